This design comes from an exercise in tuning for small area, a short achievable clock period and few clock cycles on the open sky130 flow, not from production work. At most, simulation tests tie the RTL to the original design; equivalence was not proved. Runs are listed by start time; runs that overlapped did not see each other's results, and the first one shown may already differ from the original design. Not every run is shown, and edits may drop behaviour that the tests do not exercise. For run 4, only the layout was checked, not whether the RTL still works. Power is estimated from default activity; no workload was simulated.

File: run.sh
#!/bin/bash
# synth_recipe.tcl (not shown) runs the flow's synth.tcl, then flattens the netlist and writes it again
# the make line also repeats each setting of config.mk as NAME=value (left out here)
make -C /OpenROAD-flow-scripts/flow DESIGN_CONFIG=/design/flow/config.mk WORK_HOME=/design/flow/orfs CLKGATE_MAP_FILE= SYNTH_SCRIPT=/design/flow/synth_recipe.tcl finish
File: config.mk
export PLATFORM = sky130hd
export DESIGN_NAME = processor
export DESIGN_NICKNAME = processor
export VERILOG_FILES = /design/flow/design.v
export SDC_FILE = /design/flow/constraint.sdc
export NUM_CORES = 4
export LEC_CHECK = 0
export CAP_MARGIN = 20
export CORE_MARGIN = 2
export CORE_UTILIZATION = 40
export SLEW_MARGIN = 20
File: constraint.sdc
create_clock -name core_clock -period 12.0 [get_ports {Clk}]
set_input_delay 2.4000 -clock core_clock [delete_from_list [all_inputs] [get_ports {Clk}]]
set_output_delay 2.4000 -clock core_clock [all_outputs]
set_load 0.01 [all_outputs]
File: design.v
`timescale 1ns / 1ps
`timescale 1ns / 1ps
`timescale 1ns / 1ps
module  pipereg (
        input clk,
        input rst,
        input flush,
        input stall,
        input [WIDTH-1:0] in,
        output reg [WIDTH-1:0] out
    );
    parameter WIDTH = 32;
    always @(posedge clk)
    begin
    if(rst)
       out <= {WIDTH{1'b0}};
    else 
       out <= (stall == 1'b1) ?    out :
              (flush == 1'b1) ?    {WIDTH{1'b0}}  :
                                   in  ;
    end
endmodule
`timescale 1ns / 1ps
module ROM(
    input Clk,
    input Rst,
    input En,
    input [31:0] Addr,
    output [31:0] Data,
    output Imiss,
    output [31:0] MemAddr,
    input [31:0] MemData
);
wire [31:0] o_rom;
assign MemAddr = Addr;
assign o_rom = MemData;
assign Data =   (Rst)     ?     32'b0:  
                                o_rom;
assign Imiss = 0;                          
endmodule
`timescale 1ns / 1ps
module InstrFetch(
    input Clk,
    input Rst,
    input [31:0] InstrAddr,
    input IF_ID_Flush,
    input IF_ID_Stall,
    output [31:0] IR,
    output Imiss,
    output [31:0] IMemAddr,
    input [31:0] IMemData
    );
     ROM inst_mem(
      .Clk(Clk),                                                   
      .Rst(Rst),                                                    
      .En(~(IF_ID_Flush | IF_ID_Stall)),                                                  
      .Addr(InstrAddr),                                                    
      .Data(IR),
      .Imiss(Imiss),
      .MemAddr(IMemAddr),
      .MemData(IMemData)                                                         
    );
endmodule
`timescale 1ns / 1ps
module PCUpdate(
    input Clk,
    input Rst,
    output reg [31:0] PC,
    output reg [31:0] InstrAddr,  
    input FlushPipeandPC,
    input PCStall,
    input [31:0] Predict,
    input PCSource,
    input [31:0] JmpAddr
    );
    wire [31:0]    new_InstrAddr;
    assign new_InstrAddr = (Rst)            ?  32'b0:
                           (FlushPipeandPC) ?  JmpAddr:
                           (PCStall)        ?  InstrAddr:                           
                           (PCSource)       ?  Predict:
                                               PC;
    always@ (posedge Clk)
    begin
    if(Rst)
    begin
            PC <= 32'b0;
            InstrAddr <= 32'b0;
    end
    else
    begin
            InstrAddr <= new_InstrAddr; 
            PC <=  new_InstrAddr + 32'd4;
    end
    end  
endmodule
`timescale 1ns / 1ps
module PredictCache(
    input Rst,
    input Clk,
    input [31:0] RAddr,          
    input [31:0] WAddr,          
    input WE,                    
    input [1:0] Instr_new_CB,    
    input [31:0] Data,           
    output wire [33:0] PPC_CB,   
    output PC_Source             
    );
reg [(32 + 32 + 2 + 1)-1:0] cache [32-1:0];    
wire [(32 + 32 + 2 + 1)-1:0] RcacheLine;                
assign RcacheLine = cache[RAddr[6:2]];      
assign PC_Source = ((RAddr == RcacheLine[66:35]) && ((RcacheLine[2:1] == 2'b10) || (RcacheLine[2:1] == 2'b11)) && (RcacheLine[0]));
assign PPC_CB = {RcacheLine[34:3],RcacheLine[2:1]};
integer i;
always@(posedge Clk) begin
    if(Rst)
        begin
            for (i=0; i<32;i=i+1)
                cache[i] <= {(32 + 32 + 2 + 1){1'd0}};
        end
    else if (WE)
        cache[WAddr[6:2]] <= {WAddr,Data,Instr_new_CB,1'b1}; 
end
endmodule
`timescale 1ns / 1ps
module fetchLogic(
    input Clk,
    input Rst,
    input FlushPipeandPC,
    input PCStall,
    input IF_ID_Flush,
    input IF_ID_Stall,
    input WriteEnable,
    input [1:0] CB_o,
    output Imiss,
    input [31:0] JmpAddr,
    input [31:0] JmpInstrAddr,
    input [31:0] JmpTarget,
    output [31:0] IMemAddr,
    input [31:0] IMemData,
    output [31:0] IR,
    output [31:0] PC,
    output [31:0] InstrAddr,
    output PCSource,
    output [31:0] Predict,
    output [1:0] CB
    );
   PCUpdate pcupdate(
       .Clk(Clk),
       .Rst(Rst),
       .PC(PC),
       .InstrAddr(InstrAddr),
       .FlushPipeandPC(FlushPipeandPC),
       .PCStall(PCStall),
       .Predict(Predict),
       .PCSource(PCSource),
       .JmpAddr(JmpAddr)
    );
    InstrFetch instfetch(
       .Clk(Clk),
       .Rst(Rst),
       .InstrAddr(InstrAddr),
       .IF_ID_Flush(IF_ID_Flush),
       .IF_ID_Stall(IF_ID_Stall),
       .IR(IR),
       .Imiss(Imiss),
       .IMemAddr(IMemAddr),
       .IMemData(IMemData)
    );
    wire [33:0] PPC_CB;
    PredictCache predictcache(
        .Rst(Rst),
        .Clk(Clk),
        .RAddr(InstrAddr),  
        .WAddr(JmpInstrAddr), 
        .WE(WriteEnable),
        .Instr_new_CB(CB_o),
        .PPC_CB(PPC_CB),
        .Data(JmpTarget),
        .PC_Source(PCSource)
    );
   assign CB=PPC_CB[1:0];
   assign Predict=PPC_CB[33:2];
endmodule
`timescale 1ns / 1ps
 `timescale 1ns / 1ps
module IF(
    input Clk,
    input Rst,
    input FlushPipeandPC,
    input WriteEnable,
    input [1:0] CB_o,
    input PCStall,    
    input IF_ID_Stall,
    input IF_ID_Flush,
    output Imiss,
    input [31:0] JmpAddr,
    input [31:0] JmpInstrAddr,
    input [31:0] JmpTarget,
    output [31:0] IMemAddr,
    input [31:0] IMemData,
    output [31:0] IR,
    output [31:0] PC,
    output [31:0] InstrAddr,
    output PCSource,
    output [33:0] PPCCB
);
    wire [31:0] IR_w, PC_w, InstrAddr_w, Predict_w;
    wire PCSource_w;
    wire [1:0] CB_w;
    fetchLogic fetchlogic(
        .Clk(Clk),               
        .Rst(Rst),               
        .FlushPipeandPC(FlushPipeandPC),
        .PCStall(PCStall),   
        .IF_ID_Flush(IF_ID_Flush),              
        .IF_ID_Stall(IF_ID_Stall),      
        .WriteEnable(WriteEnable),   
        .CB_o(CB_o),          
        .Imiss(Imiss),         
        .JmpAddr(JmpAddr),       
        .JmpInstrAddr(JmpInstrAddr),
        .JmpTarget(JmpTarget),
        .IMemAddr(IMemAddr),
        .IMemData(IMemData),        
        .IR(IR_w),            
        .PC(PC_w),            
        .InstrAddr(InstrAddr_w),         
        .PCSource(PCSource_w),      
        .Predict(Predict_w),       
        .CB(CB_w)            
    );
    wire [(32 + 1 + 32 + 34 + 32)-1:0]in;
    assign in = (Rst)          ?      {(32 + 1 + 32 + 34 + 32){1'b0}}:
                                      {InstrAddr_w,CB_w,Predict_w,PC_w,PCSource_w,IR_w};
    wire [(32 + 1 + 32 + 34 + 32)-1:0]out;
    assign IR = (Rst)          ?      32'b0:
                                      out[(32 - 1 + (0)) : (0)];
    assign PC = (Rst)          ?      32'b0:
                                      out[(32 - 1 + ((1 - 1 + ((32 - 1 + (0)) + 1)) + 1)) : ((1 - 1 + ((32 - 1 + (0)) + 1)) + 1)];
    assign InstrAddr = (Rst)   ?      32'b0:
                                      out[(32 - 1 + ((34 - 1 + ((32 - 1 + ((1 - 1 + ((32 - 1 + (0)) + 1)) + 1)) + 1)) + 1)) : ((34 - 1 + ((32 - 1 + ((1 - 1 + ((32 - 1 + (0)) + 1)) + 1)) + 1)) + 1)];
    assign PPCCB = (Rst)       ?      34'b0:                 
                                      out[(34 - 1 + ((32 - 1 + ((1 - 1 + ((32 - 1 + (0)) + 1)) + 1)) + 1)) : ((32 - 1 + ((1 - 1 + ((32 - 1 + (0)) + 1)) + 1)) + 1)];
    assign PCSource = (Rst)    ?      1'b0:   
                                      out[(1 - 1 + ((32 - 1 + (0)) + 1)) : ((32 - 1 + (0)) + 1)];
    pipereg #((32 + 1 + 32 + 34 + 32)) IFIDreg(
        .clk(Clk),                
        .rst(Rst),                
        .flush(IF_ID_Flush),              
        .stall(IF_ID_Stall),              
        .in(in),     
        .out(out)  
    );
endmodule
`timescale 1ns / 1ps
 `timescale 1ns / 1ps
module signExtend(
    input [1:0] msb,
    input [22:0] imm_i,
    output [31:0] imm_o
    );
    assign imm_o =  (msb == 2'b00)     ?       {{(31-15){imm_i[15]}},imm_i[15:0]} : 
                    (msb == 2'b01)     ?       {{(31-16){imm_i[16]}},imm_i[16:0]} :
                    (msb == 2'b10)     ?       {{(31-21){imm_i[21]}},imm_i[21:0]} : 
                    (msb == 2'b11)     ?       {{(31-22){imm_i[22]}},imm_i[22:0]} : 
                                                                0;
endmodule
`timescale 1ns / 1ps
module registerFile(
    input [4:0] oRAddr1,
    input [4:0] oRAddr2,
    output [31:0] oData1,
    output [31:0] oData2,
    input [4:0] iWAddr,
    input [31:0] iWData,
    input we,
    input clk,
    input reset
    );
	reg [31:0] buff[31:0];
	assign oData1 = (we && (iWAddr == oRAddr1)) ? iWData : buff[oRAddr1];
	assign oData2 = (we && (iWAddr == oRAddr2)) ? iWData : buff[oRAddr2];
always@ (posedge clk) 
begin
    if(reset) begin
        buff[ 0] <= 0;                                                                                                                                                                                                                  
        buff[ 1] <= 0;                                                                                                                                                                                                                  
        buff[ 2] <= 0;                                                                                                                                                                                                                  
        buff[ 3] <= 0;                                                                                                                                                                                                                  
        buff[ 4] <= 0;                                                                                                                                                                                                                  
        buff[ 5] <= 0;                                                                                                                                                                                                                  
        buff[ 6] <= 0;                                                                                                                                                                                                                  
        buff[ 7] <= 0;                                                                                                                                                                                                                  
        buff[ 8] <= 0;                                                                                                                                                                                                                  
        buff[ 9] <= 0;                                                                                                                                                                                                                  
        buff[10] <= 0;                                                                                                                                                                                                                  
        buff[11] <= 0;                                                                                                                                                                                                                  
        buff[12] <= 0;                                                                                                                                                                                                                  
        buff[13] <= 0;                                                                                                                                                                                                                  
        buff[14] <= 0;                                                                                                                                                                                                                  
        buff[15] <= 0;                                                                                                                                                                                                                  
        buff[16] <= 0;                                                                                                                                                                                                                  
        buff[17] <= 0;                                                                                                                                                                                                                  
        buff[18] <= 0;                                                                                                                                                                                                                  
        buff[19] <= 0;                                                                                                                                                                                                                  
        buff[20] <= 0;                                                                                                                                                                                                                  
        buff[21] <= 0;                                                                                                                                                                                                                  
        buff[22] <= 0;                                                                                                                                                                                                                  
        buff[23] <= 0;                                                                                                                                                                                                                  
        buff[24] <= 0;                                                                                                                                                                                                                  
        buff[25] <= 0;                                                                                                                                                                                                                  
        buff[26] <= 0;                                                                                                                                                                                                                  
        buff[27] <= 0;                                                                                                                                                                                                                  
        buff[28] <= 0;                                                                                                                                                                                                                  
        buff[29] <= 0;                                                                                                                                                                                                                  
        buff[30] <= 0;                                                                                                                                                                                                                  
        buff[31] <= 0;
    end
    else if(we) begin
        buff[iWAddr] <= iWData;
    end
end
endmodule
`timescale 1ns / 1ps
 `timescale 1ns / 1ps
 `timescale 1ns / 1ps
module ControlUnit(
        input Clk,
        input reset,
        input [4:0] opcode,
        input bit16,
        input [3:0] CondBits,
        output reg [1:0] SignExt,
        output reg RS2_Sel,
        output reg [14:0] EXStage,
        output reg [1:0] MAStage,
        output reg [2:0] WBStage
    );
always @(*)
begin
    SignExt =  2'b0;
    RS2_Sel =  1'b0;
    EXStage =  15'b0;
    MAStage =  2'b0;
    WBStage =  3'b0;
    if(!reset)
        case(opcode) 
            5'd0 :
            begin
                SignExt = 2'b0;
                RS2_Sel = 1'b0;
                EXStage[14:11] = 4'b0;
                EXStage[10:8] = 3'b0;
                EXStage[7:6] = 2'b0;
                EXStage[5] = 1'b0;
                EXStage[4] = 1'b0;
                EXStage[3] = 1'b0;
                EXStage[2 ] = 1'b0;
                EXStage[1] = 1'b0;
                EXStage[0] =  1'b0;
                MAStage[1] = 1'b0;
                MAStage[0] = 1'b0;                  
                WBStage[2] = 1'b0;
                WBStage[1:0] = 2'b0;           
            end
            5'd1 : 
            begin
                SignExt = bit16 ? 0 : 2'b0;
                RS2_Sel = 1'b0;
                EXStage[14:11] = 4'b0;
                EXStage[10:8] = 3'b001;
                EXStage[7:6] = 2'b00;
                EXStage[5] = bit16;
                EXStage[4] = 1;
                EXStage[3] = 0;
                EXStage[2 ] = 0;
                EXStage[1] = 1;
                EXStage[0] = !bit16;
                MAStage[1] = 0;
                MAStage[0] = 0;               
                WBStage[2] = 1;
                WBStage[1:0] = 2'b01;           
            end
            5'd2 :
            begin
                SignExt = bit16 ? 0 : 2'b0;
                RS2_Sel = 1'b0;
                EXStage[14:11] = 4'b0;
                EXStage[10:8] = 3'b010;
                EXStage[7:6] = 2'b00;
                EXStage[5] = bit16;
                EXStage[4] = 1;
                EXStage[3] = 0;
                EXStage[2 ] = 0;
                EXStage[1] = 1;
                EXStage[0] = !bit16;
                MAStage[1] = 0; 
                MAStage[0] = 0;               
                WBStage[2] = 1;
                WBStage[1:0] = 2'b01;           
            end
            5'd3  :
            begin
                SignExt = bit16 ? 0 : 2'b0;
                RS2_Sel = 1'b0;
                EXStage[14:11] = 4'b0;
                EXStage[10:8] = 3'b011;
                EXStage[7:6] = 2'b00;
                EXStage[5] = bit16;
                EXStage[4] = 0;
                EXStage[3] = 0;
                EXStage[2] = 0;
                EXStage[1] = 1;
                EXStage[0] = !bit16;
                MAStage[1] = 0;
                MAStage[0] = 0;               
                WBStage[2] = 1;
                WBStage[1:0] = 2'b01;           
            end  
            5'd4 : 
            begin
                SignExt = bit16 ? 0 : 2'b0;
                RS2_Sel = 1'b0;
                EXStage[14:11] = 4'b0;
                EXStage[10:8] = 3'b100;
                EXStage[7:6] = 2'b00;
                EXStage[5] = bit16;
                EXStage[4] = 0;
                EXStage[3] = 0;
                EXStage[2 ] = 0;
                EXStage[1] = 1;
                EXStage[0] = !bit16;
                MAStage[1] = 0;
                MAStage[0] = 0;               
                WBStage[2] = 1;
                WBStage[1:0] = 2'b01; 
            end
            5'd5 :
            begin
                SignExt = 2'b0;
                RS2_Sel = 1'b0;
                EXStage[14:11] = 4'b0;
                EXStage[10:8] = 3'b101;
                EXStage[7:6] = 2'b00;
                EXStage[5] = 1'b0;
                EXStage[4] = 0;
                EXStage[3] = 0;
                EXStage[2 ] = 0;
                EXStage[1] = 1;
                EXStage[0] = 0;
                MAStage[1] = 0; 
                MAStage[0] = 0;               
                WBStage[2] = 1;
                WBStage[1:0] = 2'b01;           
            end
            5'd6 :
            begin
                SignExt = bit16 ? 0 : 2'b0;
                RS2_Sel = 1'b0;
                EXStage[14:11] = 4'b0;
                EXStage[10:8] = 3'b110;
                EXStage[7:6] = 2'b00;
                EXStage[5] = bit16;
                EXStage[4] = 0;
                EXStage[3] = 0;
                EXStage[2] = 0;
                EXStage[1] = 1;
                EXStage[0] = !bit16;
                MAStage[1] = 0;
                MAStage[0] = 0;               
                WBStage[2] = 1;
                WBStage[1:0] = 2'b01; 
            end
            5'd7 :
            begin
                SignExt = bit16 ? 0 : 2'b0;
                RS2_Sel = 1'b0;
                EXStage[14:11] = 4'b0;
                EXStage[10:8] = 3'b010;
                EXStage[7:6] = 2'b00;
                EXStage[5] = bit16;
                EXStage[4] = 1;
                EXStage[3] = 0;
                EXStage[2] = 0;
                EXStage[1] = 1;
                EXStage[0] = !bit16;
                MAStage[1] = 0;
                MAStage[0] = 0;               
                WBStage[2] = 0;
                WBStage[1:0] = 2'b00; 
            end
            5'd8 :
            begin
                SignExt = 2'b11;
                RS2_Sel = 1'b0;
                EXStage[14:11] = CondBits;
                EXStage[10:8] = 3'b001;
                EXStage[7:6] = 2'b01;
                EXStage[5] = 1'b1;
                EXStage[4] = 0;
                EXStage[3] = 0;
                EXStage[2 ] = 1;
                EXStage[1] = 0;
                EXStage[0] = 0;
                MAStage[1] = 0; 
                MAStage[0] = 0;               
                WBStage[2] = 0;
                WBStage[1:0] = 2'b0;           
            end
            5'd9 :
            begin
                SignExt = 2'b00;
                RS2_Sel = 1'b0;
                EXStage[14:11] = 4'b0;
                EXStage[10:8] = 3'b001;
                EXStage[7:6] = 2'b00;
                EXStage[5] = 1'b1;
                EXStage[4] = 0;
                EXStage[3] = 1;
                EXStage[2] = 0;
                EXStage[1] = 1;
                EXStage[0] = 0;
                MAStage[1] = 0;
                MAStage[0] = 0;                     
                WBStage[2] = bit16;
                WBStage[1:0] = (bit16)? 2'b10:2'b0; 
            end
            5'd10 :
            begin
                SignExt = 2'b10;
                RS2_Sel = 1'b0;
                EXStage[14:11] = 4'b0;
                EXStage[10:8] = 3'b001;
                EXStage[7:6] = 2'b10;
                EXStage[5] = 1;
                EXStage[4] = 0;
                EXStage[3] = 0;
                EXStage[2 ] = 0;
                EXStage[1] = 0;
                EXStage[0] = 0;
                MAStage[1] = 0;
                MAStage[0] = 1;               
                WBStage[2] = 1;
                WBStage[1:0] = 2'b00; 
            end
            5'd11 :
            begin
                SignExt = 2'b10;
                RS2_Sel = 1'b0;
                EXStage[14:11] = 4'b0;
                EXStage[10:8] = 3'b001;
                EXStage[7:6] = 2'b10;
                EXStage[5] = 1'b1;
                EXStage[4] = 0;
                EXStage[3] = 0;
                EXStage[2 ] = 0;
                EXStage[1] = 0;
                EXStage[0] = 0;
                MAStage[1] = 0;
                MAStage[0] = 1;               
                WBStage[2] = 1;
                WBStage[1:0] = 2'b01;           
            end
            5'd12 :
            begin
                SignExt = 2'b01;
                RS2_Sel = 1'b0;
                EXStage[14:11] = 4'b0;
                EXStage[10:8] = 3'b001;
                EXStage[7:6] = 2'b00;
                EXStage[5] = 1'b1;
                EXStage[4] = 0;
                EXStage[3] = 0;
                EXStage[2 ] = 0;
                EXStage[1] = 1;
                EXStage[0] = 0;
                MAStage[1] = 0; 
                MAStage[0] = 1;               
                WBStage[2] = 1;
                WBStage[1:0] = 2'b00;
            end
            5'd13 : 
            begin
                SignExt = 2'b10;
                RS2_Sel = 1'b1;
                EXStage[14:11] = 4'b0;
                EXStage[10:8] = 3'b001;
                EXStage[7:6] = 2'b10;
                EXStage[5] = 1'b1;
                EXStage[4] = 0;
                EXStage[3] = 0;
                EXStage[2 ] = 0;
                EXStage[1] = 0;
                EXStage[0] = 1;
                MAStage[1] = 1;
                MAStage[0] = 1;                
                WBStage[2] = 0;
                WBStage[1:0] = 2'b0; 
            end
            5'd14 :
            begin
                SignExt = 2'b01;
                RS2_Sel = 1'b1;
                EXStage[14:11] = 4'b0;
                EXStage[10:8] = 3'b001;
                EXStage[7:6] = 2'b00;
                EXStage[5] = 1'b1;
                EXStage[4] = 0;
                EXStage[3] = 0;
                EXStage[2 ] = 0;
                EXStage[1] = 1;
                EXStage[0] = 1;
                MAStage[1] = 1;
                MAStage[0] = 1;               
                WBStage[2] = 0;
                WBStage[1:0] = 2'b0;           
            end
            5'd31 :
            begin
                SignExt = 2'b0;
                RS2_Sel = 1'b0;
                EXStage[14:11] = 4'b0;
                EXStage[10:8] = 3'b000;
                EXStage[7:6] = 2'b00;
                EXStage[5] = 1'b0;
                EXStage[4] = 0;
                EXStage[3] = 0;
                EXStage[2] = 0;
                EXStage[1] = 0;
                EXStage[0] = 0;
                MAStage[1] = 0;
                MAStage[0] = 0;               
                WBStage[2] = 0;
                WBStage[1:0] = 2'b0; 
            end
            default : ;
        endcase
    end
endmodule
`timescale 1ns / 1ps
 `timescale 1ns / 1ps
 `timescale 1ns / 1ps
module idStage(
    input [32-1:0] iIR,
    input rf_we,
    input [4:0] WAddr,
    input [31:0] WData,
    output [5-1:0] woRdsAddr,
    output [5-1:0] woRs1Addr,
    output [5-1:0] woRs2Addr,
    output [32-1:0] woOP1,
    output [32-1:0] woOP2,
    output [32-1:0] woIMM,
    input clk,
    input reset,
    input iR2Select,
    input [1:0] iSignExtCtrl
    );
    registerFile regF(
        .oRAddr1(woRs1Addr),
        .oRAddr2(woRs2Addr),
        .oData1(woOP1),
        .oData2(woOP2),
        .iWAddr(WAddr),
        .iWData(WData),
        .we(rf_we),
        .clk(clk),
        .reset(reset)
    );
    wire [4:0] Rs2 = iIR[15:11];
    wire [4:0] Rst = iIR[26:22];
    assign woRs1Addr = iIR[21:17];
    assign woRs2Addr = (iR2Select) ? Rst : Rs2;  
    assign woRdsAddr = iIR[26:22];
    signExtend sext(
        .msb(iSignExtCtrl),
        .imm_i(iIR[22:0]),
        .imm_o(woIMM)
    );
endmodule
`timescale 1ns / 1ps
 `timescale 1ns / 1ps
 `timescale 1ns / 1ps
module IDControlUnit(
    input Clk,
    input reset,
    input rf_we,
    input [4:0] WAddr,
    input [31:0] WData,
    input [32-1:0] iIC,
    input [34-1:0] iPPCCB,
    input [32-1:0] iPC, 
    input [1-1:0] iValid,
    input [32-1:0] iIR,
    input stall,
    input flush,
    output [32-1:0] oIC,
    output [34-1:0] oPPCCB,
    output [32-1:0] oPC, 
    output [1-1:0] oValid,
    output [5-1:0] oRDS,
    output [5-1:0] oRS1,
    output [5-1:0] oRS2,
    output [32-1:0] oOP1,
    output [32-1:0] oOP2,
    output [32-1:0] oIM,
    output [15-1:0] oEX,   
    output [2-1:0] oMA,
    output [3-1:0] oWB,
    output [5-1:0] oIDRS1,
    output [5-1:0] oIDRS2,
    output oIDNeedRS1,
    output oIDNeedRS2
    );
    wire [(3 + 2 + 15 + 1 + 32 + 32 + 32 + 5 + 5 + 5 + 32 + 34 + 32)-1:0] idStageOutBus;
    wire [(3 + 2 + 15 + 1 + 32 + 32 + 32 + 5 + 5 + 5 + 32 + 34 + 32)-1:0] oEXStage;
    wire [1:0] iSignExtCtrl;
    wire iR2Select;
    ControlUnit cUnit(
    .Clk(Clk),
    .reset(reset),
    .opcode(iIR[31:27]),
    .bit16(iIR[16]),
    .CondBits(iIR[26:23]),
    .SignExt(iSignExtCtrl),
    .RS2_Sel(iR2Select),
    .EXStage(idStageOutBus[(15 - 1 + ((2 - 1 + ((3 - 1 + (0)) + 1)) + 1)) : ((2 - 1 + ((3 - 1 + (0)) + 1)) + 1)]),
    .MAStage(idStageOutBus[(2 - 1 + ((3 - 1 + (0)) + 1)) : ((3 - 1 + (0)) + 1)]),
    .WBStage(idStageOutBus[(3 - 1 + (0)) : (0)])
    );
    idStage idStage(
    .iIR(iIR),
    .rf_we(rf_we),
    .WAddr(WAddr),
    .WData(WData),
    .woRdsAddr(idStageOutBus[(5 - 1 + ((32 - 1 + ((32 - 1 + ((32 - 1 + ((1 - 1 + ((15 - 1 + ((2 - 1 + ((3 - 1 + (0)) + 1)) + 1)) + 1)) + 1)) + 1)) + 1)) + 1)) : ((32 - 1 + ((32 - 1 + ((32 - 1 + ((1 - 1 + ((15 - 1 + ((2 - 1 + ((3 - 1 + (0)) + 1)) + 1)) + 1)) + 1)) + 1)) + 1)) + 1)]),
    .woRs1Addr(idStageOutBus[(5 - 1 + ((5 - 1 + ((32 - 1 + ((32 - 1 + ((32 - 1 + ((1 - 1 + ((15 - 1 + ((2 - 1 + ((3 - 1 + (0)) + 1)) + 1)) + 1)) + 1)) + 1)) + 1)) + 1)) + 1)) : ((5 - 1 + ((32 - 1 + ((32 - 1 + ((32 - 1 + ((1 - 1 + ((15 - 1 + ((2 - 1 + ((3 - 1 + (0)) + 1)) + 1)) + 1)) + 1)) + 1)) + 1)) + 1)) + 1)]),
    .woRs2Addr(idStageOutBus[(5 - 1 + ((5 - 1 + ((5 - 1 + ((32 - 1 + ((32 - 1 + ((32 - 1 + ((1 - 1 + ((15 - 1 + ((2 - 1 + ((3 - 1 + (0)) + 1)) + 1)) + 1)) + 1)) + 1)) + 1)) + 1)) + 1)) + 1)) : ((5 - 1 + ((5 - 1 + ((32 - 1 + ((32 - 1 + ((32 - 1 + ((1 - 1 + ((15 - 1 + ((2 - 1 + ((3 - 1 + (0)) + 1)) + 1)) + 1)) + 1)) + 1)) + 1)) + 1)) + 1)) + 1)]),
    .woOP1(idStageOutBus[(32 - 1 + ((1 - 1 + ((15 - 1 + ((2 - 1 + ((3 - 1 + (0)) + 1)) + 1)) + 1)) + 1)) : ((1 - 1 + ((15 - 1 + ((2 - 1 + ((3 - 1 + (0)) + 1)) + 1)) + 1)) + 1)]),
    .woOP2(idStageOutBus[(32 - 1 + ((32 - 1 + ((1 - 1 + ((15 - 1 + ((2 - 1 + ((3 - 1 + (0)) + 1)) + 1)) + 1)) + 1)) + 1)) : ((32 - 1 + ((1 - 1 + ((15 - 1 + ((2 - 1 + ((3 - 1 + (0)) + 1)) + 1)) + 1)) + 1)) + 1)]),
    .woIMM(idStageOutBus[(32 - 1 + ((32 - 1 + ((32 - 1 + ((1 - 1 + ((15 - 1 + ((2 - 1 + ((3 - 1 + (0)) + 1)) + 1)) + 1)) + 1)) + 1)) + 1)) : ((32 - 1 + ((32 - 1 + ((1 - 1 + ((15 - 1 + ((2 - 1 + ((3 - 1 + (0)) + 1)) + 1)) + 1)) + 1)) + 1)) + 1)]),
    .clk(Clk),
    .reset(reset),
    .iR2Select(iR2Select),
    .iSignExtCtrl(iSignExtCtrl)
    );
    assign idStageOutBus[(1 - 1 + ((15 - 1 + ((2 - 1 + ((3 - 1 + (0)) + 1)) + 1)) + 1)) : ((15 - 1 + ((2 - 1 + ((3 - 1 + (0)) + 1)) + 1)) + 1)] = iValid;
    assign idStageOutBus[(32 - 1 + ((5 - 1 + ((5 - 1 + ((5 - 1 + ((32 - 1 + ((32 - 1 + ((32 - 1 + ((1 - 1 + ((15 - 1 + ((2 - 1 + ((3 - 1 + (0)) + 1)) + 1)) + 1)) + 1)) + 1)) + 1)) + 1)) + 1)) + 1)) + 1)) : ((5 - 1 + ((5 - 1 + ((5 - 1 + ((32 - 1 + ((32 - 1 + ((32 - 1 + ((1 - 1 + ((15 - 1 + ((2 - 1 + ((3 - 1 + (0)) + 1)) + 1)) + 1)) + 1)) + 1)) + 1)) + 1)) + 1)) + 1)) + 1)]    = iPC;
    assign idStageOutBus[(34 - 1 + ((32 - 1 + ((5 - 1 + ((5 - 1 + ((5 - 1 + ((32 - 1 + ((32 - 1 + ((32 - 1 + ((1 - 1 + ((15 - 1 + ((2 - 1 + ((3 - 1 + (0)) + 1)) + 1)) + 1)) + 1)) + 1)) + 1)) + 1)) + 1)) + 1)) + 1)) + 1)) : ((32 - 1 + ((5 - 1 + ((5 - 1 + ((5 - 1 + ((32 - 1 + ((32 - 1 + ((32 - 1 + ((1 - 1 + ((15 - 1 + ((2 - 1 + ((3 - 1 + (0)) + 1)) + 1)) + 1)) + 1)) + 1)) + 1)) + 1)) + 1)) + 1)) + 1)) + 1)] = iPPCCB;
    assign idStageOutBus[(32 - 1 + ((34 - 1 + ((32 - 1 + ((5 - 1 + ((5 - 1 + ((5 - 1 + ((32 - 1 + ((32 - 1 + ((32 - 1 + ((1 - 1 + ((15 - 1 + ((2 - 1 + ((3 - 1 + (0)) + 1)) + 1)) + 1)) + 1)) + 1)) + 1)) + 1)) + 1)) + 1)) + 1)) + 1)) + 1)) : ((34 - 1 + ((32 - 1 + ((5 - 1 + ((5 - 1 + ((5 - 1 + ((32 - 1 + ((32 - 1 + ((32 - 1 + ((1 - 1 + ((15 - 1 + ((2 - 1 + ((3 - 1 + (0)) + 1)) + 1)) + 1)) + 1)) + 1)) + 1)) + 1)) + 1)) + 1)) + 1)) + 1)) + 1)]    = iIC;
    pipereg #(.WIDTH((3 + 2 + 15 + 1 + 32 + 32 + 32 + 5 + 5 + 5 + 32 + 34 + 32))) IDEXRegs(
     .clk(Clk),
     .rst(reset),
     .flush(flush),
     .stall(stall),
     .in(idStageOutBus),
     .out(oEXStage)
    );
    wire [15-1:0] idEX = idStageOutBus[(15 - 1 + ((2 - 1 + ((3 - 1 + (0)) + 1)) + 1)) : ((2 - 1 + ((3 - 1 + (0)) + 1)) + 1)];
    assign oIDRS1     = idStageOutBus[(5 - 1 + ((5 - 1 + ((32 - 1 + ((32 - 1 + ((32 - 1 + ((1 - 1 + ((15 - 1 + ((2 - 1 + ((3 - 1 + (0)) + 1)) + 1)) + 1)) + 1)) + 1)) + 1)) + 1)) + 1)) : ((5 - 1 + ((32 - 1 + ((32 - 1 + ((32 - 1 + ((1 - 1 + ((15 - 1 + ((2 - 1 + ((3 - 1 + (0)) + 1)) + 1)) + 1)) + 1)) + 1)) + 1)) + 1)) + 1)];
    assign oIDRS2     = idStageOutBus[(5 - 1 + ((5 - 1 + ((5 - 1 + ((32 - 1 + ((32 - 1 + ((32 - 1 + ((1 - 1 + ((15 - 1 + ((2 - 1 + ((3 - 1 + (0)) + 1)) + 1)) + 1)) + 1)) + 1)) + 1)) + 1)) + 1)) + 1)) : ((5 - 1 + ((5 - 1 + ((32 - 1 + ((32 - 1 + ((32 - 1 + ((1 - 1 + ((15 - 1 + ((2 - 1 + ((3 - 1 + (0)) + 1)) + 1)) + 1)) + 1)) + 1)) + 1)) + 1)) + 1)) + 1)];
    assign oIDNeedRS1 = idEX[1];
    assign oIDNeedRS2 = idEX[0];
    assign oEX    = oEXStage[(15 - 1 + ((2 - 1 + ((3 - 1 + (0)) + 1)) + 1)) : ((2 - 1 + ((3 - 1 + (0)) + 1)) + 1)];
    assign oMA    = oEXStage[(2 - 1 + ((3 - 1 + (0)) + 1)) : ((3 - 1 + (0)) + 1)];
    assign oWB    = oEXStage[(3 - 1 + (0)) : (0)];
    assign oIC    = oEXStage[(32 - 1 + ((34 - 1 + ((32 - 1 + ((5 - 1 + ((5 - 1 + ((5 - 1 + ((32 - 1 + ((32 - 1 + ((32 - 1 + ((1 - 1 + ((15 - 1 + ((2 - 1 + ((3 - 1 + (0)) + 1)) + 1)) + 1)) + 1)) + 1)) + 1)) + 1)) + 1)) + 1)) + 1)) + 1)) + 1)) : ((34 - 1 + ((32 - 1 + ((5 - 1 + ((5 - 1 + ((5 - 1 + ((32 - 1 + ((32 - 1 + ((32 - 1 + ((1 - 1 + ((15 - 1 + ((2 - 1 + ((3 - 1 + (0)) + 1)) + 1)) + 1)) + 1)) + 1)) + 1)) + 1)) + 1)) + 1)) + 1)) + 1)) + 1)];
    assign oPPCCB = oEXStage[(34 - 1 + ((32 - 1 + ((5 - 1 + ((5 - 1 + ((5 - 1 + ((32 - 1 + ((32 - 1 + ((32 - 1 + ((1 - 1 + ((15 - 1 + ((2 - 1 + ((3 - 1 + (0)) + 1)) + 1)) + 1)) + 1)) + 1)) + 1)) + 1)) + 1)) + 1)) + 1)) + 1)) : ((32 - 1 + ((5 - 1 + ((5 - 1 + ((5 - 1 + ((32 - 1 + ((32 - 1 + ((32 - 1 + ((1 - 1 + ((15 - 1 + ((2 - 1 + ((3 - 1 + (0)) + 1)) + 1)) + 1)) + 1)) + 1)) + 1)) + 1)) + 1)) + 1)) + 1)) + 1)];
    assign oPC    = oEXStage[(32 - 1 + ((5 - 1 + ((5 - 1 + ((5 - 1 + ((32 - 1 + ((32 - 1 + ((32 - 1 + ((1 - 1 + ((15 - 1 + ((2 - 1 + ((3 - 1 + (0)) + 1)) + 1)) + 1)) + 1)) + 1)) + 1)) + 1)) + 1)) + 1)) + 1)) : ((5 - 1 + ((5 - 1 + ((5 - 1 + ((32 - 1 + ((32 - 1 + ((32 - 1 + ((1 - 1 + ((15 - 1 + ((2 - 1 + ((3 - 1 + (0)) + 1)) + 1)) + 1)) + 1)) + 1)) + 1)) + 1)) + 1)) + 1)) + 1)];
    assign oValid = oEXStage[(1 - 1 + ((15 - 1 + ((2 - 1 + ((3 - 1 + (0)) + 1)) + 1)) + 1)) : ((15 - 1 + ((2 - 1 + ((3 - 1 + (0)) + 1)) + 1)) + 1)];
    assign oRDS   = oEXStage[(5 - 1 + ((32 - 1 + ((32 - 1 + ((32 - 1 + ((1 - 1 + ((15 - 1 + ((2 - 1 + ((3 - 1 + (0)) + 1)) + 1)) + 1)) + 1)) + 1)) + 1)) + 1)) : ((32 - 1 + ((32 - 1 + ((32 - 1 + ((1 - 1 + ((15 - 1 + ((2 - 1 + ((3 - 1 + (0)) + 1)) + 1)) + 1)) + 1)) + 1)) + 1)) + 1)];
    assign oRS1   = oEXStage[(5 - 1 + ((5 - 1 + ((32 - 1 + ((32 - 1 + ((32 - 1 + ((1 - 1 + ((15 - 1 + ((2 - 1 + ((3 - 1 + (0)) + 1)) + 1)) + 1)) + 1)) + 1)) + 1)) + 1)) + 1)) : ((5 - 1 + ((32 - 1 + ((32 - 1 + ((32 - 1 + ((1 - 1 + ((15 - 1 + ((2 - 1 + ((3 - 1 + (0)) + 1)) + 1)) + 1)) + 1)) + 1)) + 1)) + 1)) + 1)];    
    assign oRS2   = oEXStage[(5 - 1 + ((5 - 1 + ((5 - 1 + ((32 - 1 + ((32 - 1 + ((32 - 1 + ((1 - 1 + ((15 - 1 + ((2 - 1 + ((3 - 1 + (0)) + 1)) + 1)) + 1)) + 1)) + 1)) + 1)) + 1)) + 1)) + 1)) : ((5 - 1 + ((5 - 1 + ((32 - 1 + ((32 - 1 + ((32 - 1 + ((1 - 1 + ((15 - 1 + ((2 - 1 + ((3 - 1 + (0)) + 1)) + 1)) + 1)) + 1)) + 1)) + 1)) + 1)) + 1)) + 1)];
    assign oOP1   = oEXStage[(32 - 1 + ((1 - 1 + ((15 - 1 + ((2 - 1 + ((3 - 1 + (0)) + 1)) + 1)) + 1)) + 1)) : ((1 - 1 + ((15 - 1 + ((2 - 1 + ((3 - 1 + (0)) + 1)) + 1)) + 1)) + 1)];
    assign oOP2   = oEXStage[(32 - 1 + ((32 - 1 + ((1 - 1 + ((15 - 1 + ((2 - 1 + ((3 - 1 + (0)) + 1)) + 1)) + 1)) + 1)) + 1)) : ((32 - 1 + ((1 - 1 + ((15 - 1 + ((2 - 1 + ((3 - 1 + (0)) + 1)) + 1)) + 1)) + 1)) + 1)];
    assign oIM    = oEXStage[(32 - 1 + ((32 - 1 + ((32 - 1 + ((1 - 1 + ((15 - 1 + ((2 - 1 + ((3 - 1 + (0)) + 1)) + 1)) + 1)) + 1)) + 1)) + 1)) : ((32 - 1 + ((32 - 1 + ((1 - 1 + ((15 - 1 + ((2 - 1 + ((3 - 1 + (0)) + 1)) + 1)) + 1)) + 1)) + 1)) + 1)];
endmodule
`timescale 1ns / 1ps
module ALU(
    input clk,
    input i_Stall,            
    input [32-1:0] i_Op1,
    input [32-1:0] i_Op2,
    input i_CC_WE,            
    input [2:0] i_ALU_Ctrl,  
    input reset,
    output reg [32-1:0] ro_ALU_rslt, 
    output reg [3:0] ro_CCodes
    );
    reg c;  
    wire subt;
    assign subt = (i_ALU_Ctrl == 3'b010)  ?   1'b1:
                                                1'b0;  
    always@(posedge clk)
    begin
        if(reset)
            ro_CCodes <= 4'b0;
        else if(i_CC_WE & ~i_Stall)
        begin
            ro_CCodes[0] <=  ~( |ro_ALU_rslt[32-1:0]);
            ro_CCodes[1] <=  ro_ALU_rslt[32-1];
            ro_CCodes[2] <= c & ((i_ALU_Ctrl == 3'b001) | (i_ALU_Ctrl == 3'b010));
            ro_CCodes[3] <= ((ro_ALU_rslt[32-1] & ~i_Op1[32-1] & ~(subt^i_Op2[32-1])) | (~ro_ALU_rslt[32-1] & i_Op1[32-1] & (subt^i_Op2[32-1])));
        end
    end
    always@(*)
    begin
     c = 1'b0;
     case (i_ALU_Ctrl)
        3'b000: ro_ALU_rslt = 32'b0;
        3'b001: {c,ro_ALU_rslt} = {1'b0,i_Op1} + {1'b0,i_Op2};
        3'b010: {c,ro_ALU_rslt} = {1'b0,i_Op1} - {1'b0,i_Op2};
        3'b011: ro_ALU_rslt = i_Op1 | i_Op2;
        3'b100: ro_ALU_rslt = i_Op1 & i_Op2;
        3'b101: ro_ALU_rslt = ~i_Op1;
        3'b110: ro_ALU_rslt = i_Op1 ^ i_Op2;
        default: ro_ALU_rslt = 32'b0;
     endcase
    end
endmodule
`timescale 1ns / 1ps
module Alu_Op_Selection( 
	input [32-1:0] i_Data_From_MEM,
	input [32-1:0] i_Data_From_WB,  
	input [32-1:0] i_Rs1,
	input [32-1:0] i_Rs2,
	input [32-1:0] i_Immediate,  
	input [32-1:0] i_PC, 
	input [1:0] i_Fwrd_Ctrl1, 
	input [1:0] i_Fwrd_Ctrl2, 
	input [1:0] i_ALU_src1_Ctrl, 
	input i_ALU_src2_Ctrl,
    output reg [32-1:0] o_Op1,
    output [32-1:0] o_Op2,
    output [32-1:0] o_Store_Data
);
reg [32-1:0] r_Alu_Src1; 
reg [32-1:0] r_Alu_Src2;
assign o_Op2 = (i_ALU_src2_Ctrl == 0) ? r_Alu_Src2 : 
                                        i_Immediate;
assign o_Store_Data = r_Alu_Src2;
always @(*)
    begin
        case(i_Fwrd_Ctrl1)
            2'b00   :   r_Alu_Src1 = i_Rs1;
            2'b01   :   r_Alu_Src1 = i_Data_From_WB;
            2'b10   :   r_Alu_Src1 = i_Data_From_MEM;
            default: r_Alu_Src1 = 0;
        endcase
        case(i_Fwrd_Ctrl2)
            2'b00   :   r_Alu_Src2 = i_Rs2;
            2'b01   :   r_Alu_Src2 = i_Data_From_WB;
            2'b10   :   r_Alu_Src2 = i_Data_From_MEM;
            default: r_Alu_Src2 = 0;
        endcase
        case(i_ALU_src1_Ctrl)
            2'b00   :   o_Op1 = r_Alu_Src1;
            2'b01   :   o_Op1 = i_PC;
            2'b10   :   o_Op1 = 0;
            default: o_Op1 = 0;
        endcase
    end
endmodule
`timescale 1ns / 1ps
module PC_Eval(
    	input [32-1:0] i_PC,
    	input [32-1:0] i_ALU_rslt,
    	input [32-1:0] i_PPC,
    	input i_NPC_Ctrl,
    	input i_Predicted,
    	output [32-1:0] o_New_PC,    
    	output o_PPC_Eq
    	);
    assign o_New_PC = (i_NPC_Ctrl == 1) ?   i_PC : 
                                            i_ALU_rslt;
    wire [32-1:0] w_Fetched_Next = i_Predicted ? i_PPC : i_PC;
    assign o_PPC_Eq = (w_Fetched_Next == o_New_PC)     ?   1'b1:   
                                                    1'b0;  
endmodule
`timescale 1ns / 1ps
 `timescale 1ns / 1ps
module EX_Stage(
        input clk,
        input reset,
        input [32-1:0] i_Data_From_WB,         
        input [32-1:0] i_Data_From_MEM,
        input [1:0] i_Fwrd_Ctrl1,       
        input [1:0] i_Fwrd_Ctrl2,      
        input i_EXMA_flush,
        input i_EXMA_stall,
        input i_NPC_Ctrl,
        input i_CC_Stall,
        input [3-1:0] i_WB_Ctrl,
        input [2-1:0] i_MEM_Ctrl,
        input [15-1:0] i_EX_Ctrl,
        input i_PC_Match,   
        input i_Valid_Bit,
        input [32-1:0] i_Rs1,                       
        input [32-1:0] i_Rs2,                      
        input [32-1:0] i_Immediate,     
        input [5-1:0] i_Rs1_addr,
        input [5-1:0] i_Rs2_addr,
        input [5-1:0] i_Rds_addr,
        input [32-1:0] i_PC, 
        input [34-1:0] i_PPCCB,
        input [32-1:0] i_IC,
        output [1:0] o_CB,
        output o_Valid_Bit,
        output o_Jmp_Ctrl,
        output o_Branch_Ctrl,
        output [3:0]o_CondBits,
        output [3:0]o_CCodes,
        output o_PPC_Eq,
        output [32-1:0]o_IC,
        output [32-1:0] o_New_PC,
        output [32-1:0] o_Target,
        output [5-1:0] o_Rs1_addr,
        output [5-1:0] o_Rs2_addr,
        output [5-1:0] o_Rds_addr,
        output o_need_Rs1,
        output o_need_Rs2,
        output [3-1:0] o_EXMA_WB,
        output [2-1:0] o_EXMA_MEM,
        output [32-1:0] o_EXMA_ALU_rslt,
        output [32-1:0] o_EXMA_Rs2_val,
        output [5-1:0] o_EXMA_Rs2_addr,
        output [32-1:0] o_EXMA_PC,
        output [5-1:0] o_EXMA_Rds_addr
    );
wire [1:0] i_ALU_src1_Ctrl ;
wire i_ALU_src2_Ctrl;
wire [2:0] i_ALU_Ctrl;
wire i_CC_WE;
wire[32-1:0] i_PPC = i_PPCCB[34-1:2];
wire [32-1:0] w_ALU_Op1;  
wire [32-1:0] w_ALU_Op2;  
wire [32-1:0] o_ALU_rslt;
wire [32-1:0] o_Store_Data;
wire [(3 + 2 + 32 + 32 +  5 + 32  + 5)-1:0] i_EXMA_indata;      
wire [(3 + 2 + 32 + 32 +  5 + 32  + 5)-1:0] o_EXMA_outdata;     
assign o_Valid_Bit = i_Valid_Bit;
assign o_CB = i_PPCCB[1:0];
assign o_Rds_addr = i_Rds_addr;
assign o_Rs1_addr = i_Rs1_addr;
assign o_Rs2_addr = i_Rs2_addr;
assign o_IC = i_IC;
assign o_need_Rs1 = i_EX_Ctrl[1];
assign o_need_Rs2 = i_EX_Ctrl[0];
assign o_Jmp_Ctrl =  i_EX_Ctrl[3];
assign o_Branch_Ctrl =  i_EX_Ctrl[2];
assign o_CondBits = i_EX_Ctrl[14:11];
assign i_ALU_src1_Ctrl =  i_EX_Ctrl[7:6];
assign i_ALU_src2_Ctrl =  i_EX_Ctrl[5];
assign i_ALU_Ctrl = i_EX_Ctrl[10:8];
assign i_CC_WE = i_EX_Ctrl[4];
assign i_EXMA_indata[(3 - 1 + (0)) : (0)] = i_WB_Ctrl;
assign i_EXMA_indata[(2 - 1 + ((3 - 1 + (0)) + 1)) : ((3 - 1 + (0)) + 1)] = i_MEM_Ctrl;
assign i_EXMA_indata[(32 - 1 + ((2 - 1 + ((3 - 1 + (0)) + 1)) + 1)) : ((2 - 1 + ((3 - 1 + (0)) + 1)) + 1)] = o_ALU_rslt;
assign i_EXMA_indata[(32 - 1 + ((32 - 1 + ((2 - 1 + ((3 - 1 + (0)) + 1)) + 1)) + 1)) : ((32 - 1 + ((2 - 1 + ((3 - 1 + (0)) + 1)) + 1)) + 1)] = o_Store_Data;
assign i_EXMA_indata[(5 - 1 + ((32 - 1 + ((32 - 1 + ((2 - 1 + ((3 - 1 + (0)) + 1)) + 1)) + 1)) + 1)) : ((32 - 1 + ((32 - 1 + ((2 - 1 + ((3 - 1 + (0)) + 1)) + 1)) + 1)) + 1)] = i_Rs2_addr;
assign i_EXMA_indata[(32 - 1 + ((5 - 1 + ((32 - 1 + ((32 - 1 + ((2 - 1 + ((3 - 1 + (0)) + 1)) + 1)) + 1)) + 1)) + 1)) : ((5 - 1 + ((32 - 1 + ((32 - 1 + ((2 - 1 + ((3 - 1 + (0)) + 1)) + 1)) + 1)) + 1)) + 1)] = i_PC;
assign i_EXMA_indata[(5 - 1 + ((32 - 1 + ((5 - 1 + ((32 - 1 + ((32 - 1 + ((2 - 1 + ((3 - 1 + (0)) + 1)) + 1)) + 1)) + 1)) + 1)) + 1)) : ((32 - 1 + ((5 - 1 + ((32 - 1 + ((32 - 1 + ((2 - 1 + ((3 - 1 + (0)) + 1)) + 1)) + 1)) + 1)) + 1)) + 1)] = i_Rds_addr;
assign o_EXMA_WB = o_EXMA_outdata[(3 - 1 + (0)) : (0)];
assign o_EXMA_MEM = o_EXMA_outdata[(2 - 1 + ((3 - 1 + (0)) + 1)) : ((3 - 1 + (0)) + 1)];
assign o_EXMA_ALU_rslt = o_EXMA_outdata[(32 - 1 + ((2 - 1 + ((3 - 1 + (0)) + 1)) + 1)) : ((2 - 1 + ((3 - 1 + (0)) + 1)) + 1)];
assign o_EXMA_Rs2_val = o_EXMA_outdata[(32 - 1 + ((32 - 1 + ((2 - 1 + ((3 - 1 + (0)) + 1)) + 1)) + 1)) : ((32 - 1 + ((2 - 1 + ((3 - 1 + (0)) + 1)) + 1)) + 1)];
assign o_EXMA_Rs2_addr = o_EXMA_outdata[(5 - 1 + ((32 - 1 + ((32 - 1 + ((2 - 1 + ((3 - 1 + (0)) + 1)) + 1)) + 1)) + 1)) : ((32 - 1 + ((32 - 1 + ((2 - 1 + ((3 - 1 + (0)) + 1)) + 1)) + 1)) + 1)];
assign o_EXMA_PC = o_EXMA_outdata[(32 - 1 + ((5 - 1 + ((32 - 1 + ((32 - 1 + ((2 - 1 + ((3 - 1 + (0)) + 1)) + 1)) + 1)) + 1)) + 1)) : ((5 - 1 + ((32 - 1 + ((32 - 1 + ((2 - 1 + ((3 - 1 + (0)) + 1)) + 1)) + 1)) + 1)) + 1)];
assign o_EXMA_Rds_addr = o_EXMA_outdata[(5 - 1 + ((32 - 1 + ((5 - 1 + ((32 - 1 + ((32 - 1 + ((2 - 1 + ((3 - 1 + (0)) + 1)) + 1)) + 1)) + 1)) + 1)) + 1)) : ((32 - 1 + ((5 - 1 + ((32 - 1 + ((32 - 1 + ((2 - 1 + ((3 - 1 + (0)) + 1)) + 1)) + 1)) + 1)) + 1)) + 1)];
Alu_Op_Selection OpSelection(
                .i_Rs1(i_Rs1),
                .i_Rs2(i_Rs2),
                .i_Data_From_WB(i_Data_From_WB),
                .i_Data_From_MEM(i_Data_From_MEM),
                .i_Immediate(i_Immediate),
                .i_PC(i_PC),
                .i_Fwrd_Ctrl1(i_Fwrd_Ctrl1),
                .i_Fwrd_Ctrl2(i_Fwrd_Ctrl2),
                .i_ALU_src1_Ctrl(i_ALU_src1_Ctrl),
                .i_ALU_src2_Ctrl(i_ALU_src2_Ctrl),
                .o_Op1(w_ALU_Op1),
                .o_Op2(w_ALU_Op2),
                .o_Store_Data(o_Store_Data)
    );
assign o_Target = o_ALU_rslt;
ALU alu(
                 .clk(clk),
                 .i_Stall(i_CC_Stall),
                 .i_Op1(w_ALU_Op1),
                 .i_Op2(w_ALU_Op2),
                 .i_CC_WE(i_CC_WE),
                 .i_ALU_Ctrl(i_ALU_Ctrl),
                 .reset(reset),
                 .ro_ALU_rslt(o_ALU_rslt),
                 .ro_CCodes(o_CCodes)
        );
PC_Eval new_pc(
                 .i_PC(i_PC),
                 .i_ALU_rslt(o_ALU_rslt),
                 .i_PPC(i_PPC),
                 .i_NPC_Ctrl(i_NPC_Ctrl),
                 .i_Predicted(i_Valid_Bit),
                 .o_New_PC(o_New_PC),
                 .o_PPC_Eq(o_PPC_Eq)
        );
pipereg #((3 + 2 + 32 + 32 +  5 + 32  + 5)) EX_MA(
                .clk(clk),
                .rst(reset),
                .flush(i_EXMA_flush),
                .stall(i_EXMA_stall),
                .in(i_EXMA_indata),
                .out(o_EXMA_outdata)
                );
endmodule
`timescale 1ns / 1ps
module RAM(
    input Clk, 
    input Rst, 
    input [15:0] address, 
    input [32-1:0] data_in, 
    input rw, 
    input en, 
    output [32-1:0] data_out, 
    output miss, 
    output [15:0] MemAddr,
    output [32-1:0] MemWData,
    output MemWE,
    input [32-1:0] MemRData
    );
    wire [32-1:0] d_out;
    wire enable;
    assign miss = 0;
    assign enable = en && rw;
    assign data_out = (en & ~rw)? d_out : 32'h00000000;
    assign MemAddr = address;
    assign MemWData = data_in;
    assign MemWE = enable;
    assign d_out = MemRData;
endmodule
`timescale 1ns / 1ps
 `timescale 1ns / 1ps
module MemoryAccess(
    input Clk, 
    input Rst, 
    input [2:0]  WB_in, 
    input [1:0]  MA, 
    input [31:0] ALU_rsl_in, 
    input [31:0] Rs2_val,  
    input [4:0] Rs2_address,  
    input [31:0] PC_in,  
    input [4:0] Rdst_in,  
    input [31:0] mux_wb, 
    input OP1_MemS,  
    output[31:0] PC_out,  
    output[4:0] Rdst_out,  
    output [31:0] ALU_rsl_out,  
    output [2:0] WB_out,  
    output [4:0] EX_MEM_Rs2, 
    output [1:0] EX_MEM_MA,
    output miss,  
    output [31:0] mem_out,
    output [15:0] DMemAddr,
    output [31:0] DMemWData,
    output DMemWE,
    input [31:0] DMemRData
);
    wire [31:0] data_in; 
    wire [31:0] data_out; 
    assign WB_out = WB_in;  
    assign PC_out = PC_in;  
    assign Rdst_out = Rdst_in; 
    assign EX_MEM_Rs2 = Rs2_address;  
    assign EX_MEM_MA = MA;
    assign data_in = (~OP1_MemS)? Rs2_val : mux_wb;  
    assign ALU_rsl_out = ALU_rsl_in;  
    assign mem_out = data_out;
    RAM ram( 
        .Clk(Clk), 
        .Rst(Rst), 
        .address(ALU_rsl_in[15:0]), 
        .data_in(data_in), 
        .rw(MA[1]), 
        .en(MA[0]), 
        .data_out(data_out), 
        .MemAddr(DMemAddr),
        .MemWData(DMemWData),
        .MemWE(DMemWE),
        .MemRData(DMemRData),
        .miss(miss) 
    );
endmodule
`timescale 1ns / 1ps
 `timescale 1ns / 1ps
module stageMA(
    input clk, 
    input rst, 
    input [2:0]  i_ma_WB, 
    input [1:0]  i_ma_MA, 
    input [32-1:0] i_ma_ALU_rslt, 
    input [32-1:0] i_ma_Rs2_val,  
    input [4:0] i_ma_Rs2_addr,  
    input [32-1:0] i_ma_PC,  
    input [4:0] i_ma_Rdst,  
    input [32-1:0] i_ma_mux_wb, 
    input i_OP1_MemS,  
    input i_ma_flush,
    input i_ma_stall,
    output [32-1:0] o_ma_PC,  
    output [4:0] o_ma_Rdst,  
    output [32-1:0] o_ma_ALU_rslt,  
    output [2:0] o_ma_WB,  
    output [4:0] o_ma_EX_MEM_Rs2, 
    output [1:0] o_ma_EX_MEM_MA,
    output o_miss,  
    output [32-1:0] o_ma_mem_out,
    output [15:0] DMemAddr,
    output [32-1:0] DMemWData,
    output DMemWE,
    input [32-1:0] DMemRData
    );
    wire[32-1:0] ma_PC;  
    wire[4:0] ma_Rdst;  
    wire [32-1:0] ma_ALU_rslt;  
    wire [32-1:0] mem_data;
    wire [2:0] ma_WB;  
    wire [(3 + 32 + 5 + 32 + 32)-1:0] o_ma;
    MemoryAccess memory_access(
        .Clk(clk),
        .Rst(rst),
        .WB_in(i_ma_WB),
        .MA(i_ma_MA),
        .ALU_rsl_in(i_ma_ALU_rslt),
        .Rs2_val(i_ma_Rs2_val),
        .Rs2_address(i_ma_Rs2_addr),
        .PC_in(i_ma_PC),
        .Rdst_in(i_ma_Rdst),
        .mux_wb(i_ma_mux_wb),
        .OP1_MemS(i_OP1_MemS),
        .PC_out(ma_PC),
        .Rdst_out(ma_Rdst),
        .ALU_rsl_out(ma_ALU_rslt),
        .WB_out(ma_WB),
        .EX_MEM_Rs2(o_ma_EX_MEM_Rs2),
        .EX_MEM_MA(o_ma_EX_MEM_MA),
        .miss(o_miss),
        .mem_out(mem_data),
        .DMemAddr(DMemAddr),
        .DMemWData(DMemWData),
        .DMemWE(DMemWE),
        .DMemRData(DMemRData)
    );
    pipereg #((3 + 32 + 5 + 32 + 32)) MA_WB(
        .clk(clk),
        .rst(rst),
        .flush(i_ma_flush),
        .stall(i_ma_stall),
        .in({ma_Rdst,ma_PC, mem_data, ma_ALU_rslt, ma_WB}),
        .out(o_ma)
    );
    assign o_ma_Rdst = o_ma[(5 - 1 + ((32 - 1 + ((32 - 1 + ((32 - 1 + ((3 - 1 + (0)) + 1)) + 1)) + 1)) + 1)) : ((32 - 1 + ((32 - 1 + ((32 - 1 + ((3 - 1 + (0)) + 1)) + 1)) + 1)) + 1)];
    assign o_ma_PC = o_ma[(32 - 1 + ((32 - 1 + ((32 - 1 + ((3 - 1 + (0)) + 1)) + 1)) + 1)) : ((32 - 1 + ((32 - 1 + ((3 - 1 + (0)) + 1)) + 1)) + 1)];
    assign o_ma_mem_out = o_ma[(32 - 1 + ((32 - 1 + ((3 - 1 + (0)) + 1)) + 1)) : ((32 - 1 + ((3 - 1 + (0)) + 1)) + 1)];
    assign o_ma_ALU_rslt = o_ma[(32 - 1 + ((3 - 1 + (0)) + 1)) : ((3 - 1 + (0)) + 1)];
    assign o_ma_WB = o_ma[(3 - 1 + (0)) : (0)];
endmodule
 `timescale 1ns / 1ps
module stage_wb(
    input clk, 
    input rst, 
    input [32-1:0]i_wb_pc, 
    input [32-1:0]i_wb_data_o_ma,  
    input [32-1:0]i_wb_alu_rslt,  
    input [2:0]i_wb_cntrl, 
    input [4:0]i_wb_rdst, 
    output [4:0]o_wb_rdst, 
    output o_wb_reg_write_rf, 
    output [32-1:0] o_wb_mux, 
    output [1:0]o_wb_reg_dst_s 
);
    wire [1:0]mux_sel = i_wb_cntrl[1:0];
  assign o_wb_mux = mux_sel[1]? ( mux_sel[0]? 32'h00000000 : i_wb_pc ) : 
                                 (mux_sel[0]? i_wb_alu_rslt : i_wb_data_o_ma );
  assign o_wb_reg_write_rf = i_wb_cntrl[2];
  assign o_wb_reg_dst_s = i_wb_cntrl[1:0];
  assign o_wb_rdst = i_wb_rdst;
endmodule
`timescale 1ns / 1ps
module FU(
    input ID__Need_Rs1,
    input ID__Need_Rs2,
    input [4:0] ID__Rs1,
    input [4:0] ID__Rs2,
    input IDex__Load,
    input [4:0] IDex__Rdst,
    input IDex__Need_Rs2,
    input IDex__Need_Rs1,
    input [4:0] IDex__Rs1,
    input [4:0] IDex__Rs2,
    input EXmem__RW_MEM,
    input EXmem__MemEnable,
    input EXmem__R_WE,
    input [4:0] EXmem__Rdst,
    input [1:0] EXmem__RDst_S,
    input [4:0] MEMwb__Rdst,
    input MEMwb__R_WE,
    output [1:0] OP1_ExS,
    output [1:0] OP2_ExS,
    output Need_Stall
    );
    assign OP1_ExS = ( (EXmem__R_WE) && (EXmem__RDst_S!=2'b00) && (IDex__Need_Rs1) && (EXmem__Rdst==IDex__Rs1) )     ?   2'b10:
                     ( (MEMwb__R_WE) && (IDex__Need_Rs1) && (MEMwb__Rdst==IDex__Rs1) )       ?   2'b01:  
                                                                                                                             2'b00;                                                                                
    assign OP2_ExS = ( (EXmem__R_WE) && (EXmem__RDst_S!=2'b00) && (IDex__Need_Rs2) && (EXmem__Rdst==IDex__Rs2) )     ?   2'b10:
                     ( (MEMwb__R_WE) && (IDex__Need_Rs2) && (MEMwb__Rdst==IDex__Rs2) )       ?   2'b01: 
                                                                                                                             2'b00;
    assign Need_Stall =   ( IDex__Load && ( ((ID__Need_Rs1) && (IDex__Rdst==ID__Rs1)) || ((ID__Need_Rs2) && (IDex__Rdst==ID__Rs2)) ))     ?   1'b1:
                                                                                                                                                             1'b0;
endmodule
`timescale 1ns / 1ps
module checkcc(
    input [3:0]cc4,			 
    input [3:0]cond_bits,
    output branch_taken
    );
    assign branch_taken = (cond_bits == 4'b0000)?  1 : 
        (cond_bits == 4'b1000)? 0 : 
        (cond_bits == 4'b0001)? ~cc4[2] :
        (cond_bits == 4'b1001)? cc4[2] :
        (cond_bits == 4'b0010)? ~cc4[3] :
        (cond_bits == 4'b1010)? cc4[3] :
        (cond_bits == 4'b0011)? cc4[0] :
        (cond_bits == 4'b1011)? ~cc4[0] : 
        (cond_bits == 4'b0100)? (~cc4[1] & ~cc4[3]) | (cc4[1] & cc4[3]) :  
        (cond_bits == 4'b1100)? (cc4[1] & ~cc4[3]) | (~cc4[1] & cc4[3]) : 
        (cond_bits == 4'b0101)? ~cc4[0] & ((~cc4[1] & ~cc4[3]) | (cc4[1] & cc4[3])) : 
        (cond_bits == 4'b1101)? cc4[0] | ((cc4[1] & ~cc4[3]) | (~cc4[1] & cc4[3])) : 
        (cond_bits == 4'b0110)? ~cc4[1] :
        (cond_bits == 4'b1110)? cc4[1] : 0;
endmodule
`timescale 1ns / 1ps
module branch_unit(
    input   PcMatchValid,       
    input   JumpTaken,          
    input   BranchInstr,
    input   JumpInstr,
    input   PredicEqRes,        
    input   [1:0] CtrlIn,       
    input   Stall,              
    output  [1:0] CtrlOut,
    output  FlushPipePC,
    output  WriteEnable,
    output  [1:0] NPC
    );
    wire taken = JumpInstr | (BranchInstr & JumpTaken);
    assign NPC = {1'b0, ~taken};
    assign FlushPipePC = (PcMatchValid | BranchInstr | JumpInstr) & ~PredicEqRes & ~Stall;
    assign WriteEnable = (BranchInstr | JumpInstr) & ~Stall;
    assign CtrlOut = taken  ? ((CtrlIn == 2'b11) ? 2'b11 : CtrlIn + 2'b01) :
                              ((CtrlIn == 2'b00) ? 2'b00 : CtrlIn - 2'b01);
endmodule
`timescale 1ns / 1ps
module Stall_Unit(
    input i_Need_Stall,   
    input i_DCache_Miss,  
    input i_ICache_Miss,  
    output o_PC_Stall,    
    output o_IFID_Stall,  
    output o_IDEX_Stall,  
    output o_EXMA_Stall,  
    output o_IFID_Flush,  
    output o_IDEX_Flush,
    output o_EXMA_Flush,  
    output o_MAWB_Flush  
    );
    assign o_PC_Stall = i_Need_Stall | i_DCache_Miss | i_ICache_Miss;
    assign o_IFID_Stall = i_Need_Stall | i_DCache_Miss; 
    assign o_IDEX_Stall = i_DCache_Miss;
    assign o_EXMA_Stall = i_DCache_Miss;  
    assign o_IFID_Flush = i_ICache_Miss & ~i_Need_Stall & ~i_DCache_Miss;
    assign o_EXMA_Flush = 1'b0;
    assign o_MAWB_Flush = i_DCache_Miss;
    assign o_IDEX_Flush = i_Need_Stall & ~i_DCache_Miss;  
endmodule
`timescale 1ns / 1ps
module HazardUnit(
    input ID__Need_Rs1,
    input ID__Need_Rs2,
    input [4:0] ID__Rs1,
    input [4:0] ID__Rs2,
    input IDex__Load,
    input [4:0] IDex__Rdst,
    input IDex__Need_Rs2,
    input IDex__Need_Rs1,
    input [4:0] IDex__Rs1,
    input [4:0] IDex__Rs2,
    input EXmem__RW_MEM,
    input EXmem__MemEnable,
    input EXmem__R_WE,
    input [4:0] EXmem__Rdst,
    input [1:0] EXmem__RDst_S,
    input [4:0] MEMwb__Rdst,
    input MEMwb__R_WE,
    output [1:0] OP1_ExS,
    output [1:0] OP2_ExS,
    input   PcMatchValid,
    input   BranchInstr,
    input   JumpInstr,
    input   PredicEqRes,
    input   [1:0] CtrlIn,
    output  [1:0] CtrlOut,
    output  FlushPipePC,
    output  WriteEnable,
    output  [1:0] NPC,
    input [3:0]cc4,			 
    input [3:0]cond_bits,
    input i_DCache_Miss,  
    input i_ICache_Miss,  
    output o_PC_Stall,    
    output o_IFID_Stall,  
    output o_IDEX_Stall,  
    output o_EXMA_Stall,  
    output o_EXMA_Flush,  
    output o_MAWB_Flush,  
    output Flush_IF_ID,
    output Flush_ID_EX
    );
    wire Need_Stall, branch_taken, o_IFID_Flush, o_IDEX_Flush;
    FU ForwardUnit(
        .ID__Need_Rs1(ID__Need_Rs1),
        .ID__Need_Rs2(ID__Need_Rs2),
        .ID__Rs1(ID__Rs1),
        .ID__Rs2(ID__Rs2),
        .IDex__Load(IDex__Load),
        .IDex__Rdst(IDex__Rdst),
        .IDex__Need_Rs2(IDex__Need_Rs2),
        .IDex__Need_Rs1(IDex__Need_Rs1),
        .IDex__Rs1(IDex__Rs1),
        .IDex__Rs2(IDex__Rs2),
        .EXmem__RW_MEM(EXmem__RW_MEM),   
        .EXmem__MemEnable(EXmem__MemEnable),
        .EXmem__R_WE(EXmem__R_WE),
        .EXmem__Rdst(EXmem__Rdst),
        .EXmem__RDst_S(EXmem__RDst_S),
        .MEMwb__Rdst(MEMwb__Rdst),
        .MEMwb__R_WE(MEMwb__R_WE),
        .OP1_ExS(OP1_ExS),
        .OP2_ExS(OP2_ExS),
        .Need_Stall(Need_Stall)
        );
    branch_unit BranchUnit(
        .PcMatchValid(PcMatchValid),
        .JumpTaken(branch_taken),
        .BranchInstr(BranchInstr),
        .JumpInstr(JumpInstr),
        .PredicEqRes(PredicEqRes),
        .CtrlIn(CtrlIn),
        .Stall(1'b0),
        .CtrlOut(CtrlOut),
        .FlushPipePC(FlushPipePC),
        .WriteEnable(WriteEnable),
        .NPC(NPC)
        );
     checkcc ChechCC(
        .cc4(cc4),             
        .cond_bits(cond_bits),
        .branch_taken(branch_taken)
     );
     Stall_Unit StallUnit(
         .i_Need_Stall(Need_Stall),   
         .i_DCache_Miss(i_DCache_Miss),  
         .i_ICache_Miss(i_ICache_Miss),  
         .o_PC_Stall(o_PC_Stall),    
         .o_IFID_Stall(o_IFID_Stall),  
         .o_IDEX_Stall(o_IDEX_Stall),  
         .o_EXMA_Stall(o_EXMA_Stall),  
         .o_IFID_Flush(o_IFID_Flush),  
         .o_IDEX_Flush(o_IDEX_Flush),
         .o_EXMA_Flush(o_EXMA_Flush),  
         .o_MAWB_Flush(o_MAWB_Flush)  
         );
     assign Flush_IF_ID =  FlushPipePC | o_IFID_Flush;
     assign Flush_ID_EX = FlushPipePC | o_IDEX_Flush;
endmodule
`timescale 1ns / 1ps
 `timescale 1ns / 1ps
module processor(
       input Clk,
       input Rst,
       output [31:0] IMemAddr,
       input  [31:0] IMemData,
       output [15:0] DMemAddr,
       output [31:0] DMemWData,
       output DMemWE,
       input  [31:0] DMemRData
    );
    wire ID_FlushPipeandPC, ID_WriteEnable, PCStall, IF_ID_Stall, IF_ID_Flush, Imiss, ID_PCSrc;
    wire WB_RWE, IDEX_Stall, IDEX_Flush, EX_Valid;
    wire BR_Valid, BR_JmpCtrl, BR_BranchCtrl, PPC_Eq, w_need_Rs1, w_need_Rs2;
    wire EX_EXMA_Flush, EX_EXMA_Stall, MAWB_Flush, Dmiss;
    wire [1:0] ID_CB_o;
    wire [31:0] JMPIC;
    wire [31:0] JMPAddr;
    wire [31:0] JMPTarget;
    wire [31:0] ID_IR;
    wire [31:0] ID_PC;
    wire [31:0] ID_IAddr;
    wire [33:0] ID_PPCCB;
    IF fetch(
         .Clk(Clk),
         .Rst(Rst),
         .FlushPipeandPC(ID_FlushPipeandPC),
         .WriteEnable(ID_WriteEnable),
         .CB_o(ID_CB_o),  
         .PCStall(PCStall),
         .IF_ID_Stall(IF_ID_Stall),
         .IF_ID_Flush(IF_ID_Flush),
         .Imiss(Imiss),
         .JmpAddr(JMPAddr),
         .JmpInstrAddr(JMPIC),
         .JmpTarget(JMPTarget),
         .IMemAddr(IMemAddr),
         .IMemData(IMemData),
         .IR(ID_IR),
         .PC(ID_PC),
         .InstrAddr(ID_IAddr),
         .PCSource(ID_PCSrc),
         .PPCCB(ID_PPCCB)
    );
    wire [4:0] WB_RdsAddr;
    wire [31:0] EX_IC;
    wire [33:0] EX_PPCCB;
    wire [31:0] EX_PC;
    wire [4:0] EX_Rds;
    wire [4:0] EX_Rs1;  
    wire [4:0] EX_Rs2;  
    wire [31:0] EX_Op1;
    wire [31:0] EX_Op2;
    wire [31:0] EX_Im;
    wire [14:0] EX_ExCtrl;
    wire [1:0] EX_MA;
    wire [2:0] EX_WB;
    wire [4:0] ID_Rs1, ID_Rs2;
    wire ID_NeedRs1, ID_NeedRs2;
    wire [31:0] DataFromWB;  
    IDControlUnit decode(
         .Clk(Clk),
         .reset(Rst),
         .rf_we(WB_RWE),
         .WAddr(WB_RdsAddr),
         .WData(DataFromWB),
         .iIC(ID_IAddr),
         .iPPCCB(ID_PPCCB),
         .iPC(ID_PC), 
         .iValid(ID_PCSrc),
         .iIR(ID_IR),
         .stall(IDEX_Stall),
         .flush(IDEX_Flush),
         .oIC(EX_IC),
         .oPPCCB(EX_PPCCB),
         .oPC(EX_PC),
         .oValid(EX_Valid), 
         .oRDS(EX_Rds),
         .oRS1(EX_Rs1),
         .oRS2(EX_Rs2),
         .oOP1(EX_Op1),
         .oOP2(EX_Op2),
         .oIM(EX_Im),
         .oEX(EX_ExCtrl),
         .oMA(EX_MA),
         .oWB(EX_WB),
         .oIDRS1(ID_Rs1),
         .oIDRS2(ID_Rs2),
         .oIDNeedRS1(ID_NeedRs1),
         .oIDNeedRS2(ID_NeedRs2)
    );
        wire [31:0] ALU_Rslt_MA_WB;              
        wire [1:0] EX_Op1_ExS;
        wire [1:0] EX_Op2_ExS;
        wire [1:0] EX_NPC;
        wire [1:0] BR_CBI;        
        wire [3:0] condBits;
        wire [3:0] condCodes;
        wire [4:0] w_Rs1_addr;
        wire [4:0] w_Rs2_addr;
        wire [4:0] w_Rds_addr;     
        wire [2:0] WB_EX_MA;
        wire [1:0] MA_EX_MA;
        wire [31:0] ALUrslt_EX_MA;
        wire [31:0] Rs2val_EX_MA;
        wire [4:0] Rs2addr_EX_MA;  
        wire [31:0] PC_EX_MA;
        wire [4:0] Rdsaddr_EX_MA;
        wire [31:0] MEM_Fwd_Data = (WB_EX_MA[1:0] == 2'b10) ? PC_EX_MA : ALUrslt_EX_MA;
            EX_Stage execute(
        .clk(Clk),
        .reset(Rst),
        .i_Data_From_WB(DataFromWB),
        .i_Data_From_MEM(MEM_Fwd_Data),
        .i_Fwrd_Ctrl1(EX_Op1_ExS),
        .i_Fwrd_Ctrl2(EX_Op2_ExS),
        .i_EXMA_flush(EX_EXMA_Flush),
        .i_EXMA_stall(EX_EXMA_Stall),
        .i_NPC_Ctrl(EX_NPC[0]),
        .i_CC_Stall(IDEX_Stall),
        .i_WB_Ctrl(EX_WB),
        .i_MEM_Ctrl(EX_MA),
        .i_EX_Ctrl(EX_ExCtrl),
        .i_PC_Match(EX_Valid),
        .i_Valid_Bit(EX_Valid),
        .i_Rs1(EX_Op1),              
        .i_Rs2(EX_Op2),              
        .i_Immediate(EX_Im),        
        .i_Rs1_addr(EX_Rs1),
        .i_Rs2_addr(EX_Rs2),
        .i_Rds_addr(EX_Rds),
        .i_PC(EX_PC), 
        .i_PPCCB(EX_PPCCB),
        .i_IC(EX_IC),
        .o_CB(BR_CBI),
        .o_Valid_Bit(BR_Valid),
        .o_Jmp_Ctrl(BR_JmpCtrl),
        .o_Branch_Ctrl(BR_BranchCtrl),
        .o_CondBits(condBits),
        .o_CCodes(condCodes),
        .o_PPC_Eq(PPC_Eq),
        .o_IC(JMPIC),
        .o_New_PC(JMPAddr),
        .o_Target(JMPTarget),
        .o_Rs1_addr(w_Rs1_addr),
        .o_Rs2_addr(w_Rs2_addr),
        .o_Rds_addr(w_Rds_addr),     
        .o_need_Rs1(w_need_Rs1),
        .o_need_Rs2(w_need_Rs2),
        .o_EXMA_WB(WB_EX_MA),
        .o_EXMA_MEM(MA_EX_MA),
        .o_EXMA_ALU_rslt(ALUrslt_EX_MA),
        .o_EXMA_Rs2_val(Rs2val_EX_MA),
        .o_EXMA_Rs2_addr(Rs2addr_EX_MA),  
        .o_EXMA_PC(PC_EX_MA),
        .o_EXMA_Rds_addr(Rdsaddr_EX_MA)
        );
        wire [31:0] PCSrc_MA_WB;
        wire [4:0] RDS_MA_WB;
        wire [2:0] o_ma_WB;
        wire [31:0] Data_Mem_MA_WB;              
        wire [1:0] HU_MEM_RW;  
        wire [2:0] MA_EX_MA2;   
    stageMA MAccesss(
        .clk(Clk), 
        .rst(Rst), 
        .i_ma_WB(WB_EX_MA), 
        .i_ma_MA(MA_EX_MA), 
        .i_ma_ALU_rslt(ALUrslt_EX_MA), 
        .i_ma_Rs2_val(Rs2val_EX_MA),  
        .i_ma_Rs2_addr(Rs2addr_EX_MA),  
        .i_ma_PC(PC_EX_MA),  
        .i_ma_Rdst(Rdsaddr_EX_MA),  
        .i_ma_mux_wb(DataFromWB), 
        .i_OP1_MemS(1'b0),  
        .i_ma_flush(MAWB_Flush),
        .i_ma_stall(1'b0),  
        .DMemAddr(DMemAddr),
        .DMemWData(DMemWData),
        .DMemWE(DMemWE),
        .DMemRData(DMemRData),
        .o_ma_PC(PCSrc_MA_WB),  
        .o_ma_Rdst(RDS_MA_WB),  
        .o_ma_ALU_rslt(ALU_Rslt_MA_WB),  
        .o_ma_WB(o_ma_WB),  
        .o_ma_EX_MEM_Rs2(), 
        .o_ma_EX_MEM_MA(HU_MEM_RW),
        .o_miss(Dmiss),  
        .o_ma_mem_out(Data_Mem_MA_WB)
    );
    stage_wb WBack (
        .clk(Clk),
        .rst(Rst),
        .i_wb_pc(PCSrc_MA_WB),
        .i_wb_data_o_ma(Data_Mem_MA_WB),  
        .i_wb_alu_rslt(ALU_Rslt_MA_WB),  
        .i_wb_cntrl(o_ma_WB), 
        .i_wb_rdst(RDS_MA_WB), 
        .o_wb_rdst(WB_RdsAddr), 
        .o_wb_reg_write_rf(WB_RWE), 
        .o_wb_mux(DataFromWB), 
        .o_wb_reg_dst_s() 
    );
    HazardUnit HazardU(
         .ID__Need_Rs1(ID_NeedRs1),
         .ID__Need_Rs2(ID_NeedRs2),
         .ID__Rs1(ID_Rs1),
         .ID__Rs2(ID_Rs2),
         .IDex__Load(EX_MA[0] & ~EX_MA[1] & EX_WB[2] & (EX_WB[1:0] == 2'b00)),
         .IDex__Rdst(EX_Rds),
         .IDex__Need_Rs2(w_need_Rs2),
         .IDex__Need_Rs1(w_need_Rs1),
         .IDex__Rs1(w_Rs1_addr),
         .IDex__Rs2(w_Rs2_addr),
         .EXmem__RW_MEM(HU_MEM_RW[1]),
         .EXmem__MemEnable(HU_MEM_RW[0]),
         .EXmem__R_WE(WB_EX_MA[2]),
         .EXmem__Rdst(Rdsaddr_EX_MA),
         .EXmem__RDst_S(WB_EX_MA[1:0]),
         .MEMwb__Rdst(WB_RdsAddr),
         .MEMwb__R_WE(WB_RWE),
         .OP1_ExS(EX_Op1_ExS),
         .OP2_ExS(EX_Op2_ExS),
         .PcMatchValid(BR_Valid),
         .BranchInstr(BR_BranchCtrl),
         .JumpInstr(BR_JmpCtrl),
         .PredicEqRes(PPC_Eq),
         .CtrlIn(BR_CBI),
         .CtrlOut(ID_CB_o),
         .FlushPipePC(ID_FlushPipeandPC),
         .WriteEnable(ID_WriteEnable),
         .NPC(EX_NPC),
         .cc4(condCodes),             
         .cond_bits(condBits),
         .i_DCache_Miss(Dmiss),  
         .i_ICache_Miss(Imiss),  
         .o_PC_Stall(PCStall),    
         .o_IFID_Stall(IF_ID_Stall),  
         .o_IDEX_Stall(IDEX_Stall),  
         .o_EXMA_Stall(EX_EXMA_Stall),  
         .o_EXMA_Flush(EX_EXMA_Flush),  
         .o_MAWB_Flush(MAWB_Flush),  
         .Flush_IF_ID(IF_ID_Flush),
         .Flush_ID_EX(IDEX_Flush)
        );
endmodule
==> results of run 1 <==
-- metrics by stage --
step / cells / hold slack [ps] / cell area, sq um / util [%]
4_1_cts: 20700 / 392 / 201000 / 44.8
2_1_floorplan: 15000 / 415 / 180000 / -
3_5_place_dp: 20000 / 435 / 188000 / 41.9
6_report: 21000 / 378 / 202000 / 45.0
3_3_place_gp: 20000 / 426 / 188000 / 41.9
5_1_grt: 21000 / 398 / 202000 / 45.0
-- state kept, by name (all words and copies together), names as in the netlist --
register,flops
decode.IDEXRegs.out,219
execute.alu.ro_CCodes,4
fetch.fetchlogic.predictcache.cache,2144
execute.EX_MA.out,106
fetch.fetchlogic.pcupdate.PC,30
fetch.fetchlogic.pcupdate.InstrAddr,32
decode.idStage.regF.buff,1024
fetch.IFIDreg.out,129
MAccesss.MA_WB.out,104
-- synthesized netlist by cell type (51+ instances only) --
master / instances
buf_2: 117
mux4_2: 758
xor2_1: 66
mux2i_1: 611
mux2_2: 85
ha_1: 88
a22o_1: 88
xnor2_1: 108
nor2b_1: 162
a21o_1: 78
inv_1: 202
buf_1: 159
nand4_1: 51
edfxtp_1: 3136
a21oi_1: 320
and3_1: 1023
dfxtp_1: 656
o22ai_1: 126
nor2_1: 2482
and2_1: 210
o21ai_0: 178
buf_4: 81
a311oi_1: 208
nor3_1: 85
a31oi_1: 96
clkbuf_1: 1148
nand3_1: 358
nand2_1: 1509
a211oi_1: 100
-- worst paths after layout --
path	startpoint	to	slack, ps	depth (start not counted)
worst min register to register	execute.EX_MA.out[21]$_SDFF_PP0_	MAccesss.MA_WB.out[19]$_SDFF_PP0_	380	1
worst max register to register	MAccesss.MA_WB.out[1]$_SDFF_PP0_	fetch.fetchlogic.pcupdate.PC[28]$_SDFF_PP0_	970	36
worst max-delay path	MAccesss.MA_WB.out[1]$_SDFF_PP0_	fetch.fetchlogic.pcupdate.PC[28]$_SDFF_PP0_	970	36
worst min-delay path	execute.EX_MA.out[21]$_SDFF_PP0_	MAccesss.MA_WB.out[19]$_SDFF_PP0_	380	1
-- layout make-up --
cell class	instances	area share, %
tap	5952	3.69
sequential	3792	53.2
clock inverter	174	0.811
multi-input combinational	9450	33.4
clock buffer	582	5.71
timing repair buffer	567	2.45
inverter	207	0.389
antenna	249	0.309
-- per-layer routing --
metal	global-route usage (%)	vias up	part of all wire (%)	wire [microns]
met5	0	-	0.0095	66
met2	43.2	9291	43	299000
met1	40.7	65800	38	265000
met3	8.04	1627	13	90800
li1	-	53700	-	-
met4	16.6	10	6.2	43300
-- worst max-delay path, delay by kind of cell, from the launching register on --
kind	cells	cell delay [ps]
buffers and inverters	3	980
and+or+nand+nor	11	2310
adders and majority gates	2	610
DFF	1	690
muxes	4	1400
xor gates and xnor gates	2	330
AOI/OAI and AO/OA	14	4590
-- where the power goes --
group	switching [mW]	internal (mW)	total (mW)
Clock	5.44	7.18	12.6
Sequential	0.227	14.7	14.9
Combinational	2.04	0.960	3.00
-- logic make-up (layout without fill, tap and decap cells) --
| group | Yosys count | after routing | synth area share (%) |
|---|---|---|---|
| mux | 1462 | 1462 | 13.5 |
| other cells | 1 | 329 | 0.00208 |
| flops | 3792 | 3792 | 59.6 |
| xor+xnor | 174 | 174 | 0.846 |
| fa+ha+maj | 90 | 90 | 0.634 |
| buf+inv | 1727 | 1530 | 3.91 |
| compound gates | 1555 | 1555 | 6.05 |
| simple gates | 6089 | 6089 | 15.5 |
==> flow_metrics.env, run 1 <==
export IMPL_post_place_ws_ps=1200
export IMPL_yosys_most_used_dff="edfxtp_1"
export IMPL_setup_viol=0
export IMPL_cp_end_kind="flop"
export IMPL_path_common_cell="o211ai_1"
export IMPL_gp_congestion=0.958
export IMPL_initial_core_util_pct=40.1
export IMPL_fin_crit_sh_pct=92.0
export IMPL_syn_area_sq_um=180000
export IMPL_die_height_microns=675
export IMPL_final_cell_mix="edfxtp_1, nor2_1, nand2_1"
export IMPL_synthCells=14900
export IMPL_io_pins=147
export IMPL_hpwl_mm=414
export IMPL_synth_area_leader_cell="edfxtp_1"
export IMPL_die_x_microns=675
export IMPL_grt_max_degree=184
export IMPL_clk_pin_slew_ps=60
export IMPL_die_area_sq_um=455000
export IMPL_drv_cap=0
export IMPL_clockBufferDepth=4
export IMPL_crit_required_ps=12910
export IMPL_synth_edf_count=3136
export IMPL_cts_root_buffer="clkbuf_16"
export IMPL_drt_first_pass_iters=9
export IMPL_setup_ws_ps=965
export IMPL_clock_skew_ps=133
export IMPL_synth_area_leaders="edfxtp_1, mux4_2, dfxtp_1"
export IMPL_peakVddDrop_v=0.000123
export IMPL_status="timing/DRC/antenna clean"
export IMPL_cp_arrival_ps=11940
export IMPL_vias_per_cell=6.22
export IMPL_finalHoldViolCount=0
export IMPL_cts_buffers=404
export IMPL_core_area_sq_um=448000
export IMPL_syn_avg_cell_area_sq_um=12.1
export IMPL_hold_class="flop to flop"
export IMPL_synth_seq_cells=3792
export IMPL_io_buffers=146
export IMPL_grt_usage_pct=29.9
export IMPL_path_max_fanout=39
export IMPL_slew_viol_final=0
export IMPL_worst_pin_slew_ps=1340
export IMPL_holdBufCountCts=0
export IMPL_overflow=0
export IMPL_yosysSeqAreaShare_pct=59.6
export IMPL_crit_type="flop to flop"
export IMPL_worstSetupStartpointType="flop"
export IMPL_fin_nets=14600
export IMPL_num_vias=130000
export IMPL_rows=246
export IMPL_drt_wl_total_mm=698
export IMPL_async_flop_share_pct=0
export IMPL_period_needed_ps=11030
export IMPL_cts_htree_levels=5
export IMPL_setup_tns_ps=0
export IMPL_p_leak_nw=72.7
export IMPL_final_common_cell="edfxtp_1"
export IMPL_drc=0
export IMPL_layout_drive_gt1_share_pct=14.9
export IMPL_route_antenna_remaining_nets=0
export IMPL_worstSkewPairLatency_ps=1030
export IMPL_synthToLayoutAreaGrowth_pct=12.1
export IMPL_multi_input_area_sq_um=67400
export IMPL_slew_headroom_pct=10.5
export IMPL_postCtsSetupBuffers=0
export IMPL_cpMaxStageDelayCell="a2bb2oi_4"
export IMPL_synth_distinct_cells=117
export IMPL_max_freq_mhz=90.6
export IMPL_cts_tree="done"
export IMPL_synth_warnings=10
export IMPL_post_cts_resized=0
export IMPL_routedWlPerCell_microns=33.3
export IMPL_grt_pass1_vias=124000
export IMPL_seq_area_sq_um=107000
export IMPL_grt_antenna_before_repair=62
export IMPL_total_power_mw=30.5
export IMPL_rsz0062_at_grt="false"
export IMPL_cp_slowest_stage_delay_ps=840
export IMPL_grt_pass1_wl_mm=967
export IMPL_cellPowerDensity_nw_per_um2=151
export IMPL_drt_iter0_markers=20600
export IMPL_fillers=40200
export IMPL_yosysTopAreaCellShare_pct=52.3
export IMPL_cts_sinks=3792
==> run 2: changes to the inputs <==
==> design.v (replaced) <==
`timescale 1ns / 1ps
module processor(
       input Clk,
       input Rst,
       output [31:0] IMemAddr,
       input  [31:0] IMemData,
       output [15:0] DMemAddr,
       output [31:0] DMemWData,
       output DMemWE,
       input  [31:0] DMemRData
    );
    integer i;
    reg  [9:0]  pc;
    reg  [31:0] ir;
    reg         d_v;
    reg  [10:0] d_pc1;      
    reg         e_we, e_fl, e_st;
    reg         e_add, e_sub, e_or, e_and, e_xor, e_not, e_pb, e_ld;
    reg  [4:0]  e_rd;
    reg  [31:0] e_a, e_b, e_sd;
    reg  [15:0] e_addr;
    reg         fz, fn, fc, fv;
    reg  [31:0] rf [0:31];
    reg  [31:0] rfv;        
    assign IMemAddr  = {20'b0, pc, 2'b00};
    assign DMemAddr  = e_addr;
    assign DMemWData = e_sd;
    assign DMemWE    = e_st;
    wire [31:0] bx  = e_sub ? ~e_b : e_b;
    wire [32:0] sum = {1'b0, e_a} + {1'b0, bx} + {32'b0, e_sub};
    wire al_z = e_sub ? (e_a == e_b) : ((e_a ^ e_b) == {e_a[30:0] | e_b[30:0], 1'b0});
    wire al_n = sum[31];
    wire al_c = sum[32] ^ e_sub;
    wire al_v = (e_a[31] == bx[31]) & (sum[31] != e_a[31]);
    wire [31:0] e_res = ({32{e_add}} & sum[31:0])
                      | ({32{e_or }} & (e_a | e_b))
                      | ({32{e_and}} & (e_a & e_b))
                      | ({32{e_xor}} & (e_a ^ e_b))
                      | ({32{e_not}} & ~e_a)
                      | ({32{e_pb }} & e_b)
                      | ({32{e_ld }} & DMemRData);
    wire [4:0] op   = ir[31:27];
    wire is_add = op == 5'd1;
    wire is_sub = op == 5'd2;
    wire is_or  = op == 5'd3;
    wire is_and = op == 5'd4;
    wire is_not = op == 5'd5;
    wire is_xor = op == 5'd6;
    wire is_cmp = op == 5'd7;
    wire is_b   = op == 5'd8;
    wire is_jmp = op == 5'd9;
    wire is_ld  = op == 5'd10;
    wire is_ldi = op == 5'd11;
    wire is_ldx = op == 5'd12;
    wire is_st  = op == 5'd13;
    wire is_stx = op == 5'd14;
    wire [4:0] rs1 = ir[21:17];
    wire [4:0] rb  = (is_st | is_stx) ? ir[26:22] : ir[15:11];
    wire [31:0] s1 = (32'b1 << rs1) & rfv;
    wire [31:0] s2 = (32'b1 << rb)  & rfv;
    reg  [31:0] r1, r2;
    always @* begin
        r1 = 32'b0;
        r2 = 32'b0;
        for (i = 0; i < 32; i = i + 1) begin
            r1 = r1 | ({32{s1[i]}} & rf[i]);
            r2 = r2 | ({32{s2[i]}} & rf[i]);
        end
    end
    wire byp1 = e_we & (e_rd == rs1);
    wire byp2 = e_we & (e_rd == rb);
    wire [31:0] v1  = byp1 ? e_res : r1;
    wire [31:0] v2  = byp2 ? e_res : r2;
    wire [31:0] v1f = byp1 ? e_b : r1;
    wire stall = d_v & (is_jmp | is_ldx | is_stx) & byp1 & ~e_pb;
    wire z = e_fl ? al_z : fz;
    wire n = e_fl ? al_n : fn;
    wire c = e_fl ? al_c : fc;
    wire v = e_fl ? al_v : fv;
    reg  cbase;
    always @* begin
        case (ir[25:23])
            3'b000: cbase = 1'b1;
            3'b001: cbase = ~c;
            3'b010: cbase = ~v;
            3'b011: cbase = z;
            3'b100: cbase = ~(n ^ v);
            3'b101: cbase = ~z & ~(n ^ v);
            3'b110: cbase = ~n;
            default: cbase = 1'b1;
        endcase
    end
    wire taken = (ir[25:23] != 3'b111) & (cbase ^ ir[26]);
    wire [9:0]  tgt_b = d_pc1[9:0] + ir[11:2];
    wire [11:0] jsum  = v1f[11:0] + ir[11:0];
    wire [9:0]  tgt_j = jsum[11:2];
    wire redir_b = d_v & is_b & taken;
    wire redir_j = d_v & is_jmp & ~stall;
    wire redirect = redir_b | redir_j;
    wire [10:0] pc_inc = {1'b0, pc} + 11'd1;
    wire [9:0]  pc_nxt = redir_j ? tgt_j :
                         redir_b ? tgt_b :
                         stall   ? pc    : pc_inc[9:0];
    wire dv = d_v & ~stall;
    always @(posedge Clk) begin
        if (Rst) begin
            pc  <= 10'b0;
            d_v <= 1'b0;
        end else begin
            pc <= pc_nxt;
            if (!stall)
                d_v <= ~redirect;
        end
        if (!stall) begin
            ir    <= IMemData;
            d_pc1 <= pc_inc;
        end
    end
    always @(posedge Clk) begin
        if (Rst) begin
            e_we <= 1'b0;
            e_fl <= 1'b0;
            e_st <= 1'b0;
        end else begin
            e_we <= dv & (is_add | is_sub | is_or | is_and | is_not | is_xor |
                          is_ld | is_ldi | is_ldx | (is_jmp & ir[16]));
            e_fl <= dv & (is_add | is_sub | is_cmp);
            e_st <= dv & (is_st | is_stx);
        end
        e_add  <= is_add | is_sub | is_cmp;
        e_sub  <= is_sub | is_cmp;
        e_or   <= is_or;
        e_and  <= is_and;
        e_xor  <= is_xor;
        e_not  <= is_not;
        e_pb   <= is_ldi | is_jmp;
        e_ld   <= is_ld | is_ldx;
        e_rd   <= ir[26:22];
        e_a    <= v1;
        e_b    <= is_ldi ? {{10{ir[21]}}, ir[21:0]} :
                  is_jmp ? {19'b0, d_pc1, 2'b00} :
                  ir[16] ? {{16{ir[15]}}, ir[15:0]} : v2;
        e_sd   <= v2;
        e_addr <= ((is_ldx | is_stx) ? v1f[15:0] : 16'b0) + ir[15:0];
    end
    always @(posedge Clk) begin
        if (Rst) begin
            fz <= 1'b0; fn <= 1'b0; fc <= 1'b0; fv <= 1'b0;
        end else if (e_fl) begin
            fz <= al_z; fn <= al_n; fc <= al_c; fv <= al_v;
        end
    end
    always @(posedge Clk) begin
        if (e_we)
            rf[e_rd] <= e_res;
        if (Rst)
            rfv <= 32'b0;
        else if (e_we)
            rfv[e_rd] <= 1'b1;
    end
endmodule
==> run 2 against run 1 <==
Net effect:
- setup slack improved by 4700 ps
- routed wire length fell by 61%
- sequential power fell by 68%
- worst hold slack improved by 110 ps
- clock power fell by 65%
- first-iteration DRC count fell by 46%
- sequential cell count fell by 2550
- critical path depth fell by 13
- critical path type unchanged
- register-to-register slack improved by 4700 ps
- clock skew fell by 80 ps
- critical endpoint is now e_addr[15]$_DFF_P_
- design area fell by 68%
==> flow_metrics.env, run 2 <==
export IMPL_fin_cells=6459
export IMPL_synth_edf_count=1067
export IMPL_period_needed_ps=6380
export IMPL_fillers=12400
export IMPL_syn_avg_cell_area_sq_um=13.0
export IMPL_drc=0
export IMPL_critPathBufInv=2
export IMPL_drt_first_pass_iters=11
export IMPL_cts_htree_levels=4
export IMPL_crit_type="flop to flop"
export IMPL_intPower_mw=7.43
export IMPL_routedWlPerCell_microns=42.7
export IMPL_reg2reg_depth=23
export IMPL_overflow=0
export IMPL_top_register="rf"
export IMPL_drv_cap=0
export IMPL_hold_class="flop to flop"
export IMPL_synthCells=4351
export IMPL_fin_nets=4647
export IMPL_fin_crit_sh_pct=53.1
export IMPL_clkPwrFrac_pct=45.6
export IMPL_io_buffers=124
export IMPL_num_vias=48200
export IMPL_path_common_cell="a21boi_0"
export IMPL_hp_start="fc$_SDFF_PP0_"
export IMPL_yosysTopAreaCellShare_pct=56.5
export IMPL_p_comb_share_pct=4.4
export IMPL_cts_tree="done"
export IMPL_seq_power_share_pct=49.9
export IMPL_cellPowerDensity_nw_per_um2=147
export IMPL_clockBufferDepth=3
export IMPL_min_to="fc$_SDFF_PP0_"
export IMPL_grt_pass1_vias=44500
export IMPL_finalHoldViolCount=0
export IMPL_synth_seq_cells=1242
export IMPL_cp_slowest_stage_delay_ps=750
export IMPL_r2r_end="e_addr[15]$_DFF_P_"
export IMPL_grt_antenna_before_repair=16
export IMPL_synthToLayoutAreaGrowth_pct=15.1
export IMPL_cts_buffers=135
export IMPL_synth_commonest_cells="edfxtp_1, a22oi_1, a221oi_1"
export IMPL_synth_distinct_cells=86
export IMPL_dpl_cell_area_sq_um=60500
export IMPL_crit_required_ps=12680
export IMPL_grt_max_degree=52
export IMPL_route_antenna_remaining_nets=0
export IMPL_postCtsSetupBuffers=0
export IMPL_drt_iter0_markers=11200
export IMPL_async_flop_share_pct=0
export IMPL_worstSkewPairLatency_ps=810
export IMPL_switching_power_mw=2.19
export IMPL_post_cts_resized=0
export IMPL_holdBufCountCts=0
export IMPL_critPathTopFamily="simple AND/OR/NAND/NOR gates"
export IMPL_hpwl_mm=160
export IMPL_die_height_microns=380
export IMPL_yosys_most_used_dff="edfxtp_1"
export IMPL_hold_slack_ps=486
export IMPL_synth_warnings=1
export IMPL_grt_usage_pct=36.8
export IMPL_synth_area_leaders="edfxtp_1, a22oi_1, dfxtp_1"
export IMPL_gp_congestion=0.991
export IMPL_final_area_sq_um=65200
export IMPL_setup_viol=0
export IMPL_drt_wl_total_mm=275
export IMPL_synth_most_common_cell="edfxtp_1"
export IMPL_die_x_microns=380
export IMPL_rows=138
export IMPL_initial_core_util_pct=40.2
export IMPL_setup_tns_ps=0
export IMPL_rsz0062_at_grt="false"
export IMPL_cts_root_buffer="clkbuf_16"
export IMPL_worstSetupStartpointType="flop"
export IMPL_die_area_sq_um=145000
export IMPL_path_max_fanout=19
export IMPL_slew_viol_final=0
export IMPL_synth_area_leader_cell="edfxtp_1"
export IMPL_switching_share_pct=22.8
export IMPL_cp_arrival_ps=7050
export IMPL_layout_drive_gt1_share_pct=11.5
export IMPL_crit_chain="nor3b_2 > and3_2 > buf_4 > a221oi_1 > nand4_1 > nor3_1 > nand4_1 > a21boi_0 > nand2_1 > inv_1 > ha_1 > a21o_1 > a21oi_1 > o21ai_0 > a21oi_1 > nand2b_1 > a21boi_0 > o21ai_0 > a21boi_0 > o21a_1 > or4_1 > a311o_1 > xnor2_1"
export IMPL_cts_sinks=1242
export IMPL_clk_pin_slew_ps=60
export IMPL_dp_cells=6197
export IMPL_worst_pin_slew_ps=1350
export IMPL_total_power_mw=9.62
export IMPL_p_leak_nw=22.1
export IMPL_clock_skew_ps=53.0
export IMPL_io_pins=147
export IMPL_peakVddDrop_v=0.000160
export IMPL_yosysSeqAreaShare_pct=62.7
export IMPL_cpMaxStageDelayCell="and3_2"
export IMPL_utilization_pct=46.2
export IMPL_max_freq_mhz=157
export IMPL_core_area_sq_um=141000
export IMPL_hold_depth=2
export IMPL_final_cell_mix="edfxtp_1, a22oi_1, a221oi_1"
export IMPL_reg2reg_slack_ps=5620
export IMPL_largest_register_ffs=1024
export IMPL_grt_pass1_wl_mm=368
export IMPL_vias_per_cell=7.47
export IMPL_reg2reg_from="ir[17]$_DFFE_PN_"
export IMPL_critPathLaunch="ir[17]$_DFFE_PN_"
export IMPL_cp_end_kind="flop"
export IMPL_syn_area_sq_um=56700
export IMPL_status="timing/DRC/antenna clean"
export IMPL_post_place_ws_ps=5960
export IMPL_setup_ws_ps=5620
export IMPL_final_common_cell="edfxtp_1"
export IMPL_slew_headroom_pct=9.68
-- run 2: cells by family (layout without fill, tap and decap cells) --
logic type	Yosys count	count (layout)	synth area share, %
buffers and inverters	459	643	3.42
flip-flops	1242	1242	62.7
AND/OR/NAND/NOR	860	860	8.17
XOR/XNOR	145	145	2.24
other	1	35	0.00661
adder cells (fa/ha/maj)	137	137	3.06
AO/OA/AOI/OAI	1471	1471	19.8
multiplexers	36	36	0.660
-- run 2: routing by layer --
| layer | global-route usage (%) | vias to the layer above | share of wire (%) |
|---|---|---|---|
| li1 | - | 17900 | - |
| met1 | 46.0 | 23500 | 35 |
| met2 | 52.0 | 5338 | 40 |
| met3 | 17.8 | 1462 | 17 |
| met4 | 19.5 | 18 | 7.1 |
| met5 | 1.09 | - | 0.13 |
-- run 2: cell type report --
class	instances	area, sq um	area share (%)
diodes	13	32.5	0.0499
clock buffers	156	3560	5.46
clock inverters	93	1070	1.64
inverters	116	435	0.668
multi-input cells	2671	19800	30.4
flip-flops and latches	1242	35500	54.5
well taps	1890	2360	3.63
repair buffers	278	2390	3.67
-- run 2: power by group through the flow --
stage | Clock [mW] | Combinational (mW) | Sequential [mW]
CTS | 4.40 | 0.417 | 4.80
detailed placement | 0 | 0.414 | 4.89
floorplan | 0 | 0.240 | 4.87
global route | 4.56 | 0.455 | 4.80
global placement | 0 | 0.413 | 4.89
finish | 4.39 | 0.428 | 4.80
-- run 2: tightest hold or removal path, stage by stage, from the launching register on --
cell and delay [ps]:
dfxtp_1 300, nand2_1 80, a21oi_1 70
-- run 2: worst max path at each step --
stage | endpoint | slack [ps] | cells past startpoint
finish | e_addr[15]$_DFF_P_ | 5620 | 23
floorplan | e_b[27]$_DFF_P_ | 6950 | 16
global route | e_addr[15]$_DFF_P_ | 5420 | 23
CTS | e_addr[15]$_DFF_P_ | 5930 | 23
global placement | e_addr[15]$_DFF_P_ | 5850 | 24
detailed placement | e_addr[15]$_DFF_P_ | 5960 | 23
Testbench counts for the RTL of run 2, summed over its fixed seeds: cycles 123,439.
==> run 3: changes to the inputs <==
--- a/design.v
+++ b/design.v
@@ -19,6 +19,8 @@
     reg  [4:0]  e_rd;
     reg  [31:0] e_a, e_b, e_sd;
     reg  [15:0] e_addr;
+    reg  [31:0] d_s1, d_s2;   
+    reg         d_b1, d_b2;   
     reg         fz, fn, fc, fv;
     reg  [31:0] rf [0:31];
     reg  [31:0] rfv;        
@@ -26,9 +28,9 @@
     assign DMemAddr  = e_addr;
     assign DMemWData = e_sd;
     assign DMemWE    = e_st;
-    wire [31:0] bx  = e_sub ? ~e_b : e_b;
+    wire [31:0] bx  = e_b;
     wire [32:0] sum = {1'b0, e_a} + {1'b0, bx} + {32'b0, e_sub};
-    wire al_z = e_sub ? (e_a == e_b) : ((e_a ^ e_b) == {e_a[30:0] | e_b[30:0], 1'b0});
+    wire al_z = e_sub ? ((e_a ^ e_b) == 32'hFFFFFFFF) : ((e_a ^ e_b) == {e_a[30:0] | e_b[30:0], 1'b0});
     wire al_n = sum[31];
     wire al_c = sum[32] ^ e_sub;
     wire al_v = (e_a[31] == bx[31]) & (sum[31] != e_a[31]);
@@ -56,8 +58,8 @@
     wire is_stx = op == 5'd14;
     wire [4:0] rs1 = ir[21:17];
     wire [4:0] rb  = (is_st | is_stx) ? ir[26:22] : ir[15:11];
-    wire [31:0] s1 = (32'b1 << rs1) & rfv;
-    wire [31:0] s2 = (32'b1 << rb)  & rfv;
+    wire [31:0] s1 = d_s1 & rfv;
+    wire [31:0] s2 = d_s2 & rfv;
     reg  [31:0] r1, r2;
     always @* begin
         r1 = 32'b0;
@@ -67,8 +69,8 @@
             r2 = r2 | ({32{s2[i]}} & rf[i]);
         end
     end
-    wire byp1 = e_we & (e_rd == rs1);
-    wire byp2 = e_we & (e_rd == rb);
+    wire byp1 = e_we & d_b1;
+    wire byp2 = e_we & d_b2;
     wire [31:0] v1  = byp1 ? e_res : r1;
     wire [31:0] v2  = byp2 ? e_res : r2;
     wire [31:0] v1f = byp1 ? e_b : r1;
@@ -102,6 +104,10 @@
                          redir_b ? tgt_b :
                          stall   ? pc    : pc_inc[9:0];
     wire dv = d_v & ~stall;
+    wire [31:0] nir   = stall ? ir : IMemData;
+    wire        n_sst = (nir[31:27] == 5'd13) | (nir[31:27] == 5'd14);
+    wire [4:0]  n_rs1 = nir[21:17];
+    wire [4:0]  n_rb  = n_sst ? nir[26:22] : nir[15:11];
     always @(posedge Clk) begin
         if (Rst) begin
             pc  <= 10'b0;
@@ -115,6 +121,10 @@
             ir    <= IMemData;
             d_pc1 <= pc_inc;
         end
+        d_s1 <= 32'b1 << n_rs1;
+        d_s2 <= 32'b1 << n_rb;
+        d_b1 <= ir[26:22] == n_rs1;
+        d_b2 <= ir[26:22] == n_rb;
     end
     always @(posedge Clk) begin
         if (Rst) begin
@@ -139,6 +149,7 @@
         e_a    <= v1;
         e_b    <= is_ldi ? {{10{ir[21]}}, ir[21:0]} :
                   is_jmp ? {19'b0, d_pc1, 2'b00} :
+                  (is_sub | is_cmp) ? ~(ir[16] ? {{16{ir[15]}}, ir[15:0]} : v2) :
                   ir[16] ? {{16{ir[15]}}, ir[15:0]} : v2;
         e_sd   <= v2;
         e_addr <= ((is_ldx | is_stx) ? v1f[15:0] : 16'b0) + ir[15:0];
==> run 3 against run 2 <==
Net effect:
- maximum frequency rose by 14%
- power rose by 3.2%
- critical endpoint is now e_addr[14]$_DFF_P_
- setup slack improved by 790 ps
- global-route usage rose by 1.0 points
- die area rose by 2.7%
- sequential cell count rose by 66
- still clean
- synthesized area rose by 2.7%
- sequential power rose by 4.4%
- first-iteration DRC count rose by 13%
- largest cell class unchanged
==> flow_metrics.env, run 3 <==
export IMPL_grt_antenna_before_repair=19
export IMPL_drc=0
export IMPL_synth_commonest_cells="edfxtp_1, a22oi_1, a221oi_1"
export IMPL_fin_nets=4890
export IMPL_clk_pin_slew_ps=60
export IMPL_cellPowerDensity_nw_per_um2=148
export IMPL_drt_iter0_markers=12600
export IMPL_utilization_pct=46.1
export IMPL_initial_core_util_pct=40.2
export IMPL_synth_area_leader_cell="edfxtp_1"
export IMPL_post_cts_resized=0
export IMPL_clkPwrFrac_pct=44.9
export IMPL_grt_pass1_vias=46500
export IMPL_largest_register_ffs=1024
export IMPL_path_max_fanout=18
export IMPL_worst_pin_slew_ps=1320
export IMPL_dp_cells=6492
export IMPL_die_x_microns=386
export IMPL_hpwl_mm=163
export IMPL_critPathLaunch="rfv[7]$_SDFFE_PP0P_"
export IMPL_die_area_sq_um=149000
export IMPL_cts_htree_levels=4
export IMPL_route_antenna_remaining_nets=0
export IMPL_p_leak_nw=23.0
export IMPL_switching_share_pct=22.9
export IMPL_synth_distinct_cells=96
export IMPL_fillers=12900
export IMPL_dpl_cell_area_sq_um=62100
export IMPL_max_freq_mhz=179
export IMPL_layout_drive_gt1_share_pct=11.0
export IMPL_cts_root_buffer="clkbuf_16"
export IMPL_synth_most_common_cell="edfxtp_1"
export IMPL_io_pins=147
export IMPL_synth_seq_cells=1308
export IMPL_cts_sinks=1308
export IMPL_slew_headroom_pct=11.7
export IMPL_grt_usage_pct=37.8
export IMPL_vias_per_cell=7.56
export IMPL_status="timing/DRC/antenna clean"
export IMPL_fin_cells=6776
export IMPL_period_needed_ps=5590
export IMPL_final_area_sq_um=66900
export IMPL_grt_pass1_wl_mm=386
export IMPL_post_place_ws_ps=6690
export IMPL_final_common_cell="edfxtp_1"
export IMPL_syn_area_sq_um=58300
export IMPL_drt_first_pass_iters=16
export IMPL_yosysTopAreaCellShare_pct=54.0
export IMPL_top_register="rf"
export IMPL_switching_power_mw=2.27
export IMPL_synthToLayoutAreaGrowth_pct=14.8
export IMPL_cts_buffers=138
export IMPL_core_area_sq_um=145000
export IMPL_num_vias=51200
export IMPL_clockBufferDepth=3
export IMPL_synth_area_leaders="edfxtp_1, dfxtp_1, a22oi_1"
export IMPL_clock_skew_ps=37.2
export IMPL_setup_tns_ps=0
export IMPL_cts_tree="done"
export IMPL_reg2reg_slack_ps=6410
export IMPL_fin_crit_sh_pct=46.6
export IMPL_cp_end_kind="flop"
export IMPL_rows=140
export IMPL_slew_viol_final=0
export IMPL_postCtsSetupBuffers=0
export IMPL_finalHoldViolCount=0
export IMPL_routedWlPerCell_microns=42.7
export IMPL_yosysSeqAreaShare_pct=62.9
export IMPL_syn_avg_cell_area_sq_um=12.6
export IMPL_async_flop_share_pct=0
export IMPL_synthCells=4626
export IMPL_p_comb_share_pct=4.7
export IMPL_seq_power_share_pct=50.5
export IMPL_grt_max_degree=49
export IMPL_crit_required_ps=12650
export IMPL_reg2reg_from="rfv[7]$_SDFFE_PP0P_"
export IMPL_io_buffers=124
export IMPL_cp_arrival_ps=6240
export IMPL_synth_warnings=1
export IMPL_holdBufCountCts=0
export IMPL_overflow=0
export IMPL_hp_start="ir[22]$_DFF_P_"
export IMPL_gp_congestion=0.970
export IMPL_intPower_mw=7.65
export IMPL_setup_viol=0
export IMPL_die_height_microns=386
export IMPL_setup_ws_ps=6410
export IMPL_yosys_most_used_dff="edfxtp_1"
export IMPL_worstSkewPairLatency_ps=790
export IMPL_drt_wl_total_mm=289
export IMPL_drv_cap=0
export IMPL_synth_edf_count=1047
export IMPL_peakVddDrop_v=0.000108
export IMPL_final_cell_mix="edfxtp_1, a22oi_1, a221oi_1"
export IMPL_worstSetupStartpointType="flop"
export IMPL_hold_class="flop to flop"
export IMPL_rsz0062_at_grt="false"
export IMPL_crit_type="flop to flop"
==> run 3: cell type report <==
class / count / area [sq um] / share of cell area (%)
sequential: 1308 / 36700 / 54.8
tap: 1917 / 2400 / 3.59
clock inverter: 73 / 800 / 1.20
inverter: 142 / 533 / 0.797
multi-input combinational: 2848 / 20100 / 30.1
timing repair buffer: 279 / 2400 / 3.59
antenna: 26 / 65.1 / 0.0973
clock buffer: 183 / 3860 / 5.77
==> run 3: kinds of logic (layout without fill, tap and decap cells) <==
family | count (synthesis) | after routing | synth area share (%)
buf+inv | 491 | 677 | 3.39
other cells | 1 | 48 | 0.00644
flops | 1308 | 1308 | 62.9
mux | 50 | 50 | 0.909
simple gates | 1010 | 1010 | 8.51
fa+ha+maj | 107 | 107 | 2.35
compound gates | 1556 | 1556 | 20.3
xor+xnor | 103 | 103 | 1.55
==> run 3: critical path: stages, from the launching register on <==
cell and delay (ps):
dfxtp_1 320, and2_2 480, buf_4 460, a22o_1 290, a221oi_1 220, nand3_1 140
nor3_1 850, a22oi_1 260, and2_1 260, ha_1 310, o21ai_0 120, a21boi_0 250
o21ai_0 150, a21boi_0 250, o21ai_0 140, a21boi_0 260, o21ai_0 150, a21oi_1 190
nor2_1 90, o311ai_0 280
==> run 3: power by group through the flow <==
stage	combinational [mW]	sequential, mW	clock, mW
6_report	0.463	5.01	4.45
3_3_place_gp	0.439	5.10	0
3_5_place_dp	0.444	5.10	0
5_1_grt	0.489	5.01	4.62
4_1_cts	0.446	5.01	4.42
2_1_floorplan	0.264	5.08	0
==> run 3: worst paths after layout <==
kind / cells after the start / end
hold / removal: 0 / e_rd[0]$_DFF_P_
setup / recovery: 19 / e_addr[14]$_DFF_P_
setup reg to reg: 19 / e_addr[14]$_DFF_P_
hold reg to reg: 0 / e_rd[0]$_DFF_P_
==> run 3: routing by layer <==
layer  share of wire [%]  GRT usage, %
met1                  33          44.7
met2                  40          52.9
met3                  18          19.4
met4                 9.6          25.8
met5                0.19          1.43
==> run 3: per-stage QoR <==
step | hold WS (ps) | total power, mW
2_1_floorplan | 329 | 5.35
3_3_place_gp | 439 | 5.54
3_5_place_dp | 439 | 5.55
4_1_cts | 463 | 9.88
5_1_grt | 464 | 10.1
6_report | 457 | 9.92
Testbench counts for the RTL of run 3, summed over its fixed seeds: cycles 123,439.
==> run 4: changes to the inputs <==
--- a/design.v
+++ b/design.v
@@ -17,7 +17,7 @@
     reg         e_we, e_fl, e_st;
     reg         e_add, e_sub, e_or, e_and, e_xor, e_not, e_pb, e_ld;
     reg  [4:0]  e_rd;
-    reg  [31:0] e_a, e_b, e_sd;
+    reg  [31:0] e_a, e_b;       
     reg  [15:0] e_addr;
     reg  [31:0] d_s1, d_s2;   
     reg         d_b1, d_b2;   
@@ -26,7 +26,7 @@
     reg  [31:0] rfv;        
     assign IMemAddr  = {20'b0, pc, 2'b00};
     assign DMemAddr  = e_addr;
-    assign DMemWData = e_sd;
+    assign DMemWData = e_b;
     assign DMemWE    = e_st;
     wire [31:0] bx  = e_b;
     wire [32:0] sum = {1'b0, e_a} + {1'b0, bx} + {32'b0, e_sub};
@@ -149,9 +149,9 @@
         e_a    <= v1;
         e_b    <= is_ldi ? {{10{ir[21]}}, ir[21:0]} :
                   is_jmp ? {19'b0, d_pc1, 2'b00} :
+                  (is_st | is_stx) ? v2 :
                   (is_sub | is_cmp) ? ~(ir[16] ? {{16{ir[15]}}, ir[15:0]} : v2) :
                   ir[16] ? {{16{ir[15]}}, ir[15:0]} : v2;
-        e_sd   <= v2;
         e_addr <= ((is_ldx | is_stx) ? v1f[15:0] : 16'b0) + ir[15:0];
     end
     always @(posedge Clk) begin
==> flow/run.sh (new file) <==
#!/bin/bash
set -euo pipefail
bash standard.sh SETUP_SLACK_MARGIN=8 TNS_END_PERCENT=100 finish > standard_flow.log 2>&1
==> standard.sh (new file) <==
#!/bin/bash
# synth_recipe.tcl (not shown) runs the flow's synth.tcl, then flattens the netlist and writes it again
# the make line also repeats each setting of config.mk as NAME=value (left out here)
make -C /OpenROAD-flow-scripts/flow DESIGN_CONFIG=/design/flow/config.mk WORK_HOME=/design/flow/orfs CLKGATE_MAP_FILE= SYNTH_SCRIPT=/design/flow/synth_recipe.tcl "${@:-finish}"
--- a/config.mk
+++ b/config.mk
@@ -7,5 +7,5 @@
 export LEC_CHECK = 0
 export CAP_MARGIN = 20
 export CORE_MARGIN = 2
-export CORE_UTILIZATION = 40
+export CORE_UTILIZATION = 30
 export SLEW_MARGIN = 20
removed: run.sh
==> run 4 against run 3 <==
Net effect:
- maximum frequency grew 25%
- routed wire length grew 3.4%
- worst hold slack lost 17 ps
- highest routed layer unchanged
- combinational power grew 11%
- global-route usage shrank 8.3 points
==> flow_metrics.env, run 4 <==
export IMPL_synthCells=4547
export IMPL_synth_xor_area_share_pct=1.51
export IMPL_cp_end_kind="flop"
export IMPL_clk_pin_slew_ps=60
export IMPL_cp_arrival_ps=5180
export IMPL_cts_sinks=1276
export IMPL_synth_warnings=1
export IMPL_final_area_sq_um=69700
export IMPL_die_area_sq_um=195000
export IMPL_dp_cells=7017
export IMPL_worst_pin_slew_ps=1380
export IMPL_hold_slack_ps=440
export IMPL_synth_seq_cells=1276
export IMPL_top_register="rf"
export IMPL_synth_area_leaders="edfxtp_1, dfxtp_1, a22oi_1"
export IMPL_async_flop_share_pct=0
export IMPL_hp_start="ir[22]$_DFF_P_"
export IMPL_reg2reg_depth=12
export IMPL_crit_required_ps=12730
export IMPL_use_met1_pct=34.3
export IMPL_synth_most_common_cell="edfxtp_1"
export IMPL_total_power_mw=9.57
export IMPL_cts_tree="done"
export IMPL_synthToLayoutAreaGrowth_pct=21.5
export IMPL_synthMuxAreaShare_pct=0.646
export IMPL_period_needed_ps=4450
export IMPL_hold_class="flop to flop"
export IMPL_synth_compound_area_share_pct=20.8
export IMPL_synth_edf_count=1047
export IMPL_max_freq_mhz=225
export IMPL_largest_register_ffs=1024
export IMPL_syn_avg_cell_area_sq_um=12.6
export IMPL_grt_util_met2_pct=41.8
export IMPL_rows=160
export IMPL_holdBufCountCts=0
export IMPL_yosysSeqAreaShare_pct=62.9
export IMPL_gr_max_usage_layer="met2"
export IMPL_synth_area_leader_cell="edfxtp_1"
export IMPL_hold_depth=0
export IMPL_slew_viol_final=0
export IMPL_drt_iter0_markers=12900
export IMPL_grt_usage_pct=29.5
export IMPL_num_vias=52200
export IMPL_grt_pass1_wl_mm=396
export IMPL_syn_area_sq_um=57300
export IMPL_drc=0
export IMPL_vias_per_cell=7.00
export IMPL_fin_cells=7449
export IMPL_min_to="e_rd[0]$_DFF_P_"
export IMPL_yosysTopAreaCellShare_pct=54.9
export IMPL_slew_headroom_pct=8.21
export IMPL_gp_congestion=0.995
export IMPL_finalHoldViolCount=0
export IMPL_die_height_microns=441
export IMPL_reg2reg_slack_ps=7550
export IMPL_initial_core_util_pct=30.2
export IMPL_die_x_microns=441
export IMPL_grt_pass1_vias=47000
export IMPL_fin_crit_sh_pct=37.1
export IMPL_io_pins=147
export IMPL_synth_fa_ha_area_share_pct=2.39
export IMPL_overflow=0
export IMPL_synth_simple_area_share_pct=8.33
export IMPL_drt_wl_total_mm=299
export IMPL_cellPowerDensity_nw_per_um2=137
export IMPL_cts_htree_levels=4
export IMPL_layout_drive_gt1_share_pct=17.7
export IMPL_grt_max_degree=49
export IMPL_route_antenna_remaining_nets=0
export IMPL_crit_type="flop to flop"
export IMPL_drt_first_pass_iters=17
export IMPL_clockBufferDepth=3
export IMPL_cts_buffers=135
export IMPL_path_max_fanout=18
export IMPL_final_common_cell="edfxtp_1"
export IMPL_synth_top_family_by_area="compound AO/OA/AOI/OAI gates"
export IMPL_peakVddDrop_v=0.000166
export IMPL_yosys_most_used_dff="edfxtp_1"
export IMPL_critPathLaunch="e_we$_SDFF_PP0_"
export IMPL_status="timing/DRC/antenna clean"
export IMPL_p_leak_nw=23.9
export IMPL_routedWlPerCell_microns=40.2
export IMPL_reg2reg_from="e_we$_SDFF_PP0_"
export IMPL_worstSkewPairLatency_ps=820
export IMPL_hpwl_mm=168
export IMPL_worstSetupStartpointType="flop"
export IMPL_io_buffers=124
export IMPL_r2r_end="e_addr[14]$_DFF_P_"
export IMPL_clock_skew_ps=34.1
export IMPL_cts_root_buffer="clkbuf_16"
export IMPL_synth_commonest_cells="edfxtp_1, a22oi_1, a221oi_1"
export IMPL_core_area_sq_um=190000
export IMPL_drv_cap=0
export IMPL_rsz0062_at_grt="true"
export IMPL_grt_antenna_before_repair=16
export IMPL_dpl_cell_area_sq_um=62000
export IMPL_final_cell_mix="edfxtp_1, a22oi_1, a221oi_1"
export IMPL_fin_nets=4979
export IMPL_setup_tns_ps=0
export IMPL_setup_viol=0
export IMPL_synth_distinct_cells=86
export IMPL_fillers=17900
export IMPL_met3_usage_pct=14.9
-- run 4: cell types whose count changed after synthesis, sizes merged, moves of 10 or more --
cell     before  now
a211oi       26   11
a21o         22    8
a221oi      264  280
a22o        192  206
a2bb2oi      16    1
buf         117  105
clkbuf      232  242
dfxtp       261  229
mux2         11    0
nor2        247  231
nor3         83   72
o221ai        8   24
o22ai        13   31
-- run 4: what timing repair did --
item                                    in CTS  in global routing
buffers inserted                           105                 35
cloned                                      16                  1
pin swaps                                   59                 43
gates resized for setup                    377                138
endpoints found under the setup margin     600                202
-- run 4: per-stage QoR --
| stage | utilization, % | worst slack [ps] |
|---|---|---|
| 6_report | 36.7 | 7550 |
| 5_1_grt | 36.6 | 7640 |
| 4_1_cts | 36.1 | 7770 |
| 3_5_place_dp | 32.6 | 6490 |
| 3_3_place_gp | 32.6 | 6320 |
| 2_1_floorplan | - | 7960 |
-- run 4: critical path, stage by stage, from the launching register on --
cell,delay (ps)
dfxtp_4,340
buf_4,190
and2_2,530
a21oi_1,240
nand2_1,90
a221oi_1,340
nand4_1,140
nor3_1,970
a221oi_1,260
ha_1,410
or4b_2,620
o211ai_1,110
a211o_1,130
-- run 4: how the worst max path moves through the flow --
stage	slack, ps	endpoint
after floorplan	7960	e_b[17]$_DFF_P_
after global placement	6320	e_addr[14]$_DFF_P_
after detailed placement	6490	e_addr[14]$_DFF_P_
after CTS	7770	e_addr[14]$_DFF_P_
after global routing	7640	e_addr[14]$_DFF_P_
final	7550	e_addr[14]$_DFF_P_
-- run 4: cell families after synthesis --
group | Yosys count
compound gates | 1567
simple gates | 971
flops | 1276
fa+ha+maj | 107
xor+xnor | 99
buf+inv | 489
mux | 37
other cells | 1
-- run 4: cell type report --
| type | count | area [sq um] | area share, % |
|---|---|---|---|
| antenna | 21 | 52.6 | 0.0754 |
| clock buffer | 190 | 3820 | 5.49 |
| clock inverter | 58 | 448 | 0.643 |
| inverter | 142 | 551 | 0.790 |
| multi-input combinational | 2804 | 20900 | 30.0 |
| sequential | 1276 | 36100 | 51.8 |
| tap | 2511 | 3140 | 4.51 |
| timing repair buffer | 443 | 4580 | 6.57 |
| timing repair inverter | 4 | 30.0 | 0.0431 |
-- run 4: metal layers --
metal / part of all wire (%) / vias to the layer above
li1: - / 18900
met1: 32 / 25000
met2: 40 / 6199
met3: 18 / 2012
met4: 10 / 26
met5: 0.17 / -
-- run 4: report_power, final --
group | total (mW) | leakage [nW] | switching [mW] | internal [mW]
sequential | 4.90 | 11.8 | 0.0531 | 4.85
clock | 4.15 | 2.11 | 1.83 | 2.32
combinational | 0.516 | 10.0 | 0.348 | 0.168
total | 9.57 | 23.9 | 2.23 | 7.33
==> run 5: changes to the inputs <==
--- a/design.v
+++ b/design.v
@@ -1,3 +1,34 @@
+`timescale 1ns / 1ps
+module pfx_add #(parameter W = 16) (
+    input  [W-1:0] a,
+    input  [W-1:0] b,
+    input          cin,
+    output [W-1:0] s,
+    output         cout
+);
+    localparam L = (W + 1 > 32) ? 6 : (W + 1 > 16) ? 5 : (W + 1 > 8) ? 4 : (W + 1 > 4) ? 3 : 2;
+    wire [W:0] g [0:L];
+    wire [W:0] p [0:L];
+    assign g[0] = {a & b, cin};
+    assign p[0] = {a ^ b, 1'b0};
+    genvar l, k;
+    generate
+        for (l = 0; l < L; l = l + 1) begin : lv
+            for (k = 0; k <= W; k = k + 1) begin : bt
+                if (((k >> l) & 1) == 1) begin : cmb
+                    localparam integer J = ((k >> l) << l) - 1;
+                    assign g[l+1][k] = g[l][k] | (p[l][k] & g[l][J]);
+                    assign p[l+1][k] = p[l][k] & p[l][J];
+                end else begin : pas
+                    assign g[l+1][k] = g[l][k];
+                    assign p[l+1][k] = p[l][k];
+                end
+            end
+        end
+    endgenerate
+    assign s    = (a ^ b) ^ g[L][W-1:0];
+    assign cout = g[L][W];
+endmodule
 `timescale 1ns / 1ps
 module processor(
        input Clk,
@@ -14,6 +45,11 @@
     reg  [31:0] ir;
     reg         d_v;
     reg  [10:0] d_pc1;      
+    reg         d_pt;       
+    reg         d_jf;       
+    reg         d_jp;       
+    reg  [11:0] d_jchk;     
+    reg  [9:0]  ras;        
     reg         e_we, e_fl, e_st;
     reg         e_add, e_sub, e_or, e_and, e_xor, e_not, e_pb, e_ld;
     reg  [4:0]  e_rd;
@@ -29,7 +65,8 @@
     assign DMemWData = e_b;
     assign DMemWE    = e_st;
     wire [31:0] bx  = e_b;
-    wire [32:0] sum = {1'b0, e_a} + {1'b0, bx} + {32'b0, e_sub};
+    wire [32:0] sum;
+    pfx_add #(32) alu_add (.a(e_a), .b(bx), .cin(e_sub), .s(sum[31:0]), .cout(sum[32]));
     wire al_z = e_sub ? ((e_a ^ e_b) == 32'hFFFFFFFF) : ((e_a ^ e_b) == {e_a[30:0] | e_b[30:0], 1'b0});
     wire al_n = sum[31];
     wire al_c = sum[32] ^ e_sub;
@@ -58,8 +95,8 @@
     wire is_stx = op == 5'd14;
     wire [4:0] rs1 = ir[21:17];
     wire [4:0] rb  = (is_st | is_stx) ? ir[26:22] : ir[15:11];
-    wire [31:0] s1 = d_s1 & rfv;
-    wire [31:0] s2 = d_s2 & rfv;
+    wire [31:0] s1 = d_s1;
+    wire [31:0] s2 = d_s2;
     reg  [31:0] r1, r2;
     always @* begin
         r1 = 32'b0;
@@ -74,7 +111,7 @@
     wire [31:0] v1  = byp1 ? e_res : r1;
     wire [31:0] v2  = byp2 ? e_res : r2;
     wire [31:0] v1f = byp1 ? e_b : r1;
-    wire stall = d_v & (is_jmp | is_ldx | is_stx) & byp1 & ~e_pb;
+    wire stall = d_v & ((is_jmp & ~d_jf) | is_ldx | is_stx) & byp1 & ~e_pb;
     wire z = e_fl ? al_z : fz;
     wire n = e_fl ? al_n : fn;
     wire c = e_fl ? al_c : fc;
@@ -94,25 +131,46 @@
     end
     wire taken = (ir[25:23] != 3'b111) & (cbase ^ ir[26]);
     wire [9:0]  tgt_b = d_pc1[9:0] + ir[11:2];
-    wire [11:0] jsum  = v1f[11:0] + ir[11:0];
+    wire [11:0] jsum;
+    pfx_add #(12) j_add (.a(v1f[11:0]), .b(ir[11:0]), .cin(1'b0), .s(jsum), .cout());
     wire [9:0]  tgt_j = jsum[11:2];
-    wire redir_b = d_v & is_b & taken;
-    wire redir_j = d_v & is_jmp & ~stall;
+    wire redir_b = d_v & is_b & (taken ^ d_pt);
+    wire jp_ok   = d_jp & (v1f[11:0] == d_jchk);
+    wire redir_j = d_v & is_jmp & ~stall & ~d_jf & ~jp_ok;
     wire redirect = redir_b | redir_j;
     wire [10:0] pc_inc = {1'b0, pc} + 11'd1;
+    wire       f_bt  = (IMemData[31:27] == 5'd8) & IMemData[22] &
+                       (IMemData[25:23] != 3'b111) & (IMemData[26:23] != 4'b1000);
+    wire [9:0] f_tgt;
+    pfx_add #(10) bt_add (.a(pc), .b(IMemData[11:2]), .cin(1'b1), .s(f_tgt), .cout());
+    wire        f_jmp  = IMemData[31:27] == 5'd9;
+    wire        f_jf   = f_jmp & d_v & is_ldi & (IMemData[21:17] == ir[26:22]);
+    wire        f_jp   = f_jmp & ~f_jf;
+    wire [11:0] f_jtgt, f_jchk;
+    pfx_add #(12) jf_add (.a(ir[11:0]), .b(IMemData[11:0]), .cin(1'b0), .s(f_jtgt), .cout());
+    pfx_add #(12) jc_add (.a({ras, 2'b00}), .b(~IMemData[11:0]), .cin(1'b1), .s(f_jchk), .cout());
+    wire [15:0] addr_sum;
+    pfx_add #(16) a_add (.a((is_ldx | is_stx) ? v1f[15:0] : 16'b0), .b(ir[15:0]), .cin(1'b0), .s(addr_sum), .cout());
     wire [9:0]  pc_nxt = redir_j ? tgt_j :
-                         redir_b ? tgt_b :
-                         stall   ? pc    : pc_inc[9:0];
+                         redir_b ? (d_pt ? d_pc1[9:0] : tgt_b) :
+                         stall   ? pc    :
+                         f_jf    ? f_jtgt[11:2] :
+                         f_jp    ? ras   :
+                         f_bt    ? f_tgt : pc_inc[9:0];
     wire dv = d_v & ~stall;
     wire [31:0] nir   = stall ? ir : IMemData;
     wire        n_sst = (nir[31:27] == 5'd13) | (nir[31:27] == 5'd14);
     wire [4:0]  n_rs1 = nir[21:17];
     wire [4:0]  n_rb  = n_sst ? nir[26:22] : nir[15:11];
+    wire [31:0] rfv_n = Rst ? 32'b0 : (rfv | ({31'b0, e_we} << e_rd));
     always @(posedge Clk) begin
         if (Rst) begin
             pc  <= 10'b0;
             d_v <= 1'b0;
+            ras <= 10'b0;
         end else begin
+            if (dv & is_jmp & ir[16])
+                ras <= d_pc1[9:0];
             pc <= pc_nxt;
             if (!stall)
                 d_v <= ~redirect;
@@ -120,9 +178,13 @@
         if (!stall) begin
             ir    <= IMemData;
             d_pc1 <= pc_inc;
-        end
-        d_s1 <= 32'b1 << n_rs1;
-        d_s2 <= 32'b1 << n_rb;
+            d_pt  <= f_bt;
+            d_jf  <= f_jf;
+            d_jp  <= f_jp;
+            d_jchk <= f_jchk;
+        end
+        d_s1 <= (32'b1 << n_rs1) & rfv_n;
+        d_s2 <= (32'b1 << n_rb)  & rfv_n;
         d_b1 <= ir[26:22] == n_rs1;
         d_b2 <= ir[26:22] == n_rb;
     end
@@ -152,7 +214,7 @@
                   (is_st | is_stx) ? v2 :
                   (is_sub | is_cmp) ? ~(ir[16] ? {{16{ir[15]}}, ir[15:0]} : v2) :
                   ir[16] ? {{16{ir[15]}}, ir[15:0]} : v2;
-        e_addr <= ((is_ldx | is_stx) ? v1f[15:0] : 16'b0) + ir[15:0];
+        e_addr <= addr_sum;
     end
     always @(posedge Clk) begin
         if (Rst) begin
@@ -164,9 +226,6 @@
     always @(posedge Clk) begin
         if (e_we)
             rf[e_rd] <= e_res;
-        if (Rst)
-            rfv <= 32'b0;
-        else if (e_we)
-            rfv[e_rd] <= 1'b1;
+        rfv <= rfv_n;
     end
 endmodule
--- a/config.mk
+++ b/config.mk
@@ -8,4 +8,5 @@
 export CAP_MARGIN = 20
 export CORE_MARGIN = 2
 export CORE_UTILIZATION = 30
+export PLACE_DENSITY = 0.4
 export SLEW_MARGIN = 20
==> run 5 against run 4 <==
Net effect:
- clock skew is 19 ps higher
- still clean
- setup slack got worse by 1100 ps
- cell count up 1.9%
- sequential power up 2%
- register-to-register slack got worse by 1100 ps
- via count shrank 2.3%
==> flow_metrics.env, run 5 <==
export IMPL_syn_avg_cell_area_sq_um=12.8
export IMPL_fillers=18800
export IMPL_fin_nets=5132
export IMPL_cts_sinks=1300
export IMPL_reg2reg_slack_ps=6440
export IMPL_fin_crit_sh_pct=46.3
export IMPL_worst_pin_slew_ps=1230
export IMPL_grt_pass1_wl_mm=446
export IMPL_overflow=0
export IMPL_status="timing/DRC/antenna clean"
export IMPL_setup_tns_ps=0
export IMPL_cts_root_buffer="clkbuf_16"
export IMPL_clock_skew_ps=53.5
export IMPL_route_antenna_remaining_nets=0
export IMPL_clockBufferDepth=3
export IMPL_syn_area_sq_um=58700
export IMPL_cts_htree_levels=4
export IMPL_async_flop_share_pct=0
export IMPL_synth_area_leaders="edfxtp_1, a22oi_1, dfxtp_1"
export IMPL_hpwl_mm=200
export IMPL_rows=162
export IMPL_core_area_sq_um=195000
export IMPL_setup_viol=0
export IMPL_synth_seq_cells=1300
export IMPL_drt_wl_total_mm=344
export IMPL_finalHoldViolCount=0
export IMPL_initial_core_util_pct=30.1
export IMPL_grt_max_degree=54
export IMPL_grt_antenna_before_repair=17
export IMPL_cp_end_kind="flop"
export IMPL_crit_required_ps=12710
export IMPL_total_power_mw=10.5
export IMPL_grt_usage_pct=33.2
export IMPL_synthToLayoutAreaGrowth_pct=23.5
export IMPL_worstSetupStartpointType="flop"
export IMPL_grt_pass1_vias=47500
export IMPL_crit_type="flop to flop"
export IMPL_slew_headroom_pct=18.3
export IMPL_hold_depth=0
export IMPL_reg2reg_from="e_sub$_DFF_P_"
export IMPL_yosysTopAreaCellShare_pct=54.3
export IMPL_p_leak_nw=24.8
export IMPL_yosysSeqAreaShare_pct=62.5
export IMPL_drt_iter0_markers=9677
export IMPL_period_needed_ps=5560
export IMPL_gp_congestion=0.898
export IMPL_largest_register_ffs=1024
export IMPL_die_area_sq_um=199000
export IMPL_max_freq_mhz=180
export IMPL_worstSkewPairLatency_ps=850
export IMPL_path_max_fanout=6
export IMPL_drv_cap=0
export IMPL_final_common_cell="edfxtp_1"
export IMPL_peakVddDrop_v=0.000156
export IMPL_cts_buffers=152
export IMPL_top_register="rf"
export IMPL_vias_per_cell=6.72
export IMPL_cts_tree="done"
export IMPL_hp_start="ir[22]$_DFF_P_"
export IMPL_rsz0062_at_grt="true"
export IMPL_die_x_microns=446
export IMPL_holdBufCountCts=0
export IMPL_drt_first_pass_iters=7
export IMPL_min_to="e_rd[0]$_DFF_P_"
export IMPL_synth_distinct_cells=83
export IMPL_synthCells=4578
export IMPL_cellPowerDensity_nw_per_um2=145
export IMPL_layout_drive_gt1_share_pct=18.8
export IMPL_reg2reg_depth=25
export IMPL_r2r_end="pc[2]$_SDFFE_PP0P_"
export IMPL_io_buffers=124
export IMPL_synth_warnings=5
export IMPL_num_vias=51000
export IMPL_io_pins=147
export IMPL_drc=0
export IMPL_hold_class="flop to flop"
export IMPL_yosys_most_used_dff="edfxtp_1"
export IMPL_routedWlPerCell_microns=45.4
export IMPL_final_cell_mix="edfxtp_1, a22oi_1, buf_4"
export IMPL_clk_pin_slew_ps=60
export IMPL_synth_most_common_cell="edfxtp_1"
export IMPL_synth_commonest_cells="edfxtp_1, a22oi_1, dfxtp_1"
export IMPL_slew_viol_final=0
export IMPL_die_height_microns=446
export IMPL_synth_area_leader_cell="edfxtp_1"
export IMPL_synth_edf_count=1061
export IMPL_cp_arrival_ps=6270
==> run 5: timing repair <==
item	4_1_cts	5_1_grt
setup buffers	43	108
pin swaps	31	66
resized for setup	272	342
setup endpoints to repair	385	389
cloned	6	13
==> run 5: cell families (layout without fill, tap and decap cells) <==
logic type / count (synthesis) / count (layout) / share of synthesized area [%]
AO/OA/AOI/OAI: 1527 / 1527 / 19.6
flip-flops: 1300 / 1300 / 62.5
multiplexers: 60 / 60 / 1.05
AND/OR/NAND/NOR: 952 / 953 / 8.38
adder cells (fa/ha/maj): 149 / 149 / 3.42
buffers and inverters: 463 / 903 / 3.15
XOR/XNOR: 126 / 126 / 1.88
other: 1 / 31 / 0.00639
==> run 5: critical path, cell delays in order, from the launching register on <==
cell	delay (ps)
dfxtp_4	350
buf_12	120
fa_2	390
a211oi_4	310
o21ai_4	110
a311oi_4	470
nor3_4	70
o2111ai_2	220
a31oi_2	130
o21ai_1	190
nand2b_1	130
fa_2	600
xor2_2	100
a31oi_4	250
buf_4	160
o21ai_4	60
o2bb2ai_4	190
o21ai_2	180
o211ai_4	110
buf_12	160
mux2i_4	200
buf_6	160
buf_6	120
or4_1	490
nand3b_1	110
o21ai_1	60
==> run 5: cell type report <==
class / count / area [sq um] / area share, %
Multi-Input combinational cell: 2837 / 21900 / 30.2
Clock buffer: 191 / 4090 / 5.64
Clock inverter: 85 / 1020 / 1.41
Timing Repair inverter: 6 / 45.0 / 0.0622
Timing Repair Buffer: 471 / 4770 / 6.59
Sequential cell: 1300 / 36800 / 50.8
Antenna cell: 9 / 22.5 / 0.0311
Tap cell: 2542 / 3180 / 4.39
Inverter: 150 / 598 / 0.825
==> run 5: metal layers <==
metal	track usage, %	share of wire [%]	wire, microns	vias up
li1	-	-	-	19300
met1	43.6	38	133000	26400
met2	49.3	43	147000	4348
met3	10.4	13	45300	987
met4	16.3	5.7	19800	10
met5	0	0.022	76	-
==> run 5: worst max-delay path by stage <==
| stage | start | to | slack (ps) | cells after the start |
|---|---|---|---|---|
| final | e_sub$_DFF_P_ | pc[2]$_SDFFE_PP0P_ | 6440 | 25 |
| after global routing | e_b[9]$_DFF_P_ | pc[2]$_SDFFE_PP0P_ | 6250 | 25 |
| after CTS | e_sub$_DFF_P_ | pc[2]$_SDFFE_PP0P_ | 6700 | 23 |
| after detailed placement | e_sub$_DFF_P_ | pc[7]$_SDFFE_PP0P_ | 5490 | 21 |
| after global placement | e_sub$_DFF_P_ | pc[4]$_SDFFE_PP0P_ | 5580 | 21 |
| after floorplan | e_a[0]$_DFF_P_ | pc[8]$_SDFFE_PP0P_ | 7270 | 21 |
==> run 5: metrics by stage <==
step	utilization [%]	hold WS, ps	setup WS, ps	cells	cell area [sq um]
6_report	37.2	471	6440	7591	72500
5_1_grt	37.2	498	6250	7583	72400
4_1_cts	36.0	481	6700	7459	70000
2_1_floorplan	-	326	7270	4599	58900
3_5_place_dp	32.8	473	5490	7134	63800
3_3_place_gp	32.8	473	5580	7132	63800
==> run 5: power breakdown <==
part	leakage, nW	switching, mW	total (mW)	internal (mW)
combinational	10.7	0.428	0.646	0.218
sequential	11.6	0.0581	5.00	4.95
clock	2.46	2.06	4.86	2.80
total	24.8	2.54	10.5	7.96
Testbench counts for the RTL of run 5, summed over its fixed seeds: cycles 108,459.
==> run 6: changes to the inputs <==
--- a/design.v
+++ b/design.v
@@ -53,6 +53,10 @@
     reg         e_we, e_fl, e_st;
     reg         e_add, e_sub, e_or, e_and, e_xor, e_not, e_pb, e_ld;
     reg  [4:0]  e_rd;
+    reg         e_br;       
+    reg         e_pt;       
+    reg  [3:0]  e_cc;
+    reg  [9:0]  e_btgt;     
     reg  [31:0] e_a, e_b;       
     reg  [15:0] e_addr;
     reg  [31:0] d_s1, d_s2;   
@@ -111,32 +115,32 @@
     wire [31:0] v1  = byp1 ? e_res : r1;
     wire [31:0] v2  = byp2 ? e_res : r2;
     wire [31:0] v1f = byp1 ? e_b : r1;
-    wire stall = d_v & ((is_jmp & ~d_jf) | is_ldx | is_stx) & byp1 & ~e_pb;
+    wire stall = d_v & ~e_redir & ((is_jmp & ~d_jf) | is_ldx | is_stx) & byp1 & ~e_pb;
     wire z = e_fl ? al_z : fz;
-    wire n = e_fl ? al_n : fn;
-    wire c = e_fl ? al_c : fc;
-    wire v = e_fl ? al_v : fv;
+    wire bfast = (ir[25:23] == 3'b000) | (ir[25:23] == 3'b011);
+    wire taken = ((ir[25:23] == 3'b000) | z) ^ ir[26];
     reg  cbase;
     always @* begin
-        case (ir[25:23])
+        case (e_cc[2:0])
             3'b000: cbase = 1'b1;
-            3'b001: cbase = ~c;
-            3'b010: cbase = ~v;
-            3'b011: cbase = z;
-            3'b100: cbase = ~(n ^ v);
-            3'b101: cbase = ~z & ~(n ^ v);
-            3'b110: cbase = ~n;
+            3'b001: cbase = ~fc;
+            3'b010: cbase = ~fv;
+            3'b011: cbase = fz;
+            3'b100: cbase = ~(fn ^ fv);
+            3'b101: cbase = ~fz & ~(fn ^ fv);
+            3'b110: cbase = ~fn;
             default: cbase = 1'b1;
         endcase
     end
-    wire taken = (ir[25:23] != 3'b111) & (cbase ^ ir[26]);
+    wire e_taken = (e_cc[2:0] != 3'b111) & (cbase ^ e_cc[3]);
+    wire e_redir = e_br & (e_taken ^ e_pt);
     wire [9:0]  tgt_b = d_pc1[9:0] + ir[11:2];
     wire [11:0] jsum;
     pfx_add #(12) j_add (.a(v1f[11:0]), .b(ir[11:0]), .cin(1'b0), .s(jsum), .cout());
     wire [9:0]  tgt_j = jsum[11:2];
-    wire redir_b = d_v & is_b & (taken ^ d_pt);
+    wire redir_b = d_v & ~e_redir & is_b & bfast & (taken ^ d_pt);
     wire jp_ok   = d_jp & (v1f[11:0] == d_jchk);
-    wire redir_j = d_v & is_jmp & ~stall & ~d_jf & ~jp_ok;
+    wire redir_j = d_v & ~e_redir & is_jmp & ~stall & ~d_jf & ~jp_ok;
     wire redirect = redir_b | redir_j;
     wire [10:0] pc_inc = {1'b0, pc} + 11'd1;
     wire       f_bt  = (IMemData[31:27] == 5'd8) & IMemData[22] &
@@ -151,13 +155,14 @@
     pfx_add #(12) jc_add (.a({ras, 2'b00}), .b(~IMemData[11:0]), .cin(1'b1), .s(f_jchk), .cout());
     wire [15:0] addr_sum;
     pfx_add #(16) a_add (.a((is_ldx | is_stx) ? v1f[15:0] : 16'b0), .b(ir[15:0]), .cin(1'b0), .s(addr_sum), .cout());
-    wire [9:0]  pc_nxt = redir_j ? tgt_j :
+    wire [9:0]  pc_nxt = e_redir ? e_btgt :
+                         redir_j ? tgt_j :
                          redir_b ? (d_pt ? d_pc1[9:0] : tgt_b) :
                          stall   ? pc    :
                          f_jf    ? f_jtgt[11:2] :
                          f_jp    ? ras   :
                          f_bt    ? f_tgt : pc_inc[9:0];
-    wire dv = d_v & ~stall;
+    wire dv = d_v & ~stall & ~e_redir;
     wire [31:0] nir   = stall ? ir : IMemData;
     wire        n_sst = (nir[31:27] == 5'd13) | (nir[31:27] == 5'd14);
     wire [4:0]  n_rs1 = nir[21:17];
@@ -172,7 +177,9 @@
             if (dv & is_jmp & ir[16])
                 ras <= d_pc1[9:0];
             pc <= pc_nxt;
-            if (!stall)
+            if (e_redir)
+                d_v <= 1'b0;
+            else if (!stall)
                 d_v <= ~redirect;
         end
         if (!stall) begin
@@ -193,7 +200,9 @@
             e_we <= 1'b0;
             e_fl <= 1'b0;
             e_st <= 1'b0;
+            e_br <= 1'b0;
         end else begin
+            e_br <= dv & is_b & ~bfast;
             e_we <= dv & (is_add | is_sub | is_or | is_and | is_not | is_xor |
                           is_ld | is_ldi | is_ldx | (is_jmp & ir[16]));
             e_fl <= dv & (is_add | is_sub | is_cmp);
@@ -208,6 +217,9 @@
         e_pb   <= is_ldi | is_jmp;
         e_ld   <= is_ld | is_ldx;
         e_rd   <= ir[26:22];
+        e_cc   <= ir[26:23];
+        e_pt   <= d_pt;
+        e_btgt <= d_pt ? d_pc1[9:0] : tgt_b;
         e_a    <= v1;
         e_b    <= is_ldi ? {{10{ir[21]}}, ir[21:0]} :
                   is_jmp ? {19'b0, d_pc1, 2'b00} :
==> run 6 against run 5 <==
Net effect:
- design area rose by 0.57%
- highest routed layer unchanged
- sequential share of layout area rose by 0.12 points
- largest power group unchanged
- combinational power barely moved
- synthesized cell count rose by 1.6%
- count of clock-buffer cells in the layout rose by 2
- still clean on timing, DRC and antenna
==> flow_metrics.env, run 6 <==
export IMPL_layout_drive_gt1_share_pct=18.9
export IMPL_cts_tree="done"
export IMPL_syn_avg_cell_area_sq_um=12.7
export IMPL_initial_core_util_pct=30.2
export IMPL_cellPowerDensity_nw_per_um2=146
export IMPL_cp_arrival_ps=5290
export IMPL_synth_area_leaders="edfxtp_1, a22oi_1, dfxtp_1"
export IMPL_cpMaxStageDelayCell="fa_2"
export IMPL_path_common_cell="a21oi_2"
export IMPL_synth_warnings=5
export IMPL_cts_htree_levels=4
export IMPL_hpwl_mm=200
export IMPL_hold_class="flop to flop"
export IMPL_crit_required_ps=12760
export IMPL_async_flop_share_pct=0
export IMPL_rsz0062_at_grt="true"
export IMPL_worstSetupStartpointType="flop"
export IMPL_worst_pin_slew_ps=1260
export IMPL_highest_layer="met5"
export IMPL_final_area_sq_um=72900
export IMPL_die_area_sq_um=200000
export IMPL_synthToLayoutAreaGrowth_pct=23.4
export IMPL_hold_slack_ps=445
export IMPL_grt_pass1_vias=48200
export IMPL_synth_edf_count=1061
export IMPL_drt_iter0_markers=10600
export IMPL_status="timing/DRC/antenna clean"
export IMPL_drt_wl_total_mm=347
export IMPL_cts_buffers=154
export IMPL_synthCells=4653
export IMPL_peakVddDrop_v=0.000155
export IMPL_grt_usage_pct=33.5
export IMPL_slew_viol_final=0
export IMPL_syn_area_sq_um=59100
export IMPL_cts_root_buffer="clkbuf_16"
export IMPL_core_area_sq_um=195000
export IMPL_period_needed_ps=4530
export IMPL_yosys_most_used_dff="edfxtp_1"
export IMPL_cp_end_kind="flop"
export IMPL_die_x_microns=448
export IMPL_yosysTopAreaCellShare_pct=53.9
export IMPL_fin_crit_sh_pct=37.7
export IMPL_gp_congestion=0.928
export IMPL_synth_most_common_cell="edfxtp_1"
export IMPL_dpl_cell_area_sq_um=64300
export IMPL_met1_length_mm=129
export IMPL_slew_headroom_pct=15.7
export IMPL_clk_pin_slew_ps=60
export IMPL_final_common_cell="edfxtp_1"
export IMPL_vias_per_cell=6.68
export IMPL_synth_distinct_cells=94
export IMPL_holdBufCountCts=0
export IMPL_grt_antenna_before_repair=23
export IMPL_cp_slowest_stage_delay_ps=470
export IMPL_fin_nets=5176
export IMPL_grt_pass1_wl_mm=451
export IMPL_io_pins=147
export IMPL_grt_max_degree=60
export IMPL_drv_cap=0
export IMPL_clock_skew_ps=45.2
export IMPL_critPathBufInv=2
export IMPL_drt_first_pass_iters=10
export IMPL_yosysSeqAreaShare_pct=62.4
export IMPL_critPathTopFamily="compound AO/OA/AOI/OAI gates"
export IMPL_synth_area_leader_cell="edfxtp_1"
export IMPL_worstSkewPairLatency_ps=840
export IMPL_wl_met3_mm=45.5
export IMPL_setup_viol=0
export IMPL_cts_sinks=1312
export IMPL_wl_met2_mm=148
export IMPL_setup_tns_ps=0
export IMPL_final_cell_mix="edfxtp_1, a22oi_1, buf_4"
export IMPL_synth_seq_cells=1312
export IMPL_crit_chain="inv_4 > ha_4 > o21a_1 > o2111ai_2 > o211a_4 > or4_4 > a2111o_1 > a31oi_4 > a21oi_2 > o21bai_2 > fa_2 > a221o_1 > a211oi_4 > buf_6 > a22oi_2 > a21oi_2 > o22ai_1 > o21ai_1"
export IMPL_clockBufferDepth=3
export IMPL_path_max_fanout=3
export IMPL_die_height_microns=448
export IMPL_num_vias=51600
export IMPL_drc=0
export IMPL_synth_commonest_cells="edfxtp_1, a22oi_1, dfxtp_1"
export IMPL_max_freq_mhz=221
export IMPL_routedWlPerCell_microns=44.9
export IMPL_overflow=0
export IMPL_route_antenna_remaining_nets=0
export IMPL_rows=162
export IMPL_largest_register_ffs=1024
export IMPL_p_leak_nw=25.3
export IMPL_top_register="rf"
export IMPL_finalHoldViolCount=0
export IMPL_crit_type="flop to flop"
export IMPL_io_buffers=124
-- run 6: cell types whose count changed in the layout (fill, tap and decap cells not counted), sizes merged, moves of 13 or more --
| cell | before | now |
|---|---|---|
| a21oi | 140 | 168 |
| a221oi | 150 | 117 |
| a22o | 122 | 88 |
| a22oi | 722 | 790 |
| buf | 341 | 307 |
| nand2 | 133 | 154 |
| nand4 | 118 | 140 |
| o211ai | 26 | 39 |
| o21ai | 90 | 103 |
| o22ai | 16 | 30 |
-- run 6: per-stage QoR --
stage | std cells | power (mW) | setup slack [ps] | utilization (%)
final | 7727 | 10.7 | 7470 | 37.3
after global placement | 7267 | 5.73 | 6380 | 32.9
after CTS | 7670 | 10.7 | 7390 | 36.8
after detailed placement | 7269 | 5.72 | 6440 | 32.9
after floorplan | 4674 | 5.44 | 7600 | -
after global routing | 7716 | 10.9 | 7320 | 37.3
-- run 6: kinds of logic (layout without fill, tap and decap cells) --
family / count (synthesis) / count (layout) / synth area share, %
AOI/OAI and AO/OA: 1559 / 1559 / 19.5
xor gates and xnor gates: 122 / 122 / 1.81
adders and majority gates: 148 / 148 / 3.38
buffers and inverters: 470 / 883 / 3.17
DFF: 1312 / 1312 / 62.4
muxes: 63 / 63 / 1.15
other: 1 / 36 / 0.00635
and+or+nand+nor: 978 / 980 / 8.59
-- run 6: worst reg2reg max path, stage by stage (launching register included) --
cell and delay [ps]:
dfxtp_4 380, inv_4 40, ha_4 260, o21a_1 160, o2111ai_2 170, o211a_4 300, or4_4 460, a2111o_1 450
a31oi_4 210, a21oi_2 90, o21bai_2 200, fa_2 480, a221o_1 400, a211oi_4 170, buf_6 160, a22oi_2 150
a21oi_2 170, o22ai_1 80, o21ai_1 160
-- run 6: what timing repair did --
action                                  4_1_cts  5_1_grt
endpoints found under the setup margin      421      406
resized for setup                           427      132
pin swaps                                    51       51
buffers inserted                            102       34
gates cloned                                 16        8
-- run 6: routing by layer --
metal	vias up	GRT usage, %
met3	1286	11.1
met1	26100	42.5
met4	8	18.9
met2	4721	50.0
met5	-	0
li1	19500	-
-- run 6: final timing paths --
kind / from / endpoint / slack, ps / depth (start not counted)
setup / recovery: e_b[5]$_DFF_P_ / e_b[31]$_DFF_P_ / 7470 / 18
hold / removal: ir[22]$_DFF_P_ / e_rd[0]$_DFF_P_ / 450 / 0
setup reg to reg: e_b[5]$_DFF_P_ / e_b[31]$_DFF_P_ / 7470 / 18
hold reg to reg: ir[22]$_DFF_P_ / e_rd[0]$_DFF_P_ / 450 / 0
-- run 6: final cells by class --
type | count | area (sq um)
Clock inverter | 90 | 1090
Timing Repair inverter | 11 | 101
Inverter | 154 | 644
Timing Repair Buffer | 435 | 4480
Fill cell | 18900 | 123000
Sequential cell | 1312 | 37100
Tap cell | 2624 | 3280
Multi-Input combinational cell | 2894 | 22000
Antenna cell | 14 | 35.0
Clock buffer | 193 | 4140
-- run 6: where the power goes --
| part | switching [mW] | internal, mW | total (mW) |
|---|---|---|---|
| clock network | 2.07 | 2.89 | 4.97 |
| registers | 0.0678 | 4.99 | 5.06 |
| logic | 0.419 | 0.226 | 0.645 |
| total | 2.56 | 8.11 | 10.7 |
Testbench counts for the RTL of run 6, summed over its fixed seeds: cycles 110,310.
==> run 7: changes to the inputs <==
--- a/design.v
+++ b/design.v
@@ -61,27 +61,33 @@
     reg  [15:0] e_addr;
     reg  [31:0] d_s1, d_s2;   
     reg         d_b1, d_b2;   
+    reg         d_w1, d_w2;   
+    reg         e_fa, e_fb;   
+    reg         w_we;
+    reg  [4:0]  w_rd;
+    reg  [31:0] w_res;
     reg         fz, fn, fc, fv;
     reg  [31:0] rf [0:31];
     reg  [31:0] rfv;        
     assign IMemAddr  = {20'b0, pc, 2'b00};
     assign DMemAddr  = e_addr;
-    assign DMemWData = e_b;
+    assign DMemWData = eb;
     assign DMemWE    = e_st;
-    wire [31:0] bx  = e_b;
+    wire [31:0] ea  = e_fa ? w_res : e_a;
+    wire [31:0] eb  = e_fb ? (e_sub ? ~w_res : w_res) : e_b;
     wire [32:0] sum;
-    pfx_add #(32) alu_add (.a(e_a), .b(bx), .cin(e_sub), .s(sum[31:0]), .cout(sum[32]));
-    wire al_z = e_sub ? ((e_a ^ e_b) == 32'hFFFFFFFF) : ((e_a ^ e_b) == {e_a[30:0] | e_b[30:0], 1'b0});
+    pfx_add #(32) alu_add (.a(ea), .b(eb), .cin(e_sub), .s(sum[31:0]), .cout(sum[32]));
+    wire al_z = e_sub ? ((ea ^ eb) == 32'hFFFFFFFF) : ((ea ^ eb) == {ea[30:0] | eb[30:0], 1'b0});
     wire al_n = sum[31];
     wire al_c = sum[32] ^ e_sub;
-    wire al_v = (e_a[31] == bx[31]) & (sum[31] != e_a[31]);
-    wire [31:0] e_res = ({32{e_add}} & sum[31:0])
-                      | ({32{e_or }} & (e_a | e_b))
-                      | ({32{e_and}} & (e_a & e_b))
-                      | ({32{e_xor}} & (e_a ^ e_b))
-                      | ({32{e_not}} & ~e_a)
-                      | ({32{e_pb }} & e_b)
-                      | ({32{e_ld }} & DMemRData);
+    wire al_v = (ea[31] == eb[31]) & (sum[31] != ea[31]);
+    wire [31:0] e_alu = ({32{e_add}} & sum[31:0])
+                      | ({32{e_or }} & (ea | eb))
+                      | ({32{e_and}} & (ea & eb))
+                      | ({32{e_xor}} & (ea ^ eb))
+                      | ({32{e_not}} & ~ea)
+                      | ({32{e_pb }} & eb);
+    wire [31:0] e_res = e_ld ? DMemRData : e_alu;
     wire [4:0] op   = ir[31:27];
     wire is_add = op == 5'd1;
     wire is_sub = op == 5'd2;
@@ -112,9 +118,11 @@
     end
     wire byp1 = e_we & d_b1;
     wire byp2 = e_we & d_b2;
-    wire [31:0] v1  = byp1 ? e_res : r1;
-    wire [31:0] v2  = byp2 ? e_res : r2;
-    wire [31:0] v1f = byp1 ? e_b : r1;
+    wire wb1 = w_we & d_w1;
+    wire wb2 = w_we & d_w2;
+    wire [31:0] v1d = wb1 ? w_res : r1;
+    wire [31:0] v2d = wb2 ? w_res : r2;
+    wire [31:0] v1f = byp1 ? e_b : v1d;
     wire stall = d_v & ~e_redir & ((is_jmp & ~d_jf) | is_ldx | is_stx) & byp1 & ~e_pb;
     wire z = e_fl ? al_z : fz;
     wire bfast = (ir[25:23] == 3'b000) | (ir[25:23] == 3'b011);
@@ -163,11 +171,17 @@
                          f_jp    ? ras   :
                          f_bt    ? f_tgt : pc_inc[9:0];
     wire dv = d_v & ~stall & ~e_redir;
+    wire        b_reg = ~is_ldi & ~is_jmp & (is_st | is_stx | ~ir[16]);
+    wire        b_inv = is_sub | is_cmp;
+    wire [31:0] sx16  = {{16{ir[15]}}, ir[15:0]};
+    wire [31:0] b_imm = is_ldi ? {{10{ir[21]}}, ir[21:0]} :
+                        is_jmp ? {19'b0, d_pc1, 2'b00} :
+                        b_inv  ? ~sx16 : sx16;
     wire [31:0] nir   = stall ? ir : IMemData;
     wire        n_sst = (nir[31:27] == 5'd13) | (nir[31:27] == 5'd14);
     wire [4:0]  n_rs1 = nir[21:17];
     wire [4:0]  n_rb  = n_sst ? nir[26:22] : nir[15:11];
-    wire [31:0] rfv_n = Rst ? 32'b0 : (rfv | ({31'b0, e_we} << e_rd));
+    wire [31:0] rfv_n = Rst ? 32'b0 : (rfv | ({31'b0, w_we} << w_rd));
     always @(posedge Clk) begin
         if (Rst) begin
             pc  <= 10'b0;
@@ -194,6 +208,8 @@
         d_s2 <= (32'b1 << n_rb)  & rfv_n;
         d_b1 <= ir[26:22] == n_rs1;
         d_b2 <= ir[26:22] == n_rb;
+        d_w1 <= e_rd == n_rs1;
+        d_w2 <= e_rd == n_rb;
     end
     always @(posedge Clk) begin
         if (Rst) begin
@@ -220,12 +236,10 @@
         e_cc   <= ir[26:23];
         e_pt   <= d_pt;
         e_btgt <= d_pt ? d_pc1[9:0] : tgt_b;
-        e_a    <= v1;
-        e_b    <= is_ldi ? {{10{ir[21]}}, ir[21:0]} :
-                  is_jmp ? {19'b0, d_pc1, 2'b00} :
-                  (is_st | is_stx) ? v2 :
-                  (is_sub | is_cmp) ? ~(ir[16] ? {{16{ir[15]}}, ir[15:0]} : v2) :
-                  ir[16] ? {{16{ir[15]}}, ir[15:0]} : v2;
+        e_a    <= v1d;
+        e_fa   <= byp1;
+        e_b    <= b_reg ? (b_inv ? ~v2d : v2d) : b_imm;
+        e_fb   <= byp2 & b_reg;
         e_addr <= addr_sum;
     end
     always @(posedge Clk) begin
@@ -236,8 +250,14 @@
         end
     end
     always @(posedge Clk) begin
-        if (e_we)
-            rf[e_rd] <= e_res;
+        if (Rst)
+            w_we <= 1'b0;
+        else
+            w_we <= e_we;
+        w_rd  <= e_rd;
+        w_res <= e_res;
+        if (w_we)
+            rf[w_rd] <= w_res;
         rfv <= rfv_n;
     end
 endmodule
==> run 7 against run 6 <==
Net effect:
- synthesized area grew 3.2%
- clock power shrank 2%
- synthesized cell count grew 5.6%
- clock skew grew 0.81 ps
- design area grew 4.6%
- sequential share of layout area shrank 1.2 points
- routed wire length grew 3.0%
- sequential cell count grew 42
- critical endpoint is now DMemWData[30]
==> flow_metrics.env, run 7 <==
export IMPL_status="timing/DRC/antenna clean"
export IMPL_grt_pass1_wl_mm=467
export IMPL_cp_end_kind="output port"
export IMPL_grt_pass1_vias=50300
export IMPL_hold_slack_ps=425
export IMPL_final_cell_mix="edfxtp_1, a22oi_1, buf_4"
export IMPL_path_common_cell="buf_6"
export IMPL_yosysSeqAreaShare_pct=61.9
export IMPL_fin_crit_sh_pct=38.1
export IMPL_synth_area_leaders="edfxtp_1, dfxtp_1, a22oi_1"
export IMPL_multi_input_area_sq_um=23200
export IMPL_hpwl_mm=202
export IMPL_synthCells=4913
export IMPL_async_flop_share_pct=0
export IMPL_crit_chain="buf_6 > buf_12 > buf_16 > xnor2_4 > a21oi_4 > buf_6"
export IMPL_io_buffers=124
export IMPL_layout_drive_gt1_share_pct=19.8
export IMPL_cpMaxStageDelayCell="dfxtp_4"
export IMPL_max_freq_mhz=219
export IMPL_grt_usage_pct=33.6
export IMPL_cts_buffers=158
export IMPL_finalHoldViolCount=0
export IMPL_crit_type="flop to output port"
export IMPL_holdBufCountCts=0
export IMPL_clkPwrFrac_pct=44.9
export IMPL_core_area_sq_um=202000
export IMPL_drc=0
export IMPL_yosys_most_used_dff="edfxtp_1"
export IMPL_synthToLayoutAreaGrowth_pct=25.1
export IMPL_cts_htree_levels=4
export IMPL_switching_power_mw=2.68
export IMPL_hold_class="flop to flop"
export IMPL_largest_register_ffs=1024
export IMPL_intPower_mw=8.19
export IMPL_grt_max_degree=63
export IMPL_p_comb_share_pct=7.0
export IMPL_route_antenna_remaining_nets=0
export IMPL_slew_headroom_pct=12.6
export IMPL_switching_share_pct=24.7
export IMPL_setup_viol=0
export IMPL_worstSetupStartpointType="flop"
export IMPL_synth_area_leader_cell="edfxtp_1"
export IMPL_syn_avg_cell_area_sq_um=12.4
export IMPL_drt_iter0_markers=10400
export IMPL_synth_commonest_cells="edfxtp_1, a22oi_1, nor2_1"
export IMPL_fin_nets=5515
export IMPL_top_register="rf"
export IMPL_fin_cells=8115
export IMPL_synth_seq_cells=1354
export IMPL_die_area_sq_um=207000
export IMPL_cts_sinks=1354
export IMPL_synth_edf_count=1061
export IMPL_cts_root_buffer="clkbuf_16"
export IMPL_setup_tns_ps=0
export IMPL_final_area_sq_um=76200
export IMPL_initial_core_util_pct=30.2
export IMPL_drt_first_pass_iters=9
export IMPL_fillers=19300
export IMPL_vias_per_cell=6.57
export IMPL_grt_antenna_before_repair=17
export IMPL_cts_tree="done"
export IMPL_cp_slowest_stage_delay_ps=410
export IMPL_synth_warnings=5
export IMPL_gp_congestion=0.895
export IMPL_p_leak_nw=27.2
export IMPL_clockBufferDepth=3
export IMPL_clk_pin_slew_ps=60
export IMPL_rsz0062_at_grt="true"
export IMPL_dpl_cell_area_sq_um=66200
export IMPL_synth_most_common_cell="edfxtp_1"
export IMPL_seq_area_sq_um=37900
export IMPL_die_x_microns=455
export IMPL_dp_cells=7581
export IMPL_yosysTopAreaCellShare_pct=52.3
export IMPL_critPathBufInv=4
export IMPL_worst_pin_slew_ps=1310
export IMPL_path_max_fanout=6
export IMPL_drt_wl_total_mm=357
export IMPL_final_common_cell="edfxtp_1"
export IMPL_period_needed_ps=4570
export IMPL_num_vias=53300
export IMPL_clock_skew_ps=46.0
export IMPL_rows=165
export IMPL_cellPowerDensity_nw_per_um2=143
export IMPL_seq_power_share_pct=48.0
export IMPL_slew_viol_final=0
export IMPL_worstSkewPairLatency_ps=870
export IMPL_critPathTopFamily="buffers and inverters"
export IMPL_die_height_microns=455
export IMPL_peakVddDrop_v=0.000164
export IMPL_syn_area_sq_um=60900
export IMPL_routedWlPerCell_microns=44.0
export IMPL_overflow=0
export IMPL_cp_arrival_ps=2170
export IMPL_io_pins=147
export IMPL_crit_required_ps=9600
export IMPL_drv_cap=0
export IMPL_synth_distinct_cells=86
==> run 7: cell count changes after synthesis, moves of 18 or more <==
| cell | previous run | this run |
|---|---|---|
| o21ai_0 | 100 | 65 |
| a21oi_1 | 168 | 239 |
| mux2i_1 | 44 | 70 |
| clkbuf_1 | 228 | 255 |
| o211ai_1 | 39 | 18 |
| nand2_1 | 153 | 219 |
| nor2_1 | 225 | 303 |
| nand3_1 | 154 | 129 |
| xnor2_1 | 81 | 127 |
| dfxtp_1 | 251 | 293 |
| o22ai_1 | 30 | 48 |
| a221oi_1 | 116 | 135 |
| a22o_1 | 88 | 117 |
| a22oi_1 | 790 | 701 |
==> run 7: what timing repair did <==
item,CTS,global route
gates resized for setup,677,110
gates cloned,20,2
setup endpoints to repair,176,114
pin swaps,87,72
setup buffers,177,32
==> run 7: area by class of cell <==
class                           count  share of cell area [%]
Antenna cell                       12                  0.0394
Clock buffer                      209                    5.65
Clock inverter                     81                    1.10
Inverter                          170                   0.857
Multi-Input combinational cell   3070                    30.4
Sequential cell                  1354                    49.7
Tap cell                         2672                    4.39
Timing Repair Buffer              547                    7.82
==> run 7: layer usage <==
metal / wire [microns] / track usage (%) / share of wire, % / vias to the layer above
li1: - / - / - / 20400
met1: 142000 / 45.6 / 40 / 27200
met2: 145000 / 47.5 / 41 / 4652
met3: 44000 / 9.52 / 12 / 1116
met4: 25700 / 19.7 / 7.2 / 6
met5: 76 / 0 / 0.021 / -
==> run 7: logic make-up (layout without fill, tap and decap cells) <==
kind of cell	count (synthesis)	in the layout	share of synthesized area [%]
AO/OA/AOI/OAI	1551	1551	18.7
other	1	34	0.00615
flip-flops	1354	1354	61.9
buffers and inverters	510	1007	3.29
XOR/XNOR	173	173	2.49
AND/OR/NAND/NOR	1089	1089	8.87
multiplexers	87	87	1.47
adder cells (fa/ha/maj)	148	148	3.27
==> run 7: power by group through the flow <==
| stage | clock network [mW] | registers (mW) | logic (mW) |
|---|---|---|---|
| finish | 4.89 | 5.22 | 0.763 |
| global route | 5.08 | 5.23 | 0.811 |
| CTS | 4.91 | 5.22 | 0.722 |
| detailed placement | 0 | 5.33 | 0.618 |
| global placement | 0 | 5.33 | 0.620 |
| floorplan | 0 | 5.34 | 0.308 |
==> run 7: final timing paths <==
check	from	slack, ps	cells after the start	endpoint
max	e_sub$_DFF_P_	7430	6	DMemWData[30]
min reg2reg	e_rd[0]$_DFF_P_	420	0	w_rd[0]$_DFF_P_
min	e_rd[0]$_DFF_P_	420	0	w_rd[0]$_DFF_P_
max reg2reg	e_sub$_DFF_P_	7540	21	pc[7]$_SDFFE_PP0P_
==> run 7: stage by stage <==
step                      util (%)  setup slack [ps]  power (mW)
after floorplan                  -              7100        5.65
after global placement        32.8              5990        5.95
after detailed placement      32.8              6040        5.95
after CTS                     37.3              7490        10.9
after global routing          37.7              7410        11.1
final                         37.7              7430        10.9
==> run 7: worst register-to-register path, stage by stage (launching register included) <==
cell and delay [ps]:
dfxtp_4 410, buf_6 160, buf_12 110, buf_16 150
xnor2_4 140, a21oi_4 220, buf_4 140, buf_4 120
inv_1 70, ha_4 230, buf_4 140, a222oi_1 300
nand3_1 140, o22a_1 230, or4_4 640, nand3_1 120
nor3b_2 190, buf_6 190, buf_4 150, mux2i_1 220
o221a_1 230, a211oi_2 40
Testbench counts for the RTL of run 7, summed over its fixed seeds: cycles 110,310.
==> run 8: changes to the inputs <==
--- a/design.v
+++ b/design.v
@@ -76,7 +76,7 @@
     wire [31:0] ea  = e_fa ? w_res : e_a;
     wire [31:0] eb  = e_fb ? (e_sub ? ~w_res : w_res) : e_b;
     wire [32:0] sum;
-    pfx_add #(32) alu_add (.a(ea), .b(eb), .cin(e_sub), .s(sum[31:0]), .cout(sum[32]));
+    assign sum = {1'b0, ea} + {1'b0, eb} + {32'b0, e_sub};
     wire al_z = e_sub ? ((ea ^ eb) == 32'hFFFFFFFF) : ((ea ^ eb) == {ea[30:0] | eb[30:0], 1'b0});
     wire al_n = sum[31];
     wire al_c = sum[32] ^ e_sub;
@@ -162,7 +162,7 @@
     pfx_add #(12) jf_add (.a(ir[11:0]), .b(IMemData[11:0]), .cin(1'b0), .s(f_jtgt), .cout());
     pfx_add #(12) jc_add (.a({ras, 2'b00}), .b(~IMemData[11:0]), .cin(1'b1), .s(f_jchk), .cout());
     wire [15:0] addr_sum;
-    pfx_add #(16) a_add (.a((is_ldx | is_stx) ? v1f[15:0] : 16'b0), .b(ir[15:0]), .cin(1'b0), .s(addr_sum), .cout());
+    assign addr_sum = ((is_ldx | is_stx) ? v1f[15:0] : 16'b0) + ir[15:0];
     wire [9:0]  pc_nxt = e_redir ? e_btgt :
                          redir_j ? tgt_j :
                          redir_b ? (d_pt ? d_pc1[9:0] : tgt_b) :
==> run 8 against run 7 <==
Net effect:
- count of clock-buffer cells in the layout decreased by 8
- cell count rose by 1.3%
- power decreased by 0.46%
- routed wire length hardly changed
- worst hold slack worse by 7.1 ps
- via count up 1.6%
- combinational power barely moved
- setup slack worse by 51 ps
- design area is 1.0% higher
- sequential share of layout area shrank 0.48 points
- critical path type unchanged
==> flow_metrics.env, run 8 <==
export IMPL_clock_skew_ps=59.7
export IMPL_cts_sinks=1354
export IMPL_cts_tree="done"
export IMPL_core_area_sq_um=205000
export IMPL_final_cell_mix="edfxtp_1, a22oi_1, nor2_1"
export IMPL_p_comb_share_pct=7.1
export IMPL_max_freq_mhz=216
export IMPL_crit_type="flop to output port"
export IMPL_fin_crit_sh_pct=38.5
export IMPL_worstSetupStartpointType="flop"
export IMPL_die_x_microns=458
export IMPL_synth_seq_cells=1354
export IMPL_grt_antenna_before_repair=14
export IMPL_utilization_pct=37.6
export IMPL_slew_viol_final=0
export IMPL_yosysTopAreaCellShare_pct=51.4
export IMPL_setup_tns_ps=0
export IMPL_hpwl_mm=205
export IMPL_rows=166
export IMPL_period_needed_ps=4620
export IMPL_grt_max_degree=74
export IMPL_fin_nets=5604
export IMPL_clockBufferDepth=3
export IMPL_cellPowerDensity_nw_per_um2=141
export IMPL_fillers=19700
export IMPL_synthToLayoutAreaGrowth_pct=24.3
export IMPL_synth_area_leader_cell="edfxtp_1"
export IMPL_hold_class="flop to flop"
export IMPL_worst_pin_slew_ps=1270
export IMPL_grt_pass1_vias=51200
export IMPL_routedWlPerCell_microns=43.4
export IMPL_rsz0062_at_grt="true"
export IMPL_intPower_mw=8.16
export IMPL_cp_arrival_ps=2220
export IMPL_synth_area_leaders="edfxtp_1, dfxtp_1, a22oi_1"
export IMPL_cp_end_kind="output port"
export IMPL_drv_cap=0
export IMPL_synth_most_common_cell="edfxtp_1"
export IMPL_cts_root_buffer="clkbuf_16"
export IMPL_peakVddDrop_v=0.000147
export IMPL_overflow=0
export IMPL_yosysSeqAreaShare_pct=60.9
export IMPL_switching_share_pct=24.6
export IMPL_grt_pass1_wl_mm=467
export IMPL_final_common_cell="edfxtp_1"
export IMPL_top_register="rf"
export IMPL_synth_distinct_cells=97
export IMPL_setup_viol=0
export IMPL_die_height_microns=458
export IMPL_clk_pin_slew_ps=60
export IMPL_synth_commonest_cells="edfxtp_1, a22oi_1, nor2_1"
export IMPL_vias_per_cell=6.59
export IMPL_synth_warnings=3
export IMPL_cts_htree_levels=4
export IMPL_drc=0
export IMPL_yosys_most_used_dff="edfxtp_1"
export IMPL_layout_drive_gt1_share_pct=19.9
export IMPL_status="timing/DRC/antenna clean"
export IMPL_syn_area_sq_um=61900
export IMPL_route_antenna_remaining_nets=0
export IMPL_die_area_sq_um=210000
export IMPL_io_buffers=124
export IMPL_gp_congestion=0.907
export IMPL_worstSkewPairLatency_ps=840
export IMPL_drt_iter0_markers=10300
export IMPL_io_pins=147
export IMPL_async_flop_share_pct=0
export IMPL_grt_usage_pct=32.7
export IMPL_drt_first_pass_iters=9
export IMPL_crit_required_ps=9600
export IMPL_drt_wl_total_mm=357
export IMPL_seq_power_share_pct=48.3
export IMPL_synthCells=5020
export IMPL_reg2reg_slack_ps=7390
export IMPL_cts_buffers=156
export IMPL_finalHoldViolCount=0
export IMPL_largest_register_ffs=1024
export IMPL_switching_power_mw=2.66
export IMPL_path_max_fanout=6
export IMPL_p_leak_nw=26.6
export IMPL_synth_edf_count=1061
export IMPL_total_power_mw=10.8
export IMPL_holdBufCountCts=0
export IMPL_clkPwrFrac_pct=44.6
export IMPL_num_vias=54100
export IMPL_syn_avg_cell_area_sq_um=12.3
export IMPL_slew_headroom_pct=14.6
export IMPL_initial_core_util_pct=30.2
==> run 8: critical path: stages (launching register included) <==
cell	delay (ps)
dfxtp_4	500
buf_6	160
buf_16	150
buf_12	140
xnor2_4	70
a21oi_4	240
buf_6	130
==> run 8: worst paths after layout <==
kind | from | end | depth (start not counted)
min | e_rd[0]$_DFF_P_ | w_rd[0]$_DFF_P_ | 0
max reg2reg | e_sub$_DFF_P_ | pc[8]$_SDFFE_PP0P_ | 15
max | e_sub$_DFF_P_ | DMemWData[19] | 6
min reg2reg | e_rd[0]$_DFF_P_ | w_rd[0]$_DFF_P_ | 0
==> run 8: per-stage QoR <==
| step | hold slack (ps) | cell area (sq um) | setup WS, ps | instances |
|---|---|---|---|---|
| detailed placement | 400 | 67200 | 6050 | 7690 |
| floorplan | 326 | 62300 | 7180 | 5041 |
| global placement | 398 | 67100 | 5980 | 7687 |
| finish | 418 | 77000 | 7380 | 8217 |
| global route | 430 | 77000 | 7330 | 8214 |
| CTS | 418 | 75100 | 7370 | 8125 |
==> run 8: layout make-up <==
class	count	area (sq um)	share of cell area [%]
inverters	156	618	0.803
multi-input cells	3184	24300	31.6
well taps	2688	3360	4.37
clock inverters	84	870	1.13
diodes	6	15.0	0.0195
clock buffers	201	4210	5.46
flip-flops and latches	1354	37900	49.2
repair buffers	544	5660	7.36
==> run 8: cell families after synthesis <==
family / Yosys count / synth area share (%)
XOR/XNOR: 166 / 2.35
buffers and inverters: 505 / 3.32
AO/OA/AOI/OAI: 1626 / 19.4
multiplexers: 102 / 1.85
other: 1 / 0.00606
adder cells (fa/ha/maj): 142 / 3.03
AND/OR/NAND/NOR: 1124 / 9.15
flip-flops: 1354 / 60.9
==> run 8: layer usage <==
metal / share of wire, % / vias up / track usage (%)
met5: 0.0050 / - / 0
met4: 6.9 / 2 / 17.6
met3: 12 / 1100 / 7.93
met2: 42 / 4656 / 47.9
met1: 39 / 27500 / 44.5
li1: - / 20900 / -
==> run 8: what timing repair did <==
item	in CTS	in global routing
resized for setup	535	199
pin swaps	72	79
endpoints found under the setup margin	183	136
endpoints found under the hold margin	0	0
cloned	12	4
setup buffers	138	81
==> run 8: power by group through the flow <==
| stage | sequential, mW | clock (mW) | combinational (mW) |
|---|---|---|---|
| floorplan | 5.34 | 0 | 0.316 |
| global placement | 5.34 | 0 | 0.626 |
| detailed placement | 5.33 | 0 | 0.625 |
| CTS | 5.23 | 4.87 | 0.698 |
| global route | 5.24 | 5.03 | 0.813 |
| finish | 5.23 | 4.82 | 0.765 |
Testbench counts for the RTL of run 8, summed over its fixed seeds: cycles 110,310.
==> run 9: changes to the inputs <==
--- a/design.v
+++ b/design.v
@@ -63,6 +63,7 @@
     reg         d_b1, d_b2;   
     reg         d_w1, d_w2;   
     reg         e_fa, e_fb;   
+    reg         e_fbn, e_fbi; 
     reg         w_we;
     reg  [4:0]  w_rd;
     reg  [31:0] w_res;
@@ -74,9 +75,9 @@
     assign DMemWData = eb;
     assign DMemWE    = e_st;
     wire [31:0] ea  = e_fa ? w_res : e_a;
-    wire [31:0] eb  = e_fb ? (e_sub ? ~w_res : w_res) : e_b;
+    wire [31:0] eb  = e_fbn ? w_res : e_fbi ? ~w_res : e_b;
     wire [32:0] sum;
-    assign sum = {1'b0, ea} + {1'b0, eb} + {32'b0, e_sub};
+    pfx_add #(32) alu_add (.a(ea), .b(eb), .cin(e_sub), .s(sum[31:0]), .cout(sum[32]));
     wire al_z = e_sub ? ((ea ^ eb) == 32'hFFFFFFFF) : ((ea ^ eb) == {ea[30:0] | eb[30:0], 1'b0});
     wire al_n = sum[31];
     wire al_c = sum[32] ^ e_sub;
@@ -125,7 +126,8 @@
     wire [31:0] v1f = byp1 ? e_b : v1d;
     wire stall = d_v & ~e_redir & ((is_jmp & ~d_jf) | is_ldx | is_stx) & byp1 & ~e_pb;
     wire z = e_fl ? al_z : fz;
-    wire bfast = (ir[25:23] == 3'b000) | (ir[25:23] == 3'b011);
+    wire bfast = (ir[25:23] == 3'b000) |
+                 ((ir[25:23] == 3'b011) & ~(e_fl & (e_fa | e_fb)));
     wire taken = ((ir[25:23] == 3'b000) | z) ^ ir[26];
     reg  cbase;
     always @* begin
@@ -162,7 +164,7 @@
     pfx_add #(12) jf_add (.a(ir[11:0]), .b(IMemData[11:0]), .cin(1'b0), .s(f_jtgt), .cout());
     pfx_add #(12) jc_add (.a({ras, 2'b00}), .b(~IMemData[11:0]), .cin(1'b1), .s(f_jchk), .cout());
     wire [15:0] addr_sum;
-    assign addr_sum = ((is_ldx | is_stx) ? v1f[15:0] : 16'b0) + ir[15:0];
+    pfx_add #(16) a_add (.a((is_ldx | is_stx) ? v1f[15:0] : 16'b0), .b(ir[15:0]), .cin(1'b0), .s(addr_sum), .cout());
     wire [9:0]  pc_nxt = e_redir ? e_btgt :
                          redir_j ? tgt_j :
                          redir_b ? (d_pt ? d_pc1[9:0] : tgt_b) :
@@ -240,6 +242,8 @@
         e_fa   <= byp1;
         e_b    <= b_reg ? (b_inv ? ~v2d : v2d) : b_imm;
         e_fb   <= byp2 & b_reg;
+        e_fbn  <= byp2 & b_reg & ~b_inv;
+        e_fbi  <= byp2 & b_reg & b_inv;
         e_addr <= addr_sum;
     end
     always @(posedge Clk) begin
==> run 9 against run 8 <==
Net effect:
- sequential cell count rose by 2
- first-iteration DRC count rose by 4.6%
- sequential share of layout area rose by 0.46 points
- setup slack got worse by 2.1 ps
- combinational power fell by 9.9%
- clock skew fell by 11 ps
- largest cell class unchanged
- highest routed layer unchanged
==> flow_metrics.env, run 9 <==
export IMPL_status="timing/DRC/antenna clean"
export IMPL_synthCells=4910
export IMPL_top_register="rf"
export IMPL_synth_warnings=5
export IMPL_total_power_mw=11.0
export IMPL_setup_tns_ps=0
export IMPL_vias_per_cell=6.55
export IMPL_die_area_sq_um=208000
export IMPL_gp_congestion=0.890
export IMPL_seq_area_sq_um=38000
export IMPL_hold_class="flop to flop"
export IMPL_synth_most_common_cell="edfxtp_1"
export IMPL_met3_usage_pct=8.65
export IMPL_p_comb_share_pct=6.3
export IMPL_p_leak_nw=26.9
export IMPL_die_x_microns=457
export IMPL_grt_antenna_before_repair=21
export IMPL_dpl_cell_area_sq_um=66700
export IMPL_routedWlPerCell_microns=43.7
export IMPL_cp_end_kind="output port"
export IMPL_syn_area_sq_um=61400
export IMPL_drc=0
export IMPL_cp_arrival_ps=2220
export IMPL_drv_cap=0
export IMPL_multi_input_area_sq_um=23400
export IMPL_clockBufferDepth=3
export IMPL_peakVddDrop_v=0.000152
export IMPL_max_freq_mhz=216
export IMPL_hpwl_mm=202
export IMPL_rows=166
export IMPL_hold_slack_ps=405
export IMPL_cellPowerDensity_nw_per_um2=144
export IMPL_synth_edf_count=1061
export IMPL_dp_cells=7573
export IMPL_synth_area_leaders="edfxtp_1, dfxtp_1, a22oi_1"
export IMPL_cts_sinks=1356
export IMPL_num_vias=53300
export IMPL_fin_nets=5504
export IMPL_worst_pin_slew_ps=1390
export IMPL_cp_slowest_stage_delay_ps=420
export IMPL_cts_buffers=160
export IMPL_core_area_sq_um=204000
export IMPL_period_needed_ps=4620
export IMPL_grt_pass1_vias=50700
export IMPL_cts_root_buffer="clkbuf_16"
export IMPL_synth_distinct_cells=85
export IMPL_crit_required_ps=9600
export IMPL_cts_tree="done"
export IMPL_synth_seq_cells=1356
export IMPL_slew_viol_final=0
export IMPL_grt_max_degree=73
export IMPL_yosys_most_used_dff="edfxtp_1"
export IMPL_initial_core_util_pct=30.1
export IMPL_io_pins=147
export IMPL_synth_commonest_cells="edfxtp_1, a22oi_1, dfxtp_1"
export IMPL_cts_htree_levels=4
export IMPL_async_flop_share_pct=0
export IMPL_fin_crit_sh_pct=38.5
export IMPL_drt_wl_total_mm=356
export IMPL_gr_max_usage_layer="met2"
export IMPL_fillers=19600
export IMPL_final_area_sq_um=76500
export IMPL_switching_share_pct=24.5
export IMPL_crit_type="flop to output port"
export IMPL_die_height_microns=457
export IMPL_setup_viol=0
export IMPL_overflow=0
export IMPL_clk_pin_slew_ps=60
export IMPL_clock_skew_ps=48.7
export IMPL_synthToLayoutAreaGrowth_pct=24.5
export IMPL_finalHoldViolCount=0
export IMPL_final_cell_mix="edfxtp_1, a22oi_1, buf_4"
export IMPL_holdBufCountCts=0
export IMPL_rsz0062_at_grt="true"
export IMPL_grt_usage_pct=33.0
export IMPL_grt_util_met2_pct=48.3
export IMPL_drt_iter0_markers=10800
export IMPL_worstSetupStartpointType="flop"
export IMPL_yosysTopAreaCellShare_pct=51.9
export IMPL_switching_power_mw=2.70
export IMPL_final_common_cell="edfxtp_1"
export IMPL_crit_chain="buf_16 > buf_8 > mux2i_4 > mux2i_4 > buf_6 > buf_6"
export IMPL_largest_register_ffs=1024
export IMPL_drt_first_pass_iters=10
export IMPL_intPower_mw=8.32
export IMPL_cpMaxStageDelayCell="dfxtp_4"
export IMPL_route_antenna_remaining_nets=0
export IMPL_slew_headroom_pct=7.30
export IMPL_path_max_fanout=5
export IMPL_worstSkewPairLatency_ps=850
export IMPL_use_met1_pct=44.3
export IMPL_fin_cells=8139
export IMPL_clkPwrFrac_pct=46.0
export IMPL_layout_drive_gt1_share_pct=19.8
export IMPL_yosysSeqAreaShare_pct=61.5
export IMPL_grt_pass1_wl_mm=466
export IMPL_seq_power_share_pct=47.7
export IMPL_io_buffers=124
export IMPL_syn_avg_cell_area_sq_um=12.5
export IMPL_synth_area_leader_cell="edfxtp_1"
run 9: cell count changes after synthesis, sizes merged, moves of 23 or more:
cell	delta
mux2i	+59
a22o	-26
a22oi	+63
xnor2	-25
a211oi	-23
inv	+44
a21oi	-67
nor2	-66
run 9: worst max-delay path: cells and delay by family (launching register included):
kind	cells	cell delay [ps]
mux	2	430
buf+inv	4	550
flops	1	420
run 9: what timing repair did:
action                                  4_1_cts  5_1_grt
endpoints found under the hold margin         0        0
pin swaps                                    67       32
endpoints found under the setup margin      175      106
cloned                                       17        0
resized for setup                           634       79
buffers inserted                            196       30
run 9: area by class of cell:
type                       instances  area share [%]
inverter                         200            1.03
timing repair inverter             1         0.00654
multi-input combinational       3040            30.6
timing repair buffer             531            7.15
sequential                      1356            49.7
antenna                           25          0.0818
clock buffer                     200            5.62
clock inverter                    98            1.39
tap                             2688            4.40
run 9: per-stage QoR:
step	util [%]	setup WS [ps]
after global routing	37.5	7320
after CTS	37.1	7370
after floorplan	-	7480
final	37.5	7380
after global placement	32.7	6330
after detailed placement	32.7	6310
run 9: power by group through the flow:
stage | Sequential, mW | Clock [mW] | Combinational (mW)
3_5_place_dp | 5.38 | 0 | 0.555
6_report | 5.26 | 5.07 | 0.689
4_1_cts | 5.26 | 5.11 | 0.660
3_3_place_gp | 5.38 | 0 | 0.556
2_1_floorplan | 5.34 | 0 | 0.305
5_1_grt | 5.26 | 5.27 | 0.734
run 9: routing by layer:
metal / wire [microns] / vias up
li1: - / 20400
met3: 45000 / 1109
met2: 149000 / 4749
met1: 138000 / 27000
met4: 24700 / 22
met5: 182 / -
run 9: final timing paths:
kind	slack, ps	startpoint	cells past startpoint	endpoint
max	7380	e_fbi$_DFF_P_	6	DMemWData[12]
min	400	e_rd[0]$_DFF_P_	0	w_rd[0]$_DFF_P_
max reg2reg	7470	e_fbi$_DFF_P_	21	fv$_SDFFE_PP0P_
min reg2reg	400	e_rd[0]$_DFF_P_	0	w_rd[0]$_DFF_P_
run 9: cells by family (layout without fill, tap and decap cells):
group           Yosys count  in the layout  share of synthesized area [%]
simple gates           1023           1024                           8.49
flops                  1356           1356                           61.5
fa+ha+maj               148            148                           3.25
other cells               1             47                        0.00610
xor+xnor                156            156                           2.22
mux                     154            154                           2.63
buf+inv                 536           1030                           3.49
compound gates         1536           1536                           18.4
Testbench counts for the RTL of run 9, summed over its fixed seeds: cycles 110,505.
==> run 10: changes to the inputs <==
==> design.v: back to that of run 6 <==
==> flow/run.sh (replaced) <==
#!/bin/bash
set -euo pipefail
bash standard.sh SETUP_SLACK_MARGIN=7.5 finish > standard_flow.log 2>&1
==> run 10 against run 9 <==
Net effect:
- worst hold slack better by 88 ps
- sequential share of layout area rose by 2.6 points
- clock power down 6.9%
- cell count fell by 6.0%
==> flow_metrics.env, run 10 <==
export IMPL_clock_skew_ps=55.4
export IMPL_status="timing/DRC/antenna clean"
export IMPL_grt_usage_pct=33.3
export IMPL_die_height_microns=448
export IMPL_drt_iter0_markers=10100
export IMPL_gp_congestion=0.938
export IMPL_clockBufferDepth=3
export IMPL_synth_most_common_cell="edfxtp_1"
export IMPL_max_freq_mhz=222
export IMPL_final_common_cell="edfxtp_1"
export IMPL_syn_area_sq_um=59100
export IMPL_synth_area_leader_cell="edfxtp_1"
export IMPL_fin_crit_sh_pct=37.5
export IMPL_switching_power_mw=2.51
export IMPL_slew_headroom_pct=12.4
export IMPL_final_cell_mix="edfxtp_1, a22oi_1, buf_4"
export IMPL_crit_required_ps=12740
export IMPL_yosys_most_used_dff="edfxtp_1"
export IMPL_die_area_sq_um=200000
export IMPL_period_needed_ps=4500
export IMPL_drc=0
export IMPL_drv_cap=0
export IMPL_rows=162
export IMPL_cellPowerDensity_nw_per_um2=147
export IMPL_initial_core_util_pct=30.2
export IMPL_worst_pin_slew_ps=1310
export IMPL_grt_pass1_vias=47500
export IMPL_vias_per_cell=6.68
export IMPL_setup_tns_ps=0
export IMPL_cts_htree_levels=4
export IMPL_crit_type="flop to flop"
export IMPL_synthToLayoutAreaGrowth_pct=19.8
export IMPL_syn_avg_cell_area_sq_um=12.7
export IMPL_p_leak_nw=24.4
export IMPL_synth_warnings=5
export IMPL_post_place_ws_ps=6410
export IMPL_num_vias=51100
export IMPL_synth_edf_count=1061
export IMPL_cp_end_kind="flop"
export IMPL_yosysTopAreaCellShare_pct=53.9
export IMPL_finalHoldViolCount=0
export IMPL_grt_pass1_wl_mm=448
export IMPL_cts_sinks=1312
export IMPL_synth_seq_cells=1312
export IMPL_core_area_sq_um=195000
export IMPL_clk_pin_slew_ps=60
export IMPL_holdBufCountCts=0
export IMPL_cp_arrival_ps=5240
export IMPL_seq_power_share_pct=48.7
export IMPL_peakVddDrop_v=0.000145
export IMPL_grt_max_degree=52
export IMPL_cts_root_buffer="clkbuf_16"
export IMPL_async_flop_share_pct=0
export IMPL_drt_first_pass_iters=12
export IMPL_synth_distinct_cells=94
export IMPL_cts_tree="done"
export IMPL_overflow=0
export IMPL_final_area_sq_um=70800
export IMPL_clkPwrFrac_pct=45.5
export IMPL_cts_buffers=151
export IMPL_fin_nets=5096
export IMPL_synth_commonest_cells="edfxtp_1, a22oi_1, dfxtp_1"
export IMPL_rsz0062_at_grt="true"
export IMPL_routedWlPerCell_microns=45.2
export IMPL_dpl_cell_area_sq_um=64100
export IMPL_yosysSeqAreaShare_pct=62.4
export IMPL_intPower_mw=7.86
export IMPL_drt_wl_total_mm=346
export IMPL_hold_class="flop to flop"
export IMPL_hold_slack_ps=493
export IMPL_layout_drive_gt1_share_pct=14.7
export IMPL_largest_register_ffs=1024
export IMPL_switching_share_pct=24.2
export IMPL_path_max_fanout=23
export IMPL_hpwl_mm=201
export IMPL_worstSetupStartpointType="flop"
export IMPL_io_pins=147
export IMPL_synth_area_leaders="edfxtp_1, a22oi_1, dfxtp_1"
export IMPL_top_register="rf"
export IMPL_p_comb_share_pct=5.8
export IMPL_worstSkewPairLatency_ps=860
export IMPL_synthCells=4653
export IMPL_grt_antenna_before_repair=21
export IMPL_setup_viol=0
export IMPL_setup_ws_ps=7500
export IMPL_slew_viol_final=0
export IMPL_die_x_microns=448
export IMPL_route_antenna_remaining_nets=0
export IMPL_io_buffers=124
[run 10: cell count changes after synthesis, moves of 29 or more]
| cell | delta |
|---|---|
| mux2i_1 | -85 |
| nor2_1 | -53 |
| xnor2_1 | -29 |
| a22o_1 | -31 |
| nand3_1 | +32 |
| a21oi_1 | -36 |
| a22oi_1 | +106 |
| dfxtp_1 | -44 |
| a221oi_1 | -38 |
| inv_1 | -45 |
[run 10: layout make-up]
| cell class | instances | area, sq um |
|---|---|---|
| Clock buffer | 201 | 4100 |
| Fill cell | 18900 | 125000 |
| Multi-Input combinational cell | 2893 | 21300 |
| Inverter | 154 | 593 |
| Antenna cell | 15 | 37.5 |
| Tap cell | 2624 | 3280 |
| Sequential cell | 1312 | 37000 |
| Clock inverter | 78 | 815 |
| Timing Repair Buffer | 368 | 3570 |
| Timing Repair inverter | 2 | 22.5 |
[run 10: what timing repair did]
| item | in CTS | in global routing |
|---|---|---|
| pin swaps | 25 | 16 |
| resized for setup | 132 | 118 |
| setup endpoints to repair | 157 | 145 |
| setup buffers | 26 | 40 |
| gates cloned | 1 | 8 |
[run 10: worst paths after layout]
check,from,end,slack [ps],depth (start not counted)
hold reg to reg,ir[22]$_DFF_P_,e_rd[0]$_DFF_P_,490,0
hold / removal,ir[22]$_DFF_P_,e_rd[0]$_DFF_P_,490,0
setup / recovery,d_s1[25]$_DFF_P_,e_addr[13]$_DFF_P_,7500,18
setup reg to reg,d_s1[25]$_DFF_P_,e_addr[13]$_DFF_P_,7500,18
[run 10: metrics by stage]
step,power [mW],util (%),instances
global placement,5.71,32.8,7275
global route,10.6,36.2,7634
finish,10.4,36.2,7647
floorplan,5.43,-,4674
CTS,10.4,35.7,7581
detailed placement,5.71,32.8,7275
[run 10: kinds of logic (layout without fill, tap and decap cells)]
logic type | after synthesis | after routing | synth area share [%]
xor+xnor | 122 | 122 | 1.81
buf+inv | 470 | 803 | 3.17
simple gates | 978 | 979 | 8.59
compound gates | 1559 | 1559 | 19.5
mux | 63 | 63 | 1.15
other cells | 1 | 37 | 0.00635
fa+ha+maj | 148 | 148 | 3.38
flops | 1312 | 1312 | 62.4
[run 10: critical path, cell delays in order, from the launching register on]
cell and delay (ps):
dfxtp_2 490, buf_6 370, a22oi_1 210, nand3_1 140, nor4_4 280, buf_4 230, a22oi_1 150, and2_1 190
ha_1 210, a21o_1 170, a21o_1 220, a21oi_2 220, o21ai_2 110, a41o_1 270, o41a_1 450, and2_4 220
o21a_1 170, nor2_1 120, xnor2_1 130
[run 10: power by group through the flow]
| stage | Clock, mW | Sequential, mW | Combinational (mW) |
|---|---|---|---|
| 2_1_floorplan | 0 | 5.13 | 0.299 |
| 3_3_place_gp | 0 | 5.15 | 0.559 |
| 3_5_place_dp | 0 | 5.15 | 0.557 |
| 4_1_cts | 4.74 | 5.06 | 0.574 |
| 5_1_grt | 4.91 | 5.06 | 0.641 |
| 6_report | 4.72 | 5.06 | 0.601 |
[run 10: layer usage]
layer,part of all wire [%],vias up,track usage [%]
li1,-,19300,-
met1,38,26200,43.4
met2,43,4569,49.6
met3,13,1074,10.7
met4,6.0,14,16.6
met5,0.036,-,0
Testbench counts for the RTL of run 10, summed over its fixed seeds: cycles 110,310.
==> run 11: changes to the inputs <==
==> flow/run.sh (replaced) <==
#!/bin/bash
set -euo pipefail
bash standard.sh SETUP_SLACK_MARGIN=8 finish > standard_flow.log 2>&1
--- a/config.mk
+++ b/config.mk
@@ -10,3 +10,5 @@
 export CORE_UTILIZATION = 30
 export PLACE_DENSITY = 0.4
 export SLEW_MARGIN = 20
+export SYNTH_HIERARCHICAL = 1
+export SYNTH_MINIMUM_KEEP_SIZE = 0
==> run 11 against run 10 <==
Net effect:
- critical path depth down 4
- routed wire length up 1.3%
- synthesized area up 2.5%
- count of clock-buffer cells in the layout down 7
- register-to-register slack better by 270 ps
- via count up 2.2%
- power down 0.32%
- sequential share of layout area down 2.3 points
- die area up 2.4%
- non-clock buffer count up 86
- sequential cell count up 1
- critical path type unchanged
- critical endpoint is now pc[9]$_SDFFE_PP0P_
- largest cell class unchanged
==> flow_metrics.env, run 11 <==
export IMPL_final_common_cell="edfxtp_1"
export IMPL_peakVddDrop_v=0.000145
export IMPL_switching_share_pct=24.5
export IMPL_crit_chain="buf_6 > buf_6 > a22o_1 > a221oi_1 > and3_2 > a31oi_4 > ha_1 > a21o_1 > a311oi_2 > nor2_1 > a221o_1 > xor2_1 > a2111o_1 > a31o_1"
export IMPL_path_max_fanout=17
export IMPL_drt_wl_total_mm=350
export IMPL_gp_congestion=0.899
export IMPL_worstSkewPairLatency_ps=840
export IMPL_clkPwrFrac_pct=44.8
export IMPL_reg2reg_from="d_s1[14]$_DFF_P_"
export IMPL_grt_max_degree=61
export IMPL_drt_first_pass_iters=10
export IMPL_fin_nets=5338
export IMPL_period_needed_ps=4230
export IMPL_final_area_sq_um=74300
export IMPL_worstSetupStartpointType="flop"
export IMPL_gr_max_usage_layer="met2"
export IMPL_critPathLaunch="d_s1[14]$_DFF_P_"
export IMPL_post_place_ws_ps=6330
export IMPL_cpMaxStageDelayCell="buf_6"
export IMPL_p_leak_nw=26.1
export IMPL_cp_end_kind="flop"
export IMPL_synth_warnings=11
export IMPL_dp_cells=7403
export IMPL_cts_htree_levels=4
export IMPL_synthToLayoutAreaGrowth_pct=22.8
export IMPL_overflow=0
export IMPL_routedWlPerCell_microns=44.5
export IMPL_cts_tree="done"
export IMPL_finalHoldViolCount=0
export IMPL_grt_usage_pct=33.0
export IMPL_drt_iter0_markers=9795
export IMPL_crit_type="flop to flop"
export IMPL_io_pins=147
export IMPL_top_register="rf"
export IMPL_clock_skew_ps=33.7
export IMPL_syn_area_sq_um=60500
export IMPL_rows=164
export IMPL_layout_drive_gt1_share_pct=19.7
export IMPL_slew_viol_final=0
export IMPL_clockBufferDepth=3
export IMPL_grt_antenna_before_repair=13
export IMPL_final_cell_mix="edfxtp_1, a22oi_1, buf_4"
export IMPL_grt_pass1_vias=49000
export IMPL_route_antenna_remaining_nets=0
export IMPL_setup_tns_ps=0
export IMPL_dpl_cell_area_sq_um=65700
export IMPL_core_area_sq_um=200000
export IMPL_reg2reg_depth=14
export IMPL_die_height_microns=453
export IMPL_holdBufCountCts=0
export IMPL_cellPowerDensity_nw_per_um2=139
export IMPL_crit_required_ps=12700
export IMPL_rsz0062_at_grt="true"
export IMPL_fillers=19300
export IMPL_io_buffers=124
export IMPL_hold_class="flop to flop"
export IMPL_cts_buffers=149
export IMPL_initial_core_util_pct=30.3
export IMPL_status="timing/DRC/antenna clean"
export IMPL_num_vias=52200
export IMPL_setup_ws_ps=7770
export IMPL_grt_pass1_wl_mm=457
export IMPL_seq_power_share_pct=49.0
export IMPL_syn_avg_cell_area_sq_um=12.7
export IMPL_slew_headroom_pct=16.1
export IMPL_fin_cells=7872
export IMPL_switching_power_mw=2.53
export IMPL_drc=0
export IMPL_setup_viol=0
export IMPL_p_comb_share_pct=6.2
export IMPL_worst_pin_slew_ps=1260
export IMPL_hpwl_mm=203
export IMPL_vias_per_cell=6.64
export IMPL_grt_util_met2_pct=49.5
export IMPL_max_freq_mhz=237
export IMPL_use_met1_pct=42.0
export IMPL_clk_pin_slew_ps=60
export IMPL_met3_usage_pct=10.5
export IMPL_path_common_cell="buf_6"
export IMPL_cts_sinks=1313
export IMPL_largest_register_ffs=1024
export IMPL_die_x_microns=453
export IMPL_cts_root_buffer="clkbuf_16"
export IMPL_reg2reg_slack_ps=7770
export IMPL_intPower_mw=7.81
export IMPL_utilization_pct=37.2
export IMPL_r2r_end="pc[9]$_SDFFE_PP0P_"
export IMPL_die_area_sq_um=205000
export IMPL_cp_endpoint="pc[9]$_SDFFE_PP0P_"
export IMPL_drv_cap=0
export IMPL_cp_slowest_stage_delay_ps=440
export IMPL_synthCells=4761
export IMPL_fin_crit_sh_pct=35.2
export IMPL_cp_arrival_ps=4930
## run 11: worst min path at each step
| stage | startpoint | end | slack (ps) | cells after the start |
|---|---|---|---|---|
| after floorplan | ir[23]$_DFF_P_ | e_cc[0]$_DFF_P_ | 330 | 0 |
| after global placement | e_btgt[1]$_DFF_P_ | pc[1]$_SDFFE_PP0P_ | 450 | 2 |
| after detailed placement | e_btgt[1]$_DFF_P_ | pc[1]$_SDFFE_PP0P_ | 450 | 2 |
| after CTS | e_btgt[8]$_DFF_P_ | pc[8]$_SDFFE_PP0P_ | 450 | 2 |
| after global routing | e_btgt[6]$_DFF_P_ | pc[6]$_SDFFE_PP0P_ | 470 | 2 |
| final | e_btgt[8]$_DFF_P_ | pc[8]$_SDFFE_PP0P_ | 450 | 2 |
## run 11: stage by stage
stage | hold slack [ps] | total power, mW
final | 453 | 10.3
after global routing | 470 | 10.6
after CTS | 453 | 10.3
after detailed placement | 455 | 5.75
after global placement | 451 | 5.75
after floorplan | 329 | 5.47
## run 11: power by group through the flow
stage               Combinational, mW  Sequential, mW  Clock [mW]
floorplan                       0.337            5.13           0
global placement                0.578            5.17           0
detailed placement              0.580            5.17           0
CTS                             0.608            5.07        4.66
global route                    0.686            5.07        4.83
finish                          0.637            5.07        4.63
## run 11: layout make-up
class | instances | area (sq um) | share of cell area (%)
clock inverters | 81 | 812 | 1.09
repair buffers | 454 | 4820 | 6.49
inverters | 224 | 896 | 1.21
multi-input cells | 2931 | 23200 | 31.2
repair inverters | 11 | 82.6 | 0.111
clock buffers | 194 | 4030 | 5.42
flip-flops and latches | 1313 | 37200 | 50.0
well taps | 2656 | 3320 | 4.47
diodes | 8 | 20.0 | 0.0269
## run 11: what timing repair did
item | 4_1_cts | 5_1_grt
cloned | 17 | 6
resized for setup | 497 | 166
buffers inserted | 114 | 46
endpoints found under the setup margin | 834 | 545
pin swaps | 50 | 80
## run 11: worst max-delay path: cells and delay by family, from the launching register on
family / cells / cell delay [ps]
compound gates: 8 / 2060
flops: 1 / 320
xor+xnor: 1 / 150
simple gates: 2 / 340
fa+ha+maj: 1 / 370
buf+inv: 2 / 810
## run 11: routing by layer
metal  vias to the layer above  wire, microns
met5                         -            335
met4                        12          24000
met3                      1141          43900
met2                      4578         150000
met1                     26600         132000
li1                      19900              -
==> run 12: changes to the inputs <==
==> flow/run.sh (replaced) <==
#!/bin/bash
set -euo pipefail
bash standard.sh SETUP_SLACK_MARGIN=7.8 finish > standard_flow.log 2>&1
==> run 12 against run 11 <==
Net effect:
- count of clock-buffer cells in the layout rose by 3
- setup slack got worse by 140 ps
- die area did not move
- power fell by 0.73%
- worst hold slack improved by 6.2 ps
- cell count fell by 0.80%
- routed wire length fell by 0.38%
- sequential power barely moved
- synthesized cell count did not move
- largest cell class unchanged
==> flow_metrics.env, run 12 <==
export IMPL_gp_congestion=0.918
export IMPL_cts_htree_levels=4
export IMPL_grt_pass1_vias=48300
export IMPL_multi_input_area_sq_um=22600
export IMPL_status="timing/DRC/antenna clean"
export IMPL_grt_usage_pct=32.8
export IMPL_clockBufferDepth=3
export IMPL_drc=0
export IMPL_path_max_fanout=4
export IMPL_grt_antenna_before_repair=16
export IMPL_synthToLayoutAreaGrowth_pct=20.6
export IMPL_slew_headroom_pct=5.27
export IMPL_total_power_mw=10.3
export IMPL_fin_nets=5282
export IMPL_fin_crit_sh_pct=36.4
export IMPL_cellPowerDensity_nw_per_um2=141
export IMPL_worstSetupStartpointType="input port"
export IMPL_final_cell_mix="edfxtp_1, a22oi_1, inv_1"
export IMPL_cts_root_buffer="clkbuf_16"
export IMPL_cp_arrival_ps=5070
export IMPL_cts_buffers=149
export IMPL_worstSkewPairLatency_ps=840
export IMPL_io_pins=147
export IMPL_layout_drive_gt1_share_pct=16.7
export IMPL_clk_pin_slew_ps=60
export IMPL_reg2reg_depth=14
export IMPL_crit_required_ps=12710
export IMPL_synth_warnings=11
export IMPL_cts_sinks=1313
export IMPL_vias_per_cell=6.63
export IMPL_seq_area_sq_um=37200
export IMPL_setup_viol=0
export IMPL_synthCells=4761
export IMPL_rsz0062_at_grt="true"
export IMPL_die_height_microns=453
export IMPL_io_buffers=124
export IMPL_core_area_sq_um=200000
export IMPL_initial_core_util_pct=30.3
export IMPL_grt_max_degree=79
export IMPL_grt_pass1_wl_mm=454
export IMPL_holdBufCountCts=0
export IMPL_period_needed_ps=4370
export IMPL_die_area_sq_um=205000
export IMPL_hold_depth=2
export IMPL_cp_end_kind="flop"
export IMPL_fillers=19300
export IMPL_hpwl_mm=201
export IMPL_top_register="rf"
export IMPL_num_vias=51800
export IMPL_die_x_microns=453
export IMPL_largest_register_ffs=1024
export IMPL_hold_class="flop to flop"
export IMPL_utilization_pct=36.5
export IMPL_drt_wl_total_mm=349
export IMPL_setup_tns_ps=0
export IMPL_routedWlPerCell_microns=44.7
export IMPL_cts_tree="done"
export IMPL_p_leak_nw=25.8
export IMPL_peakVddDrop_v=0.0000972
export IMPL_syn_avg_cell_area_sq_um=12.7
export IMPL_drt_iter0_markers=9798
export IMPL_drt_first_pass_iters=10
export IMPL_worst_pin_slew_ps=1420
export IMPL_finalHoldViolCount=0
export IMPL_drv_cap=0
export IMPL_slew_viol_final=0
export IMPL_crit_type="input port to flop"
export IMPL_overflow=0
export IMPL_clock_skew_ps=32.0
export IMPL_max_freq_mhz=229
export IMPL_final_common_cell="edfxtp_1"
export IMPL_route_antenna_remaining_nets=0
export IMPL_rows=164
export IMPL_syn_area_sq_um=60500
## run 12: path summary, 6_finish.rpt
check,from,end,slack [ps]
setup / recovery,IMemData[10],pc[9]$_SDFFE_PP0P_,7630
hold / removal,e_btgt[6]$_DFF_P_,pc[6]$_SDFFE_PP0P_,460
setup reg to reg,d_s1[25]$_DFF_P_,pc[9]$_SDFFE_PP0P_,7660
hold reg to reg,e_btgt[6]$_DFF_P_,pc[6]$_SDFFE_PP0P_,460
## run 12: what timing repair did
| item | in CTS | in global routing |
|---|---|---|
| pin swaps | 37 | 39 |
| gates cloned | 12 | 5 |
| gates resized for setup | 321 | 116 |
| buffers inserted | 67 | 44 |
| setup endpoints to repair | 534 | 473 |
## run 12: cell type report
cell class	count	share of cell area [%]
diodes	8	0.0274
clock buffers	197	5.58
clock inverters	71	0.950
inverters	224	1.20
multi-input cells	2933	31.0
flip-flops and latches	1313	50.9
well taps	2656	4.55
repair buffers	402	5.69
repair inverters	5	0.0480
## run 12: through the flow
| step | area [sq um] | hold slack [ps] | worst slack [ps] | cells |
|---|---|---|---|---|
| after global placement | 65500 | 455 | 6330 | 7397 |
| after global routing | 73000 | 482 | 7530 | 7802 |
| final | 73000 | 459 | 7630 | 7809 |
| after detailed placement | 65600 | 457 | 6330 | 7402 |
| after CTS | 72100 | 456 | 7590 | 7749 |
| after floorplan | 60800 | 329 | 7200 | 4789 |
## run 12: worst max-delay path, stage by stage
cell	delay [ps]
clkdlybuf4s50_1	480
ha_1	360
a2111o_1	400
nor3_1	150
o211ai_1	120
or2_2	310
o211ai_1	100
nand2_1	90
o211a_1	120
a2111o_1	340
a31o_1	200
## run 12: power by group
part	switching [mW]	internal [mW]
clock network	2.03	2.56
registers	0.0710	4.99
logic	0.396	0.211
## run 12: per-layer routing
metal | vias up | wire (microns) | GRT usage (%)
li1 | 19800 | - | -
met1 | 26400 | 131000 | 41.7
met2 | 4445 | 148000 | 49.2
met3 | 1074 | 44000 | 9.87
met4 | 12 | 25800 | 19.4
met5 | - | 103 | 0.140
==> run 13: changes to the inputs <==
==> flow/run.sh (replaced) <==
#!/bin/bash
set -euo pipefail
bash standard.sh SETUP_SLACK_MARGIN=8.3 finish > standard_flow.log 2>&1
==> run 13 against run 12 <==
Net effect:
- core utilization grew 2.3 points
- sequential power is essentially flat
- synthesized area is the same
- first-iteration DRC count grew 3.6%
- routed wire length grew 3.3%
- synthesized cell count is the same
- worst hold slack lost 10 ps
- critical path type unchanged
- largest cell class unchanged
- highest routed layer unchanged
==> flow_metrics.env, run 13 <==
export IMPL_grt_pass1_wl_mm=469
export IMPL_period_needed_ps=4160
export IMPL_final_cell_mix="edfxtp_1, a22oi_1, buf_4"
export IMPL_fin_nets=5520
export IMPL_use_met1_pct=43.3
export IMPL_cts_root_buffer="clkbuf_16"
export IMPL_grt_antenna_before_repair=26
export IMPL_cpMaxStageDelayCell="fa_2"
export IMPL_die_x_microns=453
export IMPL_critPathBufInv=2
export IMPL_drc=0
export IMPL_clk_pin_slew_ps=60
export IMPL_top_register="rf"
export IMPL_grt_max_degree=61
export IMPL_worst_pin_slew_ps=1320
export IMPL_synthCells=4761
export IMPL_holdBufCountCts=0
export IMPL_grt_usage_pct=33.9
export IMPL_syn_area_sq_um=60500
export IMPL_cp_slowest_stage_delay_ps=450
export IMPL_setup_ws_ps=7840
export IMPL_routedWlPerCell_microns=44.7
export IMPL_worstSkewPairLatency_ps=840
export IMPL_cts_sinks=1313
export IMPL_reg2reg_slack_ps=8000
export IMPL_hp_start="e_btgt[5]$_DFF_P_"
export IMPL_crit_chain="buf_8 > clkinv_4 > fa_2 > nor2b_4 > o2111a_2 > o211a_1 > or3_4 > fa_2 > or2_4 > o211ai_1 > nand2_1 > o211ai_1 > a311oi_1"
export IMPL_clockBufferDepth=3
export IMPL_drt_first_pass_iters=7
export IMPL_die_height_microns=453
export IMPL_cellPowerDensity_nw_per_um2=137
export IMPL_synthToLayoutAreaGrowth_pct=28.2
export IMPL_clock_skew_ps=31.7
export IMPL_worstSetupStartpointType="input port"
export IMPL_drt_iter0_markers=10200
export IMPL_slew_headroom_pct=11.7
export IMPL_reg2reg_depth=14
export IMPL_cts_tree="done"
export IMPL_slew_viol_final=0
export IMPL_die_area_sq_um=205000
export IMPL_setup_tns_ps=0
export IMPL_gp_congestion=0.898
export IMPL_final_common_cell="edfxtp_1"
export IMPL_critPathTopFamily="compound AO/OA/AOI/OAI gates"
export IMPL_num_vias=53800
export IMPL_hold_depth=2
export IMPL_critPathLaunch="IMemData[2]"
export IMPL_path_max_fanout=4
export IMPL_total_power_mw=10.6
export IMPL_grt_util_met2_pct=50.9
export IMPL_peakVddDrop_v=0.0000933
export IMPL_gr_max_usage_layer="met2"
export IMPL_overflow=0
export IMPL_initial_core_util_pct=30.3
export IMPL_hold_class="flop to flop"
export IMPL_setup_viol=0
export IMPL_hpwl_mm=203
export IMPL_vias_per_cell=6.68
export IMPL_syn_avg_cell_area_sq_um=12.7
export IMPL_route_antenna_remaining_nets=0
export IMPL_drt_wl_total_mm=360
export IMPL_fin_crit_sh_pct=34.7
export IMPL_r2r_end="pc[9]$_SDFFE_PP0P_"
export IMPL_layout_drive_gt1_share_pct=26.1
export IMPL_drv_cap=0
export IMPL_largest_register_ffs=1024
export IMPL_io_pins=147
export IMPL_cts_htree_levels=4
export IMPL_rows=164
export IMPL_p_leak_nw=27.3
export IMPL_io_buffers=124
export IMPL_finalHoldViolCount=0
export IMPL_cp_arrival_ps=4820
export IMPL_cp_end_kind="flop"
export IMPL_cts_buffers=148
export IMPL_crit_required_ps=12660
export IMPL_min_to="pc[5]$_SDFFE_PP0P_"
export IMPL_max_freq_mhz=240
export IMPL_synth_warnings=11
export IMPL_crit_type="input port to flop"
export IMPL_reg2reg_from="e_we$_SDFF_PP0_"
export IMPL_status="timing/DRC/antenna clean"
export IMPL_core_area_sq_um=200000
export IMPL_post_place_ws_ps=6370
export IMPL_met3_usage_pct=10.4
export IMPL_rsz0062_at_grt="true"
export IMPL_grt_pass1_vias=50200
[run 13: cell types whose count changed in the layout (fill, tap and decap cells not counted), moves of 25 or more]
| cell | delta |
|---|---|
| buf_4 | +140 |
| buf_6 | +66 |
| clkinvlp_4 | +48 |
| dlygate4sd2_1 | -37 |
| inv_1 | -32 |
| buf_12 | +31 |
| clkdlybuf4s50_1 | -31 |
| o21ai_0 | -30 |
| ha_1 | -28 |
| dfxtp_4 | +27 |
| and3_4 | +25 |
[run 13: power by group]
group	internal [mW]	switching, mW
Combinational	0.283	0.456
Clock	2.82	2.04
Sequential	4.99	0.0675
[run 13: how the worst max path moves through the flow]
| stage | to | depth (start not counted) |
|---|---|---|
| after floorplan | pc[7]$_SDFFE_PP0P_ | 11 |
| after global placement | pc[8]$_SDFFE_PP0P_ | 14 |
| after detailed placement | pc[8]$_SDFFE_PP0P_ | 14 |
| after CTS | pc[7]$_SDFFE_PP0P_ | 13 |
| after global routing | pc[8]$_SDFFE_PP0P_ | 15 |
| final | pc[7]$_SDFFE_PP0P_ | 13 |
[run 13: layer usage]
layer | routed length, microns | share of wire (%) | vias up
met5 | 161 | 0.045 | -
met4 | 25400 | 7.1 | 20
met3 | 45800 | 13 | 1219
met2 | 154000 | 43 | 4669
met1 | 135000 | 37 | 27500
li1 | - | - | 20300
[run 13: metrics by stage]
stage               util, %  hold slack (ps)  instance area, sq um  cells
floorplan                 -              329                 60900   4789
global placement       32.8              460                 65700   7398
detailed placement     32.9              455                 65700   7403
CTS                    38.0              456                 76000   7961
global route           38.8              475                 77600   8045
finish                 38.8              449                 77600   8054
[run 13: layout make-up]
type                            instances  area, sq um
Timing Repair Buffer                  619         6820
Antenna cell                           11         27.5
Clock buffer                          190         4060
Timing Repair inverter                 28          210
Fill cell                           18900       122000
Clock inverter                         81         1000
Inverter                              224          946
Multi-Input combinational cell       2932        24000
Sequential cell                      1313        37200
Tap cell                             2656         3320
[run 13: worst reg2reg max path, cell delays in order (launching register included)]
cell and delay (ps):
dfxtp_4 380, and2_4 230, buf_12 160, buf_12 220
a2111oi_2 380, buf_4 230, a31oi_4 160, ha_1 410
a21o_1 230, a311oi_2 280, nor2_1 100, a221o_1 360
xor2_1 150, a2111o_1 370, a31o_1 210
[run 13: repair_timing]
action	CTS	global route
endpoints found under the hold margin	0	0
setup buffers	247	68
pin swaps	141	129
resized for setup	988	216
gates cloned	40	12
setup endpoints to repair	1011	714

[port drivers added, routing unchanged]
Ports are ideal in the flow. The routed layouts listed here were re-timed in OpenROAD.
Step 1, drivers: a clkbuf_16 drives Clk and a buf_2 each remaining input, both assumed.
Step 2, shift: input delay + t, output delay - t, t = (earliest + latest rising clock arrival at the registers) / 2. This alone moves slack from input paths to output paths.
Slacks: no drivers / after step 1 / after step 2; pairs: no drivers / after step 1.
run	t (ns)	setup slack, ns	pins driven straight from the clock port
run 1	1.106	0.965 / 0.965 / 0.965	1
run 2	0.877	5.622 / 5.622 / 5.622	1
run 3	0.853	6.414 / 6.414 / 6.401	1
run 4	0.885	7.548 / 7.548 / 7.174	1
run 5	0.921	6.443 / 6.443 / 6.443	1
run 6	0.914	7.471 / 7.471 / 7.053	1
run 7	0.936	7.428 / 7.342 / 6.768	1
run 8	0.907	7.377 / 7.282 / 6.674	1
run 9	0.930	7.375 / 7.275 / 6.807	1
run 10	0.916	7.502 / 7.502 / 6.803	1
run 11	0.913	7.773 / 7.773 / 6.981	1
run 12	0.907	7.632 / 7.664 / 6.791	1
run 13	0.909	7.838 / 7.882 / 6.973	1
After both steps setup and hold are still met in every run listed. The setup slack of run 13, which loses most, moves by +0.044 ns with the drivers and by -0.865 ns with both steps.
